Source: an optimization exercise on an open RTL-to-GDS flow (aim: small area). Production flows keep margins and buffers that such runs may drop. In this exercise RTL edits were held to simulation tests only and were not proved equivalent to the original. Order is by start time. A run may have started before the one above it ended, and the first run may already hold edits. Not every run is shown, and edits may drop behaviour that the tests do not exercise. No activity file was given, so power comes from the tool's default toggle rates. The flow treats the clock pin as an ideal source, which a real chip does not have.

==> flow/design.v <==
module sigle_block(
    input  [15:0] in_low,
    input  [15:0] in_high,
    output [15:0] out_high
);
    assign out_high = in_low
                    ^ ({in_high[14:0],in_high[15]} & {in_high[7:0],in_high[15:8]})
                    ^ {in_high[13:0],in_high[15:14]};
endmodule
module simon_key(
    input  [63:0]  keytext,
    input          clk, rst,
    output [511:0] key_total
);
    localparam [61:0] Z = 62'b01100111000011010100100010111110110011100001101010010001011111;
    reg [15:0] k [0:31];
    reg [4:0]  cnt;    
    wire [15:0] t   = {k[31][2:0], k[31][15:3]} ^ k[29];
    wire [15:0] nk  = k[28] ^ t ^ {t[0], t[15:1]} ^ {15'h7ffe, Z[cnt - 5'd1]};
    wire load  = (cnt == 5'd0);
    wire shift = (cnt != 5'd0) && (cnt != 5'd29);
    always @(posedge clk) begin
        if (!rst)
            cnt <= 5'd0;
        else if (cnt != 5'd29)
            cnt <= cnt + 5'd1;
    end
    integer j;
    always @(posedge clk) begin
        if (rst && load) begin
            k[28] <= keytext[15:0];
            k[29] <= keytext[31:16];
            k[30] <= keytext[47:32];
            k[31] <= keytext[63:48];
        end else if (rst && shift) begin
            for (j = 0; j < 31; j = j + 1)
                k[j] <= k[j+1];
            k[31] <= nk;
        end
    end
    genvar g;
    generate
        for (g = 0; g < 32; g = g + 1) begin : out
            assign key_total[16*g+15:16*g] = k[g];
        end
    endgenerate
endmodule
module simon_pipeline(
    input  [31:0] plaintext,
    input  [63:0] keytext,
    input         clk, rst,
    output reg [31:0] ciphertext
);
    wire [511:0] key_total;
    simon_key key_generate(
        .keytext(keytext),
        .clk(clk),
        .rst(rst),
        .key_total(key_total)
    );
    reg  [15:0] x [0:31];
    reg  [15:0] w [0:31];
    wire [15:0] nx [0:31];
    genvar i;
    generate
        for (i = 0; i < 32; i = i + 1) begin : round
            sigle_block E(
                .in_low(w[i]),
                .in_high(x[i]),
                .out_high(nx[i])
            );
            if (i < 31) begin : st
                always @(posedge clk) begin
                    x[i+1] <= nx[i];
                    w[i+1] <= x[i] ^ key_total[16*(i+1)+15:16*(i+1)];
                end
            end
        end
    endgenerate
    always @(posedge clk) begin
        x[0] <= plaintext[31:16];
        w[0] <= plaintext[15:0] ^ key_total[15:0];
        ciphertext <= {nx[31], x[31]};
    end
endmodule
==> flow/run.sh <==
#!/bin/bash
# synth_recipe.tcl (not shown) runs the flow's synth.tcl, then flattens the netlist and writes it again
# the make line also repeats each setting of config.mk as NAME=value (left out here)
make -C /OpenROAD-flow-scripts/flow DESIGN_CONFIG=/design/flow/config.mk WORK_HOME=/design/flow/orfs CLKGATE_MAP_FILE= SYNTH_SCRIPT=/design/flow/synth_recipe.tcl finish
==> flow/config.mk <==
export PLATFORM = sky130hd
export DESIGN_NAME = simon_pipeline
export DESIGN_NICKNAME = simon_pipeline
export VERILOG_FILES = /design/flow/design.v
export SDC_FILE = /design/flow/constraint.sdc
export NUM_CORES = 4
export LEC_CHECK = 0
export CAP_MARGIN = 20
export CORE_MARGIN = 2
export CORE_UTILIZATION = 40
export PLACE_DENSITY = 0.6
export SLEW_MARGIN = 20
==> flow/constraint.sdc <==
create_clock -name core_clock -period 5.0 [get_ports {clk}]
set_input_delay 1.0000 -clock core_clock [delete_from_list [all_inputs] [get_ports {clk}]]
set_output_delay 1.0000 -clock core_clock [all_outputs]
set_load 0.01 [all_outputs]
==> results of run 1 <==
## flip-flops by register name, summed over array words and instances (netlist names)
register / count
key_generate.k: 512
w: 512
x: 512
ciphertext: 32
key_generate.cnt: 5
## worst max-delay path, stage by stage, from the launching register on
cell     delay, ns
dfxtp_1       0.54
inv_1         0.14
ha_1          0.31
nor3b_1       0.19
and2b_1       0.25
nor2b_4       0.43
buf_12        0.25
buf_12        0.38
## synth_stat cells
| cell | instances |
|---|---|
| nor4_1 | 1 |
| and2_1 | 1 |
| o31a_1 | 2 |
| o311a_1 | 1 |
| xor2_1 | 1032 |
| nor2b_1 | 1 |
| dfxtp_1 | 1061 |
| mux2i_1 | 1 |
| nor3b_1 | 1 |
| and2b_1 | 1 |
| a31oi_1 | 3 |
| nand2b_1 | 3 |
| nand2_1 | 516 |
| nand3b_1 | 1 |
| a211oi_1 | 1 |
| xnor2_1 | 556 |
| o32ai_2 | 1 |
| o21ai_0 | 3 |
| mux2_2 | 49 |
| a21oi_1 | 19 |
| clkbuf_1 | 3 |
| buf_1 | 1 |
| buf_6 | 1 |
| buf_2 | 7 |
| inv_1 | 3 |
| a221oi_1 | 1 |
| ha_1 | 5 |
| nand3_1 | 2 |
| o22ai_1 | 1 |
| nand4_1 | 1 |
| nor2_1 | 22 |
| edfxtp_1 | 512 |
## through the flow
step	area (µm²)	TNS, ns	hold WS, ns
after detailed placement	57100	0	0.400
final	62600	0	0.403
after global placement	57100	0	0.397
after CTS	62500	0	0.407
after floorplan	53500	-1690.96	0.374
after global routing	62600	0	0.419
## cell families (layout without fill, tap and decap cells)
kind of cell               Yosys count  count (layout)  synth area share [%]
and+or+nand+nor                    550             550                  3.92
other                                0               1                     0
adders and majority gates            5               5                 0.117
buffers and inverters               15             445                 0.136
muxes                               50              50                  1.05
AOI/OAI and AO/OA                   32              32                 0.365
DFF                               1573            1573                  68.4
xor gates and xnor gates          1588            1588                  26.0
## routing by layer
metal | track usage (%) | routed length (µm) | vias to the layer above
li1 | - | - | 12800
met1 | 25.7 | 59800 | 13100
met2 | 28.2 | 56500 | 442
met3 | 2.94 | 4400 | 175
met4 | 5.15 | 2590 | 0
met5 | 0 | 0 | -
## how the worst max path moves through the flow
stage                                     start                               end  slack, ns  cells past startpoint
6_report       key_generate.cnt[0]$_SDFFE_PN0P_   key_generate.k[8][15]$_DFFE_PP_       2.01                      7
5_1_grt        key_generate.cnt[0]$_SDFFE_PN0P_    key_generate.k[8][8]$_DFFE_PP_       1.85                      7
4_1_cts        key_generate.cnt[0]$_SDFFE_PN0P_  key_generate.k[19][10]$_DFFE_PP_       1.69                      6
3_3_place_gp                                rst    key_generate.k[9][8]$_DFFE_PP_       1.43                      4
3_5_place_dp                                rst   key_generate.k[19][0]$_DFFE_PP_       1.40                      4
2_1_floorplan                               rst    key_generate.k[0][0]$_DFFE_PP_      -3.77                      2
## cell type report
type / instances / share of cell area [%]
repair buffers: 145 / 2.38
diodes: 1 / 0.00400
well taps: 1768 / 3.54
flip-flops and latches: 1573 / 58.5
multi-input cells: 2225 / 26.9
inverters: 3 / 0.0180
clock inverters: 74 / 1.32
clock buffers: 223 / 7.29
==> results_dict.tcl, run 1 <==
set metrics [dict create \
    status "finished clean" \
    place_congestion 0.789 \
    syn_avg_cell_area_um2 14.0 \
    cp.arrival_ns 3.39 \
    drt_iter0_drc 1677 \
    grt_pass1_wl_um 182000 \
    cts_tree "yes" \
    ff2ff_setup_slack_ns 2.01 \
    die-width_um 370 \
    hold_path.class "register to register" \
    rr_startpoint "key_generate.cnt[0]$_SDFFE_PN0P_" \
    h-tree-depth 4 \
    period_needed_ns 2.99 \
    maxCapViolations 0 \
    cts_buffers 158 \
    cp_max_fo 80 \
    synth_top_cell_by_area "dfxtp_1" \
    die_h_um 370 \
    max_slew_margin_pct 35.7 \
    tightest_slew_ns 0.965 \
    synth-seq-cells 1573 \
    viasPerCell 4.42 \
    grt_max_degree 81 \
    setup_violations 0 \
    max_freq_mhz 335 \
    num_vias 26600 \
    r2r_cells 7 \
    cts_sinks 1573 \
    final_core_util_pct 47.0 \
    mostFrequentLayoutCells "1061 x dfxtp_1, 1032 x xor2_1, 556 x xnor2_1, 515 x nand2_1, 512 x edfxtp_1" \
    num_rows 134 \
    final_common_cell "dfxtp_1" \
    clk_pin_slew_ns 0.06 \
    antenna_left 0 \
    yosysWarnings 7 \
    synth_cells 3813 \
    post_cts_resized 0 \
    critPathLaunchType "register" \
    r2r-end "key_generate.k[8][15]$_DFFE_PP_" \
    post-place-ws_ns 1.40 \
    insertion_delay_ns 0.78 \
    cts_setup_buffers 0 \
    synth.distinct_cells 32 \
    drt-pass1-iter-count 5 \
    core_mm2 0.133 \
    grt_overflow_total 0 \
    synthDominantCellAreaShare_pct 39.7 \
    drc 0 \
    placedCellCount 5713 \
    multi_input_area_mm2 0.0168 \
    cp-end-kind "register" \
    die-area_mm2 0.137 \
    seqCellArea_mm2 0.0366 \
    cts_hold_buffers 0 \
    root_buffer "clkbuf_16" \
    grt_setup_unrepaired "no" \
    cts-root-to-sink-buffers 3 \
    hold_end "ciphertext[7]$_DFF_P_" \
    syn_to_final_growth_pct 16.9 \
    yosysSeqAreaShare_pct 68.4 \
    port_buffers 129 \
    worst_slack_ns 2.01 \
    antenna_found_initial 0 \
    timing.final.crit_share_pct 59.8 \
    dp_hpwl_um 87100 \
    yosys-top-cells-area "dfxtp_1 40%, edfxtp_1 29%, xor2_1 17%, xnor2_1 9.1%, nand2_1 3.6%" \
    crit_type "register to register" \
    first_global_vias 27700 \
    finClkSkew_ns 0.0445 \
    nFillCells 11800 \
    grt_usage_pct 18.0 \
    drive_gt1_share_pct 7.54 \
    start_util_pct 40.2 \
    slew_violations 0 \
    hold_viol 0 \
    wl_per_cell_um 20.5 \
    hp-start "x[31][7]$_DFF_P_" \
    syn-cell-area_mm2 0.0535 \
    hold_depth 0 \
    nNetsFinal 4209 \
    final_cells 6012 \
    critPathRequiredTime_ns 5.40 \
    wl_um 123000 \
    synthesis.nets 3916 \
    ioPinCount 130 \
]
Power of run 1 is not shown: the default activity estimate is doubtful for this run.
==> run 2, diff against run 1 <==
--- a/flow/config.mk
+++ b/flow/config.mk
@@ -6,4 +6,5 @@
 export NUM_CORES = 4
 export LEC_CHECK = 0
+export ABC_AREA = 1
 export CAP_MARGIN = 20
 export CORE_MARGIN = 2
==> run 2 against run 1 <==
Still clean on timing, DRC and antenna. Non-clock buffer count decreased by 6. Via count rose by 2.0%. Cell area is essentially flat. First-iteration DRC count up 3.4%. Synthesized area rose by 0.50%. Cell count grew 2.2%. Worst hold slack worse by 0.0023 ns. Routed wire length shrank 2.8%. Clock skew decreased by 0.022 ns. Utilization down 0.10 points. Register-to-register slack improved by 0.14 ns. Critical path type is now primary input to register. Critical endpoint is now key_generate.k[31][0]$_DFFE_PP_.
==> results_dict.tcl, run 2 <==
set metrics [dict create \
    cts-root-to-sink-buffers 3 \
    cts_setup_buffers 0 \
    cts_buffers 162 \
    grt_setup_unrepaired "no" \
    syn_to_final_growth_pct 16.4 \
    synth-edff-count 512 \
    seqCellArea_mm2 0.0366 \
    multi_input_area_mm2 0.0170 \
    start_util_pct 40.3 \
    port_buffers 129 \
    irDropWorstVdd_mv 0.408 \
    period_needed_ns 2.96 \
    use_met2_pct 28.0 \
    num_rows 134 \
    drt_iter0_drc 1734 \
    status "finished clean" \
    core_mm2 0.133 \
    nFillCells 11900 \
    num_vias 27100 \
    drt-pass1-iter-count 5 \
    critPathRequiredTime_ns 5.51 \
    yosysSeqAreaShare_pct 68.1 \
    tightest_slew_ns 0.845 \
    grt_usage_pct 17.5 \
    cp-end-kind "register" \
    top_usage_layer "met2" \
    hold_viol 0 \
    synthTopCellsByCount "1061 x dfxtp_1, 1055 x xor2_1, 698 x nand2_1" \
    cts_tree "yes" \
    power_leakage_nw 23.9 \
    cts_hold_buffers 0 \
    antenna_left 0 \
    yosys-top-cells-area "dfxtp_1 39%, edfxtp_1 29%, xor2_1 17%, xnor2_1 8.6%, nand2_1 4.9%" \
    final_common_cell "dfxtp_1" \
    drive_gt1_share_pct 6.47 \
    drc 0 \
    syn-cell-area_mm2 0.0538 \
    die-area_mm2 0.137 \
    place_congestion 0.798 \
    mostFrequentLayoutCells "1060 x dfxtp_1, 1055 x xor2_1, 697 x nand2_1, 527 x xnor2_1, 512 x edfxtp_1" \
    synthesis.nets 4053 \
    insertion_delay_ns 0.77 \
    synth_most_common_cell "dfxtp_1" \
    first_global_vias 28400 \
    hold_ws_ns 0.401 \
    syn_avg_cell_area_um2 13.6 \
    grt_overflow_total 0 \
    n_antenna_cell 0 \
    synth_cells 3950 \
    root_buffer "clkbuf_16" \
    yosysWarnings 7 \
    slew_violations 0 \
    fin_setup_tns_ns 0 \
    cp_max_fo 52 \
    post_cts_resized 0 \
    power_density_mw_per_mm2 775 \
    setup_violations 0 \
    dp_hpwl_um 83600 \
    nNetsFinal 4342 \
    synth.distinct_cells 27 \
    synthFlopType "dfxtp_1" \
    timing.final.crit_share_pct 59.1 \
    synthDominantCellAreaShare_pct 39.5 \
    wl_per_cell_um 19.5 \
    antenna_found_initial 0 \
    reg_top3 "key_generate.k (512), w (512), x (512)" \
    max_slew_margin_pct 43.6 \
    grt_pass1_wl_um 181000 \
    async_flop_share_pct 0 \
    wl_um 120000 \
    cp.arrival_ns 3.46 \
    crit_type "primary input to register" \
    synth-seq-cells 1573 \
    die-width_um 371 \
    ioPinCount 130 \
    viasPerCell 4.41 \
    synth_top_cell_by_area "dfxtp_1" \
    cts_sinks 1573 \
    die_h_um 371 \
    use_met1_pct 24.6 \
    critPathLaunchType "primary input" \
    clk_pin_slew_ns 0.06 \
    finClkSkew_ns 0.0226 \
    max_freq_mhz 338 \
    h-tree-depth 4 \
    met3_usage_pct 2.96 \
    grt_max_degree 105 \
    maxCapViolations 0 \
    hold_path.class "register to register" \
]
==> run 2: changes by cell type after synthesis, moves of 14 or more <==
cell / change
mux2_2: -49
nor2_1: -19
nand2_1: +182
a21oi_1: -15
xor2_1: +23
o21ai_2: +19
inv_1: +14
xnor2_1: -29
==> run 2: final timing paths <==
path / from / slack [ns] / depth (start not counted) / to
worst max register to register: key_generate.cnt[0]$_SDFFE_PN0P_ / 2.15 / 9 / key_generate.k[31][0]$_DFFE_PP_
worst min register to register: x[31][9]$_DFF_P_ / 0.40 / 0 / ciphertext[9]$_DFF_P_
worst max-delay path: rst / 2.04 / 6 / key_generate.k[31][0]$_DFFE_PP_
worst min-delay path: x[31][9]$_DFF_P_ / 0.40 / 0 / ciphertext[9]$_DFF_P_
==> run 2: cell type report <==
| type | count | share of cell area [%] |
|---|---|---|
| flip-flops and latches | 1573 | 58.5 |
| multi-input cells | 2342 | 27.1 |
| clock buffers | 247 | 7.59 |
| well taps | 1768 | 3.54 |
| repair buffers | 139 | 2.26 |
| clock inverters | 53 | 0.830 |
| inverters | 21 | 0.134 |
==> run 2: layer usage <==
layer,vias up,routed length (µm)
met1,13200,56800
met2,520,55800
met5,-,0
met3,161,4920
li1,13200,-
met4,0,2350
==> run 2: power breakdown <==
group | internal, W | total, W | switching, W | leakage, nW
Clock | 0.00690 | 0.0119 | 0.00496 | 2.58
Combinational | 0.00656 | 0.0121 | 0.00552 | 7.49
Sequential | 0.0187 | 0.0246 | 0.00591 | 13.8
==> run 2: logic make-up (layout without fill, tap and decap cells) <==
group	after synthesis	in the layout	share of synthesized area, %
AOI/OAI and AO/OA	27	27	0.389
xor gates and xnor gates	1582	1582	25.8
adders and majority gates	5	5	0.116
buffers and inverters	35	460	0.414
DFF	1573	1573	68.1
and+or+nand+nor	728	728	5.23
==> run 2: worst max-delay path, stage by stage <==
cell and delay [ns]:
clkdlybuf4s50_1 0.66, inv_1 0.24, nor2_8 0.68, inv_2 0.58, nand3_1 0.23, nand2_1 0.07
==> run 2: stage by stage <==
| stage | cells | util [%] | worst slack [ns] | area (µm²) | power [W] |
|---|---|---|---|---|---|
| 2_1_floorplan | 3950 | - | -3.07 | 53800 | 0.0322 |
| 3_3_place_gp | 5843 | 42.9 | 1.30 | 57300 | 0.0369 |
| 3_5_place_dp | 5843 | 42.9 | 1.26 | 57300 | 0.0369 |
| 4_1_cts | 6143 | 46.9 | 2.07 | 62600 | 0.0490 |
| 5_1_grt | 6143 | 46.9 | 1.92 | 62600 | 0.0514 |
| 6_report | 6143 | 46.9 | 2.04 | 62600 | 0.0485 |
==> run 3, diff against run 2 <==
--- a/flow/config.mk
+++ b/flow/config.mk
@@ -6,8 +6,10 @@
 export NUM_CORES = 4
 export LEC_CHECK = 0
-export ABC_AREA = 1
 export CAP_MARGIN = 20
 export CORE_MARGIN = 2
 export CORE_UTILIZATION = 40
+export CTS_BUF_LIST = sky130_fd_sc_hd__clkbuf_16
+export CTS_CLUSTER_DIAMETER = 60
+export CTS_CLUSTER_SIZE = 30
 export PLACE_DENSITY = 0.6
 export SLEW_MARGIN = 20
==> run 3 against run 2 <==
Via count fell by 3.2%. Synthesized cell count decreased by 3.5%. Non-clock buffer count increased by 6. Cell area decreased by 2.4%. Routed wire length is 1.9% higher. Fmax about the same. Worst setup slack got worse by 0.0017 ns. Worst hold slack gained 0.0073 ns. First-iteration DRC count grew 1.5%. Cell count is 3.5% lower. Synthesized area shrank 0.50%. Largest cell class unchanged. Highest routed layer unchanged.
==> results_dict.tcl, run 3 <==
set metrics [dict create \
    critPathLaunchType "register" \
    wl_um 122000 \
    synthDominantCellAreaShare_pct 39.7 \
    crit_top_cell "buf_12" \
    synth_most_common_cell "dfxtp_1" \
    first_global_vias 27100 \
    place_area_mm2 0.0571 \
    cts_sinks 1573 \
    status "finished clean" \
    antenna_left 0 \
    maxCapViolations 0 \
    post_cts_resized 0 \
    syn_to_final_growth_pct 14.2 \
    period_needed_ns 2.96 \
    max_freq_mhz 338 \
    nNetsFinal 4162 \
    cts_tree "yes" \
    drt-pass1-iter-count 6 \
    grt_pass1_wl_um 180000 \
    synth_cells 3813 \
    hold_path.class "register to register" \
    h-tree-depth 3 \
    cts_buffers 111 \
    timing.final.crit_share_pct 59.2 \
    yosys-top-cells-area "dfxtp_1 40%, edfxtp_1 29%, xor2_1 17%, xnor2_1 9.1%, nand2_1 3.6%" \
    cp_cell_sequence "inv_1 > ha_1 > nor3b_1 > and2b_1 > nor2b_4 > buf_12 > buf_12" \
    grt_setup_unrepaired "no" \
    ioPinCount 130 \
    mostFrequentLayoutCells "1061 x dfxtp_1, 1032 x xor2_1, 556 x xnor2_1, 515 x nand2_1, 512 x edfxtp_1" \
    hold_viol 0 \
    num_rows 134 \
    syn_avg_cell_area_um2 14.0 \
    worst_slack_ns 2.04 \
    critPathSlowestCell "dfxtp_1" \
    port_buffers 129 \
    synthesis.nets 3916 \
    final_common_cell "dfxtp_1" \
    fin_setup_tns_ns 0 \
    reg_top3 "key_generate.k (512), w (512), x (512)" \
    clk_pin_slew_ns 0.08 \
    core_mm2 0.133 \
    insertion_delay_ns 0.75 \
    yosysWarnings 7 \
    crit_type "register to register" \
    grt_usage_pct 17.8 \
    yosysSeqAreaShare_pct 68.4 \
    grt_max_degree 81 \
    drt_iter0_drc 1760 \
    grt_overflow_total 0 \
    die-area_mm2 0.137 \
    die-width_um 370 \
    max_stage_delay_ns 0.55 \
    viasPerCell 4.42 \
    place_congestion 0.789 \
    drive_gt1_share_pct 6.30 \
    cp-end-kind "register" \
    cp_max_fo 80 \
    fin_area_mm2 0.0611 \
    cts_setup_buffers 0 \
    start_util_pct 40.2 \
    critPathRequiredTime_ns 5.38 \
    syn-cell-area_mm2 0.0535 \
    n_antenna_cell 0 \
    root_buffer "clkbuf_16" \
    synth_top_cell_by_area "dfxtp_1" \
    synthFlopType "dfxtp_1" \
    die_h_um 370 \
    slew_violations 0 \
    synth-edff-count 512 \
    max_slew_margin_pct 35.8 \
    final_core_util_pct 45.9 \
    post-place-ws_ns 1.40 \
    synthTopCellsByCount "1061 x dfxtp_1, 1032 x xor2_1, 556 x xnor2_1" \
    synth.distinct_cells 32 \
    antenna_found_initial 0 \
    cts_hold_buffers 0 \
    synth-seq-cells 1573 \
    cts-root-to-sink-buffers 3 \
    num_vias 26200 \
    cp.arrival_ns 3.34 \
    finClkSkew_ns 0.0632 \
    tightest_slew_ns 0.963 \
    async_flop_share_pct 0 \
    dp_hpwl_um 87100 \
    setup_violations 0 \
    drc 0 \
    wl_per_cell_um 20.6 \
]
==> run 3: changes by cell type after synthesis, moves of 6 or more <==
cell,delta
a21oi_1,+15
buf_6,-6
inv_1,-14
mux2_2,+49
nand2_1,-182
nand2_2,-8
nand3_1,-11
nor2_1,+19
o21ai_2,-19
xnor2_1,+29
xor2_1,-23
==> run 3: worst max-delay path, delay by kind of cell, from the launching register on <==
kind	cells	cell delay [ns]
buffers and inverters	3	0.80
and+or+nand+nor	3	0.86
adders and majority gates	1	0.31
DFF	1	0.55
==> run 3: path summary, 6_finish.rpt <==
| kind | start | end | slack, ns | cells after the start |
|---|---|---|---|---|
| max | key_generate.cnt[0]$_SDFFE_PN0P_ | key_generate.k[8][0]$_DFFE_PP_ | 2.04 | 7 |
| max reg2reg | key_generate.cnt[0]$_SDFFE_PN0P_ | key_generate.k[8][0]$_DFFE_PP_ | 2.04 | 7 |
| min reg2reg | x[31][12]$_DFF_P_ | ciphertext[12]$_DFF_P_ | 0.41 | 0 |
| min | x[31][12]$_DFF_P_ | ciphertext[12]$_DFF_P_ | 0.41 | 0 |
==> run 3: layer usage <==
layer	share of wire [%]	up-vias	wire [µm]	global-route usage, %
li1	-	12700	-	-
met1	48	12900	59100	25.6
met2	46	414	56500	28.3
met3	3.6	143	4340	2.55
met4	1.8	0	2210	3.88
met5	0	-	0	0
==> run 3: final cells by class <==
type | instances | area [µm²]
multi-input cells | 2225 | 16800
well taps | 1768 | 2210
repair buffers | 145 | 1490
fillers | 11900 | 72000
inverters | 3 | 11.3
flip-flops and latches | 1573 | 36600
clock buffers | 116 | 2900
clock inverters | 95 | 1030
==> run 3: per-stage QoR <==
step / hold slack [ns] / std cells
detailed placement: 0.400 / 5713
CTS: 0.410 / 5924
global route: 0.420 / 5925
finish: 0.408 / 5925
floorplan: 0.374 / 3813
global placement: 0.397 / 5713
==> run 3: logic make-up after synthesis <==
group,share of synthesized area [%]
buf+inv,0.136
mux,1.05
compound gates,0.365
flops,68.4
simple gates,3.92
fa+ha+maj,0.117
xor+xnor,26.0
Power of run 3 is not shown: the default activity estimate is doubtful for this run.
==> run 4, diff against run 3 <==
--- a/flow/config.mk
+++ b/flow/config.mk
@@ -9,7 +9,7 @@
 export CORE_MARGIN = 2
 export CORE_UTILIZATION = 40
-export CTS_BUF_LIST = sky130_fd_sc_hd__clkbuf_16
-export CTS_CLUSTER_DIAMETER = 60
-export CTS_CLUSTER_SIZE = 30
+export CTS_BUF_LIST = sky130_fd_sc_hd__clkbuf_8
+export CTS_CLUSTER_DIAMETER = 40
+export CTS_CLUSTER_SIZE = 14
 export PLACE_DENSITY = 0.6
 export SLEW_MARGIN = 20
==> run 4 against run 3 <==
Via count increased by 1.4%. Worst hold slack better by 0.0020 ns. Sequential share of layout area shrank 0.49 points. Register-to-register slack worse by 0.03 ns. Clock skew rose by 0.0033 ns. Count of clock-buffer cells in the layout up 91. Cell count is 2.4% higher. Die area is the same. Largest cell class unchanged.
==> results_dict.tcl, run 4 <==
set metrics [dict create \
    syn-cell-area_mm2 0.0535 \
    mostFrequentLayoutCells "1061 x dfxtp_1, 1032 x xor2_1, 556 x xnor2_1, 515 x nand2_1, 512 x edfxtp_1" \
    antenna_left 0 \
    grt_overflow_total 0 \
    syn_to_final_growth_pct 15.1 \
    final_common_cell "dfxtp_1" \
    grt_setup_unrepaired "no" \
    slew_violations 0 \
    tightest_slew_ns 0.979 \
    setup_violations 0 \
    grt_max_degree 81 \
    dp_hpwl_um 87100 \
    synth-edff-count 512 \
    cts_buffers 185 \
    synth-seq-cells 1573 \
    wl_per_cell_um 20.3 \
    cts-root-to-sink-buffers 3 \
    fin_setup_tns_ns 0 \
    yosysWarnings 7 \
    synthFlopType "dfxtp_1" \
    synth.distinct_cells 32 \
    cp_cell_sequence "inv_1 > ha_1 > nor3b_1 > and2b_1 > nor2b_4 > buf_12 > buf_12" \
    cts_sinks 1573 \
    synth_top_cell_by_area "dfxtp_1" \
    yosys-top-cells-area "dfxtp_1 40%, edfxtp_1 29%, xor2_1 17%, xnor2_1 9.1%, nand2_1 3.6%" \
    core_mm2 0.133 \
    finClkSkew_ns 0.0665 \
    num_rows 134 \
    die-width_um 370 \
    syn_avg_cell_area_um2 14.0 \
    critPathRequiredTime_ns 5.52 \
    crit_top_cell "buf_12" \
    timing.final.crit_share_pct 59.7 \
    synth_most_common_cell "dfxtp_1" \
    die_h_um 370 \
    drc 0 \
    ff2ff_setup_slack_ns 2.01 \
    crit_type "register to register" \
    drt-pass1-iter-count 5 \
    synthDominantCellAreaShare_pct 39.7 \
    ioPinCount 130 \
    num_vias 26600 \
    hold_viol 0 \
    worst_slack_ns 2.01 \
    period_needed_ns 2.99 \
    endpoint "key_generate.k[0][9]$_DFFE_PP_" \
    yosysSeqAreaShare_pct 68.4 \
    r2r-end "key_generate.k[0][9]$_DFFE_PP_" \
    rr_startpoint "key_generate.cnt[0]$_SDFFE_PN0P_" \
    r2r_cells 7 \
    die-area_mm2 0.137 \
    startpoint "key_generate.cnt[0]$_SDFFE_PN0P_" \
    place_area_mm2 0.0571 \
    insertion_delay_ns 0.90 \
    drt_iter0_drc 1654 \
    post_cts_resized 0 \
    maxCapViolations 0 \
    viasPerCell 4.38 \
    drive_gt1_share_pct 9.14 \
    hold_path.class "register to register" \
    post-place-ws_ns 1.40 \
    nNetsFinal 4236 \
    first_global_vias 27700 \
    synth_cells 3813 \
    max_freq_mhz 335 \
    cp_max_fo 80 \
    antenna_found_initial 1 \
    reg_top3 "key_generate.k (512), w (512), x (512)" \
    final_core_util_pct 46.3 \
    synthesis.nets 3916 \
    wl_um 123000 \
    clk_pin_slew_ns 0.07 \
    h-tree-depth 4 \
    root_buffer "clkbuf_8" \
    async_flop_share_pct 0 \
    critPathLaunchType "register" \
    grt_pass1_wl_um 182000 \
    status "finished clean" \
    cp-end-kind "register" \
    critPathSlowestCell "dfxtp_1" \
    port_buffers 129 \
    cts_setup_buffers 0 \
    cts_hold_buffers 0 \
    fin_area_mm2 0.0616 \
    cts_tree "yes" \
    max_slew_margin_pct 34.8 \
    cp.arrival_ns 3.50 \
    start_util_pct 40.2 \
    grt_usage_pct 18.0 \
    synthTopCellsByCount "1061 x dfxtp_1, 1032 x xor2_1, 556 x xnor2_1" \
    max_stage_delay_ns 0.53 \
    place_congestion 0.789 \
]
## run 4: cell counts after synthesis
Identical to the previous run, type by type.
## run 4: kinds of logic after synthesis
logic type	synth area share (%)
DFF	68.4
and+or+nand+nor	3.92
xor gates and xnor gates	26.0
adders and majority gates	0.117
AOI/OAI and AO/OA	0.365
muxes	1.05
buffers and inverters	0.136
## run 4: metal layers
layer / GRT usage, % / vias to the layer above / part of all wire, %
li1: - / 12900 / -
met2: 28.3 / 468 / 46
met1: 25.6 / 13000 / 48
met4: 5.21 / 0 / 1.9
met5: 0 / - / 0
met3: 2.85 / 178 / 3.8
## run 4: worst min path at each step
stage	startpoint	to	cells after the start
2_1_floorplan	x[31][12]$_DFF_P_	ciphertext[12]$_DFF_P_	0
3_3_place_gp	x[31][7]$_DFF_P_	ciphertext[7]$_DFF_P_	0
3_5_place_dp	x[31][7]$_DFF_P_	ciphertext[7]$_DFF_P_	0
4_1_cts	x[31][7]$_DFF_P_	ciphertext[7]$_DFF_P_	0
5_1_grt	x[31][1]$_DFF_P_	ciphertext[1]$_DFF_P_	0
6_report	x[31][7]$_DFF_P_	ciphertext[7]$_DFF_P_	0
## run 4: critical path, delay by kind of cell, from the launching register on
kind / cells / cell delay, ns
fa+ha+maj: 1 / 0.31
buf+inv: 3 / 0.79
flops: 1 / 0.53
simple gates: 3 / 0.89
## run 4: stage by stage
stage | instances | hold WS (ns)
2_1_floorplan | 3813 | 0.374
3_3_place_gp | 5713 | 0.397
3_5_place_dp | 5713 | 0.400
4_1_cts | 6065 | 0.418
5_1_grt | 6067 | 0.428
6_report | 6067 | 0.410
## run 4: area by class of cell
class,instances,area (µm²)
tap,1768,2210
fill,11900,71500
sequential,1573,36600
antenna,1,2.50
inverter,3,11.3
clock buffer,207,2850
timing repair buffer,145,1490
multi-input combinational,2225,16800
clock inverter,145,1580
Power of run 4 is not shown: the default activity estimate is doubtful for this run.
==> run 5, diff against run 4 <==
==> flow/flow/run.sh (new file) <==
#!/bin/bash
# Standard ORFS layout with two changes: ports are buffered with buf_1, and
# CTS builds its tree without dummy balancing loads from clkbuf cells.
set -euo pipefail
export BUFFER_PORTS_ARGS="-buffer_cell sky130_fd_sc_hd__buf_1"
export CTS_ARGS="-sink_clustering_enable -repair_clock_nets -dont_use_dummy_load -buf_list sky130_fd_sc_hd__clkbuf_16 -sink_clustering_size 30 -sink_clustering_max_diameter 60"
bash standard.sh finish > standard_finish.log 2>&1
==> flow/standard.sh (new file) <==
#!/bin/bash
# synth_recipe.tcl (not shown) runs the flow's synth.tcl, then flattens the netlist and writes it again
# the make line also repeats each setting of config.mk as NAME=value (left out here)
make -C /OpenROAD-flow-scripts/flow DESIGN_CONFIG=/design/flow/config.mk WORK_HOME=/design/flow/orfs CLKGATE_MAP_FILE= SYNTH_SCRIPT=/design/flow/synth_recipe.tcl "${@:-finish}"
--- a/flow/config.mk
+++ b/flow/config.mk
@@ -9,7 +9,4 @@
 export CORE_MARGIN = 2
 export CORE_UTILIZATION = 40
-export CTS_BUF_LIST = sky130_fd_sc_hd__clkbuf_8
-export CTS_CLUSTER_DIAMETER = 40
-export CTS_CLUSTER_SIZE = 14
 export PLACE_DENSITY = 0.6
 export SLEW_MARGIN = 20
removed: flow/run.sh
==> run 5 against run 4 <==
Synthesized cell count stayed put. Global-route usage decreased by 0.54 points. Utilization shrank 2.0 points. Critical path depth is 1 lower. Clock skew is 0.0081 ns higher. Register-to-register slack got worse by 0.12 ns. Critical endpoint is now key_generate.k[22][3]$_DFFE_PP_. Cell area is 4.4% lower. Largest cell class unchanged.
==> results_dict.tcl, run 5 <==
set metrics [dict create \
    max_stage_delay_ns 0.57 \
    finClkSkew_ns 0.0746 \
    cp_cell_sequence "inv_1 > ha_1 > nor3b_1 > and2b_1 > nor2b_4 > buf_12" \
    startpoint "key_generate.cnt[0]$_SDFFE_PN0P_" \
    drc 0 \
    hold_ws_ns 0.352 \
    first_global_vias 27000 \
    synthDominantCellAreaShare_pct 39.7 \
    cts-root-to-sink-buffers 3 \
    antenna_found_initial 1 \
    cts_sinks 1573 \
    post_cts_resized 0 \
    crit_type "register to register" \
    period_needed_ns 3.11 \
    yosys.area_share.xor_xnor_pct 26.0 \
    drt_iter0_drc 1639 \
    endpoint "key_generate.k[22][3]$_DFFE_PP_" \
    hold_viol 0 \
    maxCapViolations 0 \
    synthTopCellsByCount "1061 x dfxtp_1, 1032 x xor2_1, 556 x xnor2_1" \
    wl_um 120000 \
    core_mm2 0.133 \
    met3_usage_pct 2.63 \
    insertion_delay_ns 0.73 \
    clk_pin_slew_ns 0.10 \
    port_buffers 129 \
    nNetsFinal 4149 \
    yosys.area_share.adder_pct 0.117 \
    grt_usage_pct 17.5 \
    slew_violations 0 \
    cp_max_fo 106 \
    grt_setup_unrepaired "no" \
    synth_cells 3813 \
    timing.final.crit_share_pct 62.2 \
    final_core_util_pct 44.2 \
    die-area_mm2 0.137 \
    synth-edff-count 512 \
    synthMuxAreaShare_pct 1.05 \
    synthFlopType "dfxtp_1" \
    synth-compound-area-share_pct 0.365 \
    h-tree-depth 3 \
    tightest_slew_ns 0.861 \
    viasPerCell 4.47 \
    die_h_um 370 \
    num_vias 26000 \
    cts_tree "yes" \
    final_common_cell "dfxtp_1" \
    r2r-end "key_generate.k[22][3]$_DFFE_PP_" \
    hold_path.class "primary input to register" \
    synth_most_common_cell "dfxtp_1" \
    grt_pass1_wl_um 178000 \
    yosys-top-cells-area "dfxtp_1 40%, edfxtp_1 29%, xor2_1 17%, xnor2_1 9.1%, nand2_1 3.6%" \
    reg_top3 "key_generate.k (512), w (512), x (512)" \
    cts_setup_buffers 0 \
    die-width_um 370 \
    synth-seq-cells 1573 \
    critPathLaunchType "register" \
    ioPinCount 130 \
    grt_max_degree 107 \
    synth_top_cell_by_area "dfxtp_1" \
    place_congestion 0.815 \
    post-place-ws_ns 1.87 \
    root_buffer "clkbuf_16" \
    critPathSlowestCell "nor2b_4" \
    use_met1_pct 25.1 \
    cts_hold_buffers 0 \
    max_freq_mhz 321 \
    num_rows 134 \
    synth.distinct_cells 32 \
    drt-pass1-iter-count 5 \
    synth_top_family_by_area "XOR/XNOR gates" \
    yosysWarnings 7 \
    setup_violations 0 \
    max_slew_margin_pct 42.6 \
    mostFrequentLayoutCells "1061 x dfxtp_1, 1032 x xor2_1, 556 x xnor2_1, 515 x nand2_1, 512 x edfxtp_1" \
    drive_gt1_share_pct 4.13 \
    ff2ff_setup_slack_ns 1.89 \
    start_util_pct 40.2 \
    rr_startpoint "key_generate.cnt[0]$_SDFFE_PN0P_" \
    worst_slack_ns 1.89 \
    cp-end-kind "register" \
    syn_to_final_growth_pct 10.1 \
    grt_overflow_total 0 \
    use_met2_pct 27.9 \
    antenna_left 0 \
    hold_depth 1 \
    r2r_cells 6 \
    syn-cell-area_mm2 0.0535 \
    cts_buffers 104 \
    critPathRequiredTime_ns 5.28 \
    n_antenna_cell 0 \
    yosys.area_share.simple_pct 3.92 \
    async_flop_share_pct 0 \
    syn_avg_cell_area_um2 14.0 \
    synthesis.nets 3916 \
    yosysSeqAreaShare_pct 68.4 \
    cp.arrival_ns 3.39 \
    dp_hpwl_um 86000 \
    top_usage_layer "met2" \
    wl_per_cell_um 20.6 \
    status "finished clean" \
]
## run 5: cell counts after synthesis
No cell type changed its count.
## run 5: how the worst min path moves through the flow
stage                       from                endpoint  slack, ns
2_1_floorplan  x[31][12]$_DFF_P_  ciphertext[12]$_DFF_P_       0.37
3_3_place_gp    x[31][8]$_DFF_P_   ciphertext[8]$_DFF_P_       0.41
3_5_place_dp    x[31][7]$_DFF_P_   ciphertext[7]$_DFF_P_       0.41
4_1_cts            plaintext[16]         x[0][0]$_DFF_P_       0.28
5_1_grt            plaintext[16]         x[0][0]$_DFF_P_       0.29
6_report           plaintext[16]         x[0][0]$_DFF_P_       0.35
## run 5: cells by family after synthesis
kind of cell	after synthesis
AO/OA/AOI/OAI	32
XOR/XNOR	1588
adder cells (fa/ha/maj)	5
buffers and inverters	15
flip-flops	1573
multiplexers	50
AND/OR/NAND/NOR	550
## run 5: per-stage QoR
stage                     cell area [µm²]  std cells   TNS, ns
after detailed placement            56300       5708         0
after global routing                58900       5812         0
final                               58900       5812         0
after CTS                           58900       5812         0
after global placement              56300       5708         0
after floorplan                     53500       3813  -1690.96
## run 5: area by class of cell
| cell class | count | area (µm²) |
|---|---|---|
| Clock buffer | 104 | 2600 |
| Fill cell | 12100 | 74200 |
| Inverter | 3 | 11.3 |
| Multi-Input combinational cell | 2225 | 16800 |
| Sequential cell | 1573 | 36600 |
| Tap cell | 1768 | 2210 |
| Timing Repair Buffer | 139 | 622 |
## run 5: critical path: cells and delay by family, from the launching register on
family	cells	cell delay (ns)
AND/OR/NAND/NOR	3	1.02
buffers and inverters	2	0.65
flip-flops	1	0.55
adder cells (fa/ha/maj)	1	0.31
## run 5: per-layer routing
layer | vias up | share of wire, %
met3 | 152 | 3.4
met4 | 2 | 1.9
li1 | 12600 | -
met5 | - | 0.011
met2 | 402 | 46
met1 | 12900 | 48
Power of run 5 is not shown: the default activity estimate is doubtful for this run.
==> run 6, diff against run 5 <==
==> flow/flow/run.sh (replaced) <==
#!/bin/bash
# Standard ORFS layout with two changes: ports are buffered with buf_1, and
# CTS builds its tree without dummy balancing loads from clkbuf cells.
set -euo pipefail
export BUFFER_PORTS_ARGS="-buffer_cell sky130_fd_sc_hd__buf_1"
export CTS_ARGS="-sink_clustering_enable -repair_clock_nets -dont_use_dummy_load -buf_list sky130_fd_sc_hd__clkbuf_16 -sink_clustering_size 30 -sink_clustering_max_diameter 80"
bash standard.sh finish > standard_finish.log 2>&1
==> run 6 against run 5 <==
Worst hold slack improved by 0.027 ns. Synthesized cell count unchanged. Fmax increased by 1.0%. Count of clock-buffer cells in the layout decreased by 34. Routed wire length decreased by 0.40%. Synthesized area unchanged. Die area unchanged. Critical path depth unchanged. Utilization decreased by 0.64 points. Critical path type unchanged. Largest cell class unchanged. Highest routed layer unchanged.
==> results_dict.tcl, run 6 <==
set metrics [dict create \
    grt_setup_unrepaired "no" \
    setup_violations 0 \
    wl_um 119000 \
    syn-cell-area_mm2 0.0535 \
    grt_pass1_wl_um 177000 \
    port_buffers 129 \
    placedCellCount 5708 \
    yosysSeqAreaShare_pct 68.4 \
    wl_per_cell_um 20.6 \
    status "finished clean" \
    die_h_um 370 \
    max_slew_margin_pct 43.1 \
    timing.final.crit_share_pct 61.6 \
    ioPinCount 130 \
    hold_path.class "primary input to register" \
    synth_cells 3813 \
    period_needed_ns 3.08 \
    first_global_vias 26600 \
    cts_hold_buffers 0 \
    hold_viol 0 \
    max_freq_mhz 325 \
    die-area_mm2 0.137 \
    synth_most_common_cell "dfxtp_1" \
    synthTopCellsByCount "1061 x dfxtp_1, 1032 x xor2_1, 556 x xnor2_1" \
    crit_type "register to register" \
    root_buffer "clkbuf_16" \
    viasPerCell 4.46 \
    reg_top3 "key_generate.k (512), w (512), x (512)" \
    syn_to_final_growth_pct 8.49 \
    final_common_cell "dfxtp_1" \
    critPathLaunchType "register" \
    grt_max_degree 107 \
    final_cells 5779 \
    drt-pass1-iter-count 5 \
    h-tree-depth 3 \
    async_flop_share_pct 0 \
    insertion_delay_ns 0.70 \
    cp-end-kind "register" \
    cts_sinks 1573 \
    place_congestion 0.815 \
    syn_avg_cell_area_um2 14.0 \
    yosys-top-cells-area "dfxtp_1 40%, edfxtp_1 29%, xor2_1 17%, xnor2_1 9.1%, nand2_1 3.6%" \
    yosysWarnings 7 \
    post_cts_resized 0 \
    nNetsFinal 4115 \
    synth_top_cell_by_area "dfxtp_1" \
    num_rows 134 \
    cp.arrival_ns 3.34 \
    grt_usage_pct 17.4 \
    core_mm2 0.133 \
    clk_pin_slew_ns 0.11 \
    die-width_um 370 \
    start_util_pct 40.2 \
    synthesis.nets 3916 \
    grt_overflow_total 0 \
    antenna_found_initial 1 \
    cts_setup_buffers 0 \
    synth-seq-cells 1573 \
    slew_violations 0 \
    synthDominantCellAreaShare_pct 39.7 \
    synth.distinct_cells 32 \
    dp_hpwl_um 86000 \
    tightest_slew_ns 0.853 \
    num_vias 25800 \
    maxCapViolations 0 \
    mostFrequentLayoutCells "1061 x dfxtp_1, 1032 x xor2_1, 556 x xnor2_1, 515 x nand2_1, 512 x edfxtp_1" \
    cts_buffers 70 \
    cp_max_fo 106 \
    cts-root-to-sink-buffers 3 \
    drive_gt1_share_pct 3.32 \
    finClkSkew_ns 0.0774 \
    drc 0 \
    drt_iter0_drc 1778 \
    synth-edff-count 512 \
    nFillCells 12200 \
    synthFlopType "dfxtp_1" \
    antenna_left 0 \
    critPathRequiredTime_ns 5.27 \
    cts_tree "yes" \
]
## run 6: changes by cell type in the layout (fill, tap and decap cells not counted), sizes merged
cell	change
diode	+1
clkbuf	-34
## run 6: metal layers
metal	up-vias	routed length, µm	global-route usage, %
li1	12500	-	-
met1	12900	58100	25.1
met2	315	55300	27.9
met4	2	2130	3.57
met5	-	13	0
met3	117	3500	2.39
## run 6: through the flow
stage          util [%]  cell area [µm²]  setup slack, ns  hold WS [ns]  setup TNS, ns
6_report           43.6            58100             1.92         0.378              0
5_1_grt            43.6            58100             1.75         0.323              0
4_1_cts            43.6            58000             1.86         0.307              0
3_5_place_dp       42.3            56300             1.87         0.407              0
3_3_place_gp       42.3            56300             1.92         0.406              0
2_1_floorplan         -            53500            -3.77         0.374       -1690.96
## run 6: path summary, 6_finish.rpt
path,startpoint,end,slack [ns],cells past startpoint
worst max-delay path,key_generate.cnt[0]$_SDFFE_PN0P_,key_generate.k[21][11]$_DFFE_PP_,1.92,6
worst min register to register,key_generate.k[21][3]$_DFFE_PP_,w[21][3]$_DFF_P_,0.41,1
worst min-delay path,plaintext[25],x[0][9]$_DFF_P_,0.38,1
worst max register to register,key_generate.cnt[0]$_SDFFE_PN0P_,key_generate.k[21][11]$_DFFE_PP_,1.92,6
## run 6: final cells by class
class                   count  area [µm²]  share of cell area [%]
inverters                   3        11.3                  0.0194
diodes                      1        2.50                 0.00431
repair buffers            139         622                    1.07
well taps                1768        2210                    3.81
multi-input cells        2225       16800                    29.0
clock buffers              70        1750                    3.02
flip-flops and latches   1573       36600                    63.1
## run 6: cells by family (layout without fill, tap and decap cells)
logic type               after synthesis  after routing  synth area share (%)
AO/OA/AOI/OAI                         32             32                 0.365
multiplexers                          50             50                  1.05
buffers and inverters                 15            212                 0.136
AND/OR/NAND/NOR                      550            550                  3.92
other                                  0              1                     0
XOR/XNOR                            1588           1588                  26.0
flip-flops                          1573           1573                  68.4
adder cells (fa/ha/maj)                5              5                 0.117
## run 6: worst max-delay path, stage by stage, from the launching register on
cell	delay, ns
dfxtp_1	0.55
inv_1	0.15
ha_1	0.31
nor3b_1	0.20
and2b_1	0.25
nor2b_4	0.57
buf_12	0.49
Power of run 6 is not shown: the default activity estimate is doubtful for this run.
==> run 7, diff against run 6 <==
--- a/flow/design.v
+++ b/flow/design.v
@@ -14,35 +14,34 @@
 );
     localparam [61:0] Z = 62'b01100111000011010100100010111110110011100001101010010001011111;
-    reg [15:0] k [0:31];
+    reg [15:0] c [0:30];
     reg [4:0]  cnt;    
-    wire [15:0] t   = {k[31][2:0], k[31][15:3]} ^ k[29];
-    wire [15:0] nk  = k[28] ^ t ^ {t[0], t[15:1]} ^ {15'h7ffe, Z[cnt - 5'd1]};
-    wire load  = (cnt == 5'd0);
-    wire shift = (cnt != 5'd0) && (cnt != 5'd29);
+    wire [15:0] t   = {c[30][2:0], c[30][15:3]} ^ c[28];
+    wire [15:0] gen = c[27] ^ t ^ {t[0], t[15:1]} ^ {15'h7ffe, Z[cnt - 5'd1]};
     always @(posedge clk) begin
         if (!rst)
             cnt <= 5'd0;
-        else if (cnt != 5'd29)
+        else if (cnt != 5'd28)
             cnt <= cnt + 5'd1;
     end
     integer j;
     always @(posedge clk) begin
-        if (rst && load) begin
-            k[28] <= keytext[15:0];
-            k[29] <= keytext[31:16];
-            k[30] <= keytext[47:32];
-            k[31] <= keytext[63:48];
-        end else if (rst && shift) begin
-            for (j = 0; j < 31; j = j + 1)
-                k[j] <= k[j+1];
-            k[31] <= nk;
+        if (rst && cnt == 5'd0) begin
+            c[27] <= keytext[15:0];
+            c[28] <= keytext[31:16];
+            c[29] <= keytext[47:32];
+            c[30] <= keytext[63:48];
+        end else if (rst && cnt != 5'd28) begin
+            for (j = 0; j < 30; j = j + 1)
+                c[j] <= c[j+1];
+            c[30] <= gen;
         end
     end
     genvar g;
     generate
-        for (g = 0; g < 32; g = g + 1) begin : out
-            assign key_total[16*g+15:16*g] = k[g];
+        for (g = 0; g < 31; g = g + 1) begin : out
+            assign key_total[16*g+15:16*g] = c[g];
         end
     endgenerate
+    assign key_total[511:496] = gen;
 endmodule
 module simon_pipeline(
--- a/flow/flow/run.sh
+++ b/flow/flow/run.sh
@@ -1,5 +1,5 @@
 #!/bin/bash
 # Standard ORFS layout with two changes: ports are buffered with buf_1, and
-# CTS builds its tree without dummy balancing loads from clkbuf cells.
+# CTS builds its tree from clkbuf_16 without dummy balancing loads.
 set -euo pipefail
 export BUFFER_PORTS_ARGS="-buffer_cell sky130_fd_sc_hd__buf_1"
==> run 7 against run 6 <==
Register-to-register slack gained 0.13 ns. Critical path depth rose by 1. Critical path type unchanged. First-iteration DRC count down 7.2%. Synthesized area shrank 0.91%. Worst hold slack improved by 0.018 ns. Still clean. Global-route usage decreased by 0.47 points.
==> results_dict.tcl, run 7 <==
set metrics [dict create \
    cp_max_fo 35 \
    yosysWarnings 7 \
    antenna_left 0 \
    critPathSlowestCell "and2_4" \
    max_freq_mhz 339 \
    tightest_slew_ns 0.864 \
    syn_to_final_growth_pct 8.69 \
    cp.arrival_ns 3.26 \
    ioPinCount 130 \
    root_buffer "clkbuf_16" \
    cp-end-kind "register" \
    hold_viol 0 \
    wl_um 116000 \
    yosysSeqAreaShare_pct 68.1 \
    drive_gt1_share_pct 2.23 \
    max_slew_margin_pct 42.4 \
    synthesis.nets 3994 \
    grt_overflow_total 0 \
    synth_most_common_cell "dfxtp_1" \
    cts_tree "yes" \
    grt_setup_unrepaired "no" \
    setup_violations 0 \
    die-width_um 368 \
    die_h_um 368 \
    clk_pin_slew_ns 0.08 \
    syn-cell-area_mm2 0.0530 \
    wl_per_cell_um 19.8 \
    port_buffers 129 \
    synth.distinct_cells 28 \
    path_buf_inv 3 \
    nNetsFinal 4192 \
    place_congestion 0.807 \
    cts_hold_buffers 0 \
    antenna_found_initial 6 \
    dp_hpwl_um 84200 \
    cp_cell_sequence "inv_1 > ha_1 > nand4_1 > and2_4 > and2_4 > buf_12 > buf_12" \
    max_stage_delay_ns 0.56 \
    num_rows 133 \
    insertion_delay_ns 0.69 \
    synth_top_cell_by_area "dfxtp_1" \
    grt_pass1_wl_um 172000 \
    drt_iter0_drc 1650 \
    synth_cells 3892 \
    drc 0 \
    critPathRequiredTime_ns 5.31 \
    cts_sinks 1557 \
    viasPerCell 4.42 \
    die-area_mm2 0.135 \
    cts-root-to-sink-buffers 3 \
    hold_path.class "register to register" \
    hold_ws_ns 0.397 \
    reg_top3 "w (512), x (512), key_generate.c (496)" \
    synthDominantCellAreaShare_pct 40.1 \
    synthTopCellsByCount "1061 x dfxtp_1, 1014 x xor2_1, 658 x nand2_1" \
    drt-pass1-iter-count 5 \
    synth-seq-cells 1557 \
    cts_setup_buffers 0 \
    grt_usage_pct 16.9 \
    final_common_cell "dfxtp_1" \
    synth-edff-count 496 \
    maxCapViolations 0 \
    num_vias 25900 \
    timing.final.crit_share_pct 58.9 \
    critPathLaunchType "register" \
    period_needed_ns 2.95 \
    post_cts_resized 0 \
    cts_buffers 71 \
    h-tree-depth 3 \
    crit_type "register to register" \
    yosys-top-cells-area "dfxtp_1 40%, edfxtp_1 28%, xor2_1 17%, xnor2_1 9.5%, nand2_1 4.7%" \
    status "finished clean" \
    synthFlopType "dfxtp_1" \
    finClkSkew_ns 0.0671 \
    slew_violations 0 \
    async_flop_share_pct 0 \
    syn_avg_cell_area_um2 13.6 \
    core_mm2 0.131 \
    crit_family "simple AND/OR/NAND/NOR gates" \
    start_util_pct 40.3 \
    mostFrequentLayoutCells "1061 x dfxtp_1, 1014 x xor2_1, 658 x nand2_1, 578 x xnor2_1, 496 x edfxtp_1" \
    first_global_vias 26500 \
    grt_max_degree 78 \
]
## run 7: worst paths after layout
kind / slack (ns) / startpoint / depth (start not counted) / to
max: 2.05 / key_generate.cnt[0]$_SDFFE_PN0N_ / 7 / key_generate.c[18][3]$_DFFE_PP_
min: 0.40 / x[31][11]$_DFF_P_ / 0 / ciphertext[11]$_DFF_P_
max reg2reg: 2.05 / key_generate.cnt[0]$_SDFFE_PN0N_ / 7 / key_generate.c[18][3]$_DFFE_PP_
min reg2reg: 0.40 / x[31][11]$_DFF_P_ / 0 / ciphertext[11]$_DFF_P_
## run 7: cell families (layout without fill, tap and decap cells)
kind of cell | after synthesis | after routing | share of synthesized area [%]
XOR/XNOR | 1592 | 1592 | 26.3
flip-flops | 1557 | 1557 | 68.1
AND/OR/NAND/NOR | 689 | 689 | 4.93
AO/OA/AOI/OAI | 25 | 25 | 0.260
buffers and inverters | 22 | 218 | 0.184
adder cells (fa/ha/maj) | 4 | 4 | 0.0944
multiplexers | 3 | 3 | 0.0897
other | 0 | 2 | 0
## run 7: cell type report
cell class                 count  area [µm²]
tap                         1755        2200
antenna                        2        5.00
timing repair buffer         142         694
inverter                       5        18.8
sequential                  1557       36100
multi-input combinational   2313       16800
clock buffer                  71        1780
fill                       12100       73800
## run 7: worst reg2reg max path: stages (launching register included)
cell	delay (ns)
dfxtp_1	0.52
inv_1	0.14
ha_1	0.27
nand4_1	0.23
and2_4	0.19
and2_4	0.56
buf_12	0.42
buf_12	0.27
## run 7: metrics by stage
stage / setup WS, ns / cell area [µm²] / std cells / setup TNS [ns] / utilization (%)
6_report: 2.05 / 57600 / 5845 / 0 / 43.8
5_1_grt: 1.87 / 57600 / 5843 / 0 / 43.8
4_1_cts: 2.05 / 57600 / 5842 / 0 / 43.8
3_5_place_dp: 2.01 / 55800 / 5771 / 0 / 42.5
3_3_place_gp: 2.02 / 55800 / 5771 / 0 / 42.5
2_1_floorplan: -0.124 / 53000 / 3892 / -53.70 / -
## run 7: per-layer routing
layer	global-route usage, %	wire length [µm]
met1	24.5	56900
met2	26.9	52600
met3	2.37	3540
met4	3.79	2500
met5	0	60
Power of run 7 is not shown: the default activity estimate is doubtful for this run.
==> run 8, diff against run 7 <==
==> flow/flow/run.sh (replaced) <==
#!/bin/bash
# Standard ORFS layout with two changes: ports are buffered with buf_1, and
# CTS builds its tree from clkbuf_16 without dummy balancing loads.
set -euo pipefail
export BUFFER_PORTS_ARGS="-buffer_cell sky130_fd_sc_hd__buf_1"
export CTS_ARGS="-sink_clustering_enable -repair_clock_nets -dont_use_dummy_load -buf_list sky130_fd_sc_hd__clkbuf_16 -sink_clustering_size 35 -sink_clustering_max_diameter 80"
bash standard.sh finish > standard_finish.log 2>&1
--- a/flow/config.mk
+++ b/flow/config.mk
@@ -8,5 +8,5 @@
 export CAP_MARGIN = 20
 export CORE_MARGIN = 2
-export CORE_UTILIZATION = 40
-export PLACE_DENSITY = 0.6
+export CORE_UTILIZATION = 60
+export PLACE_DENSITY = 0.75
 export SLEW_MARGIN = 20
==> run 8 against run 7 <==
First-iteration DRC count grew 31%. Synthesized area is the same. Global-route usage grew 6.5 points. Synthesized cell count is the same. Register-to-register slack gained 0.02 ns. Utilization grew 20 points. Sequential share of layout area grew 1.4 points. Critical endpoint is now key_generate.c[8][10]$_DFFE_PP_.
==> results_dict.tcl, run 8 <==
set metrics [dict create \
    status "finished clean" \
    async_flop_share_pct 0 \
    period_needed_ns 2.93 \
    path_buf_inv 2 \
    synth-compound-area-share_pct 0.260 \
    critPathSlowestCell "dfxtp_1" \
    drive_gt1_share_pct 1.72 \
    hp-start "x[31][14]$_DFF_P_" \
    hold_end "ciphertext[14]$_DFF_P_" \
    dp_hpwl_um 77500 \
    critPathRequiredTime_ns 5.30 \
    yosysSeqAreaShare_pct 68.1 \
    r2r_cells 6 \
    drt-pass1-iter-count 4 \
    insertion_delay_ns 0.68 \
    antenna_found_initial 2 \
    cts_hold_buffers 0 \
    synth_cells 3892 \
    antenna_left 0 \
    place_congestion 0.859 \
    tightest_slew_ns 1.02 \
    core_mm2 0.0880 \
    nFillCells 6683 \
    cp_cell_sequence "inv_1 > ha_1 > nand4_1 > and2_4 > and2_4 > buf_12" \
    synthFlopType "dfxtp_1" \
    drt_iter0_drc 2155 \
    yosysWarnings 7 \
    dr_wl_met3_um 4700 \
    synth_top_cell_by_area "dfxtp_1" \
    cp-end-kind "register" \
    grt_max_degree 136 \
    synthesis.nets 3994 \
    yosys-top-cells-area "dfxtp_1 40%, edfxtp_1 28%, xor2_1 17%, xnor2_1 9.5%, nand2_1 4.7%" \
    die-width_um 301 \
    post_cts_resized 0 \
    hold_path.class "register to register" \
    syn_to_final_growth_pct 6.31 \
    highest_layer "met5" \
    wl_um 107000 \
    critPathLaunchType "register" \
    cts-root-to-sink-buffers 3 \
    ff2ff_setup_slack_ns 2.07 \
    final_common_cell "dfxtp_1" \
    syn_avg_cell_area_um2 13.6 \
    yosys.area_share.adder_pct 0.0944 \
    met2_length_um 47500 \
    max_stage_delay_ns 0.51 \
    max_freq_mhz 341 \
    clk_pin_slew_ns 0.12 \
    grt_usage_pct 23.4 \
    crit_top_cell "and2_4" \
    nNetsFinal 4171 \
    max_slew_margin_pct 32.3 \
    die-area_mm2 0.0908 \
    num_vias 26400 \
    wl_per_cell_um 20.4 \
    h-tree-depth 2 \
    first_global_vias 25900 \
    synth-seq-cells 1557 \
    rr_startpoint "key_generate.cnt[0]$_SDFFE_PN0N_" \
    synthMuxAreaShare_pct 0.0897 \
    r2r-end "key_generate.c[8][10]$_DFFE_PP_" \
    cp_max_fo 135 \
    synth_top_family_by_area "XOR/XNOR gates" \
    num_rows 109 \
    wl_met1_um 52400 \
    synth-edff-count 496 \
    cp.arrival_ns 3.23 \
    fin_setup_tns_ns 0 \
    start_util_pct 60.3 \
    grt_setup_unrepaired "no" \
    setup_violations 0 \
    root_buffer "clkbuf_16" \
    yosys.area_share.xor_xnor_pct 26.3 \
    port_buffers 129 \
    cts_buffers 54 \
    crit_family "simple AND/OR/NAND/NOR gates" \
    reg_top3 "w (512), x (512), key_generate.c (496)" \
    maxCapViolations 0 \
    grt_overflow_total 0 \
    finClkSkew_ns 0.0591 \
    final_core_util_pct 64.1 \
    ioPinCount 130 \
    slew_violations 0 \
    synth_most_common_cell "dfxtp_1" \
    hold_depth 0 \
    mostFrequentLayoutCells "1061 x dfxtp_1, 1014 x xor2_1, 658 x nand2_1, 578 x xnor2_1, 496 x edfxtp_1" \
    syn-cell-area_mm2 0.0530 \
    n_antenna_cell 0 \
    timing.final.crit_share_pct 58.6 \
    drc 0 \
    hold_viol 0 \
    cts_tree "yes" \
    cts_sinks 1557 \
    crit_type "register to register" \
    grt_pass1_wl_um 160000 \
    yosys.area_share.simple_pct 4.93 \
    synthDominantCellAreaShare_pct 40.1 \
    synth.distinct_cells 28 \
    cts_setup_buffers 0 \
    die_h_um 301 \
    synthTopCellsByCount "1061 x dfxtp_1, 1014 x xor2_1, 658 x nand2_1" \
    viasPerCell 5.05 \
]
==> run 8: area by class of cell <==
type | instances | area [µm²] | share of cell area (%)
clock buffers | 54 | 1350 | 2.40
inverters | 5 | 18.8 | 0.0333
multi-input cells | 2313 | 16800 | 29.8
flip-flops and latches | 1557 | 36100 | 64.1
well taps | 1165 | 1460 | 2.59
repair buffers | 138 | 602 | 1.07
==> run 8: logic make-up (layout without fill, tap and decap cells) <==
| kind of cell | Yosys count | in the layout |
|---|---|---|
| AND/OR/NAND/NOR | 689 | 689 |
| XOR/XNOR | 1592 | 1592 |
| flip-flops | 1557 | 1557 |
| AO/OA/AOI/OAI | 25 | 25 |
| multiplexers | 3 | 3 |
| buffers and inverters | 22 | 197 |
| adder cells (fa/ha/maj) | 4 | 4 |
==> run 8: routing by layer <==
layer  global-route usage [%]  vias to the layer above
met5                        0                        -
met4                     4.81                        2
met3                     2.90                      121
met2                     35.4                      461
met1                     36.3                    13200
li1                         -                    12600
==> run 8: worst max path at each step <==
stage	start	to	slack, ns	depth (start not counted)
floorplan	rst	key_generate.c[0][0]$_DFFE_PP_	-0.12	2
global placement	rst	key_generate.c[0][12]$_DFFE_PP_	2.12	5
detailed placement	rst	key_generate.c[8][12]$_DFFE_PP_	2.10	5
CTS	key_generate.cnt[0]$_SDFFE_PN0N_	key_generate.c[1][12]$_DFFE_PP_	2.17	6
global route	key_generate.cnt[0]$_SDFFE_PN0N_	key_generate.c[8][8]$_DFFE_PP_	1.95	6
finish	key_generate.cnt[0]$_SDFFE_PN0N_	key_generate.c[8][10]$_DFFE_PP_	2.07	6
==> run 8: through the flow <==
| step | setup slack (ns) | cell area (µm²) | std cells | hold WS (ns) |
|---|---|---|---|---|
| finish | 2.07 | 56400 | 5232 | 0.399 |
| global route | 1.95 | 56400 | 5232 | 0.384 |
| CTS | 2.17 | 56400 | 5231 | 0.362 |
| detailed placement | 2.10 | 55000 | 5177 | 0.393 |
| global placement | 2.12 | 55000 | 5177 | 0.396 |
| floorplan | -0.124 | 53000 | 3892 | 0.374 |
Power of run 8 is not shown: the default activity estimate is doubtful for this run.
==> run 9, diff against run 8 <==
==> flow/flow/run.sh (replaced) <==
#!/bin/bash
# Standard ORFS layout with two changes: ports are buffered with buf_1, and
# CTS builds its tree from clkbuf_16 without dummy balancing loads.
set -euo pipefail
export BUFFER_PORTS_ARGS="-buffer_cell sky130_fd_sc_hd__buf_1"
export CTS_ARGS="-sink_clustering_enable -repair_clock_nets -dont_use_dummy_load -buf_list sky130_fd_sc_hd__clkbuf_16 -sink_clustering_size 28 -sink_clustering_max_diameter 80"
bash standard.sh finish > standard_finish.log 2>&1
--- a/flow/config.mk
+++ b/flow/config.mk
@@ -8,5 +8,5 @@
 export CAP_MARGIN = 20
 export CORE_MARGIN = 2
-export CORE_UTILIZATION = 60
-export PLACE_DENSITY = 0.75
+export CORE_UTILIZATION = 70
+export PLACE_DENSITY = 0.85
 export SLEW_MARGIN = 20
==> run 9 against run 8 <==
Flip-flop and latch count unchanged. Synthesized cell count unchanged. Count of clock-buffer cells in the layout up 12. Clock skew down 0.010 ns. Critical endpoint is now key_generate.c[6][13]$_DFFE_PP_. Worst hold slack better by 0.012 ns.
==> results_dict.tcl, run 9 <==
set metrics [dict create \
    status "finished clean" \
    grt_setup_unrepaired "no" \
    drive_gt1_share_pct 2.08 \
    wl_per_cell_um 21.1 \
    first_global_vias 27300 \
    grt_max_degree 82 \
    final_common_cell "dfxtp_1" \
    rr_startpoint "key_generate.cnt[0]$_SDFFE_PN0N_" \
    cts_sinks 1557 \
    multi_input_area_mm2 0.0168 \
    setup_violations 0 \
    ioPinCount 130 \
    async_flop_share_pct 0 \
    r2r-end "key_generate.c[6][13]$_DFFE_PP_" \
    syn_to_final_growth_pct 6.50 \
    ff2ff_setup_slack_ns 2.19 \
    syn-cell-area_mm2 0.0530 \
    synthesis.nets 3994 \
    synth.distinct_cells 28 \
    hold_viol 0 \
    grt_usage_pct 27.4 \
    slew_violations 0 \
    cts_hold_buffers 0 \
    h-tree-depth 3 \
    synth_top_cell_by_area "dfxtp_1" \
    wl_um 107000 \
    cts_tree "yes" \
    period_needed_ns 2.81 \
    num_vias 27000 \
    critPathSlowestCell "buf_4" \
    die_h_um 279 \
    mostFrequentLayoutCells "1061 x dfxtp_1, 1014 x xor2_1, 658 x nand2_1, 578 x xnor2_1, 496 x edfxtp_1" \
    nNetsFinal 4186 \
    synthDominantCellAreaShare_pct 40.1 \
    use_met2_pct 43.8 \
    yosysWarnings 7 \
    crit_top_cell "and2_4" \
    cts_setup_buffers 0 \
    place_area_mm2 0.0548 \
    num_rows 100 \
    critPathRequiredTime_ns 5.26 \
    drt-pass1-iter-count 5 \
    antenna_left 0 \
    viasPerCell 5.35 \
    post_cts_resized 0 \
    maxCapViolations 0 \
    start_util_pct 71.0 \
    n_antenna_cell 0 \
    top_usage_layer "met2" \
    drc 0 \
    nFillCells 4740 \
    antenna_found_initial 0 \
    timing.final.crit_share_pct 56.2 \
    hold_end "ciphertext[4]$_DFF_P_" \
    grt_pass1_wl_um 161000 \
    cts-root-to-sink-buffers 3 \
    dp_hpwl_um 76800 \
    finClkSkew_ns 0.0489 \
    place_congestion 0.869 \
    port_buffers 129 \
    hold_path.class "register to register" \
    r2r_cells 6 \
    max_freq_mhz 356 \
    root_buffer "clkbuf_16" \
    clk_pin_slew_ns 0.10 \
    hp-start "x[31][4]$_DFF_P_" \
    crit_type "register to register" \
    fin_area_mm2 0.0565 \
    synth_most_common_cell "dfxtp_1" \
    seqCellArea_mm2 0.0361 \
    die-width_um 279 \
    insertion_delay_ns 0.65 \
    use_met1_pct 40.5 \
    drt_iter0_drc 2369 \
    grt_overflow_total 0 \
    met3_usage_pct 3.32 \
    tightest_slew_ns 0.860 \
    cp-end-kind "register" \
    critPathLaunchType "register" \
    yosysSeqAreaShare_pct 68.1 \
    core_mm2 0.0747 \
    synthTopCellsByCount "1061 x dfxtp_1, 1014 x xor2_1, 658 x nand2_1" \
    synth-seq-cells 1557 \
    max_slew_margin_pct 42.7 \
    cp.arrival_ns 3.07 \
    reg_top3 "w (512), x (512), key_generate.c (496)" \
    synthFlopType "dfxtp_1" \
    cts_buffers 66 \
    max_stage_delay_ns 0.55 \
    die-area_mm2 0.0780 \
    hold_ws_ns 0.410 \
    cp_cell_sequence "inv_1 > ha_1 > nand4_1 > and2_4 > and2_4 > buf_4" \
    yosys-top-cells-area "dfxtp_1 40%, edfxtp_1 28%, xor2_1 17%, xnor2_1 9.5%, nand2_1 4.7%" \
    syn_avg_cell_area_um2 13.6 \
    synth-edff-count 496 \
    hold_depth 0 \
    synth_cells 3892 \
    cp_max_fo 37 \
]
-- run 9: cell count changes in the layout (fill, tap and decap cells not counted), sizes merged --
cell and delta:
clkbuf +12, buf +3
-- run 9: per-stage QoR --
step | TNS, ns | setup WS [ns] | cells | utilization (%)
6_report | 0 | 2.19 | 5051 | 75.6
4_1_cts | 0 | 2.21 | 5050 | 75.6
2_1_floorplan | -53.70 | -0.124 | 3892 | -
3_5_place_dp | 0 | 2.13 | 4984 | 73.4
3_3_place_gp | 0 | 2.16 | 4984 | 73.4
5_1_grt | 0 | 2.05 | 5051 | 75.6
-- run 9: worst max-delay path, delay by kind of cell (launching register included) --
kind	cells	cell delay (ns)
fa+ha+maj	1	0.26
simple gates	3	0.92
buf+inv	2	0.68
flops	1	0.53
-- run 9: worst max-delay path by stage --
stage / start / end / slack (ns) / depth (start not counted)
2_1_floorplan: rst / key_generate.c[0][0]$_DFFE_PP_ / -0.12 / 2
3_3_place_gp: rst / key_generate.c[6][13]$_DFFE_PP_ / 2.16 / 5
3_5_place_dp: rst / key_generate.c[5][13]$_DFFE_PP_ / 2.13 / 5
4_1_cts: key_generate.cnt[0]$_SDFFE_PN0N_ / key_generate.c[6][13]$_DFFE_PP_ / 2.21 / 6
5_1_grt: key_generate.cnt[0]$_SDFFE_PN0N_ / key_generate.c[6][13]$_DFFE_PP_ / 2.05 / 6
6_report: key_generate.cnt[0]$_SDFFE_PN0N_ / key_generate.c[6][13]$_DFFE_PP_ / 2.19 / 6
-- run 9: layout make-up --
type                            instances  area share, %
Tap cell                              969           2.15
Clock buffer                           66           2.92
Sequential cell                      1557           64.0
Inverter                                5         0.0332
Timing Repair Buffer                  141           1.15
Multi-Input combinational cell       2313           29.8
-- run 9: kinds of logic (layout without fill, tap and decap cells) --
family	Yosys count	in the layout	share of synthesized area (%)
XOR/XNOR	1592	1592	26.3
buffers and inverters	22	212	0.184
multiplexers	3	3	0.0897
AND/OR/NAND/NOR	689	689	4.93
AO/OA/AOI/OAI	25	25	0.260
adder cells (fa/ha/maj)	4	4	0.0944
flip-flops	1557	1557	68.1
-- run 9: layer usage --
metal	wire length (µm)	up-vias
li1	-	12600
met1	48300	13600
met2	50100	694
met3	6120	128
met4	2030	0
met5	0	-
Power of run 9 is not shown: the default activity estimate is doubtful for this run.
==> run 10, diff against run 9 <==
--- a/flow/config.mk
+++ b/flow/config.mk
@@ -8,5 +8,5 @@
 export CAP_MARGIN = 20
 export CORE_MARGIN = 2
-export CORE_UTILIZATION = 70
-export PLACE_DENSITY = 0.85
+export CORE_UTILIZATION = 60
+export PLACE_DENSITY = 0.75
 export SLEW_MARGIN = 20
==> run 10 against run 9 <==
Fmax down 3.3%. Sequential share of layout area fell by 0.25 points. Clock skew up 0.0058 ns. Worst setup slack worse by 0.096 ns. Cell area up 0.39%. Via count decreased by 1.5%. Critical endpoint is now key_generate.c[5][0]$_DFFE_PP_.
==> results_dict.tcl, run 10 <==
set metrics [dict create \
    final_core_util_pct 64.5 \
    synth-seq-cells 1557 \
    clk_pin_slew_ns 0.10 \
    cts_sinks 1557 \
    synth_top_cell_by_area "dfxtp_1" \
    synthTopCellsByCount "1061 x dfxtp_1, 1014 x xor2_1, 658 x nand2_1" \
    cts_hold_buffers 0 \
    period_needed_ns 2.91 \
    critPathRequiredTime_ns 5.26 \
    timing.final.crit_share_pct 58.1 \
    critPathSlowestCell "dfxtp_1" \
    post-place-ws_ns 2.10 \
    hold_viol 0 \
    max_slew_margin_pct 38.5 \
    hold_ws_ns 0.404 \
    r2r_cells 6 \
    wl_um 107000 \
    tightest_slew_ns 0.923 \
    synthFlopType "dfxtp_1" \
    root_buffer "clkbuf_16" \
    num_vias 26600 \
    setup_violations 0 \
    nNetsFinal 4184 \
    rr_startpoint "key_generate.cnt[0]$_SDFFE_PN0N_" \
    yosysWarnings 7 \
    ff2ff_setup_slack_ns 2.09 \
    core_mm2 0.0880 \
    drt_iter0_drc 1955 \
    endpoint "key_generate.c[5][0]$_DFFE_PP_" \
    yosysSeqAreaShare_pct 68.1 \
    cts_tree "yes" \
    antenna_left 0 \
    grt_overflow_total 0 \
    grt_pass1_wl_um 160000 \
    syn-cell-area_mm2 0.0530 \
    port_buffers 129 \
    path_buf_inv 2 \
    drt-pass1-iter-count 5 \
    wl_per_cell_um 20.4 \
    first_global_vias 26100 \
    syn_to_final_growth_pct 6.92 \
    synthesis.nets 3994 \
    crit_top_cell "and2_4" \
    max_freq_mhz 344 \
    ioPinCount 130 \
    die-width_um 301 \
    start_util_pct 60.3 \
    maxCapViolations 0 \
    cts_buffers 67 \
    crit_type "register to register" \
    reg_top3 "w (512), x (512), key_generate.c (496)" \
    synth_cells 3892 \
    fin_setup_tns_ns 0 \
    worst_slack_ns 2.09 \
    synth_most_common_cell "dfxtp_1" \
    mostFrequentLayoutCells "1061 x dfxtp_1, 1014 x xor2_1, 658 x nand2_1, 578 x xnor2_1, 496 x edfxtp_1" \
    drive_gt1_share_pct 2.03 \
    die-area_mm2 0.0908 \
    yosys-top-cells-area "dfxtp_1 40%, edfxtp_1 28%, xor2_1 17%, xnor2_1 9.5%, nand2_1 4.7%" \
    final_common_cell "dfxtp_1" \
    h-tree-depth 3 \
    cp_cell_sequence "inv_1 > ha_1 > nand4_1 > and2_4 > and2_4 > buf_12" \
    synth.distinct_cells 28 \
    cp.arrival_ns 3.16 \
    cp_max_fo 135 \
    antenna_found_initial 2 \
    crit_family "simple AND/OR/NAND/NOR gates" \
    drc 0 \
    n_antenna_cell 0 \
    synthDominantCellAreaShare_pct 40.1 \
    die_h_um 301 \
    grt_max_degree 136 \
    finClkSkew_ns 0.0548 \
    post_cts_resized 0 \
    syn_avg_cell_area_um2 13.6 \
    r2r-end "key_generate.c[5][0]$_DFFE_PP_" \
    cts-root-to-sink-buffers 3 \
    grt_setup_unrepaired "no" \
    viasPerCell 5.08 \
    hold_path.class "register to register" \
    num_rows 109 \
    place_congestion 0.859 \
    insertion_delay_ns 0.64 \
    startpoint "key_generate.cnt[0]$_SDFFE_PN0N_" \
    max_stage_delay_ns 0.51 \
    dp_hpwl_um 77500 \
    async_flop_share_pct 0 \
    synth-edff-count 496 \
    worst-path-stages 6 \
    grt_usage_pct 23.6 \
    slew_violations 0 \
    cts_setup_buffers 0 \
    cp-end-kind "register" \
    status "finished clean" \
    critPathLaunchType "register" \
]
[run 10: cell counts after synthesis]
Identical to the previous run, type by type.
[run 10: area by class of cell]
| class | count | area [µm²] |
|---|---|---|
| sequential | 1557 | 36100 |
| fill | 6653 | 31300 |
| multi-input combinational | 2313 | 16800 |
| clock buffer | 67 | 1680 |
| tap | 1165 | 1460 |
| timing repair buffer | 138 | 602 |
| inverter | 5 | 18.8 |
[run 10: worst min path at each step]
stage                            startpoint                endpoint  slack (ns)  cells past startpoint
after detailed placement  x[31][11]$_DFF_P_  ciphertext[11]$_DFF_P_        0.39                      0
final                     x[31][11]$_DFF_P_  ciphertext[11]$_DFF_P_        0.40                      0
after global routing          plaintext[28]        x[0][12]$_DFF_P_        0.40                      1
after floorplan            x[31][4]$_DFF_P_   ciphertext[4]$_DFF_P_        0.37                      0
after global placement    x[31][11]$_DFF_P_  ciphertext[11]$_DFF_P_        0.40                      0
after CTS                     plaintext[27]        x[0][11]$_DFF_P_        0.39                      1
[run 10: routing by layer]
| metal | routed length (µm) | track usage [%] | up-vias |
|---|---|---|---|
| met1 | 52000 | 36.2 | 13300 |
| met2 | 47700 | 35.6 | 532 |
| li1 | - | - | 12600 |
| met5 | 13 | 0 | - |
| met3 | 5510 | 3.37 | 122 |
| met4 | 2090 | 5.24 | 2 |
[run 10: metrics by stage]
step / cells / cell area [µm²]
after floorplan: 3892 / 53000
after global placement: 5177 / 55000
after detailed placement: 5177 / 55000
after CTS: 5244 / 56700
after global routing: 5245 / 56700
final: 5245 / 56700
[run 10: worst register-to-register path: cells and delay by family, from the launching register on]
| kind | cells | cell delay, ns |
|---|---|---|
| fa+ha+maj | 1 | 0.27 |
| flops | 1 | 0.51 |
| buf+inv | 2 | 0.70 |
| simple gates | 3 | 0.81 |
[run 10: logic make-up (layout without fill, tap and decap cells)]
group | Yosys count | in the layout | synth area share (%)
AOI/OAI and AO/OA | 25 | 25 | 0.260
xor gates and xnor gates | 1592 | 1592 | 26.3
adders and majority gates | 4 | 4 | 0.0944
buffers and inverters | 22 | 210 | 0.184
DFF | 1557 | 1557 | 68.1
muxes | 3 | 3 | 0.0897
and+or+nand+nor | 689 | 689 | 4.93
Power of run 10 is not shown: the default activity estimate is doubtful for this run.
==> run 11, diff against run 10 <==
==> flow/flow/run.sh (replaced) <==
#!/bin/bash
# Standard ORFS layout with two changes: ports are buffered with buf_1, and
# CTS builds its tree without dummy balancing loads.
set -euo pipefail
export BUFFER_PORTS_ARGS="-buffer_cell sky130_fd_sc_hd__buf_1"
export CTS_ARGS="-sink_clustering_enable -repair_clock_nets -dont_use_dummy_load -buf_list sky130_fd_sc_hd__clkbuf_8 -sink_clustering_size 16 -sink_clustering_max_diameter 50"
bash standard.sh finish > standard_finish.log 2>&1
==> run 11 against run 10 <==
Register-to-register slack worse by 0.02 ns. Synthesized cell count unchanged. Cell area up 0.35%. Flip-flop and latch count unchanged. Via count up 1.1%. Worst setup slack worse by 0.020 ns. Routed wire length up 0.97%. Fmax down 0.68%. Synthesized area unchanged. Cell count up 1.3%. Sequential share of layout area down 0.22 points. Critical path depth unchanged. Critical endpoint is now key_generate.c[5][6]$_DFFE_PP_.
==> results_dict.tcl, run 11 <==
set metrics [dict create \
    yosys-top-cells-area "dfxtp_1 40%, edfxtp_1 28%, xor2_1 17%, xnor2_1 9.5%, nand2_1 4.7%" \
    cts-root-to-sink-buffers 3 \
    synth_cells 3892 \
    die_h_um 301 \
    yosysSeqAreaShare_pct 68.1 \
    place_congestion 0.859 \
    clk_pin_slew_ns 0.09 \
    crit_type "register to register" \
    grt_setup_unrepaired "no" \
    mostFrequentLayoutCells "1061 x dfxtp_1, 1014 x xor2_1, 658 x nand2_1, 578 x xnor2_1, 496 x edfxtp_1" \
    drc 0 \
    hold_viol 0 \
    max_freq_mhz 342 \
    die-area_mm2 0.0908 \
    drive_gt1_share_pct 3.66 \
    synth_most_common_cell "dfxtp_1" \
    h-tree-depth 4 \
    critPathLaunchType "register" \
    grt_max_degree 136 \
    slew_violations 0 \
    max_slew_margin_pct 37.5 \
    cp.arrival_ns 3.35 \
    die-width_um 301 \
    synthFlopType "dfxtp_1" \
    drt_iter0_drc 2048 \
    grt_overflow_total 0 \
    setup_violations 0 \
    num_vias 26900 \
    period_needed_ns 2.93 \
    hold_ws_ns 0.260 \
    synthesis.nets 3994 \
    worst_slack_ns 2.07 \
    cts_buffers 136 \
    post-place-ws_ns 2.10 \
    cts_setup_buffers 0 \
    nNetsFinal 4253 \
    wl_per_cell_um 20.4 \
    grt_pass1_wl_um 162000 \
    synthTopCellsByCount "1061 x dfxtp_1, 1014 x xor2_1, 658 x nand2_1" \
    wl_um 108000 \
    viasPerCell 5.06 \
    reg_top3 "w (512), x (512), key_generate.c (496)" \
    final_common_cell "dfxtp_1" \
    async_flop_share_pct 0 \
    synth-edff-count 496 \
    antenna_found_initial 3 \
    hold_path.class "primary input to register" \
    antenna_left 0 \
    synth-seq-cells 1557 \
    insertion_delay_ns 0.83 \
    fin_setup_tns_ns 0 \
    synth.distinct_cells 28 \
    cts_tree "yes" \
    syn-cell-area_mm2 0.0530 \
    dp_hpwl_um 77500 \
    maxCapViolations 0 \
    tightest_slew_ns 0.937 \
    cp_max_fo 135 \
    syn_to_final_growth_pct 7.29 \
    critPathRequiredTime_ns 5.42 \
    num_rows 109 \
    cts_sinks 1557 \
    start_util_pct 60.3 \
    nFillCells 6678 \
    finClkSkew_ns 0.0622 \
    syn_avg_cell_area_um2 13.6 \
    drt-pass1-iter-count 7 \
    post_cts_resized 0 \
    core_mm2 0.0880 \
    ioPinCount 130 \
    root_buffer "clkbuf_8" \
    synthDominantCellAreaShare_pct 40.1 \
    port_buffers 129 \
    synth_top_cell_by_area "dfxtp_1" \
    first_global_vias 26600 \
    yosysWarnings 7 \
    grt_usage_pct 24.0 \
    cp-end-kind "register" \
    cts_hold_buffers 0 \
    timing.final.crit_share_pct 58.5 \
    status "finished clean" \
]
==> run 11: cell counts after synthesis <==
No cell type changed its count.
==> run 11: worst paths after layout <==
kind,cells past startpoint,end,startpoint,slack [ns]
min,1,x[0][11]$_DFF_P_,plaintext[27],0.26
min reg2reg,0,ciphertext[0]$_DFF_P_,x[31][0]$_DFF_P_,0.39
max,6,key_generate.c[5][6]$_DFFE_PP_,key_generate.cnt[0]$_SDFFE_PN0N_,2.07
max reg2reg,6,key_generate.c[5][6]$_DFFE_PP_,key_generate.cnt[0]$_SDFFE_PN0N_,2.07
==> run 11: cell type report <==
type | instances | area, µm² | area share, %
Antenna cell | 1 | 2.50 | 0.00440
Clock buffer | 136 | 1870 | 3.29
Inverter | 5 | 18.8 | 0.0330
Multi-Input combinational cell | 2313 | 16800 | 29.5
Sequential cell | 1557 | 36100 | 63.5
Tap cell | 1165 | 1460 | 2.56
Timing Repair Buffer | 138 | 602 | 1.06
==> run 11: through the flow <==
step | instances | utilization (%) | instance area (µm²)
floorplan | 3892 | - | 53000
global placement | 5177 | 62.5 | 55000
detailed placement | 5177 | 62.5 | 55000
CTS | 5313 | 64.7 | 56900
global route | 5315 | 64.7 | 56900
finish | 5315 | 64.7 | 56900
==> run 11: layer usage <==
| layer | GRT usage [%] | part of all wire [%] |
|---|---|---|
| met5 | 0 | 0.012 |
| met4 | 6.79 | 2.1 |
| met3 | 4.42 | 5.9 |
| met2 | 35.5 | 44 |
| met1 | 36.3 | 48 |
==> run 11: cell families after synthesis <==
logic type,share of synthesized area (%)
fa+ha+maj,0.0944
compound gates,0.260
mux,0.0897
simple gates,4.93
buf+inv,0.184
flops,68.1
xor+xnor,26.3
==> run 11: worst max-delay path: stages, from the launching register on <==
cell	delay [ns]
dfxtp_1	0.50
inv_1	0.14
ha_1	0.27
nand4_1	0.23
and2_4	0.20
and2_4	0.39
buf_12	0.50
Power of run 11 is not shown: the default activity estimate is doubtful for this run.
==> run 12, diff against run 11 <==
==> flow/flow/run.sh (replaced) <==
#!/bin/bash
# Standard ORFS layout with two changes: ports are buffered with buf_1, and
# CTS builds its tree without dummy balancing loads.
set -euo pipefail
export BUFFER_PORTS_ARGS="-buffer_cell sky130_fd_sc_hd__buf_1"
export CTS_ARGS="-sink_clustering_enable -repair_clock_nets -dont_use_dummy_load -buf_list sky130_fd_sc_hd__clkbuf_8 -sink_clustering_size 19 -sink_clustering_max_diameter 60"
bash standard.sh finish > standard_finish.log 2>&1
==> run 12 against run 11 <==
Still clean on timing, DRC and antenna. Worst setup slack better by 0.048 ns. Routed wire length down 0.68%. Utilization down 0.49 points. Critical path depth unchanged. Cell count down 0.55%. Highest routed layer unchanged.
==> results_dict.tcl, run 12 <==
set metrics [dict create \
    status "finished clean" \
    nNetsFinal 4221 \
    mostFrequentLayoutCells "1061 x dfxtp_1, 1014 x xor2_1, 658 x nand2_1, 578 x xnor2_1, 496 x edfxtp_1" \
    grt_max_degree 136 \
    start_util_pct 60.3 \
    final_common_cell "dfxtp_1" \
    first_global_vias 26200 \
    cts-root-to-sink-buffers 3 \
    antenna_left 0 \
    synth_cells 3892 \
    yosysWarnings 7 \
    drive_gt1_share_pct 2.91 \
    wl_per_cell_um 20.3 \
    async_flop_share_pct 0 \
    tightest_slew_ns 0.917 \
    timing.final.crit_share_pct 57.6 \
    period_needed_ns 2.88 \
    slew_violations 0 \
    grt_pass1_wl_um 161000 \
    synth-edff-count 496 \
    final_core_util_pct 64.2 \
    cts_tree "yes" \
    critPathRequiredTime_ns 5.37 \
    post-place-ws_ns 2.10 \
    port_buffers 129 \
    grt_overflow_total 0 \
    clk_pin_slew_ns 0.11 \
    worst_slack_ns 2.12 \
    antenna_found_initial 3 \
    ff2ff_setup_slack_ns 2.12 \
    die-width_um 301 \
    insertion_delay_ns 0.80 \
    synthDominantCellAreaShare_pct 40.1 \
    drt-pass1-iter-count 5 \
    root_buffer "clkbuf_8" \
    die_h_um 301 \
    h-tree-depth 3 \
    drt_iter0_drc 2103 \
    max_freq_mhz 347 \
    syn-cell-area_mm2 0.0530 \
    final_cells 5286 \
    setup_violations 0 \
    ioPinCount 130 \
    cp_max_fo 135 \
    grt_setup_unrepaired "no" \
    cp.arrival_ns 3.25 \
    max_slew_margin_pct 38.8 \
    synth-seq-cells 1557 \
    cts_sinks 1557 \
    syn_to_final_growth_pct 6.48 \
    post_cts_resized 0 \
    cts_setup_buffers 0 \
    syn_avg_cell_area_um2 13.6 \
    num_rows 109 \
    wl_um 108000 \
    critPathLaunchType "register" \
    cp-end-kind "register" \
    grt_usage_pct 23.7 \
    synthesis.nets 3994 \
    viasPerCell 5.05 \
    die-area_mm2 0.0908 \
    dp_hpwl_um 77500 \
    placedCellCount 5177 \
    finClkSkew_ns 0.112 \
    cts_buffers 104 \
    synth_top_cell_by_area "dfxtp_1" \
    synthTopCellsByCount "1061 x dfxtp_1, 1014 x xor2_1, 658 x nand2_1" \
    drc 0 \
    num_vias 26700 \
    hold_viol 0 \
    cts_hold_buffers 0 \
    synth_most_common_cell "dfxtp_1" \
    hold_ws_ns 0.281 \
    synthFlopType "dfxtp_1" \
    yosys-top-cells-area "dfxtp_1 40%, edfxtp_1 28%, xor2_1 17%, xnor2_1 9.5%, nand2_1 4.7%" \
    hold_path.class "primary input to register" \
    place_congestion 0.859 \
    core_mm2 0.0880 \
    crit_type "register to register" \
    yosysSeqAreaShare_pct 68.1 \
    reg_top3 "w (512), x (512), key_generate.c (496)" \
    maxCapViolations 0 \
    synth.distinct_cells 28 \
]
[run 12: cell type report]
type                       instances  area, µm²
fill                            6715      31500
multi-input combinational       2313      16800
sequential                      1557      36100
timing repair buffer             138        602
inverter                           5       18.8
antenna                            4       10.0
clock buffer                     104       1430
tap                             1165       1460
[run 12: worst max-delay path, cell delays in order, from the launching register on]
cell and delay, ns:
dfxtp_1 0.52, inv_1 0.15, ha_1 0.27, nand4_1 0.23, and2_4 0.20, and2_4 0.39
buf_12 0.50
[run 12: per-layer routing]
metal | track usage, % | wire [µm] | part of all wire, % | up-vias
met4 | 5.75 | 2220 | 2.1 | 2
li1 | - | - | - | 12700
met1 | 36.4 | 52000 | 48 | 13200
met2 | 35.4 | 47600 | 44 | 591
met3 | 3.65 | 5650 | 5.3 | 146
met5 | 0 | 13 | 0.012 | -
[run 12: final timing paths]
check / startpoint / endpoint / depth (start not counted)
setup / recovery: key_generate.cnt[0]$_SDFFE_PN0N_ / key_generate.c[5][5]$_DFFE_PP_ / 6
hold / removal: plaintext[31] / x[0][15]$_DFF_P_ / 1
setup reg to reg: key_generate.cnt[0]$_SDFFE_PN0N_ / key_generate.c[5][5]$_DFFE_PP_ / 6
hold reg to reg: key_generate.c[21][6]$_DFFE_PP_ / w[21][6]$_DFF_P_ / 1
[run 12: logic make-up after synthesis]
| family | share of synthesized area [%] |
|---|---|
| xor gates and xnor gates | 26.3 |
| DFF | 68.1 |
| and+or+nand+nor | 4.93 |
| AOI/OAI and AO/OA | 0.260 |
| buffers and inverters | 0.184 |
| adders and majority gates | 0.0944 |
| muxes | 0.0897 |
[run 12: through the flow]
stage / cell area (µm²) / TNS (ns)
6_report: 56500 / 0
5_1_grt: 56500 / 0
4_1_cts: 56400 / 0
3_5_place_dp: 55000 / 0
3_3_place_gp: 55000 / 0
2_1_floorplan: 53000 / -53.70
Power of run 12 is not shown: the default activity estimate is doubtful for this run.
==> run 13, diff against run 12 <==
--- a/flow/config.mk
+++ b/flow/config.mk
@@ -6,7 +6,7 @@
 export NUM_CORES = 4
 export LEC_CHECK = 0
-export CAP_MARGIN = 20
+export CAP_MARGIN = 5
 export CORE_MARGIN = 2
 export CORE_UTILIZATION = 60
 export PLACE_DENSITY = 0.75
-export SLEW_MARGIN = 20
+export SLEW_MARGIN = 5
==> run 13 against run 12 <==
Clock skew increased by 0.0022 ns. Global-route usage unchanged. Flip-flop and latch count unchanged. Critical endpoint unchanged. Worst hold slack got worse by 0.0013 ns. Utilization about the same. Routed wire length about the same. Register-to-register slack about the same.
==> results_dict.tcl, run 13 <==
set metrics [dict create \
    critPathSlowestCell "dfxtp_1" \
    ff2ff_setup_slack_ns 2.11 \
    grt_usage_pct 23.7 \
    drt_iter0_drc 2012 \
    syn_to_final_growth_pct 6.44 \
    cts_tree "yes" \
    wl_um 108000 \
    root_buffer "clkbuf_8" \
    die_h_um 301 \
    synthTopCellsByCount "1061 x dfxtp_1, 1014 x xor2_1, 658 x nand2_1" \
    insertion_delay_ns 0.80 \
    clk_pin_slew_ns 0.11 \
    cts_setup_buffers 0 \
    r2r_cells 6 \
    synth.distinct_cells 28 \
    period_needed_ns 2.89 \
    num_vias 26700 \
    cp.arrival_ns 3.26 \
    drt-pass1-iter-count 5 \
    cp_max_fo 135 \
    syn_avg_cell_area_um2 13.6 \
    die-area_mm2 0.0908 \
    seqCellArea_mm2 0.0361 \
    synthFlopType "dfxtp_1" \
    wl_per_cell_um 20.4 \
    placedCellCount 5177 \
    cts-root-to-sink-buffers 3 \
    dp_hpwl_um 77500 \
    antenna_left 0 \
    slew_violations 0 \
    grt_max_degree 136 \
    first_global_vias 26200 \
    max_freq_mhz 346 \
    finClkSkew_ns 0.114 \
    tightest_slew_ns 1.17 \
    timing.final.crit_share_pct 57.8 \
    crit_top_cell "and2_4" \
    synthesis.nets 3994 \
    setup_violations 0 \
    mostFrequentLayoutCells "1061 x dfxtp_1, 1014 x xor2_1, 658 x nand2_1, 578 x xnor2_1, 496 x edfxtp_1" \
    grt_setup_unrepaired "no" \
    post_cts_resized 0 \
    fin_setup_tns_ns 0 \
    cp_cell_sequence "inv_1 > ha_1 > nand4_1 > and2_4 > and2_4 > buf_12" \
    hold_ws_ns 0.280 \
    grt_pass1_wl_um 161000 \
    yosys-top-cells-area "dfxtp_1 40%, edfxtp_1 28%, xor2_1 17%, xnor2_1 9.5%, nand2_1 4.7%" \
    maxCapViolations 0 \
    place_congestion 0.859 \
    critPathLaunchType "register" \
    synth_cells 3892 \
    endpoint "key_generate.c[5][5]$_DFFE_PP_" \
    critPathRequiredTime_ns 5.37 \
    die-width_um 301 \
    h-tree-depth 3 \
    synth-seq-cells 1557 \
    hold_viol 0 \
    cts_buffers 104 \
    rr_startpoint "key_generate.cnt[0]$_SDFFE_PN0N_" \
    nFillCells 6717 \
    synth_most_common_cell "dfxtp_1" \
    crit_type "register to register" \
    grt_overflow_total 0 \
    status "finished clean" \
    max_stage_delay_ns 0.52 \
    start_util_pct 60.3 \
    antenna_found_initial 3 \
    async_flop_share_pct 0 \
    port_buffers 129 \
    drive_gt1_share_pct 2.89 \
    synth-edff-count 496 \
    viasPerCell 5.05 \
    syn-cell-area_mm2 0.0530 \
    ioPinCount 130 \
    max_slew_margin_pct 22.0 \
    r2r-end "key_generate.c[5][5]$_DFFE_PP_" \
    reg_top3 "w (512), x (512), key_generate.c (496)" \
    cts_hold_buffers 0 \
    startpoint "key_generate.cnt[0]$_SDFFE_PN0N_" \
    final_cells 5285 \
    drc 0 \
    multi_input_area_mm2 0.0168 \
    hold_path.class "primary input to register" \
    synthDominantCellAreaShare_pct 40.1 \
    final_common_cell "dfxtp_1" \
    yosysWarnings 7 \
    yosysSeqAreaShare_pct 68.1 \
    num_rows 109 \
    synth_top_cell_by_area "dfxtp_1" \
    core_mm2 0.0880 \
    cp-end-kind "register" \
    nNetsFinal 4220 \
    cts_sinks 1557 \
]
[run 13: changes by cell type in the layout (fill, tap and decap cells not counted)]
| cell | delta |
|---|---|
| buf_12 | -1 |
[run 13: cell type report]
class / instances / area share (%)
Antenna cell: 4 / 0.0177
Clock buffer: 104 / 2.54
Inverter: 5 / 0.0333
Multi-Input combinational cell: 2313 / 29.8
Sequential cell: 1557 / 64.0
Tap cell: 1165 / 2.58
Timing Repair Buffer: 137 / 1.03
[run 13: worst min-delay path by stage]
stage | cells past startpoint | endpoint | start
after detailed placement | 0 | ciphertext[11]$_DFF_P_ | x[31][11]$_DFF_P_
after global routing | 1 | x[0][15]$_DFF_P_ | plaintext[31]
after CTS | 1 | x[0][8]$_DFF_P_ | plaintext[24]
final | 1 | x[0][15]$_DFF_P_ | plaintext[31]
after global placement | 0 | ciphertext[11]$_DFF_P_ | x[31][11]$_DFF_P_
after floorplan | 0 | ciphertext[4]$_DFF_P_ | x[31][4]$_DFF_P_
[run 13: worst max-delay path, delay by kind of cell, from the launching register on]
kind / cells / cell delay [ns]
simple gates: 3 / 0.82
flops: 1 / 0.52
fa+ha+maj: 1 / 0.27
buf+inv: 2 / 0.66
[run 13: through the flow]
| step | worst slack (ns) | cell area (µm²) | util [%] |
|---|---|---|---|
| after CTS | 2.17 | 56400 | 64.2 |
| after detailed placement | 2.10 | 55000 | 62.5 |
| after global routing | 1.97 | 56400 | 64.2 |
| final | 2.11 | 56400 | 64.2 |
| after floorplan | -0.124 | 53000 | - |
| after global placement | 2.12 | 55000 | 62.5 |
[run 13: kinds of logic after synthesis]
logic type                 share of synthesized area (%)
muxes                                             0.0897
xor gates and xnor gates                            26.3
AOI/OAI and AO/OA                                  0.260
buffers and inverters                              0.184
DFF                                                 68.1
and+or+nand+nor                                     4.93
adders and majority gates                         0.0944
[run 13: layer usage]
layer / GRT usage (%) / vias to the layer above / share of wire, %
li1: - / 12700 / -
met1: 36.4 / 13300 / 49
met2: 35.4 / 555 / 44
met3: 3.65 / 148 / 4.8
met4: 5.75 / 2 / 2.1
met5: 0 / - / 0.012
Power of run 13 is not shown: the default activity estimate is doubtful for this run.
==> run 14, diff against run 13 <==
--- a/flow/config.mk
+++ b/flow/config.mk
@@ -8,5 +8,5 @@
 export CAP_MARGIN = 5
 export CORE_MARGIN = 2
-export CORE_UTILIZATION = 60
-export PLACE_DENSITY = 0.75
+export CORE_UTILIZATION = 70
+export PLACE_DENSITY = 0.85
 export SLEW_MARGIN = 5
==> run 14 against run 13 <==
Routed wire length is 1.5% lower. Cell count is 3.9% lower. Worst setup slack better by 0.061 ns. Critical path depth stayed put. Worst hold slack better by 0.054 ns. Fmax is 2.2% higher. Count of clock-buffer cells in the layout is 9 lower. Sequential share of layout area is 0.38 points higher. Flip-flop and latch count stayed put. Register-to-register slack better by 0.06 ns. Global-route usage is 3.6 points higher.
==> results_dict.tcl, run 14 <==
set metrics [dict create \
    max_slew_margin_pct 22.7 \
    syn_to_final_growth_pct 5.82 \
    cts_hold_buffers 0 \
    grt_pass1_wl_um 160000 \
    hold_depth 1 \
    place_congestion 0.869 \
    r2r-end "key_generate.c[8][5]$_DFFE_PP_" \
    cts_sinks 1557 \
    synth_most_common_cell "dfxtp_1" \
    die_h_um 279 \
    synth-edff-count 496 \
    viasPerCell 5.32 \
    synthTopCellsByCount "1061 x dfxtp_1, 1014 x xor2_1, 658 x nand2_1" \
    timing.final.crit_share_pct 56.5 \
    port_buffers 129 \
    final_core_util_pct 75.1 \
    cp-end-kind "register" \
    final_cells 5080 \
    wl_per_cell_um 20.9 \
    drc 0 \
    r2r_cells 6 \
    finClkSkew_ns 0.0705 \
    cts-root-to-sink-buffers 3 \
    synth_cells 3892 \
    synth_top_cell_by_area "dfxtp_1" \
    reg_top3 "w (512), x (512), key_generate.c (496)" \
    yosysWarnings 7 \
    synthesis.nets 3994 \
    grt_usage_pct 27.3 \
    clk_pin_slew_ns 0.11 \
    insertion_delay_ns 0.75 \
    endpoint "key_generate.c[8][5]$_DFFE_PP_" \
    antenna_found_initial 1 \
    core_mm2 0.0747 \
    startpoint "key_generate.cnt[0]$_SDFFE_PN0N_" \
    tightest_slew_ns 1.16 \
    hold_ws_ns 0.334 \
    critPathRequiredTime_ns 5.36 \
    dp_hpwl_um 76800 \
    num_rows 100 \
    die-width_um 279 \
    critPathLaunchType "register" \
    grt_overflow_total 0 \
    final_common_cell "dfxtp_1" \
    grt_setup_unrepaired "no" \
    root_buffer "clkbuf_8" \
    yosys-top-cells-area "dfxtp_1 40%, edfxtp_1 28%, xor2_1 17%, xnor2_1 9.5%, nand2_1 4.7%" \
    rr_startpoint "key_generate.cnt[0]$_SDFFE_PN0N_" \
    synthFlopType "dfxtp_1" \
    num_vias 27000 \
    max_freq_mhz 354 \
    die-area_mm2 0.0780 \
    crit_type "register to register" \
    drive_gt1_share_pct 2.75 \
    maxCapViolations 0 \
    syn-cell-area_mm2 0.0530 \
    post_cts_resized 0 \
    hold_viol 0 \
    antenna_left 0 \
    cts_buffers 95 \
    slew_violations 0 \
    worst_slack_ns 2.17 \
    placedCellCount 4984 \
    cts_tree "yes" \
    first_global_vias 27400 \
    wl_um 106000 \
    syn_avg_cell_area_um2 13.6 \
    drt-pass1-iter-count 5 \
    synth.distinct_cells 28 \
    mostFrequentLayoutCells "1061 x dfxtp_1, 1014 x xor2_1, 658 x nand2_1, 578 x xnor2_1, 496 x edfxtp_1" \
    cp.arrival_ns 3.19 \
    post-place-ws_ns 2.13 \
    start_util_pct 71.0 \
    async_flop_share_pct 0 \
    ioPinCount 130 \
    status "finished clean" \
    h-tree-depth 3 \
    grt_max_degree 82 \
    setup_violations 0 \
    ff2ff_setup_slack_ns 2.17 \
    cp_max_fo 37 \
    synthDominantCellAreaShare_pct 40.1 \
    yosysSeqAreaShare_pct 68.1 \
    hold_path.class "primary input to register" \
    nNetsFinal 4214 \
    synth-seq-cells 1557 \
    period_needed_ns 2.83 \
    drt_iter0_drc 2125 \
    cts_setup_buffers 0 \
]
[run 14: cell counts after synthesis]
No cell type changed its count.
[run 14: cell type report]
cell class,count,area [µm²]
diodes,1,2.50
repair buffers,140,629
inverters,5,18.8
well taps,969,1210
multi-input cells,2313,16800
clock buffers,95,1310
fillers,4864,18600
flip-flops and latches,1557,36100
[run 14: worst min-delay path by stage]
stage | to | start
after floorplan | ciphertext[4]$_DFF_P_ | x[31][4]$_DFF_P_
after global placement | ciphertext[14]$_DFF_P_ | x[31][14]$_DFF_P_
after detailed placement | ciphertext[4]$_DFF_P_ | x[31][4]$_DFF_P_
after CTS | x[0][11]$_DFF_P_ | plaintext[27]
after global routing | x[0][11]$_DFF_P_ | plaintext[27]
final | x[0][6]$_DFF_P_ | plaintext[22]
[run 14: critical path, stage by stage (launching register included)]
cell	delay, ns
dfxtp_1	0.53
inv_1	0.13
ha_1	0.26
nand4_1	0.21
and2_4	0.19
and2_4	0.52
buf_4	0.54
[run 14: per-stage QoR]
stage                     instance area (µm²)  setup TNS, ns
after global placement                  54800              0
final                                   56100              0
after global routing                    56100              0
after CTS                               56100              0
after floorplan                         53000         -53.70
after detailed placement                54800              0
[run 14: cell families after synthesis]
| logic type | count (synthesis) | share of synthesized area, % |
|---|---|---|
| AOI/OAI and AO/OA | 25 | 0.260 |
| xor gates and xnor gates | 1592 | 26.3 |
| adders and majority gates | 4 | 0.0944 |
| buffers and inverters | 22 | 0.184 |
| DFF | 1557 | 68.1 |
| muxes | 3 | 0.0897 |
| and+or+nand+nor | 689 | 4.93 |
[run 14: routing by layer]
metal | vias to the layer above | part of all wire (%) | routed length, µm | track usage, %
li1 | 12700 | - | - | -
met1 | 13500 | 46 | 48900 | 40.2
met2 | 669 | 46 | 49100 | 43.1
met3 | 170 | 5.2 | 5500 | 3.83
met4 | 0 | 2.3 | 2470 | 7.26
met5 | - | 0 | 0 | 0
Power of run 14 is not shown: the default activity estimate is doubtful for this run.
==> run 15, diff against run 14 <==
==> flow/flow/run.sh (replaced) <==
#!/bin/bash
# Standard ORFS layout with two changes: ports are buffered with buf_1, and
# CTS builds its tree without dummy balancing loads.
set -euo pipefail
export BUFFER_PORTS_ARGS="-buffer_cell sky130_fd_sc_hd__buf_1"
export CTS_ARGS="-sink_clustering_enable -repair_clock_nets -dont_use_dummy_load -buf_list sky130_fd_sc_hd__clkbuf_8 -sink_clustering_size 20 -sink_clustering_max_diameter 65"
bash standard.sh finish > standard_finish.log 2>&1
--- a/flow/config.mk
+++ b/flow/config.mk
@@ -8,5 +8,5 @@
 export CAP_MARGIN = 5
 export CORE_MARGIN = 2
-export CORE_UTILIZATION = 70
-export PLACE_DENSITY = 0.85
+export CORE_UTILIZATION = 60
+export PLACE_DENSITY = 0.75
 export SLEW_MARGIN = 5
==> run 15 against run 14 <==
Sequential share of layout area down 0.19 points. Via count shrank 1.4%. Global-route usage fell by 3.7 points. Synthesized cell count stayed put. Synthesized area did not move. Register-to-register slack lost 0.11 ns. Utilization decreased by 11 points. Cell count up 3.8%. Largest cell class unchanged. Cell area up 0.30%. Still clean. Worst hold slack worse by 0.021 ns. Critical endpoint is now key_generate.c[6][10]$_DFFE_PP_. Non-clock buffer count fell by 3.
==> results_dict.tcl, run 15 <==
set metrics [dict create \
    die-width_um 301 \
    mostFrequentLayoutCells "1061 x dfxtp_1, 1014 x xor2_1, 658 x nand2_1, 578 x xnor2_1, 496 x edfxtp_1" \
    critPathLaunchType "register" \
    async_flop_share_pct 0 \
    first_global_vias 26200 \
    setup_violations 0 \
    viasPerCell 5.06 \
    synth-edff-count 496 \
    hold_path.class "primary input to register" \
    cts_sinks 1557 \
    h-tree-depth 3 \
    hp-start "plaintext[31]" \
    yosysSeqAreaShare_pct 68.1 \
    r2r_cells 6 \
    synthDominantCellAreaShare_pct 40.1 \
    nNetsFinal 4209 \
    synthMuxAreaShare_pct 0.0897 \
    max_slew_margin_pct 22.5 \
    rr_startpoint "key_generate.cnt[0]$_SDFFE_PN0N_" \
    cts_buffers 93 \
    port_buffers 129 \
    yosys-top-cells-area "dfxtp_1 40%, edfxtp_1 28%, xor2_1 17%, xnor2_1 9.5%, nand2_1 4.7%" \
    yosys.area_share.adder_pct 0.0944 \
    yosys.area_share.simple_pct 4.93 \
    synthTopCellsByCount "1061 x dfxtp_1, 1014 x xor2_1, 658 x nand2_1" \
    finClkSkew_ns 0.0653 \
    status "finished clean" \
    die-area_mm2 0.0908 \
    max_stage_delay_ns 0.52 \
    die_h_um 301 \
    clk_pin_slew_ns 0.11 \
    hold_depth 1 \
    cts_setup_buffers 0 \
    hold_viol 0 \
    syn_to_final_growth_pct 6.14 \
    maxCapViolations 0 \
    drc 0 \
    grt_usage_pct 23.6 \
    max_freq_mhz 340 \
    cts_hold_buffers 0 \
    antenna_left 0 \
    final_common_cell "dfxtp_1" \
    dp_hpwl_um 77500 \
    num_rows 109 \
    synth_top_family_by_area "XOR/XNOR gates" \
    synth_cells 3892 \
    synthesis.nets 3994 \
    yosys.area_share.xor_xnor_pct 26.3 \
    ioPinCount 130 \
    core_mm2 0.0880 \
    critPathRequiredTime_ns 5.37 \
    tightest_slew_ns 1.16 \
    reg_top3 "w (512), x (512), key_generate.c (496)" \
    crit_top_cell "and2_4" \
    start_util_pct 60.3 \
    drt_iter0_drc 2086 \
    num_vias 26600 \
    synth-seq-cells 1557 \
    ff2ff_setup_slack_ns 2.06 \
    syn_avg_cell_area_um2 13.6 \
    antenna_found_initial 3 \
    hold_ws_ns 0.313 \
    syn-cell-area_mm2 0.0530 \
    cts_tree "yes" \
    drive_gt1_share_pct 2.63 \
    cp_cell_sequence "inv_1 > ha_1 > nand4_1 > and2_4 > and2_4 > buf_12" \
    wl_per_cell_um 20.3 \
    cp-end-kind "register" \
    grt_overflow_total 0 \
    r2r-end "key_generate.c[6][10]$_DFFE_PP_" \
    insertion_delay_ns 0.75 \
    hold_end "x[0][15]$_DFF_P_" \
    slew_violations 0 \
    final_core_util_pct 64.0 \
    period_needed_ns 2.94 \
    cp_max_fo 135 \
    place_congestion 0.859 \
    critPathSlowestCell "dfxtp_1" \
    timing.final.crit_share_pct 58.8 \
    grt_setup_unrepaired "no" \
    synth_top_cell_by_area "dfxtp_1" \
    root_buffer "clkbuf_8" \
    grt_pass1_wl_um 161000 \
    synth.distinct_cells 28 \
    post_cts_resized 0 \
    synthFlopType "dfxtp_1" \
    yosysWarnings 7 \
    wl_um 107000 \
    cts-root-to-sink-buffers 3 \
    synth_most_common_cell "dfxtp_1" \
    crit_type "register to register" \
    grt_max_degree 136 \
    synth-compound-area-share_pct 0.260 \
    cp.arrival_ns 3.31 \
    drt-pass1-iter-count 5 \
]
-- run 15: cell types whose count changed in the layout (fill, tap and decap cells not counted), sizes merged --
cell,previous run,this run
buf,140,137
clkbuf,95,93
-- run 15: kinds of logic (layout without fill, tap and decap cells) --
kind of cell               Yosys count  after routing
other                                0              1
xor gates and xnor gates          1592           1592
muxes                                3              3
buffers and inverters               22            235
AOI/OAI and AO/OA                   25             25
DFF                               1557           1557
and+or+nand+nor                    689            689
adders and majority gates            4              4
-- run 15: cell type report --
cell class                      count  area (µm²)
Sequential cell                  1557       36100
Fill cell                        6732       31700
Multi-Input combinational cell   2313       16800
Tap cell                         1165        1460
Clock buffer                       93        1280
Timing Repair Buffer              137         582
Inverter                            5        18.8
Antenna cell                        1        2.50
-- run 15: metal layers --
metal  global-route usage, %  share of wire [%]  vias to the layer above
met5                       0              0.012                        -
met4                    5.63                1.8                        2
met3                    3.32                5.2                      129
met2                    35.5                 44                      591
met1                    36.4                 49                    13300
li1                        -                  -                    12700
-- run 15: worst max-delay path, delay by kind of cell (launching register included) --
kind / cells / cell delay (ns)
buffers and inverters: 2 / 0.64
AND/OR/NAND/NOR: 3 / 0.82
flip-flops: 1 / 0.52
adder cells (fa/ha/maj): 1 / 0.27
-- run 15: worst max-delay path by stage --
stage                                           startpoint                               to  slack, ns  depth (start not counted)
after floorplan                                        rst   key_generate.c[0][0]$_DFFE_PP_      -0.12                          2
final                     key_generate.cnt[0]$_SDFFE_PN0N_  key_generate.c[6][10]$_DFFE_PP_       2.06                          6
after global routing      key_generate.cnt[0]$_SDFFE_PN0N_   key_generate.c[6][2]$_DFFE_PP_       1.89                          6
after global placement                                 rst  key_generate.c[0][12]$_DFFE_PP_       2.12                          5
after CTS                 key_generate.cnt[0]$_SDFFE_PN0N_   key_generate.c[5][2]$_DFFE_PP_       2.13                          6
after detailed placement                               rst  key_generate.c[8][12]$_DFFE_PP_       2.10                          5
-- run 15: per-stage QoR --
step | area, µm² | setup WS [ns] | setup TNS, ns | std cells
2_1_floorplan | 53000 | -0.124 | -53.70 | 3892
3_3_place_gp | 55000 | 2.12 | 0 | 5177
3_5_place_dp | 55000 | 2.10 | 0 | 5177
4_1_cts | 56300 | 2.13 | 0 | 5270
5_1_grt | 56300 | 1.89 | 0 | 5271
6_report | 56300 | 2.06 | 0 | 5271
Power of run 15 is not shown: the default activity estimate is doubtful for this run.
==> run 16, diff against run 15 <==
--- a/flow/design.v
+++ b/flow/design.v
@@ -14,8 +14,10 @@
 );
     localparam [61:0] Z = 62'b01100111000011010100100010111110110011100001101010010001011111;
-    reg [15:0] c [0:30];
+    reg [15:0] c [0:29];
     reg [4:0]  cnt;    
-    wire [15:0] t   = {c[30][2:0], c[30][15:3]} ^ c[28];
-    wire [15:0] gen = c[27] ^ t ^ {t[0], t[15:1]} ^ {15'h7ffe, Z[cnt - 5'd1]};
+    wire [15:0] t   = {c[29][2:0], c[29][15:3]} ^ c[27];
+    wire [15:0] gen = c[26] ^ t ^ {t[0], t[15:1]} ^ {15'h7ffe, Z[cnt - 5'd1]};
+    wire [15:0] u   = {c[2][2:0], c[2][15:3]} ^ c[0];
+    wire [15:0] rk0 = c[3] ^ u ^ {u[0], u[15:1]} ^ {15'h7ffe, Z[0]};
     always @(posedge clk) begin
         if (!rst)
@@ -27,18 +29,19 @@
     always @(posedge clk) begin
         if (rst && cnt == 5'd0) begin
-            c[27] <= keytext[15:0];
-            c[28] <= keytext[31:16];
-            c[29] <= keytext[47:32];
-            c[30] <= keytext[63:48];
+            c[26] <= keytext[15:0];
+            c[27] <= keytext[31:16];
+            c[28] <= keytext[47:32];
+            c[29] <= keytext[63:48];
         end else if (rst && cnt != 5'd28) begin
-            for (j = 0; j < 30; j = j + 1)
+            for (j = 0; j < 29; j = j + 1)
                 c[j] <= c[j+1];
-            c[30] <= gen;
+            c[29] <= gen;
         end
     end
+    assign key_total[15:0] = rk0;
     genvar g;
     generate
-        for (g = 0; g < 31; g = g + 1) begin : out
-            assign key_total[16*g+15:16*g] = c[g];
+        for (g = 0; g < 30; g = g + 1) begin : out
+            assign key_total[16*g+31:16*g+16] = c[g];
         end
     endgenerate
==> run 16 against run 15 <==
Critical path depth unchanged. Via count is essentially flat. Worst hold slack worse by 0.0088 ns. Worst setup slack worse by 0.15 ns. Routed wire length grew 5.7%. First-iteration DRC count shrank 0.48%. Still clean. Largest cell class unchanged.
==> results_dict.tcl, run 16 <==
set metrics [dict create \
    status "finished clean" \
    hold_depth 1 \
    maxCapViolations 0 \
    setup_violations 0 \
    synth_cells 3924 \
    grt_setup_unrepaired "no" \
    synthTopCellsByCount "1061 x dfxtp_1, 999 x xor2_1, 658 x nand2_1" \
    grt_pass1_wl_um 170000 \
    slew_violations 0 \
    cp.arrival_ns 3.45 \
    critPathRequiredTime_ns 5.36 \
    port_buffers 129 \
    hold_viol 0 \
    path_buf_inv 2 \
    drt-pass1-iter-count 5 \
    clk_pin_slew_ns 0.12 \
    core_mm2 0.0872 \
    critPathSlowestCell "and2_4" \
    placedCellCount 5209 \
    synthMuxAreaShare_pct 0.0898 \
    yosysWarnings 7 \
    grt_max_degree 78 \
    dp_hpwl_um 84000 \
    wl_um 113000 \
    crit_top_cell "and2_4" \
    crit_family "simple AND/OR/NAND/NOR gates" \
    timing.final.crit_share_pct 61.8 \
    nFillCells 6662 \
    yosys-top-cells-area "dfxtp_1 40%, edfxtp_1 27%, xor2_1 17%, xnor2_1 11%, nand2_1 4.7%" \
    worst_slack_ns 1.91 \
    synthDominantCellAreaShare_pct 40.1 \
    cts_buffers 91 \
    cts-root-to-sink-buffers 3 \
    r2r_cells 6 \
    yosysSeqAreaShare_pct 67.3 \
    cp_max_fo 60 \
    synth-compound-area-share_pct 0.260 \
    antenna_found_initial 1 \
    die-width_um 301 \
    cp_cell_sequence "inv_1 > ha_1 > nand4_1 > and2_4 > and2_4 > buf_4" \
    worst-path-stages 6 \
    post_cts_resized 0 \
    h-tree-depth 3 \
    ff2ff_setup_slack_ns 1.91 \
    syn-cell-area_mm2 0.0530 \
    synth.distinct_cells 28 \
    max_stage_delay_ns 0.80 \
    cts_sinks 1541 \
    max_slew_margin_pct 24.0 \
    synth_top_cell_by_area "dfxtp_1" \
    grt_usage_pct 25.2 \
    die-area_mm2 0.0907 \
    start_util_pct 60.8 \
    max_freq_mhz 323 \
    critPathLaunchType "register" \
    first_global_vias 27200 \
    final_cells 5304 \
    synthesis.nets 4026 \
    synth-seq-cells 1541 \
    antenna_left 0 \
    finClkSkew_ns 0.0930 \
    mostFrequentLayoutCells "1061 x dfxtp_1, 999 x xor2_1, 658 x nand2_1, 641 x xnor2_1, 480 x edfxtp_1" \
    yosys.area_share.adder_pct 0.0945 \
    fin_setup_tns_ns 0 \
    ioPinCount 130 \
    wl_per_cell_um 21.3 \
    yosys.area_share.simple_pct 4.94 \
    drive_gt1_share_pct 2.80 \
    die_h_um 301 \
    crit_type "register to register" \
    final_common_cell "dfxtp_1" \
    cts_setup_buffers 0 \
    yosys.area_share.xor_xnor_pct 27.1 \
    cts_tree "yes" \
    period_needed_ns 3.09 \
    hold_path.class "primary input to register" \
    synth_most_common_cell "dfxtp_1" \
    syn_avg_cell_area_um2 13.5 \
    hold_ws_ns 0.305 \
    cts_hold_buffers 0 \
    syn_to_final_growth_pct 6.25 \
    insertion_delay_ns 0.78 \
    synth-edff-count 480 \
    num_vias 26600 \
    grt_overflow_total 0 \
    synthFlopType "dfxtp_1" \
    synth_top_family_by_area "XOR/XNOR gates" \
    num_rows 108 \
    viasPerCell 5.02 \
    nNetsFinal 4249 \
    drt_iter0_drc 2076 \
    async_flop_share_pct 0 \
    post-place-ws_ns 1.86 \
    reg_top3 "w (512), x (512), key_generate.c (480)" \
    cp-end-kind "register" \
    drc 0 \
    place_congestion 0.864 \
    tightest_slew_ns 1.14 \
    root_buffer "clkbuf_8" \
]
[run 16: changes by cell type after synthesis]
cell	before	now
xor2_1	1014	999
edfxtp_1	496	480
xnor2_1	578	641
[run 16: kinds of logic after synthesis]
logic type	after synthesis
AO/OA/AOI/OAI	25
XOR/XNOR	1640
AND/OR/NAND/NOR	689
flip-flops	1541
buffers and inverters	22
adder cells (fa/ha/maj)	4
multiplexers	3
[run 16: worst paths after layout]
check / endpoint / start
setup reg to reg: key_generate.c[19][9]$_DFFE_PP_ / key_generate.cnt[0]$_SDFFE_PN0N_
hold / removal: x[0][9]$_DFF_P_ / plaintext[25]
setup / recovery: key_generate.c[19][9]$_DFFE_PP_ / key_generate.cnt[0]$_SDFFE_PN0N_
hold reg to reg: ciphertext[2]$_DFF_P_ / x[31][2]$_DFF_P_
[run 16: stage by stage]
stage                     area, µm²  utilization, %
after floorplan               53000               -
after global placement        55000            63.1
after detailed placement      55000            63.1
after CTS                     56300            64.6
after global routing          56300            64.6
final                         56300            64.6
[run 16: worst register-to-register path, stage by stage, from the launching register on]
cell	delay, ns
dfxtp_1	0.53
inv_1	0.14
ha_1	0.27
nand4_1	0.22
and2_4	0.19
and2_4	0.80
buf_4	0.56
[run 16: final cells by class]
cell class,instances,area [µm²],area share [%]
antenna,4,10.0,0.0178
sequential,1541,35700,63.4
clock buffer,91,1250,2.23
timing repair buffer,147,669,1.19
tap,1155,1450,2.57
inverter,5,18.8,0.0333
multi-input combinational,2361,17200,30.6
[run 16: layer usage]
metal	wire (µm)	GRT usage [%]	part of all wire [%]
met5	0	0	0
met4	2190	5.19	1.9
met3	4250	2.87	3.8
met2	55800	42.9	49
met1	51000	35.0	45
Power of run 16 is not shown: the default activity estimate is doubtful for this run.
==> run 17, diff against run 16 <==
==> flow/flow/run.sh (replaced) <==
#!/bin/bash
# Standard ORFS layout with two changes: ports are buffered with buf_1, and
# CTS builds its tree without dummy balancing loads.
set -euo pipefail
export BUFFER_PORTS_ARGS="-buffer_cell sky130_fd_sc_hd__buf_1"
export CTS_ARGS="-sink_clustering_enable -repair_clock_nets -dont_use_dummy_load -buf_list sky130_fd_sc_hd__clkbuf_8 -sink_clustering_size 19 -sink_clustering_max_diameter 60"
bash standard.sh finish > standard_finish.log 2>&1
--- a/flow/config.mk
+++ b/flow/config.mk
@@ -8,5 +8,5 @@
 export CAP_MARGIN = 5
 export CORE_MARGIN = 2
-export CORE_UTILIZATION = 60
-export PLACE_DENSITY = 0.75
+export CORE_UTILIZATION = 70
+export PLACE_DENSITY = 0.85
 export SLEW_MARGIN = 5
==> run 17 against run 16 <==
Worst hold slack better by 0.039 ns. Critical endpoint is now key_generate.c[12][4]$_DFFE_PP_. Worst setup slack improved by 0.19 ns. Routed wire length grew 0.67%. Highest routed layer is now met5. Count of clock-buffer cells in the layout grew 6. Synthesized area stayed put. Non-clock buffer count fell by 10. Synthesized cell count unchanged. Still clean. Via count increased by 2.3%.
==> results_dict.tcl, run 17 <==
set metrics [dict create \
    mostFrequentLayoutCells "1061 x dfxtp_1, 999 x xor2_1, 658 x nand2_1, 641 x xnor2_1, 480 x edfxtp_1" \
    syn_to_final_growth_pct 5.82 \
    first_global_vias 27700 \
    placedCellCount 5013 \
    num_rows 100 \
    grt_pass1_wl_um 170000 \
    die-area_mm2 0.0779 \
    setup_violations 0 \
    port_buffers 129 \
    antenna_found_initial 2 \
    die-width_um 279 \
    wl_per_cell_um 22.3 \
    synth_most_common_cell "dfxtp_1" \
    final_cells 5112 \
    use_met1_pct 43.8 \
    synthMuxAreaShare_pct 0.0898 \
    cp_max_fo 42 \
    met3_usage_pct 5.81 \
    antenna_left 0 \
    cp-end-kind "register" \
    cp.arrival_ns 3.27 \
    critPathRequiredTime_ns 5.37 \
    clk_pin_slew_ns 0.11 \
    place_congestion 0.913 \
    h-tree-depth 3 \
    die_h_um 279 \
    start_util_pct 70.9 \
    reg_top3 "w (512), x (512), key_generate.c (480)" \
    grt_max_degree 93 \
    yosysSeqAreaShare_pct 67.3 \
    root_buffer "clkbuf_8" \
    synth-edff-count 480 \
    synthFlopType "dfxtp_1" \
    hold_ws_ns 0.343 \
    grt_overflow_total 0 \
    yosys-top-cells-area "dfxtp_1 40%, edfxtp_1 27%, xor2_1 17%, xnor2_1 11%, nand2_1 4.7%" \
    synth.distinct_cells 28 \
    timing.final.crit_share_pct 58.0 \
    synth_cells 3924 \
    grt_usage_pct 29.5 \
    cts_setup_buffers 0 \
    cts-root-to-sink-buffers 3 \
    max_slew_margin_pct 26.6 \
    yosys.area_share.adder_pct 0.0945 \
    synth-seq-cells 1541 \
    max_freq_mhz 345 \
    viasPerCell 5.33 \
    cts_hold_buffers 0 \
    synth-compound-area-share_pct 0.260 \
    final_common_cell "dfxtp_1" \
    post_cts_resized 0 \
    hold_viol 0 \
    insertion_delay_ns 0.74 \
    core_mm2 0.0747 \
    use_met2_pct 45.0 \
    yosys.area_share.simple_pct 4.94 \
    slew_violations 0 \
    drt_iter0_drc 2489 \
    dp_hpwl_um 82700 \
    drt-pass1-iter-count 6 \
    hold_path.class "primary input to register" \
    yosysWarnings 7 \
    cts_tree "yes" \
    synthesis.nets 4026 \
    crit_type "register to register" \
    synthTopCellsByCount "1061 x dfxtp_1, 999 x xor2_1, 658 x nand2_1" \
    num_vias 27300 \
    critPathLaunchType "register" \
    tightest_slew_ns 1.10 \
    async_flop_share_pct 0 \
    syn_avg_cell_area_um2 13.5 \
    finClkSkew_ns 0.0586 \
    synth_top_family_by_area "XOR/XNOR gates" \
    nNetsFinal 4245 \
    yosys.area_share.xor_xnor_pct 27.1 \
    synthDominantCellAreaShare_pct 40.1 \
    drive_gt1_share_pct 2.70 \
    maxCapViolations 0 \
    top_usage_layer "met2" \
    cts_sinks 1541 \
    status "finished clean" \
    wl_um 114000 \
    syn-cell-area_mm2 0.0530 \
    cts_buffers 97 \
    period_needed_ns 2.90 \
    ioPinCount 130 \
    grt_setup_unrepaired "no" \
    synth_top_cell_by_area "dfxtp_1" \
    drc 0 \
]
-- run 17: cell counts after synthesis --
Identical to the previous run, type by type.
-- run 17: cell type report --
cell class | count | area (µm²)
flip-flops and latches | 1541 | 35700
fillers | 4801 | 18700
repair buffers | 137 | 594
inverters | 5 | 18.8
diodes | 2 | 5.00
clock buffers | 97 | 1340
well taps | 969 | 1210
multi-input cells | 2361 | 17200
-- run 17: worst paths after layout --
path / start / to / slack (ns) / depth (start not counted)
min reg2reg: x[31][13]$_DFF_P_ / ciphertext[13]$_DFF_P_ / 0.41 / 0
max: key_generate.cnt[0]$_SDFFE_PN0N_ / key_generate.c[12][4]$_DFFE_PP_ / 2.10 / 6
min: plaintext[28] / x[0][12]$_DFF_P_ / 0.34 / 1
max reg2reg: key_generate.cnt[0]$_SDFFE_PN0N_ / key_generate.c[12][4]$_DFFE_PP_ / 2.10 / 6
-- run 17: cells by family (layout without fill, tap and decap cells) --
family,count (synthesis),in the layout
AOI/OAI and AO/OA,25,25
xor gates and xnor gates,1640,1640
adders and majority gates,4,4
buffers and inverters,22,239
DFF,1541,1541
muxes,3,3
other,0,2
and+or+nand+nor,689,689
-- run 17: per-layer routing --
layer	share of wire (%)	vias to the layer above
li1	-	12800
met1	45	13400
met2	45	931
met3	7.7	193
met4	2.5	2
met5	0.011	-
-- run 17: through the flow --
stage	utilization [%]	setup TNS (ns)	area [µm²]	worst slack [ns]
2_1_floorplan	-	-6.06	53000	-0.0146
3_3_place_gp	73.2	0	54700	2.01
3_5_place_dp	73.2	0	54700	1.93
4_1_cts	75.0	0	56000	2.04
5_1_grt	75.0	0	56000	1.88
6_report	75.0	0	56000	2.10
-- run 17: worst max-delay path: stages (launching register included) --
cell,delay [ns]
dfxtp_1,0.52
inv_1,0.14
ha_1,0.26
nand4_1,0.20
and2_4,0.19
and2_4,0.59
buf_4,0.61
Power of run 17 is not shown: the default activity estimate is doubtful for this run.
==> run 18, diff against run 17 <==
--- a/flow/design.v
+++ b/flow/design.v
@@ -13,25 +13,28 @@
     output [511:0] key_total
 );
-    localparam [61:0] Z = 62'b01100111000011010100100010111110110011100001101010010001011111;
+    localparam [4:0] S_LOAD = 5'b11110;    
+    localparam [4:0] S_DONE = 5'b10110;    
+    reg  [4:0] s;
     reg [15:0] c [0:29];
-    reg [4:0]  cnt;    
+    wire load  = (s == S_LOAD);
+    wire shift = (s != S_LOAD) && (s != S_DONE);
     wire [15:0] t   = {c[29][2:0], c[29][15:3]} ^ c[27];
-    wire [15:0] gen = c[26] ^ t ^ {t[0], t[15:1]} ^ {15'h7ffe, Z[cnt - 5'd1]};
+    wire [15:0] gen = c[26] ^ t ^ {t[0], t[15:1]} ^ {15'h7ffe, s[0]};
     wire [15:0] u   = {c[2][2:0], c[2][15:3]} ^ c[0];
-    wire [15:0] rk0 = c[3] ^ u ^ {u[0], u[15:1]} ^ {15'h7ffe, Z[0]};
+    wire [15:0] rk0 = c[3] ^ u ^ {u[0], u[15:1]} ^ 16'hfffd;
     always @(posedge clk) begin
         if (!rst)
-            cnt <= 5'd0;
-        else if (cnt != 5'd28)
-            cnt <= cnt + 5'd1;
+            s <= S_LOAD;
+        else if (s != S_DONE)
+            s <= {s[0] ^ s[1] ^ s[2] ^ s[4], s[4:1]};
     end
     integer j;
     always @(posedge clk) begin
-        if (rst && cnt == 5'd0) begin
+        if (rst && load) begin
             c[26] <= keytext[15:0];
             c[27] <= keytext[31:16];
             c[28] <= keytext[47:32];
             c[29] <= keytext[63:48];
-        end else if (rst && cnt != 5'd28) begin
+        end else if (rst && shift) begin
             for (j = 0; j < 29; j = j + 1)
                 c[j] <= c[j+1];
==> run 18 against run 17 <==
Critical path type unchanged. Synthesized area hardly changed. Utilization hardly changed. Critical path depth stayed put. Worst setup slack better by 0.41 ns. First-iteration DRC count is 3.8% lower.
==> results_dict.tcl, run 18 <==
set metrics [dict create \
    h-tree-depth 3 \
    cp-end-kind "register" \
    max_freq_mhz 401 \
    cts_hold_buffers 0 \
    start_util_pct 70.9 \
    cts_buffers 94 \
    die-area_mm2 0.0779 \
    cts_tree "yes" \
    status "finished clean" \
    root_buffer "clkbuf_8" \
    synth_cells 3765 \
    rr_startpoint "key_generate.s[0]$_SDFFE_PN0P_" \
    drc 0 \
    synth-seq-cells 1541 \
    yosysSeqAreaShare_pct 67.3 \
    cts_sinks 1541 \
    drive_gt1_share_pct 4.36 \
    hold_end "x[0][3]$_DFF_P_" \
    syn-cell-area_mm2 0.0529 \
    synthFlopType "dfxtp_1" \
    yosysWarnings 7 \
    antenna_found_initial 1 \
    cp.arrival_ns 2.96 \
    hold_viol 0 \
    nNetsFinal 4096 \
    yosys-top-cells-area "dfxtp_1 40%, edfxtp_1 27%, xor2_1 17%, xnor2_1 9.6%, nand2_1 3.7%" \
    crit_type "register to register" \
    hp-start "plaintext[19]" \
    fin_setup_tns_ns 0 \
    synthesis.nets 3864 \
    slew_violations 0 \
    synthTopCellsByCount "1061 x dfxtp_1, 1019 x xor2_1, 583 x xnor2_1" \
    core_mm2 0.0747 \
    wl_um 110000 \
    synthDominantCellAreaShare_pct 40.1 \
    critPathLaunchType "register" \
    port_buffers 129 \
    fin_area_mm2 0.0560 \
    ioPinCount 130 \
    period_needed_ns 2.49 \
    wl_per_cell_um 22.2 \
    syn_avg_cell_area_um2 14.1 \
    first_global_vias 26400 \
    hold_path.class "primary input to register" \
    synth-edff-count 480 \
    r2r_cells 6 \
    antenna_left 0 \
    grt_max_degree 69 \
    num_rows 100 \
    r2r-end "key_generate.c[28][15]$_DFFE_PP_" \
    drt_iter0_drc 2394 \
    synth.distinct_cells 25 \
    syn_to_final_growth_pct 5.83 \
    die_h_um 279 \
    place_area_mm2 0.0547 \
    grt_usage_pct 28.5 \
    timing.final.crit_share_pct 49.8 \
    hold_ws_ns 0.359 \
    cp_max_fo 46 \
    nFillCells 4780 \
    maxCapViolations 0 \
    finClkSkew_ns 0.0453 \
    synth_top_cell_by_area "dfxtp_1" \
    drt-pass1-iter-count 5 \
    die-width_um 279 \
    place_congestion 0.901 \
    cts_setup_buffers 0 \
    num_vias 26400 \
    insertion_delay_ns 0.73 \
    ff2ff_setup_slack_ns 2.51 \
    setup_violations 0 \
    grt_pass1_wl_um 163000 \
    hold_depth 1 \
    grt_setup_unrepaired "no" \
    cts-root-to-sink-buffers 3 \
    async_flop_share_pct 0 \
    viasPerCell 5.31 \
    dp_hpwl_um 80800 \
    critPathRequiredTime_ns 5.47 \
    tightest_slew_ns 1.08 \
    post_cts_resized 0 \
    max_slew_margin_pct 28.3 \
    reg_top3 "w (512), x (512), key_generate.c (480)" \
    mostFrequentLayoutCells "1061 x dfxtp_1, 1019 x xor2_1, 583 x xnor2_1, 516 x nand2_1, 480 x edfxtp_1" \
    synth_most_common_cell "dfxtp_1" \
    final_common_cell "dfxtp_1" \
    grt_overflow_total 0 \
    clk_pin_slew_ns 0.12 \
]
-- run 18: cell types whose count changed after synthesis, moves of 5 or more --
cell / before / now
nand2_1: 658 / 516
mux2_2: 0 / 59
xnor2_1: 641 / 583
nor2_1: 21 / 0
xor2_1: 999 / 1019
a21oi_1: 17 / 0
xnor3_1: 0 / 13
clkbuf_1: 10 / 0
buf_2: 6 / 0
buf_6: 1 / 6
mux2_1: 0 / 5
-- run 18: through the flow --
| stage | utilization (%) | instances | setup slack, ns |
|---|---|---|---|
| after floorplan | - | 3765 | 0.675 |
| after global placement | 73.3 | 4870 | 1.96 |
| after detailed placement | 73.3 | 4870 | 1.97 |
| after CTS | 75.0 | 4964 | 2.50 |
| after global routing | 75.0 | 4965 | 2.35 |
| final | 75.0 | 4965 | 2.51 |
-- run 18: critical path: stages (launching register included) --
cell and delay, ns:
dfxtp_1 0.35, inv_1 0.06, ha_1 0.18, nand3_1 0.15, nor2_4 0.48, buf_4 0.59, mux2_2 0.41
-- run 18: per-layer routing --
layer	global-route usage, %	part of all wire, %	wire length (µm)	up-vias
met2	44.0	45	50100	802
met5	0	0	0	-
li1	-	-	-	12400
met4	7.33	2.2	2400	0
met3	4.20	6.6	7270	158
met1	42.6	46	50600	13000
-- run 18: layout make-up --
cell class / count / area (µm²) / area share, %
Antenna cell: 1 / 2.50 / 0.00447
Clock buffer: 94 / 1290 / 2.31
Inverter: 1 / 3.75 / 0.00670
Multi-Input combinational cell: 2217 / 17200 / 30.7
Sequential cell: 1541 / 35700 / 63.6
Tap cell: 969 / 1210 / 2.16
Timing Repair Buffer: 142 / 644 / 1.15
-- run 18: kinds of logic after synthesis --
kind of cell	count (synthesis)	share of synthesized area (%)
XOR/XNOR	1621	27.3
AND/OR/NAND/NOR	526	3.79
buffers and inverters	7	0.135
AO/OA/AOI/OAI	4	0.0567
adder cells (fa/ha/maj)	1	0.0236
flip-flops	1541	67.3
multiplexers	65	1.38
-- run 18: worst max-delay path by stage --
stage	start	endpoint	slack, ns	depth (start not counted)
3_5_place_dp	rst	key_generate.c[28][4]$_DFFE_PP_	1.97	5
5_1_grt	key_generate.s[0]$_SDFFE_PN0P_	key_generate.c[28][15]$_DFFE_PP_	2.35	6
6_report	key_generate.s[0]$_SDFFE_PN0P_	key_generate.c[28][15]$_DFFE_PP_	2.51	6
3_3_place_gp	rst	key_generate.c[29][11]$_DFFE_PP_	1.96	5
2_1_floorplan	rst	key_generate.c[0][0]$_DFFE_PP_	0.68	1
4_1_cts	key_generate.s[0]$_SDFFE_PN0P_	key_generate.c[29][8]$_DFFE_PP_	2.50	5
Power of run 18 is not shown: the default activity estimate is doubtful for this run.
==> run 19, diff against run 18 <==
--- a/flow/design.v
+++ b/flow/design.v
@@ -17,6 +17,6 @@
     reg  [4:0] s;
     reg [15:0] c [0:29];
-    wire load  = (s == S_LOAD);
-    wire shift = (s != S_LOAD) && (s != S_DONE);
+    wire load = (s == S_LOAD);
+    wire run  = (s != S_DONE);
     wire [15:0] t   = {c[29][2:0], c[29][15:3]} ^ c[27];
     wire [15:0] gen = c[26] ^ t ^ {t[0], t[15:1]} ^ {15'h7ffe, s[0]};
@@ -31,13 +31,17 @@
     integer j;
     always @(posedge clk) begin
-        if (rst && load) begin
-            c[26] <= keytext[15:0];
-            c[27] <= keytext[31:16];
-            c[28] <= keytext[47:32];
-            c[29] <= keytext[63:48];
-        end else if (rst && shift) begin
-            for (j = 0; j < 29; j = j + 1)
+        if (run) begin
+            for (j = 0; j < 26; j = j + 1)
                 c[j] <= c[j+1];
-            c[29] <= gen;
+            if (load) begin
+                c[26] <= keytext[15:0];
+                c[27] <= keytext[31:16];
+                c[28] <= keytext[47:32];
+                c[29] <= keytext[63:48];
+            end else begin
+                for (j = 26; j < 29; j = j + 1)
+                    c[j] <= c[j+1];
+                c[29] <= gen;
+            end
         end
     end
==> run 19 against run 18 <==
Die area down 0.19%. Clock skew up 0.014 ns. Cell area down 0.12%. Worst setup slack better by 0.097 ns. Count of clock-buffer cells in the layout up 5. Routed wire length down 1.9%. Synthesized area down 0.20%.
==> results_dict.tcl, run 19 <==
set metrics [dict create \
    start_util_pct 70.9 \
    timing.final.crit_share_pct 47.9 \
    critPathRequiredTime_ns 5.36 \
    syn_to_final_growth_pct 5.91 \
    dp_hpwl_um 78400 \
    grt_overflow_total 0 \
    die-area_mm2 0.0777 \
    drt_iter0_drc 1944 \
    yosys-top-cells-area "dfxtp_1 40%, edfxtp_1 27%, xor2_1 17%, xnor2_1 10%, nand2_1 3.7%" \
    cts_setup_buffers 0 \
    grt_pass1_wl_um 163000 \
    hold_end "x[0][11]$_DFF_P_" \
    cp-end-kind "register" \
    cts_hold_buffers 0 \
    grt_max_degree 154 \
    nNetsFinal 4108 \
    synthFlopType "dfxtp_1" \
    place_congestion 0.887 \
    synth_cells 3779 \
    root_buffer "clkbuf_8" \
    synthDominantCellAreaShare_pct 40.2 \
    use_met2_pct 47.9 \
    drive_gt1_share_pct 4.02 \
    ioPinCount 130 \
    post_cts_resized 0 \
    synthTopCellsByCount "1061 x dfxtp_1, 1006 x xor2_1, 602 x xnor2_1" \
    hold_path.class "primary input to register" \
    clk_pin_slew_ns 0.11 \
    r2r-end "key_generate.c[9][12]$_DFFE_PP_" \
    status "finished clean" \
    drc 0 \
    syn-cell-area_mm2 0.0528 \
    tightest_slew_ns 1.14 \
    mostFrequentLayoutCells "1059 x dfxtp_1, 1006 x xor2_1, 602 x xnor2_1, 515 x nand2_1, 480 x edfxtp_1" \
    max_freq_mhz 417 \
    setup_violations 0 \
    wl_um 108000 \
    finClkSkew_ns 0.0590 \
    use_met1_pct 38.0 \
    met3_usage_pct 3.39 \
    fin_area_mm2 0.0560 \
    yosysSeqAreaShare_pct 67.5 \
    synthesis.nets 3878 \
    ff2ff_setup_slack_ns 2.60 \
    critPathLaunchType "register" \
    cts_tree "yes" \
    final_common_cell "dfxtp_1" \
    top_usage_layer "met2" \
    cts-root-to-sink-buffers 3 \
    hold_depth 1 \
    rr_startpoint "key_generate.s[0]$_SDFFE_PN0P_" \
    hp-start "plaintext[27]" \
    syn_avg_cell_area_um2 14.0 \
    viasPerCell 5.26 \
    cp_max_fo 153 \
    wl_per_cell_um 21.8 \
    antenna_found_initial 1 \
    crit_type "register to register" \
    drt-pass1-iter-count 5 \
    synth-edff-count 480 \
    place_area_mm2 0.0546 \
    nFillCells 4713 \
    port_buffers 129 \
    r2r_cells 5 \
    die-width_um 279 \
    period_needed_ns 2.40 \
    cts_sinks 1541 \
    max_slew_margin_pct 24.1 \
    die_h_um 279 \
    core_mm2 0.0746 \
    slew_violations 0 \
    num_rows 100 \
    reg_top3 "w (512), x (512), key_generate.c (480)" \
    grt_setup_unrepaired "no" \
    async_flop_share_pct 0 \
    cts_buffers 99 \
    cp.arrival_ns 2.76 \
    maxCapViolations 0 \
    grt_usage_pct 28.0 \
    yosysWarnings 7 \
    first_global_vias 27100 \
    synth.distinct_cells 23 \
    final_cells 4977 \
    synth_most_common_cell "dfxtp_1" \
    synth_top_cell_by_area "dfxtp_1" \
    h-tree-depth 3 \
    synth-seq-cells 1541 \
    hold_viol 0 \
    antenna_left 0 \
    placedCellCount 4877 \
    insertion_delay_ns 0.74 \
    num_vias 26200 \
]
==> run 19: cell types whose count changed after synthesis, moves of 11 or more <==
cell	delta
mux2_2	-11
xor2_1	-13
nor2_1	+15
xnor2_1	+19
a21oi_1	+15
==> run 19: worst max path at each step <==
stage | startpoint | to | slack, ns | cells past startpoint
2_1_floorplan | key_generate.s[0]$_SDFFE_PN0P_ | key_generate.c[0][0]$_DFFE_PP_ | -14.26 | 3
4_1_cts | key_generate.s[0]$_SDFFE_PN0P_ | key_generate.c[3][9]$_DFFE_PP_ | 2.67 | 5
3_3_place_gp | key_generate.s[0]$_SDFFE_PN0P_ | key_generate.c[1][9]$_DFFE_PP_ | 2.73 | 5
3_5_place_dp | key_generate.s[0]$_SDFFE_PN0P_ | key_generate.c[0][7]$_DFFE_PP_ | 2.71 | 5
5_1_grt | key_generate.s[0]$_SDFFE_PN0P_ | key_generate.c[3][9]$_DFFE_PP_ | 2.49 | 5
6_report | key_generate.s[0]$_SDFFE_PN0P_ | key_generate.c[9][12]$_DFFE_PP_ | 2.60 | 5
==> run 19: stage by stage <==
stage	hold WS (ns)	TNS, ns	worst slack (ns)	utilization [%]
6_report	0.348	0	2.60	75.1
5_1_grt	0.294	0	2.49	75.1
4_1_cts	0.288	0	2.67	75.1
3_5_place_dp	0.396	0	2.71	73.2
3_3_place_gp	0.398	0	2.73	73.2
2_1_floorplan	0.374	-6892.44	-14.26	-
==> run 19: worst max-delay path, stage by stage (launching register included) <==
cell      delay, ns
dfxtp_2        0.36
inv_2          0.04
ha_4           0.15
nand4b_1       0.13
buf_4          0.41
buf_12         0.58
==> run 19: cell type report <==
| class | count | area (µm²) | share of cell area [%] |
|---|---|---|---|
| diodes | 1 | 2.50 | 0.00447 |
| clock buffers | 99 | 1360 | 2.43 |
| multi-input cells | 2228 | 17200 | 30.7 |
| flip-flops and latches | 1541 | 35700 | 63.7 |
| inverters | 2 | 7.51 | 0.0134 |
| well taps | 969 | 1210 | 2.17 |
| repair buffers | 137 | 569 | 1.02 |
==> run 19: cell families (layout without fill, tap and decap cells) <==
logic type	count (synthesis)	in the layout	synth area share [%]
simple gates	535	535	3.83
xor+xnor	1625	1625	27.4
fa+ha+maj	1	1	0.0237
compound gates	17	17	0.161
mux	50	50	1.06
flops	1541	1541	67.5
buf+inv	10	238	0.0853
other cells	0	1	0
==> run 19: layer usage <==
layer  wire length [µm]  part of all wire (%)  up-vias
li1                   -                     -    12400
met1              46400                    43    13000
met2              54100                    50      637
met3               4810                   4.4      183
met4               2980                   2.8        0
met5                  0                     0        -
Power of run 19 is not shown: the default activity estimate is doubtful for this run.
==> run 20, diff against run 19 <==
==> flow/flow/run.sh (replaced) <==
#!/bin/bash
# Standard ORFS layout with two changes: ports are buffered with buf_1, and
# CTS builds its tree without dummy balancing loads.
set -euo pipefail
export BUFFER_PORTS_ARGS="-buffer_cell sky130_fd_sc_hd__buf_1"
export CTS_ARGS="-sink_clustering_enable -repair_clock_nets -dont_use_dummy_load -buf_list sky130_fd_sc_hd__clkbuf_8 -sink_clustering_size 18 -sink_clustering_max_diameter 60"
bash standard.sh finish > standard_finish.log 2>&1
==> run 20 against run 19 <==
First-iteration DRC count grew 4.4%. Still clean on timing, DRC and antenna. Cell area about the same. Register-to-register slack about the same. Routed wire length is essentially flat. Sequential share of layout area hardly changed. Cell count about the same. Count of clock-buffer cells in the layout increased by 1. Fmax rose by 0.48%. Die area stayed put. Flip-flop and latch count unchanged. Synthesized cell count stayed put. Global-route usage about the same.
==> results_dict.tcl, run 20 <==
set metrics [dict create \
    syn_to_final_growth_pct 5.94 \
    drt_iter0_drc 2030 \
    dp_hpwl_um 78400 \
    synth-seq-cells 1541 \
    cts-root-to-sink-buffers 3 \
    r2r_cells 5 \
    die_h_um 279 \
    critPathLaunchType "register" \
    final_common_cell "dfxtp_1" \
    insertion_delay_ns 0.73 \
    antenna_left 0 \
    cts_hold_buffers 0 \
    grt_max_degree 154 \
    timing.final.crit_share_pct 47.7 \
    final_cells 4978 \
    cts_tree "yes" \
    async_flop_share_pct 0 \
    syn-cell-area_mm2 0.0528 \
    clk_pin_slew_ns 0.10 \
    grt_overflow_total 0 \
    highest_layer "met4" \
    cts_sinks 1541 \
    cts_setup_buffers 0 \
    antenna_found_initial 1 \
    yosysSeqAreaShare_pct 67.5 \
    max_slew_margin_pct 23.5 \
    die-area_mm2 0.0777 \
    hold_path.class "primary input to register" \
    wl_per_cell_um 21.8 \
    grt_pass1_wl_um 164000 \
    placedCellCount 4877 \
    synth_most_common_cell "dfxtp_1" \
    die-width_um 279 \
    critPathRequiredTime_ns 5.36 \
    maxCapViolations 0 \
    synth.distinct_cells 23 \
    reg_top3 "w (512), x (512), key_generate.c (480)" \
    hold_viol 0 \
    setup_violations 0 \
    yosys-top-cells-area "dfxtp_1 40%, edfxtp_1 27%, xor2_1 17%, xnor2_1 10%, nand2_1 3.7%" \
    status "finished clean" \
    cp-end-kind "register" \
    place_congestion 0.887 \
    tightest_slew_ns 1.15 \
    post_cts_resized 0 \
    synth_cells 3779 \
    synthesis.nets 3878 \
    crit_type "register to register" \
    hold_depth 1 \
    fin_setup_tns_ns 0 \
    yosysWarnings 7 \
    finClkSkew_ns 0.0507 \
    mostFrequentLayoutCells "1059 x dfxtp_1, 1006 x xor2_1, 602 x xnor2_1, 515 x nand2_1, 480 x edfxtp_1" \
    num_rows 100 \
    max_freq_mhz 420 \
    met2_length_um 54000 \
    start_util_pct 70.9 \
    root_buffer "clkbuf_8" \
    synthFlopType "dfxtp_1" \
    wl_um 108000 \
    drt-pass1-iter-count 7 \
    ioPinCount 130 \
    grt_usage_pct 28.0 \
    synth_top_cell_by_area "dfxtp_1" \
    wl_met1_um 46600 \
    period_needed_ns 2.38 \
    num_vias 26200 \
    h-tree-depth 3 \
    synthDominantCellAreaShare_pct 40.2 \
    drive_gt1_share_pct 4.04 \
    port_buffers 129 \
    synth-edff-count 480 \
    core_mm2 0.0746 \
    drc 0 \
    cts_buffers 100 \
    cp.arrival_ns 2.74 \
    cp_max_fo 153 \
    grt_setup_unrepaired "no" \
    syn_avg_cell_area_um2 14.0 \
    nNetsFinal 4109 \
    first_global_vias 27200 \
    slew_violations 0 \
    synthTopCellsByCount "1061 x dfxtp_1, 1006 x xor2_1, 602 x xnor2_1" \
    dr_wl_met3_um 4720 \
    viasPerCell 5.27 \
]
run 20: cell types whose count changed in the layout (fill, tap and decap cells not counted):
| cell | change |
|---|---|
| clkbuf_8 | +1 |
run 20: final cells by class:
| type | count | area [µm²] |
|---|---|---|
| Multi-Input combinational cell | 2228 | 17200 |
| Fill cell | 4723 | 18600 |
| Tap cell | 969 | 1210 |
| Clock buffer | 100 | 1380 |
| Timing Repair Buffer | 137 | 569 |
| Antenna cell | 1 | 2.50 |
| Inverter | 2 | 7.51 |
| Sequential cell | 1541 | 35700 |
run 20: cells by family (layout without fill, tap and decap cells):
logic type,after synthesis,after routing,share of synthesized area [%]
xor+xnor,1625,1625,27.4
flops,1541,1541,67.5
simple gates,535,535,3.83
mux,50,50,1.06
compound gates,17,17,0.161
buf+inv,10,239,0.0853
fa+ha+maj,1,1,0.0237
other cells,0,1,0
run 20: metal layers:
layer,GRT usage [%],up-vias
met5,0,-
met4,7.80,0
met3,3.34,185
met2,48.1,671
met1,38.0,13000
li1,-,12400
run 20: per-stage QoR:
stage,worst slack (ns),utilization (%),instance area (µm²),hold WS [ns]
after floorplan,-14.26,-,52900,0.374
after global placement,2.73,73.2,54600,0.398
after detailed placement,2.71,73.2,54600,0.396
after CTS,2.67,75.1,56000,0.297
after global routing,2.50,75.1,56000,0.297
final,2.62,75.1,56000,0.353
run 20: path summary, 6_finish.rpt:
check	to	from	slack [ns]
max reg2reg	key_generate.c[2][13]$_DFFE_PP_	key_generate.s[0]$_SDFFE_PN0P_	2.62
max	key_generate.c[2][13]$_DFFE_PP_	key_generate.s[0]$_SDFFE_PN0P_	2.62
min reg2reg	ciphertext[8]$_DFF_P_	x[31][8]$_DFF_P_	0.41
min	x[0][8]$_DFF_P_	plaintext[24]	0.35
run 20: critical path: stages, from the launching register on:
cell,delay [ns]
dfxtp_2,0.36
inv_2,0.04
ha_4,0.15
nand4b_1,0.13
buf_4,0.41
buf_12,0.57
Power of run 20 is not shown: the default activity estimate is doubtful for this run.

-- afterwards: timing with drivers on the ports --
Ports are ideal in the flow. The routed layouts listed here were re-timed in OpenROAD. Step 1 sets driving cells, clkbuf_16 on the clock port and buf_2 on the other inputs (assumed; they add their load-dependent delay and slew). Step 2 also shifts input and output timing later by t, the mid clock arrival at the registers, as if the neighbouring blocks saw the same clock. Three values: ideal, step 1, step 2; two values: the first two.
run	t (ns)	slack for setup (ns)	slew at the worst register clock pin (ns)	pins driven straight from the clock port
run 1	0.834	2.011 / 2.011 / 1.700	0.06 / 0.06	1
run 2	0.828	2.044 / 2.058 / 1.231	0.06 / 0.06	1
run 3	0.803	2.042 / 2.042 / 1.734	0.10 / 0.10	1
run 4	0.939	2.014 / 2.014 / 1.681	0.09 / 0.09	1
run 5	0.766	1.889 / 1.889 / 1.889	0.10 / 0.10	1
run 6	0.739	1.921 / 1.921 / 1.921	0.11 / 0.11	1
run 7	0.717	2.054 / 2.054 / 2.007	0.11 / 0.11	1
run 8	0.706	2.071 / 2.071 / 1.993	0.13 / 0.13	1
run 9	0.677	2.190 / 2.190 / 2.125	0.11 / 0.11	1
run 10	0.676	2.094 / 2.094 / 2.023	0.11 / 0.11	1
run 11	0.852	2.074 / 2.074 / 2.010	0.10 / 0.10	1
run 12	0.802	2.122 / 2.122 / 2.027	0.12 / 0.12	1
run 13	0.803	2.112 / 2.112 / 2.022	0.12 / 0.12	1
run 14	0.777	2.173 / 2.173 / 2.114	0.12 / 0.12	1
run 15	0.790	2.058 / 2.058 / 2.021	0.12 / 0.12	1
run 16	0.789	1.908 / 1.908 / 1.849	0.12 / 0.12	1
run 17	0.784	2.099 / 2.099 / 1.989	0.12 / 0.12	1
run 18	0.770	2.508 / 2.508 / 1.907	0.12 / 0.12	1
run 19	0.771	2.605 / 2.605 / 2.605	0.12 / 0.12	1
run 20	0.770	2.616 / 2.616 / 2.616	0.12 / 0.12	1
After both steps setup and hold are still met in every run listed. For run 2, which loses most, drivers alone change the setup slack by +0.014 ns; drivers and shift together by -0.813 ns.
